Context: an optimization exercise on an open-source flow, tuned for small area. The choices shown serve that exercise and are no tape-out recipe. At most, simulation tests tie the RTL to the original design; equivalence was not proved. The runs stand in the order in which they began. Some may have run side by side, so a run need not build on the results above it, and the first need not be the original design. The series may have gaps, and a smaller design here may also do less where the tests do not look. Function not checked in runs 1, 3 to 6 and 8: the RTL went through the layout flow alone. In runs 10 to 19 the design's own scripts or RTL, not TritonCTS, make the clock network. No driver is modelled on the clock port, so clock power and skew are understated where the tree is cut down; a real chip needs a root buffer or a tree.

`design/flow/run.sh`:
```
#!/bin/bash
# synth_recipe.tcl (not shown) runs the flow's synth.tcl, then flattens the netlist and writes it again
# the make line also repeats each setting of config.mk as NAME=value (left out here)
make -C /OpenROAD-flow-scripts/flow DESIGN_CONFIG=/design/flow/config.mk WORK_HOME=/design/flow/orfs CLKGATE_MAP_FILE= SYNTH_SCRIPT=/design/flow/synth_recipe.tcl finish
```
`design/flow/config.mk`:
```
export PLATFORM = sky130hd
export DESIGN_NAME = game_master_core
export DESIGN_NICKNAME = game_master_core
export VERILOG_FILES = /design/flow/design.v
export SDC_FILE = /design/flow/constraint.sdc
export NUM_CORES = 4
export LEC_CHECK = 0
export CAP_MARGIN = 20
export CORE_MARGIN = 2
export CORE_UTILIZATION = 40
export PLACE_DENSITY = 0.6
export SLEW_MARGIN = 20
```
`design/flow/constraint.sdc`:
```
create_clock -name core_clock -period 10.0 [get_ports {clk}]
set_input_delay 2.0000 -clock core_clock [delete_from_list [all_inputs] [get_ports {clk}]]
set_output_delay 2.0000 -clock core_clock [all_outputs]
set_load 0.01 [all_outputs]
```
`design/flow/design.v`:
```
`timescale 1ns / 1ps
module btn_debounce #(
    parameter SIZE = 8
) (
    input  clk,
    input  rst,
    input  btn_in,
    output btn_tick
);
    reg btn_in_d1, btn_in_d2, btn_in_d3, btn_in_d4;   
    wire set;   
    reg [SIZE-1:0] o;   
    always @(posedge clk or posedge rst) begin
        if (rst) begin
            btn_in_d1 <= 0;
            btn_in_d2 <= 0;
            btn_in_d3 <= 0;
            o <= 0;
        end else begin
            btn_in_d1 <= btn_in;
            btn_in_d2 <= btn_in_d1;
            if (set == 1) o <= 0;   
            else if (o[SIZE-1] == 0) o <= o + 1;   
            else btn_in_d3 <= btn_in_d2;   
        end
    end
    assign set = (btn_in_d1 != btn_in_d2) ? 1 : 0;   
    always @(posedge clk or posedge rst) begin
        if (rst) btn_in_d4 <= 0;
        else btn_in_d4 <= btn_in_d3;
    end
    assign btn_tick = btn_in_d3 & (~btn_in_d4);   
endmodule
`timescale 1ns / 1ps
module entire_fsm (
    input  logic clk,          
    input  logic rst,
    input  logic u_btn_tick,
    input  logic r_btn_tick,
    input  logic l_btn_tick,
    input  logic time_over,
    input  logic game_final,
    output logic start,
    output logic play_en,
    output logic restart,
    output logic [2:0] play_state
);
    typedef enum logic [2:0] {
        IDLE,
        START_WAIT,       
        PLAY,
        STOP,
        TIME_OVER,
        TOTAL_GAME_END,   
        RESTART
    } state;
    state cur_state, next_state;
    logic start_reg,   start_next;
    logic play_en_reg, play_en_next;
    logic restart_reg, restart_next;
    logic clock_en;
    logic clock_end_5s;
    assign start   = start_reg;
    assign play_en = play_en_reg;
    assign restart = restart_reg;
    always_ff @(posedge clk or posedge rst) begin
        if (rst) begin
            cur_state   <= IDLE;
            start_reg   <= 1'b0;
            play_en_reg <= 1'b0;
            restart_reg <= 1'b0;
        end else begin
            cur_state   <= next_state;
            start_reg   <= start_next;
            play_en_reg <= play_en_next;
            restart_reg <= restart_next;
        end
    end
    always_comb begin 
        case (cur_state)
            IDLE : play_state = 3'b000;
            START_WAIT :  play_state = 3'b001;     
            PLAY : play_state = 3'b010;
            STOP : play_state = 3'b011;
            TIME_OVER : play_state = 3'b100;
            TOTAL_GAME_END : play_state = 3'b101;  
            RESTART : play_state = 3'b110;
            default: play_state = 3'b000;
        endcase
    end
    always_comb begin
        next_state   = cur_state;
        start_next   = 1'b0;          
        play_en_next = play_en_reg;  
        restart_next = 1'b0;         
        clock_en     = 1'b0;
        case (cur_state)
            IDLE: begin
                play_en_next = 1'b0;
                if (u_btn_tick) begin
                    next_state = START_WAIT;
                    start_next = 1'b1;    
                end
            end
            START_WAIT: begin
                play_en_next = 1'b0;
                if (u_btn_tick) begin
                    next_state   = PLAY;
                    play_en_next = 1'b1;  
                end
            end
            PLAY: begin
                play_en_next = 1'b1;
                if (time_over) begin
                    next_state   = TIME_OVER;
                    play_en_next = 1'b0;
                end else if (game_final) begin
                    next_state   = TOTAL_GAME_END;
                    play_en_next = 1'b0;
                end else if (r_btn_tick) begin
                    next_state   = STOP;
                    play_en_next = 1'b0;
                end
            end
            STOP: begin
                play_en_next = 1'b0;
                if (r_btn_tick) begin
                    next_state   = PLAY;
                    play_en_next = 1'b1;
                end
            end
            TIME_OVER: begin
                play_en_next = 1'b0;
                if (l_btn_tick) begin
                    next_state   = RESTART;
                    restart_next = 1'b1;   
                end
            end
            TOTAL_GAME_END: begin
                play_en_next = 1'b0;
                if (l_btn_tick) begin
                    next_state   = RESTART;
                    restart_next = 1'b1;
                end
            end
            RESTART: begin
                play_en_next = 1'b0;
                clock_en     = 1'b1;       
                if (clock_end_5s) begin
                    next_state = START_WAIT;
                    start_next = 1'b1;     
                end
            end
            default: begin
                next_state   = IDLE;
            end
        endcase
    end
    counter_5s U_CNT_5S (
        .clk          (clk),            
        .rst          (rst),
        .clock_en     (clock_en),       
        .clock_end_5s(clock_end_5s)   
    );
endmodule
module counter_5s (
    input  logic clk,            
    input  logic rst,
    input  logic clock_en,       
    output logic clock_end_5s   
);
    localparam int MAX_COUNT = 1000 - 1;   
    logic [$clog2(MAX_COUNT+1)-1:0] counter;
    logic [2:0]                     cnt_5s;
    always_ff @(posedge clk or posedge rst) begin
        if (rst) begin
            counter       <= 0;
            cnt_5s       <= 0;
            clock_end_5s <= 1'b0;
        end else begin
            clock_end_5s <= 1'b0;
            if (!clock_en) begin
                counter <= 0;
                cnt_5s <= 0;
            end else begin
                if (counter == MAX_COUNT) begin
                    counter <= 0;
                    if (cnt_5s == 4'd2) begin
                        clock_end_5s <= 1'b1;   
                        cnt_5s       <= 0;
                    end else begin
                        cnt_5s <= cnt_5s + 1;
                    end
                end else begin
                    counter <= counter + 1;
                end
            end
        end
    end
endmodule
`timescale 1ns / 1ps
module timer (
    input  logic       clk,          
    input  logic       rst,
    input  logic       start,        
    input  logic       play_en,      
    input  logic       game_final,   
    input  logic       restart,
    output logic [3:0] sec0,         
    output logic [3:0] sec1,         
    output logic [3:0] min0,         
    output logic [3:0] min1,         
    output logic       time_over     
);
    logic clk_1s;
    logic run_stop;
    logic clear;
    timer_control_Unit U_timer_control_Unit (
        .clk(clk),
        .rst(rst),
        .start(start),   
        .play_en(play_en),   
        .game_final(game_final),   
        .time_over(time_over),   
        .restart(restart),   
        .run_stop(run_stop),
        .clear(clear)
    );
    Tick_gen_1s U_Tick_GEN_1S (
        .clk   (clk),     
        .rst   (rst),
        .run_stop(run_stop),
        .clk_1s(clk_1s)   
    );
    down_counter U_down_counter (
        .clk      (clk),
        .rst      (rst),
        .clk_1s   (clk_1s),
        .clear    (clear),
        .sec0     (sec0),
        .sec1     (sec1),
        .min0     (min0),
        .min1     (min1),
        .time_over(time_over)
    );
endmodule
module timer_control_Unit (
    input logic clk,
    input logic rst,
    input logic start,        
    input logic play_en,      
    input logic game_final,   
    input logic time_over,    
    input logic restart,      
    output logic run_stop,
    output logic clear
);
    typedef enum logic [1:0]{
        INIT,
        STOP,
        RUN,
        GAME_END
    } state_t;
    state_t cur_state, next_state;
    logic run_stop_reg, run_stop_next;
    logic clear_reg, clear_next;
    assign run_stop = run_stop_reg;
    assign clear = clear_reg;
    always_ff @(posedge clk, posedge rst) begin
        if (rst) begin
            cur_state <= INIT;
            run_stop_reg <= 0;
            clear_reg <= 1;
        end else begin
            cur_state <= next_state;
            run_stop_reg <= run_stop_next;
            clear_reg <= clear_next;
        end
    end
    always_comb begin
        next_state = cur_state;
        clear_next    = clear_reg;
        run_stop_next = run_stop_reg;
        case (cur_state)
            INIT: begin   
                clear_next = 1;
                run_stop_next = 0;
                if (start) begin
                    next_state = STOP;
                    clear_next = 0;
                    run_stop_next = 0;
                end
            end
            STOP: begin
                clear_next = 0;
                run_stop_next = 0;
                if (play_en) begin
                    next_state = RUN;
                    clear_next = 0;
                    run_stop_next = 1;
                end
            end
            RUN: begin
                clear_next = 0;
                run_stop_next = 1;
                if (time_over || game_final) begin   
                        next_state = GAME_END;
                        clear_next    = 0;
                        run_stop_next = 0;
                end else if (play_en == 0) begin
                    next_state = STOP;
                    clear_next = 0;
                    run_stop_next = 0;
                end
            end
            GAME_END: begin
                if (restart) begin
                    next_state = INIT;
                end
            end
        endcase
    end
endmodule
module down_counter (
    input  logic       clk,         
    input  logic       rst,
    input  logic       clk_1s,      
    input  logic       clear,       
    output logic [3:0] sec0,        
    output logic [3:0] sec1,        
    output logic [3:0] min0,        
    output logic [3:0] min1,        
    output logic       time_over    
);
    always_ff @(posedge clk or posedge rst) begin
        if (rst) begin
            min1      <= 4'd1;    
            min0      <= 4'd0;
            sec1      <= 4'd0;
            sec0      <= 4'd0;
            time_over <= 1'b0;
        end else begin
            if (clear) begin
                min1      <= 4'd1;
                min0      <= 4'd0;
                sec1      <= 4'd0;
                sec0      <= 4'd0;
                time_over <= 1'b0;
            end
            else if (time_over) begin
                time_over <= 1'b1;
            end
            else if (clk_1s) begin
                if ((min1 == 4'd0) && (min0 == 4'd0) &&
                    (sec1 == 4'd0) && (sec0 == 4'd1)) begin
                    min1      <= 4'd0;
                    min0      <= 4'd0;
                    sec1      <= 4'd0;
                    sec0      <= 4'd0;
                    time_over <= 1'b1;
                end else begin
                    if (sec0 > 0) begin
                        sec0 <= sec0 - 1;
                    end else begin
                        sec0 <= 4'd9;
                        if (sec1 > 0) begin
                            sec1 <= sec1 - 1;
                        end else begin
                            sec1 <= 4'd5;
                            if (min0 > 0) begin
                                min0 <= min0 - 1;
                            end else begin
                                min0 <= 4'd9;
                                if (min1 > 0) begin
                                    min1 <= min1 - 1;
                                end
                            end
                        end
                    end
                end
            end
        end
    end
endmodule
module Tick_gen_1s (
    input  logic clk,        
    input  logic rst,
    input  logic run_stop,   
    output logic clk_1s      
);
    localparam int MAX_COUNT = 1000 - 1;   
    logic [$clog2(MAX_COUNT+1)-1:0] counter;
    always_ff @(posedge clk or posedge rst) begin
        if (rst) begin
            counter <= 0;
            clk_1s  <= 0;
        end else begin
            if (!run_stop) begin
                counter <= counter;
                clk_1s  <= 0;
            end else begin
                if (counter == MAX_COUNT) begin
                    counter <= 0;
                    clk_1s  <= 1;    
                end else begin
                    counter <= counter + 1;
                    clk_1s  <= 0;
                end
            end
        end
    end
endmodule
`timescale 1ns / 1ps
module play_game_fsm(
    input  logic clk,          
    input  logic rst,
    input  logic start, 
    input  logic restart,
    input  logic play_en,
    input  logic die_en,
    input  logic [2:0] die_value,  
    input  logic final_state,  
    input logic  next_match, 
    output logic [5:0] p1_position,  
    output logic [5:0] p2_position,
    output logic i2c_show_signal,  
    output logic game_end,  
    output logic [1:0] game_win,  
    output logic wait_p1,  
    output logic wait_p2,
    output logic up_signal_p1,
    output logic down_signal_p1,
    output logic up_signal_p2,
    output logic down_signal_p2
    );
    typedef enum logic [3:0] {
        IDLE,
        NEW_MATCH,       
        WAIT_UPDATE_P1,  
        UPDATE_P1,  
        WAIT_UPDATE_P2,  
        UPDATE_P2,  
        COMPARE,  
        I2C_UPDATE,  
        CHECK_END,  
        END_CUR_MATCH,  
        WAIT_RESTART
    } state;
    state cur_state, next_state;
    logic i2c_show_signal_reg, i2c_show_signal_next;
    logic game_end_reg , game_end_next;
    logic [1:0] game_win_reg, game_win_next;
    logic [5:0] p1_position_reg, p1_position_next;
    logic [5:0] p2_position_reg, p2_position_next;
    logic wait_p1_reg , wait_p1_next;
    logic wait_p2_reg , wait_p2_next;
    logic clock_en , clock_en_reg , clock_en_next;
    logic clock_end_3s;
    logic up_en_reg_p1, up_en_next_p1;
    logic down_en_reg_p1 , down_en_next_p1;  
    logic up_en_reg_p2, up_en_next_p2;
    logic down_en_reg_p2 , down_en_next_p2;  
    localparam int I2C_DELAY_CYCLES = 8000 - 1;  
    logic [$clog2(I2C_DELAY_CYCLES+1)-1:0] i2c_cnt_reg, i2c_cnt_next;
    assign i2c_show_signal = i2c_show_signal_reg;
    assign game_end = game_end_reg;
    assign game_win = game_win_reg;
    assign p1_position = p1_position_reg;
    assign p2_position = p2_position_reg;
    assign wait_p1 = wait_p1_reg;
    assign wait_p2 = wait_p2_reg;
    assign clock_en = clock_en_reg;
    assign up_signal_p1 = up_en_reg_p1;
    assign down_signal_p1 = down_en_reg_p1;
    assign up_signal_p2 = up_en_reg_p2;
    assign down_signal_p2 = down_en_reg_p2;
    always_ff @( posedge clk or posedge rst ) begin 
        if(rst) begin
            cur_state <= IDLE;
            i2c_show_signal_reg <= 0;
            game_end_reg <= 0;
            game_win_reg <= 0;
            p1_position_reg <= 0;
            p2_position_reg <= 0;
            wait_p1_reg <=0;
            wait_p2_reg <=0;
            clock_en_reg <= 0;
            up_en_reg_p1   <=0;
            down_en_reg_p1 <=0;
            up_en_reg_p2   <=0;
            down_en_reg_p2 <=0;
            i2c_cnt_reg          <= 0; 
        end else begin
            cur_state <= next_state;
            i2c_show_signal_reg <= i2c_show_signal_next;
            game_end_reg <= game_end_next;
            game_win_reg <= game_win_next;
            p1_position_reg <= p1_position_next;
            p2_position_reg <= p2_position_next;
            wait_p1_reg <=wait_p1_next;
            wait_p2_reg <=wait_p2_next;
            clock_en_reg <= clock_en_next;
            up_en_reg_p1 <=up_en_next_p1;
            down_en_reg_p1 <=down_en_next_p1;
            up_en_reg_p2 <=up_en_next_p2;
            down_en_reg_p2 <=down_en_next_p2;
            i2c_cnt_reg          <= i2c_cnt_next; 
        end
    end
    always_comb begin
        next_state = cur_state;
        i2c_show_signal_next = i2c_show_signal_reg;
        game_end_next = 0;  
        game_win_next = game_win_reg;
        p1_position_next = p1_position_reg;
        p2_position_next = p2_position_reg;
        wait_p1_next = wait_p1_reg;
        wait_p2_next = wait_p2_reg;
        clock_en_next = clock_en_reg;
        up_en_next_p1 = up_en_reg_p1;
        down_en_next_p1 = down_en_reg_p1;
        up_en_next_p2 = up_en_reg_p2;
        down_en_next_p2 = down_en_reg_p2;
        i2c_cnt_next = i2c_cnt_reg;
        if(cur_state == IDLE) begin
            if(start) begin
                 next_state= NEW_MATCH ;
                 p1_position_next = 0;
                 p2_position_next = 0;
            end
        end 
        else if (cur_state == WAIT_RESTART) begin
                if (restart) begin
                    next_state = IDLE;
                end
        end
        if(play_en==0) begin
        end else begin
            case (cur_state)
                NEW_MATCH : begin
                    next_state = WAIT_UPDATE_P1;
                    wait_p1_next = 1;
                end
                WAIT_UPDATE_P1 : begin
                    if(die_en) begin
                        next_state = UPDATE_P1;
                        wait_p1_next = 0;
                        clock_en_next =1;  
                        p1_position_next = p1_position_reg + die_value;  
                        if(p1_position_next >= 40) p1_position_next = 6'd40;  
                    end
                end
                UPDATE_P1 : begin
                    if(clock_end_3s) begin  
                        clock_en_next = 0;
                        case (p1_position_reg)
                            6'd3 : p1_position_next = 6'd10;
                            6'd8 : p1_position_next = 6'd17;
                            6'd23: p1_position_next = 6'd30;
                            6'd11: p1_position_next = 6'd0;
                            6'd35: p1_position_next = 6'd32;
                            6'd26: p1_position_next = 6'd14;
                            default: p1_position_next = p1_position_reg;
                        endcase
                        case (p1_position_reg)
                            6'd3 : up_en_next_p1 = 1'b1;
                            6'd8 : up_en_next_p1 = 1'b1;
                            6'd23: up_en_next_p1 = 1'b1;
                            default:  up_en_next_p1 = up_en_reg_p1;
                        endcase
                        case (p1_position_reg)
                            6'd11: down_en_next_p1 = 1'b1;
                            6'd35: down_en_next_p1 = 1'b1;
                            6'd26: down_en_next_p1 = 1'b1;
                            default:  down_en_next_p1 = down_en_reg_p1;
                        endcase
                        next_state = WAIT_UPDATE_P2;
                        wait_p2_next = 1;
                    end                   
                end
                WAIT_UPDATE_P2 : begin
                    up_en_next_p1 = 1'b0;
                    down_en_next_p1 = 1'b0;
                    if(die_en) begin
                        next_state = UPDATE_P2;
                        wait_p2_next = 0;  
                        clock_en_next =1;  
                        p2_position_next = p2_position_reg + die_value; 
                        if(p2_position_next >= 40) p2_position_next = 6'd40;  
                    end
                end
                UPDATE_P2 : begin
                    if(clock_end_3s) begin  
                        clock_en_next = 0;
                        case (p2_position_reg)
                            6'd3 : p2_position_next = 6'd10;
                            6'd8 : p2_position_next = 6'd17;
                            6'd23: p2_position_next = 6'd30;
                            6'd11: p2_position_next = 6'd0;
                            6'd35: p2_position_next = 6'd32;
                            6'd26: p2_position_next = 6'd14;
                            default: p2_position_next = p2_position_reg;
                        endcase
                         case (p2_position_reg)
                            6'd3 : up_en_next_p2 = 1'b1;
                            6'd8 : up_en_next_p2 = 1'b1;
                            6'd23: up_en_next_p2 = 1'b1;
                            default:  up_en_next_p2 = up_en_reg_p2;
                        endcase
                        case (p2_position_reg)
                            6'd11: down_en_next_p2 = 1'b1;
                            6'd35: down_en_next_p2 = 1'b1;
                            6'd26: down_en_next_p2 = 1'b1;
                            default:  down_en_next_p2 = down_en_reg_p2;
                        endcase
                        next_state = COMPARE;
                    end                   
                end
                COMPARE : begin
                    up_en_next_p2 = 1'b0;
                    down_en_next_p2 = 1'b0;
                    if(p1_position_reg==p2_position_reg) begin
                        game_win_next = 2'b00; 
                    end else if (p1_position_reg>p2_position_reg) begin
                        game_win_next = 2'b01; 
                    end else if (p1_position_reg<p2_position_reg) begin
                        game_win_next = 2'b10; 
                    end
                    if (i2c_cnt_reg == I2C_DELAY_CYCLES) begin
                        i2c_cnt_next         = '0;       
                        next_state           = I2C_UPDATE;
                        i2c_show_signal_next = 1'b1;     
                    end else begin
                        i2c_cnt_next = i2c_cnt_reg + 1;
                    end
                end
                I2C_UPDATE : begin
                    i2c_show_signal_next = 0;  
                    next_state = CHECK_END;
                end 
                CHECK_END : begin  
                    if(p1_position_reg==6'd40 || p2_position_reg==6'd40) begin
                        next_state = END_CUR_MATCH;
                        game_end_next = 1;
                    end else begin  
                        next_state = WAIT_UPDATE_P1;
                        wait_p1_next = 1'b1;
                    end
                end
                END_CUR_MATCH : begin
                     if (final_state) begin
                        next_state = WAIT_RESTART;
                    end
                    else if (next_match) begin
                        next_state       = NEW_MATCH;
                        p1_position_next = 0;
                        p2_position_next = 0;
                    end
                    else begin
                        next_state = END_CUR_MATCH;
                    end          
                end
            endcase
        end
        if (restart) begin
            next_state           = IDLE;
            i2c_show_signal_next = 1'b0;
            wait_p1_next         = 1'b0;
            wait_p2_next         = 1'b0;
            clock_en_next        = 1'b0;
            up_en_next_p1        = 1'b0;
            down_en_next_p1      = 1'b0;
            up_en_next_p2        = 1'b0;
            down_en_next_p2      = 1'b0;
            i2c_cnt_next         = '0;
        end
    end
    counter_3s U_CNT_3S (
        .clk(clk),            
        .rst(rst),
        .clock_en(clock_en),       
        .clock_end_3s(clock_end_3s)   
    );
endmodule
module counter_3s (
    input  logic clk,            
    input  logic rst,
    input  logic clock_en,       
    output logic clock_end_3s   
);
    localparam int MAX_COUNT = 1000 - 1;   
    logic [$clog2(MAX_COUNT+1)-1:0] counter;
    logic [3:0]                     cnt_3s;
    always_ff @(posedge clk or posedge rst) begin
        if (rst) begin
            counter       <= 0;
            cnt_3s       <= 0;
            clock_end_3s <= 1'b0;
        end else begin
            clock_end_3s <= 1'b0;
            if (!clock_en) begin
                counter <= 0;
                cnt_3s <= 0;
            end else begin
                if (counter == MAX_COUNT) begin
                    counter <= 0;
                    if (cnt_3s == 4'd2) begin
                        clock_end_3s <= 1'b1;   
                        cnt_3s       <= 0;
                    end else begin
                        cnt_3s <= cnt_3s + 1;
                    end
                end else begin
                    counter <= counter + 1;
                end
            end
        end
    end
endmodule
`timescale 1ns / 1ps
module victory_tracker_fsm(
    input  logic       clk,        
    input  logic       rst,
    input  logic       start,      
    input  logic       restart,    
    input  logic       game_end,   
    input  logic [1:0] game_win,   
    output logic       final_state,
    output logic       next_match,   
    output logic       game_final,    
    output logic [1:0] game_result,    
    output logic [1:0] score_p1,
    output logic [1:0] score_p2
);
    typedef enum logic [2:0] {
        IDLE,           
        WAIT_GAME,      
        UPDATE_SCORE,   
        CHECK_END,      
        MATCH_OVER      
    } state_t;
    state_t cur_state, next_state;
    logic [1:0] score_p1_reg, score_p1_next;
    logic [1:0] score_p2_reg, score_p2_next;
    logic       game_final_reg,  game_final_next;
    logic [1:0] game_result_reg, game_result_next;
    logic final_state_reg, final_state_next;
    logic next_match_reg , next_match_next;
    assign game_final  = game_final_reg;
    assign game_result = game_result_reg;
    assign score_p1 = score_p1_reg;
    assign score_p2 = score_p2_reg;
    assign final_state =  final_state_reg;
    assign next_match = next_match_reg;
    localparam int I2C_DELAY_CYCLES = 8000 - 1;  
    logic [$clog2(I2C_DELAY_CYCLES+1)-1:0] i2c_cnt_reg, i2c_cnt_next;
    always_ff @(posedge clk or posedge rst) begin 
        if (rst) begin
            cur_state       <= IDLE;
            score_p1_reg        <= 2'd0;
            score_p2_reg        <= 2'd0;
            game_final_reg  <= 1'b0;
            game_result_reg <= 2'b00;
            final_state_reg <= 1'b0;
            next_match_reg  <= 1'b0;
            i2c_cnt_reg          <= 0; 
        end else begin
            cur_state       <= next_state;
            score_p1_reg        <= score_p1_next;
            score_p2_reg        <= score_p2_next;
            game_final_reg  <= game_final_next;
            game_result_reg <= game_result_next;
            final_state_reg <= final_state_next;
            next_match_reg  <= next_match_next;
            i2c_cnt_reg          <= i2c_cnt_next;
        end
    end
    always_comb begin 
        next_state       = cur_state;
        score_p1_next    = score_p1_reg;
        score_p2_next    = score_p2_reg;
        game_final_next  = 1'b0;  
        game_result_next = game_result_reg;
        final_state_next = final_state_reg;
        next_match_next  = 1'b0;  
        i2c_cnt_next = i2c_cnt_reg;
        case (cur_state)
            IDLE: begin
                score_p1_next    = 2'd0;
                score_p2_next    = 2'd0;
                game_final_next  = 1'b0;
                game_result_next = 2'b00;
                final_state_next = 1'b0;
                if (start) begin
                    next_state = WAIT_GAME;
                end
            end
            WAIT_GAME: begin
                if (game_end) begin
                    next_state = UPDATE_SCORE;
                end
                if (restart) begin
                    next_state = IDLE;
                end
            end
            UPDATE_SCORE: begin
                    if (i2c_cnt_reg == I2C_DELAY_CYCLES) begin
                        i2c_cnt_next         = '0;       
                        next_state           = CHECK_END;
                        case (game_win)
                    2'b00: begin  
                        score_p1_next = score_p1_reg + 1;
                        score_p2_next = score_p2_reg + 1;
                    end
                    2'b01: begin  
                        score_p1_next = score_p1_reg + 1;
                    end
                    2'b10: begin  
                        score_p2_next = score_p2_reg + 1;
                    end
                    default: begin
                    end
                endcase
                    end else begin
                        i2c_cnt_next = i2c_cnt_reg + 1;
                    end
            end
            CHECK_END: begin
                if (score_p1_reg == 2 || score_p2_reg == 2) begin
                    next_state      = MATCH_OVER;
                    game_final_next = 1'b1;
                    final_state_next = 1'b1;
                    if (score_p1_reg == 2 && score_p2_reg == 2)
                        game_result_next = 2'b00;  
                    else if (score_p1_reg == 2)
                        game_result_next = 2'b01;  
                    else if (score_p2_reg == 2)
                        game_result_next = 2'b10;  
                end else begin
                    next_state = WAIT_GAME;
                    next_match_next = 1'b1;
                end 
            end
            MATCH_OVER: begin
                game_final_next = 1'b0;
                if (restart) begin
                    next_state = IDLE;
                    final_state_next = 1'b0;
                end
            end
            default: begin
                next_state = IDLE;
            end
        endcase
    end
endmodule
`timescale 1ns / 1ps
module Game_Logic_Top (
    input  logic       clk,
    input  logic       rst,
    input  logic       u_btn,             
    input  logic       r_btn,             
    input  logic       l_btn,             
    input  logic       die_en,
    input  logic [2:0] die_value,         
    output logic [3:0] sec0,              
    output logic [3:0] sec1,              
    output logic [3:0] min0,              
    output logic [3:0] min1,              
    output logic [5:0] p1_position,
    output logic [5:0] p2_position,
    output logic [2:0] play_state,        
    output logic       wait_p1,           
    output logic       wait_p2,           
    output logic [1:0] score_p1,
    output logic [1:0] score_p2,
    output logic       i2c_show_signal,
    output logic [1:0] game_win,          
    output logic       game_final,        
    output logic [1:0] game_result,       
    output logic       up_signal_p1,      
    output logic       down_signal_p1,    
    output logic       up_signal_p2,      
    output logic       down_signal_p2,    
    output logic       restart
);
    logic u_btn_tick, l_btn_tick, r_btn_tick;
    logic start;
    logic play_en;
    logic time_over;
    logic w_game_final;
    logic final_state;
    logic next_match;
    logic game_end;
    logic w_restart;
    assign restart = w_restart;
    assign game_final = w_game_final;
    btn_debounce U_BTN_DEBOUNCE_UP (
        .clk     (clk),
        .rst     (rst),
        .btn_in  (u_btn),
        .btn_tick(u_btn_tick)
    );
    btn_debounce U_BTN_DEBOUNCE_R (
        .clk     (clk),
        .rst     (rst),
        .btn_in  (r_btn),
        .btn_tick(r_btn_tick)
    );
    btn_debounce U_BTN_DEBOUNCE_L (
        .clk     (clk),
        .rst     (rst),
        .btn_in  (l_btn),
        .btn_tick(l_btn_tick)
    );
    entire_fsm U_ENTIRE_FSM (
        .clk       (clk),
        .rst       (rst),
        .u_btn_tick(u_btn_tick),
        .r_btn_tick(r_btn_tick),
        .l_btn_tick(l_btn_tick),
        .time_over (time_over),
        .game_final(w_game_final),
        .start     (start),
        .play_en   (play_en),
        .restart   (w_restart),
        .play_state(play_state)      
    );
    timer U_TIMER (
        .clk       (clk),
        .rst       (rst),
        .start     (start),          
        .play_en   (play_en),        
        .game_final(w_game_final),   
        .restart   (w_restart),
        .sec0      (sec0),
        .sec1      (sec1),
        .min0      (min0),
        .min1      (min1),
        .time_over (time_over)
    );
    play_game_fsm U_PLAY_GAME_FSM (
        .clk            (clk),
        .rst            (rst),
        .start          (start),
        .restart        (w_restart),
        .play_en        (play_en),
        .die_en         (die_en),
        .die_value      (die_value),         
        .final_state    (final_state),
        .next_match     (next_match),
        .p1_position    (p1_position),
        .p2_position    (p2_position),
        .wait_p1        (wait_p1),
        .wait_p2        (wait_p2),
        .game_end       (game_end),          
        .game_win       (game_win),          
        .i2c_show_signal(i2c_show_signal),
        .up_signal_p1   (up_signal_p1),
        .down_signal_p1 (down_signal_p1),
        .up_signal_p2   (up_signal_p2),
        .down_signal_p2 (down_signal_p2)
    );
    victory_tracker_fsm U_VICTORY_TRACKER_FSM (
        .clk        (clk),
        .rst        (rst),
        .start      (start),
        .restart    (w_restart),
        .game_end   (game_end),       
        .game_win   (game_win),       
        .game_final (w_game_final),   
        .final_state(final_state),
        .next_match (next_match),
        .game_result(game_result),    
        .score_p1   (score_p1),
        .score_p2   (score_p2)
    );
endmodule
`timescale 1ns / 1ps
module I2C_Master (
    input      clk,
    input      reset,
    input      i2c_en,
    input      start,
    output reg ready,
    output reg done,
    input [1:0] mode,         
    input [6:0] slave_addr,   
    input [7:0] reg_addr,
    input [1:0] burst_len,    
    input      [31:0] tx_data,   
    output reg [31:0] rx_data,  
    output reg        tx_done,
    output reg        rx_done,
    output SCL,
    input  sda_i,
    output sda_o,
    output sda_oe
);
    localparam integer FCOUNT = 50;   
    typedef enum logic [1:0] {
        WRITE_ONLY = 2'b00,
        READ_ONLY  = 2'b01,
        REG_WRITE  = 2'b10,
        REG_READ   = 2'b11
    } mode_t;
    mode_t mode_sel;
    assign mode_sel = mode_t'(mode);
    logic slave_addr_rw;
    assign slave_addr_rw = (mode_sel == READ_ONLY) ? 1'b1 : 1'b0;  
    typedef enum logic [4:0] {
        IDLE,
        START1,
        START2,
        ADDR_W,
        ACK_ADDR_W,
        REG_ADDR,
        ACK_REG,
        WRITE_BYTE,
        ACK_WRITE,
        REP_START1,
        REP_START2,
        REP_START3,
        REP_START4,
        ADDR_R,
        ACK_ADDR_R,
        READ_BYTE,
        READ_HOLD,
        ACK_READ,
        NACK_READ,
        STOP1,
        STOP2,
        STOP3
    } state_t;
    state_t state, state_next;
    reg [7:0] temp_slave_addr_reg, temp_slave_addr_next;
    reg [7:0] temp_slave_reg_reg, temp_slave_reg_next;
    reg [31:0] temp_tx_data_reg, temp_tx_data_next;
    reg [7:0] temp_rx_data_reg, temp_rx_data_next;
    reg [3:0] bit_counter_reg, bit_counter_next;
    reg [2:0] slv_count_reg, slv_count_next;
    reg [1:0] burst_len_reg, burst_len_next;
    reg write_ack_reg, write_ack_next;
    reg read, read_next;
    reg tx_done_reg, tx_done_next;
    reg rx_done_reg, rx_done_next;
    reg [31:0] rx_data_reg, rx_data_next;
    reg [$clog2(FCOUNT)-1:0] sclk_counter_reg, sclk_counter_next;
    reg tick_sample;
    reg scl_en;
    reg start_stop_scl;
    reg data_ack_scl;
    reg sda_en;
    reg master_o_data;
    assign SCL = scl_en ? data_ack_scl : start_stop_scl;
    assign sda_o  = master_o_data;
    assign sda_oe = sda_en;
    assign tx_done = tx_done_reg;
    assign rx_done = rx_done_reg;
    assign rx_data = rx_data_reg;
    reg sclk_sync0, sclk_sync1;
    wire sclk_rising = sclk_sync0 & ~sclk_sync1;
    wire sclk_falling = ~sclk_sync0 & sclk_sync1;
    always @(posedge clk or posedge reset) begin
        if (reset) begin
            sclk_sync0 <= 1;
            sclk_sync1 <= 1;
        end else begin
            sclk_sync0 <= SCL;
            sclk_sync1 <= sclk_sync0;
        end
    end
    always @(posedge clk or posedge reset) begin
        if (reset) begin
            state               <= IDLE;
            sclk_counter_reg    <= 0;
            temp_tx_data_reg    <= 0;
            temp_slave_addr_reg <= 0;
            temp_slave_reg_reg  <= 0;
            bit_counter_reg     <= 0;
            slv_count_reg       <= 0;
            burst_len_reg       <= 0;
            tx_done_reg         <= 0;
            rx_done_reg         <= 0;
            write_ack_reg       <= 1'b1;
            read                <= 0;
            rx_data_reg         <= 0;
            temp_rx_data_reg    <= 0;
        end else begin
            state               <= state_next;
            sclk_counter_reg    <= sclk_counter_next;
            temp_tx_data_reg    <= temp_tx_data_next;
            temp_slave_addr_reg <= temp_slave_addr_next;
            temp_slave_reg_reg  <= temp_slave_reg_next;
            bit_counter_reg     <= bit_counter_next;
            slv_count_reg       <= slv_count_next;
            burst_len_reg       <= burst_len_next;
            tx_done_reg         <= tx_done_next;
            rx_done_reg         <= rx_done_next;
            write_ack_reg       <= write_ack_next;
            read                <= read_next;
            rx_data_reg         <= rx_data_next;
            temp_rx_data_reg    <= temp_rx_data_next;
        end
    end
    always @(*) begin
        state_next           = state;
        sclk_counter_next    = sclk_counter_reg;
        temp_tx_data_next    = temp_tx_data_reg;
        temp_rx_data_next    = temp_rx_data_reg;
        temp_slave_addr_next = temp_slave_addr_reg;
        temp_slave_reg_next  = temp_slave_reg_reg;
        bit_counter_next     = bit_counter_reg;
        slv_count_next       = slv_count_reg;
        burst_len_next       = burst_len_reg;
        tx_done_next         = 0;
        rx_done_next         = 0;
        write_ack_next       = write_ack_reg;
        read_next            = read;
        ready                = 0;
        done                 = 0;
        rx_data_next         = rx_data_reg;
        scl_en               = 0;
        start_stop_scl       = 1;
        sda_en               = 1;
        master_o_data        = 1;
        case (state)
            IDLE: begin
                master_o_data = 1'b1;
                ready = 1;
                if (start && i2c_en) begin
                    temp_slave_addr_next = {slave_addr, slave_addr_rw};
                    temp_slave_reg_next  = reg_addr;
                    temp_tx_data_next    = tx_data;
                    burst_len_next       = burst_len;
                    slv_count_next       = 0;
                    bit_counter_next     = 0;
                    state_next           = START1;
                end
            end
            START1: begin
                master_o_data = 0;
                if (sclk_counter_reg == FCOUNT - 1) begin
                    state_next        = START2;
                    sclk_counter_next = 0;
                end else begin
                    sclk_counter_next = sclk_counter_reg + 1;
                end
            end
            START2: begin
                master_o_data  = 1'b0;
                start_stop_scl = 1'b0;
                if (sclk_counter_reg == FCOUNT - 1) begin
                    sclk_counter_next = 0;
                    state_next        = ADDR_W;
                end else begin
                    sclk_counter_next = sclk_counter_reg + 1;
                end
            end
            ADDR_W: begin
                scl_en = 1;
                master_o_data = temp_slave_addr_reg[7];
                if (sclk_falling) begin
                    temp_slave_addr_next = {temp_slave_addr_reg[6:0], 1'b0};
                    if (bit_counter_reg == 7) begin
                        bit_counter_next = 0;
                        state_next       = ACK_ADDR_W;
                    end else begin
                        bit_counter_next = bit_counter_reg + 1;
                    end
                end
            end
            ACK_ADDR_W: begin
                scl_en = 1;
                sda_en = 0;
                if (sclk_rising) write_ack_next = sda_i;
                if (sclk_falling && (write_ack_reg == 0)) begin   
                    state_next = (mode_sel == REG_READ || mode_sel == REG_WRITE)
                               ? REG_ADDR : WRITE_BYTE;
                end else if (sclk_falling && (write_ack_reg == 1'b1))
                    state_next = STOP1;   
            end
            REG_ADDR: begin
                scl_en = 1;
                master_o_data = temp_slave_reg_reg[7];
                if (sclk_falling) begin
                    temp_slave_reg_next = {temp_slave_reg_reg[6:0], 1'b0};
                    if (bit_counter_reg == 7) begin
                        bit_counter_next = 0;
                        state_next       = ACK_REG;
                    end else begin
                        bit_counter_next = bit_counter_reg + 1;
                    end
                end
            end
            ACK_REG: begin
                scl_en = 1;
                sda_en = 0;
                if (sclk_rising) write_ack_next = sda_i;
                if (sclk_falling && write_ack_reg == 0)   
                    state_next = (mode_sel == REG_READ) ? REP_START1 : WRITE_BYTE;
                else if (sclk_falling && (write_ack_reg == 1'b1))
                    state_next = STOP1;   
            end
            WRITE_BYTE: begin
                scl_en = 1;
                master_o_data = temp_tx_data_reg[31 - (slv_count_reg*8) - bit_counter_reg];
                if (sclk_falling) begin
                    if (bit_counter_reg == 7) begin
                        bit_counter_next = 0;
                        slv_count_next   = slv_count_reg + 1;
                        state_next       = ACK_WRITE;
                        tx_done_next     = 1;
                    end else begin
                        bit_counter_next = bit_counter_reg + 1;
                    end
                end
            end
            ACK_WRITE: begin
                scl_en = 1;
                sda_en = 0;   
                if (sclk_rising) write_ack_next = sda_i;
                if (sclk_falling && write_ack_reg == 0)   
                    state_next = (slv_count_reg < burst_len_reg + 1) ? WRITE_BYTE : STOP1;
                else if (sclk_falling && (write_ack_reg == 1'b1))
                    state_next = STOP1;   
            end
            REP_START1: begin
                scl_en         = 1'b0;   
                start_stop_scl = 1'b0;   
                sda_en         = 1'b1;
                master_o_data  = 1'b1;   
                if (sclk_counter_reg == FCOUNT - 1) begin
                    sclk_counter_next    = 0;
                    state_next           = REP_START2;
                    temp_slave_addr_next = {slave_addr, 1'b1};
                    bit_counter_next     = 0;
                end else begin
                    sclk_counter_next = sclk_counter_reg + 1;
                end
            end
            REP_START2: begin
                scl_en         = 1'b0;
                start_stop_scl = 1'b1;   
                sda_en         = 1'b1;
                master_o_data  = 1'b1;   
                if (sclk_counter_reg == FCOUNT - 1) begin
                    sclk_counter_next = 0;
                    state_next        = REP_START3;
                end else begin
                    sclk_counter_next = sclk_counter_reg + 1;
                end
            end
            REP_START3: begin
                scl_en         = 1'b0;
                start_stop_scl = 1'b1;   
                sda_en         = 1'b1;
                master_o_data  = 1'b0;   
                if (sclk_counter_reg == FCOUNT - 1) begin
                    sclk_counter_next = 0;
                    state_next        = REP_START4;
                    bit_counter_next  = 0;
                    scl_en            = 1;
                end else begin
                    sclk_counter_next = sclk_counter_reg + 1;
                end
            end
            REP_START4: begin
                scl_en         = 1'b0;
                start_stop_scl = 1'b0;   
                sda_en         = 1'b1;
                master_o_data  = 1'b0;
                if (sclk_counter_reg == FCOUNT - 1) begin
                    sclk_counter_next = 0;
                    state_next        = ADDR_R;   
                    bit_counter_next  = 0;
                    scl_en            = 1;
                end else begin
                    sclk_counter_next = sclk_counter_reg + 1;
                end
            end
            ADDR_R: begin
                scl_en = 1;
                master_o_data = temp_slave_addr_reg[7];
                if (sclk_falling) begin  
                    temp_slave_addr_next = {temp_slave_addr_reg[6:0], 1'b0};
                    if (bit_counter_reg == 7) begin
                        bit_counter_next = 0;
                        state_next       = ACK_ADDR_R;
                    end else begin
                        bit_counter_next = bit_counter_reg + 1;
                    end
                end
            end
            ACK_ADDR_R: begin
                scl_en = 1;
                sda_en = 0;
                if (sclk_rising) write_ack_next = sda_i;
                if (sclk_falling && write_ack_reg == 0) state_next = READ_BYTE;
                else if (sclk_falling && (write_ack_reg == 1'b1))
                    state_next = STOP1;   
            end
            READ_BYTE: begin
                scl_en = 1;
                sda_en = 0;
                if (sclk_rising)
                    temp_rx_data_next = {temp_rx_data_reg[6:0], sda_i};
                if (sclk_falling) begin
                    if (bit_counter_reg == 7) begin
                        bit_counter_next = 0;
                        slv_count_next   = slv_count_reg + 1;
                        rx_done_next     = 1;
                        case (slv_count_reg)
                            3'd0: rx_data_next[31:24] = temp_rx_data_reg;
                            3'd1: rx_data_next[23:16] = temp_rx_data_reg;
                            3'd2: rx_data_next[15:8] = temp_rx_data_reg;
                            3'd3: rx_data_next[7:0] = temp_rx_data_reg;
                        endcase
                        state_next = READ_HOLD;
                    end else begin
                        bit_counter_next = bit_counter_reg + 1;
                    end
                end
            end
            READ_HOLD: begin
                scl_en = 1;
                if (slv_count_reg < burst_len_reg + 1) state_next = ACK_READ;
                else state_next = NACK_READ;
            end
            ACK_READ: begin
                scl_en = 1;
                master_o_data = 0;
                if (sclk_falling) state_next = READ_BYTE;
            end
            NACK_READ: begin
                scl_en = 1;
                master_o_data = 1;
                if (sclk_falling) state_next = STOP1;
            end
            STOP1: begin
                scl_en         = 0;   
                start_stop_scl = 0;   
                master_o_data  = 0;   
                if (sclk_counter_reg == 50 - 1) begin
                    sclk_counter_next = 0;
                    state_next        = STOP2;
                end else begin
                    sclk_counter_next = sclk_counter_reg + 1;
                end
            end
            STOP2: begin
                scl_en         = 0;
                start_stop_scl = 1;   
                master_o_data  = 0;  
                done           = 0;
                if (sclk_counter_reg == 25 - 1) begin
                    sclk_counter_next = 0;
                    state_next        = STOP3;
                end else begin
                    sclk_counter_next = sclk_counter_reg + 1;
                end
            end
            STOP3: begin
                scl_en         = 0;
                start_stop_scl = 1;   
                master_o_data  = 1;   
                done           = 1;
                if (sclk_counter_reg == 25 - 1) begin
                    sclk_counter_next = 0;
                    state_next        = IDLE;
                end else begin
                    sclk_counter_next = sclk_counter_reg + 1;
                end
            end
        endcase
    end
    parameter CLK3 = 100, CLK0 = 25, CLK1 = 50, CLK2 = 75;   
    reg [$clog2(CLK3)-1:0] counter_reg;
    always @(posedge clk or posedge reset) begin
        if (reset) begin
            counter_reg  <= 0;
            data_ack_scl <= 0;
        end else begin
            if (scl_en) begin
                if (counter_reg >= 0 && counter_reg < CLK0 - 1) begin
                    counter_reg  <= counter_reg + 1;
                    data_ack_scl <= 0;
                end else if (counter_reg >= CLK0-1 && counter_reg < CLK1-1) begin
                    counter_reg  <= counter_reg + 1;
                    data_ack_scl <= 1;
                end else if (counter_reg >= CLK1-1 && counter_reg < CLK2-1) begin
                    counter_reg  <= counter_reg + 1;
                    data_ack_scl <= 1;
                end else if (counter_reg >= CLK2-1 && counter_reg < CLK3-1-1) begin
                    counter_reg  <= counter_reg + 1;
                    data_ack_scl <= 0;
                end else if (counter_reg == CLK3 - 1 - 1) begin
                    counter_reg  <= counter_reg + 1;
                    data_ack_scl <= 0;
                end else if (counter_reg == CLK3 - 1) begin
                    counter_reg  <= 0;
                    data_ack_scl <= 0;
                end
            end else begin
                counter_reg  <= 0;
                data_ack_scl <= 0;
            end
        end
    end
endmodule
`timescale 1ns/1ps
module I2C_Game_Ctrl (
    input  logic       clk,
    input  logic       rst,
    input  logic       i2c_show_signal,    
    input  logic [1:0] game_win,           
    input  logic       game_final,         
    input  logic [1:0] game_result,        
    input  logic       restart,            
    input  logic       up_signal_p1,          
    input  logic       down_signal_p1,
    input  logic       up_signal_p2,          
    input  logic       down_signal_p2,
    output logic       SCL,
    input  logic       sda_i,
    output logic       sda_o,
    output logic       sda_oe
);
    localparam logic [6:0] P1_ADDR   = 7'b1010_101;   
    localparam logic [6:0] P2_ADDR   = 7'b0101_010;   
    localparam logic [7:0] REG0_ADDR = 8'h00;         
    localparam logic [7:0] REG1_ADDR = 8'h01;         
    localparam logic [7:0] REG2_ADDR = 8'h02;         
    localparam logic [1:0] MODE_REG_WRITE = 2'b10;    
    localparam logic [1:0] BURST_1BYTE    = 2'b00;    
    logic        i2c_en;
    logic        start;
    logic        ready;
    logic        done;
    logic [1:0]  mode;
    logic [6:0]  slave_addr;
    logic [7:0]  reg_addr;
    logic [1:0]  burst_len;
    logic [31:0] tx_data;
    I2C_Master U_I2C_MASTER (
        .clk        (clk),
        .reset      (rst),
        .i2c_en     (i2c_en),
        .start      (start),
        .ready      (ready),
        .done       (done),
        .mode       (mode),
        .slave_addr (slave_addr),
        .reg_addr   (reg_addr),
        .burst_len  (burst_len),
        .tx_data    (tx_data),
        .rx_data    (),
        .tx_done    (),
        .rx_done    (),
        .SCL        (SCL),
        .sda_i      (sda_i),
        .sda_o      (sda_o),
        .sda_oe     (sda_oe)
    );
    assign i2c_en = 1'b1;
    logic [7:0] p1_reg0_val, p2_reg0_val;
    logic [7:0] p1_reg1_val, p2_reg1_val;
    logic [7:0] p1_reg2_val, p2_reg2_val;
    always_comb begin
        p1_reg0_val = 8'd0;
        p2_reg0_val = 8'd0;
        case (game_win)
            2'b00: begin  
                p1_reg0_val = 8'd0;
                p2_reg0_val = 8'd0;
            end
            2'b01: begin  
                p1_reg0_val = 8'd1;
                p2_reg0_val = 8'd2;
            end
            2'b10: begin  
                p1_reg0_val = 8'd2;
                p2_reg0_val = 8'd1;
            end
            default: begin
                p1_reg0_val = 8'd0;
                p2_reg0_val = 8'd0;
            end
        endcase
        p1_reg1_val = 8'd0;
        p2_reg1_val = 8'd0;
        case (game_result)
            2'b00: begin  
                p1_reg1_val = 8'd1;
                p2_reg1_val = 8'd1;
            end
            2'b01: begin  
                p1_reg1_val = 8'd2;
                p2_reg1_val = 8'd3;
            end
            2'b10: begin  
                p1_reg1_val = 8'd3;
                p2_reg1_val = 8'd2;
            end
            default: begin
                p1_reg1_val = 8'd0;
                p2_reg1_val = 8'd0;
            end
        endcase
        p1_reg2_val = 8'd0;
        p2_reg2_val = 8'd0;
        if(up_signal_p1) p1_reg2_val=8'd2;
        if(up_signal_p2) p2_reg2_val=8'd2;
        if(down_signal_p1) p1_reg2_val=8'd1;
        if(down_signal_p2) p2_reg2_val=8'd1;
    end
    typedef enum logic [5:0] {
        ST_IDLE,
        ST_SHOW_P1_WAIT,
        ST_SHOW_P2_WAIT,
        ST_SHOW_P1_WR,
        ST_SHOW_P2_WR,        
        ST_FINAL_P1_WAIT,
        ST_FINAL_P2_WAIT,
        ST_FINAL_P1_WR,
        ST_FINAL_P2_WR,       
        ST_RST_P1_REG0_WAIT,
        ST_RST_P1_REG1_WAIT,
        ST_RST_P1_REG0_WR,
        ST_RST_P1_REG1_WR,    
        ST_RST_P2_REG0_WR,    
        ST_RST_P2_REG1_WAIT,
        ST_RST_P2_REG1_WR,    
        ST_RST_P2_WAIT_END,    
        ST_LADDER_P1_REG2_WAIT,
        ST_LADDER_P2_REG2_WAIT,
        ST_LADDER_P1_REG2_WR,
        ST_LADDER_P2_REG2_WR
    } ctrl_state_t;
    ctrl_state_t cur_state, next_state;
    logic        start_reg, start_next;
    logic [1:0]  mode_reg, mode_next;
    logic [6:0]  slave_addr_reg, slave_addr_next;
    logic [7:0]  reg_addr_reg, reg_addr_next;
    logic [1:0]  burst_len_reg, burst_len_next;
    logic [31:0] tx_data_reg, tx_data_next;
    assign start      = start_reg;
    assign mode       = mode_reg;
    assign slave_addr = slave_addr_reg;
    assign reg_addr   = reg_addr_reg;
    assign burst_len  = burst_len_reg;
    assign tx_data    = tx_data_reg;
    always_ff @(posedge clk or posedge rst) begin
        if (rst) begin
            cur_state       <= ST_IDLE;
            start_reg       <= 1'b0;
            mode_reg        <= MODE_REG_WRITE;
            slave_addr_reg  <= 7'd0;
            reg_addr_reg    <= 8'd0;
            burst_len_reg   <= BURST_1BYTE;
            tx_data_reg     <= 32'd0;
        end else begin
            cur_state       <= next_state;
            start_reg       <= start_next;
            mode_reg        <= mode_next;
            slave_addr_reg  <= slave_addr_next;
            reg_addr_reg    <= reg_addr_next;
            burst_len_reg   <= burst_len_next;
            tx_data_reg     <= tx_data_next;
        end
    end
    always_comb begin
        next_state       = cur_state;
        start_next       = 1'b0;
        mode_next        = mode_reg;
        slave_addr_next  = slave_addr_reg;
        reg_addr_next    = reg_addr_reg;
        burst_len_next   = burst_len_reg;
        tx_data_next     = tx_data_reg;
        case (cur_state)
            ST_IDLE: begin
                mode_next      = MODE_REG_WRITE;
                burst_len_next = BURST_1BYTE;
                if (restart) begin
                    slave_addr_next = P1_ADDR;
                    reg_addr_next   = REG0_ADDR;
                    tx_data_next    = {8'd0, 24'd0};     
                    next_state = ST_RST_P1_REG0_WR;
                end else if (game_final) begin
                    slave_addr_next = P1_ADDR;
                    reg_addr_next   = REG1_ADDR;
                    tx_data_next    = {p1_reg1_val, 24'd0};
                    next_state = ST_FINAL_P1_WR;
                end else if (i2c_show_signal) begin
                    slave_addr_next = P1_ADDR;
                    reg_addr_next   = REG0_ADDR;
                    tx_data_next    = {p1_reg0_val, 24'd0};
                    next_state = ST_SHOW_P1_WR;
                end else if (up_signal_p1 || down_signal_p1) begin 
                    slave_addr_next = P1_ADDR;
                    reg_addr_next   = REG2_ADDR;
                    tx_data_next    = {p1_reg2_val, 24'd0};
                    next_state = ST_LADDER_P1_REG2_WR;
                end else if (up_signal_p2 || down_signal_p2) begin 
                    slave_addr_next = P2_ADDR;
                    reg_addr_next   = REG2_ADDR;
                    tx_data_next    = {p2_reg2_val, 24'd0};
                    next_state = ST_LADDER_P2_REG2_WR;
                end
            end
            ST_SHOW_P1_WR : begin
                if (ready) begin
                    start_next = 1'b1;
                    next_state = ST_SHOW_P1_WAIT;
                end
            end
            ST_SHOW_P1_WAIT: begin
                if (done) begin
                    slave_addr_next = P2_ADDR;
                    reg_addr_next   = REG0_ADDR;
                    tx_data_next    = {p2_reg0_val, 24'd0};
                    next_state = ST_SHOW_P2_WR;
                end
            end
            ST_SHOW_P2_WR : begin
                if(ready) begin
                    start_next = 1'b1;
                    next_state = ST_SHOW_P2_WAIT;
                end
            end
            ST_SHOW_P2_WAIT: begin
                if (done) begin
                    next_state = ST_IDLE;
                end
            end
            ST_FINAL_P1_WR : begin
                if (ready) begin
                    start_next = 1'b1;
                    next_state = ST_FINAL_P1_WAIT;
                end
            end
            ST_FINAL_P1_WAIT: begin
                if (done) begin
                    slave_addr_next = P2_ADDR;
                    reg_addr_next   = REG1_ADDR;
                    tx_data_next    = {p2_reg1_val, 24'd0};
                    next_state = ST_FINAL_P2_WR;
                end
            end
            ST_FINAL_P2_WR : begin
                if(ready) begin
                    start_next = 1'b1;
                    next_state = ST_FINAL_P2_WAIT;
                end
            end
            ST_FINAL_P2_WAIT: begin
                if (done) begin
                    next_state = ST_IDLE;
                end
            end
            ST_RST_P1_REG0_WR : begin
                if (ready) begin
                        start_next = 1'b1;
                        next_state = ST_RST_P1_REG0_WAIT;
                    end
            end
            ST_RST_P1_REG0_WAIT: begin
                if (done) begin
                    slave_addr_next = P1_ADDR;
                    reg_addr_next   = REG1_ADDR;
                    tx_data_next    = {8'd0, 24'd0};
                    next_state = ST_RST_P1_REG1_WR;
                end
            end
            ST_RST_P1_REG1_WR : begin
                if(ready) begin
                    start_next = 1'b1;
                    next_state = ST_RST_P1_REG1_WAIT;
                end
            end
            ST_RST_P1_REG1_WAIT: begin
                if (done) begin
                    slave_addr_next = P2_ADDR;
                    reg_addr_next   = REG0_ADDR;
                    tx_data_next    = {8'd0, 24'd0};
                    next_state = ST_RST_P2_REG0_WR;
                end
            end
            ST_RST_P2_REG0_WR : begin
                if(ready) begin
                    start_next = 1'b1;
                    next_state = ST_RST_P2_REG1_WAIT;
                end
            end
            ST_RST_P2_REG1_WAIT: begin
                if (done) begin
                    slave_addr_next = P2_ADDR;
                    reg_addr_next   = REG1_ADDR;
                    tx_data_next    = {8'd0, 24'd0};
                    next_state =  ST_RST_P2_REG1_WR;
                end
            end
            ST_RST_P2_REG1_WR : begin
                if(ready) begin
                    start_next = 1'b1;
                    next_state = ST_RST_P2_WAIT_END;
                end
            end
            ST_RST_P2_WAIT_END: begin
                if (done) begin
                    next_state = ST_IDLE;
                end
            end
            ST_LADDER_P1_REG2_WR : begin
                if (ready) begin
                    start_next = 1'b1;
                    next_state = ST_LADDER_P1_REG2_WAIT;
                end
            end
            ST_LADDER_P1_REG2_WAIT : begin
                if (done) begin
                    next_state = ST_IDLE;
                end
            end
            ST_LADDER_P2_REG2_WR : begin
                if (ready) begin
                    start_next = 1'b1;
                    next_state = ST_LADDER_P2_REG2_WAIT;
                end
            end
            ST_LADDER_P2_REG2_WAIT : begin
                if (done) begin
                    next_state = ST_IDLE;
                end
            end
            default: begin
                next_state = ST_IDLE;
            end
        endcase
    end
endmodule
`timescale 1ns / 1ps
module game_master_core (
    input  logic       clk,
    input  logic       rst,
    input  logic       u_btn,
    input  logic       r_btn,
    input  logic       l_btn,
    input  logic       die_en,
    input  logic [2:0] die_value,
    output logic [3:0] sec0,
    output logic [3:0] sec1,
    output logic [3:0] min0,
    output logic [3:0] min1,
    output logic [5:0] p1_position,
    output logic [5:0] p2_position,
    output logic [2:0] play_state,
    output logic       wait_p1,
    output logic       wait_p2,
    output logic [1:0] score_p1,
    output logic [1:0] score_p2,
    output logic       scl,
    input  logic       sda_i,
    output logic       sda_o,
    output logic       sda_oe
);
    logic       w_i2c_show;
    logic [1:0] w_game_win;
    logic       w_game_final;
    logic [1:0] w_game_result;
    logic       w_up_p1, w_down_p1;
    logic       w_up_p2, w_down_p2;
    logic       w_restart;
    Game_Logic_Top U_GAME_LOGIC (
        .clk            (clk),
        .rst            (rst),
        .u_btn          (u_btn),
        .r_btn          (r_btn),
        .l_btn          (l_btn),
        .die_en         (die_en),
        .die_value      (die_value),
        .sec0           (sec0),
        .sec1           (sec1),
        .min0           (min0),
        .min1           (min1),
        .p1_position    (p1_position),
        .p2_position    (p2_position),
        .play_state     (play_state),
        .wait_p1        (wait_p1),
        .wait_p2        (wait_p2),
        .score_p1       (score_p1),
        .score_p2       (score_p2),
        .i2c_show_signal(w_i2c_show),
        .game_win       (w_game_win),
        .game_final     (w_game_final),
        .game_result    (w_game_result),
        .up_signal_p1   (w_up_p1),
        .down_signal_p1 (w_down_p1),
        .up_signal_p2   (w_up_p2),
        .down_signal_p2 (w_down_p2),
        .restart        (w_restart)
    );
    I2C_Game_Ctrl U_I2C_CTRL (
        .clk            (clk),
        .rst            (rst),
        .i2c_show_signal(w_i2c_show),
        .game_win       (w_game_win),
        .game_final     (w_game_final),
        .game_result    (w_game_result),
        .restart        (w_restart),
        .up_signal_p1   (w_up_p1),
        .down_signal_p1 (w_down_p1),
        .up_signal_p2   (w_up_p2),
        .down_signal_p2 (w_down_p2),
        .SCL            (scl),
        .sda_i          (sda_i),
        .sda_o          (sda_o),
        .sda_oe         (sda_oe)
    );
endmodule
```
==> run summary, run 1 <==
- Status: complete, no violations
- Final HPWL DP: 20800 um
- Critical path type: flip-flop to output pin
- Maximum clock rate: 188 MHz
- Clock Skew: 8.87 ps
- Total gr overflow: 0
- Synth warnings: 14
- Post-CTS Hold Fix Bufs: 0
- Die height: 189 um
- RSZ-0062 raised after global routing: false
- Initial Utilization: 40.8%
- Global-route total usage across every layer: 17.0%
- Largest net degree at the start of global routing: 98
- Cell with the most instances after synthesis: dfrtp_1
- Core Footprint: 33700 sq um
- FF-to-FF setup slack: 7180 ps
- Buffers inserted by post-CTS timing repair: 0
- Dominant cell type by area after synthesis: dfrtp_1
- # Max-Cap Violations: 0
- Final setup fails: 0
- Synthesized flop and latch total: 227
- Number of synthesized flops with an enable pin: 0
- Top Usage Layer GRT: met2
- CTS Buf Count: 27
- Residual DRC count: 0
- WL per Instance: 15.1 um
- RD Place Congestion: 0.887
- Max-slew violations: 0
- Met1 usage in global routing: 24.1%
- Antenna Nets Post-Route: 0
- CTS tree: done
- Vias: 11200
- DP Cell Count: 1965
- Clock buffer depth: 3
- Post-route setup TNS: 0 ps
- Num rows: 67
- Global-route wire length before repair: 52300 um
- Area of the mapped netlist: 13800 sq um
- Synth unique cells: 103
- Initial antenna violation count: 0
- Final non-filler cell total: 2014
- Nets: 1604
- Total wire length: 30400 um
- Seq/Total Area, Yosys: 41.3%
- Mean Syn Cell Area: 8.96 sq um
- Layout cell share with drive strength beyond 1: 7.66%
- Crit share post-route: 53.2%
- Final hold violation count: 0
- Crit end category: output pin
- Ranking of synthesized cells by area: dfrtp_1 40%, nor2_1 4.6%, ha_1 4.2%, o21ai_0 3.7%, a21oi_1 3.6%
- Hold Path Class: flip-flop to flip-flop
- Met3 usage: 2.09%
- Clock Latency Late Sink: 530 ps
- Syn-to-layout area delta: 12.3%
- Slew @ Worst Pin: 919 ps
- Router iterations before antenna repair: 5
- Async set or reset register ratio after synthesis: 100%
- Arr. time, crit path: 3320 ps
- Yosys top cell area share: 40.4%
- Clk root buf: clkbuf_16
- CTS clk-pin slew, worst paths: 60 ps
- Ant. Diodes: 0
- I/O Pins: 50
- Max H-tree Level: 1
- Relative slew slack: 38.7%
- Vias in the first global route: 10500
- Synth top cells by count: 222 x dfrtp_1, 167 x nor2_1, 121 x nand2_1
- Met2 Use GR: 27.5%
- Utilization after layout: 45.9%
- Max FO, Critical Path: 24
- DR vias/cell: 5.57
- Main synth FF type: dfrtp_1
- Die Wd: 189 um
- Critical Path RT: 8000 ps
- Shortest period the worst path allows: 5320 ps
- DIE AREA: 35900 sq um
- Clk sink count: 227
- Port Buffers: 49
- CTS resizes: 0
- CP startpoint kind: flip-flop
- Synth Instances: 1535
- Count of routing violations after the opening detailed-route iteration: 678
cells in the final DEF (no fill, tap or decap), types with 21 or more instances in the layout:
| cell | n |
|---|---|
| xnor2_1 | 41 |
| clkbuf_16 | 27 |
| nor2_1 | 167 |
| nand3_1 | 57 |
| nand2b_1 | 36 |
| o21ai_0 | 101 |
| nor2b_1 | 41 |
| inv_1 | 68 |
| clkdlybuf4s50_1 | 49 |
| xor2_1 | 31 |
| nand2_1 | 121 |
| nor3_1 | 31 |
| mux2i_1 | 21 |
| dfrtp_1 | 222 |
| and3_1 | 23 |
| a21oi_1 | 100 |
| ha_1 | 46 |
critical path, cell delays in order, from the launching register on:
cell	delay [ps]
dfrtp_1	790
inv_1	220
a41oi_1	320
nand2b_1	140
o2111ai_4	340
o221ai_1	200
o21ai_0	180
clkdlybuf4s50_1	600
kinds of logic after synthesis:
family	Yosys count	synth area share (%)
adders and majority gates	48	4.48
and+or+nand+nor	616	23.5
buffers and inverters	139	4.11
DFF	227	41.3
xor gates and xnor gates	72	4.58
muxes	41	3.19
AOI/OAI and AO/OA	392	18.8
per-stage QoR:
| step | worst slack [ps] | hold slack (ps) | instance area [sq um] |
|---|---|---|---|
| 2_1_floorplan | 1790 | 365 | 13800 |
| 3_5_place_dp | 5250 | 372 | 14500 |
| 5_1_grt | 4520 | 390 | 15500 |
| 3_3_place_gp | 5320 | 373 | 14500 |
| 6_report | 4680 | 379 | 15500 |
| 4_1_cts | 4690 | 382 | 15500 |
final timing paths:
path                                                                                   from                                                            to  cells after the start
worst max-delay path                           U_I2C_CTRL.U_I2C_MASTER.state[3]$_DFFE_PP0P_                                                           scl                      7
worst min-delay path                           U_I2C_CTRL.U_I2C_MASTER.sclk_sync0$_DFF_PP1_                  U_I2C_CTRL.U_I2C_MASTER.sclk_sync1$_DFF_PP1_                      0
worst max register to register  U_GAME_LOGIC.U_PLAY_GAME_FSM.p2_position_reg[0]$_DFFE_PP0P_   U_GAME_LOGIC.U_PLAY_GAME_FSM.p2_position_reg[2]$_DFFE_PP0P_                      9
worst min register to register                 U_I2C_CTRL.U_I2C_MASTER.sclk_sync0$_DFF_PP1_                  U_I2C_CTRL.U_I2C_MASTER.sclk_sync1$_DFF_PP1_                      0
max in group asynchronous                                                               rst  U_GAME_LOGIC.U_PLAY_GAME_FSM.U_CNT_3S.clock_end_3s$_DFF_PP0_                      3
min in group asynchronous                                                               rst       U_GAME_LOGIC.U_TIMER.U_down_counter.min0[3]$_DFFE_PP0P_                      2
layout make-up:
| type | count | area (sq um) |
|---|---|---|
| clock buffers | 42 | 832 |
| clock inverters | 7 | 95.1 |
| fillers | 3302 | 18200 |
| inverters | 70 | 270 |
| multi-input cells | 1169 | 7500 |
| flip-flops and latches | 227 | 5690 |
| well taps | 448 | 561 |
| repair buffers | 51 | 505 |
metal layers:
metal	part of all wire (%)	routed length, um	up-vias
met2	46	14100	216
met1	48	14500	5384
met4	2.1	648	0
met3	3.6	1090	55
li1	-	-	5558
met5	0	0	-
Power of run 1 is not shown: the default activity estimate is doubtful for this run.
==> run 2: changes to the inputs <==
==> design/flow/design.v (replaced) <==
`timescale 1ns / 1ps
module btn_debounce (
    input  logic clk,
    input  logic rst,
    input  logic btn_in,
    output logic btn_tick
);
    logic       d1, d2, d3, d4;
    logic [7:0] o;
    logic       set;
    assign set = d1 ^ d2;
    always_ff @(posedge clk or posedge rst) begin
        if (rst) begin
            d1 <= 1'b0;
            d2 <= 1'b0;
            d3 <= 1'b0;
            d4 <= 1'b0;
            o  <= 8'd0;
        end else begin
            d1 <= btn_in;
            d2 <= d1;
            d4 <= d3;
            if (set) o <= 8'd0;
            else if (!o[7]) o <= o + 8'd1;
            else d3 <= d2;
        end
    end
    assign btn_tick = d3 & ~d4;
endmodule
`timescale 1ns / 1ps
module game_master_core (
    input  logic       clk,
    input  logic       rst,
    input  logic       u_btn,
    input  logic       r_btn,
    input  logic       l_btn,
    input  logic       die_en,
    input  logic [2:0] die_value,
    output logic [3:0] sec0,
    output logic [3:0] sec1,
    output logic [3:0] min0,
    output logic [3:0] min1,
    output logic [5:0] p1_position,
    output logic [5:0] p2_position,
    output logic [2:0] play_state,
    output logic       wait_p1,
    output logic       wait_p2,
    output logic [1:0] score_p1,
    output logic [1:0] score_p2,
    output logic       scl,
    input  logic       sda_i,
    output logic       sda_o,
    output logic       sda_oe
);
    logic u_tick, r_tick, l_tick;
    btn_debounce U_DB_U (.clk(clk), .rst(rst), .btn_in(u_btn), .btn_tick(u_tick));
    btn_debounce U_DB_R (.clk(clk), .rst(rst), .btn_in(r_btn), .btn_tick(r_tick));
    btn_debounce U_DB_L (.clk(clk), .rst(rst), .btn_in(l_btn), .btn_tick(l_tick));
    localparam logic [2:0] E_IDLE = 3'd0, E_SW = 3'd1, E_PLAY = 3'd2, E_STOP = 3'd3,
                           E_TO = 3'd4, E_END = 3'd5, E_RST = 3'd6;
    logic [2:0]  es;
    logic        start_r, restart_r;
    logic        play_en;
    logic        time_over;
    logic        game_final_r;
    logic [12:0] cnt;
    logic        end_wait;
    assign play_en    = (es == E_PLAY);
    assign play_state = es;
    assign end_wait   = (es == E_RST) && !restart_r && (cnt == 13'd3000);
    always_ff @(posedge clk or posedge rst) begin
        if (rst) begin
            es        <= E_IDLE;
            start_r   <= 1'b0;
            restart_r <= 1'b0;
        end else begin
            start_r   <= 1'b0;
            restart_r <= 1'b0;
            case (es)
                E_IDLE: if (u_tick) begin es <= E_SW; start_r <= 1'b1; end
                E_SW:   if (u_tick) es <= E_PLAY;
                E_PLAY: begin
                    if (time_over) es <= E_TO;
                    else if (game_final_r) es <= E_END;
                    else if (r_tick) es <= E_STOP;
                end
                E_STOP: if (r_tick) es <= E_PLAY;
                E_TO, E_END: if (l_tick) begin es <= E_RST; restart_r <= 1'b1; end
                E_RST: if (end_wait) begin es <= E_SW; start_r <= 1'b1; end
                default: es <= E_IDLE;
            endcase
        end
    end
    localparam logic [1:0] T_INIT = 2'd0, T_STOP = 2'd1, T_RUN = 2'd2, T_END = 2'd3;
    logic [1:0] ts;
    logic       clear_r;
    logic [9:0] tcnt;
    logic       tick;
    logic       m1;
    logic [3:0] m0;
    logic [2:0] s1;
    logic [3:0] s0;
    always_ff @(posedge clk or posedge rst) begin
        if (rst) begin
            ts      <= T_INIT;
            clear_r <= 1'b1;
        end else begin
            clear_r <= (ts == T_INIT) && !start_r;
            case (ts)
                T_INIT: if (start_r) ts <= T_STOP;
                T_STOP: if (play_en) ts <= T_RUN;
                T_RUN: begin
                    if (time_over || game_final_r) ts <= T_END;
                    else if (!play_en) ts <= T_STOP;
                end
                default: if (restart_r) ts <= T_INIT;
            endcase
        end
    end
    always_ff @(posedge clk or posedge rst) begin
        if (rst) begin
            tcnt <= 10'd0;
            tick <= 1'b0;
        end else if (ts != T_RUN) begin
            tick <= 1'b0;
        end else if (tcnt == 10'd999) begin
            tcnt <= 10'd0;
            tick <= 1'b1;
        end else begin
            tcnt <= tcnt + 10'd1;
            tick <= 1'b0;
        end
    end
    assign time_over = !m1 && (m0 == 4'd0) && (s1 == 3'd0) && (s0 == 4'd0);
    always_ff @(posedge clk or posedge rst) begin
        if (rst) begin
            m1 <= 1'b1;
            m0 <= 4'd0;
            s1 <= 3'd0;
            s0 <= 4'd0;
        end else if (clear_r) begin
            m1 <= 1'b1;
            m0 <= 4'd0;
            s1 <= 3'd0;
            s0 <= 4'd0;
        end else if (tick && !time_over) begin
            if (s0 != 4'd0) s0 <= s0 - 4'd1;
            else begin
                s0 <= 4'd9;
                if (s1 != 3'd0) s1 <= s1 - 3'd1;
                else begin
                    s1 <= 3'd5;
                    if (m0 != 4'd0) m0 <= m0 - 4'd1;
                    else begin
                        m0 <= 4'd9;
                        m1 <= 1'b0;
                    end
                end
            end
        end
    end
    assign sec0 = s0;
    assign sec1 = {1'b0, s1};
    assign min0 = m0;
    assign min1 = {3'b000, m1};
    localparam logic [3:0] P_IDLE = 4'd0, P_NEW = 4'd1, P_W1 = 4'd2, P_U1 = 4'd3,
                           P_W2 = 4'd4, P_U2 = 4'd5, P_CMP = 4'd6, P_I2C = 4'd7,
                           P_CHK = 4'd8, P_END = 4'd9, P_WRS = 4'd10;
    logic [3:0] ps;
    logic [5:0] p1, p2;
    logic [1:0] gw;
    logic       game_end_r;
    logic       up1, dn1, up2, dn2;
    logic       final_state, next_match_r;
    logic       pulse3, cmp_done;
    logic [5:0] p1_sum, p2_sum;
    assign pulse3   = (cnt == 13'd3000);
    assign cmp_done = (cnt == 13'd7999);
    assign p1_sum   = p1 + {3'b000, die_value};
    assign p2_sum   = p2 + {3'b000, die_value};
    function automatic logic [5:0] ladder(input logic [5:0] p);
        case (p)
            6'd3:    ladder = 6'd10;
            6'd8:    ladder = 6'd17;
            6'd23:   ladder = 6'd30;
            6'd11:   ladder = 6'd0;
            6'd35:   ladder = 6'd32;
            6'd26:   ladder = 6'd14;
            default: ladder = p;
        endcase
    endfunction
    function automatic logic is_up(input logic [5:0] p);
        is_up = (p == 6'd3) || (p == 6'd8) || (p == 6'd23);
    endfunction
    function automatic logic is_dn(input logic [5:0] p);
        is_dn = (p == 6'd11) || (p == 6'd35) || (p == 6'd26);
    endfunction
    always_ff @(posedge clk or posedge rst) begin
        if (rst) cnt <= 13'd0;
        else if (restart_r) cnt <= 13'd1;
        else if (es == E_RST) cnt <= cnt + 13'd1;
        else begin
            case (ps)
                P_U1, P_U2: begin
                    if (pulse3) cnt <= play_en ? 13'd0 : 13'd1;
                    else cnt <= cnt + 13'd1;
                end
                P_CMP: begin
                    if (play_en) cnt <= cmp_done ? 13'd0 : cnt + 13'd1;
                end
                default: cnt <= 13'd0;
            endcase
        end
    end
    always_ff @(posedge clk or posedge rst) begin
        if (rst) begin
            ps         <= P_IDLE;
            p1         <= 6'd0;
            p2         <= 6'd0;
            gw         <= 2'b00;
            game_end_r <= 1'b0;
            up1        <= 1'b0;
            dn1        <= 1'b0;
            up2        <= 1'b0;
            dn2        <= 1'b0;
        end else begin
            game_end_r <= 1'b0;
            if (restart_r) begin
                ps  <= P_IDLE;
                up1 <= 1'b0;
                dn1 <= 1'b0;
                up2 <= 1'b0;
                dn2 <= 1'b0;
            end else begin
                if (ps == P_IDLE && start_r) begin
                    ps <= P_NEW;
                    p1 <= 6'd0;
                    p2 <= 6'd0;
                end
                if (play_en) begin
                    case (ps)
                        P_NEW: ps <= P_W1;
                        P_W1: if (die_en) begin
                            ps <= P_U1;
                            p1 <= (p1_sum >= 6'd40) ? 6'd40 : p1_sum;
                        end
                        P_U1: if (pulse3) begin
                            ps  <= P_W2;
                            p1  <= ladder(p1);
                            up1 <= is_up(p1);
                            dn1 <= is_dn(p1);
                        end
                        P_W2: begin
                            up1 <= 1'b0;
                            dn1 <= 1'b0;
                            if (die_en) begin
                                ps <= P_U2;
                                p2 <= (p2_sum >= 6'd40) ? 6'd40 : p2_sum;
                            end
                        end
                        P_U2: if (pulse3) begin
                            ps  <= P_CMP;
                            p2  <= ladder(p2);
                            up2 <= is_up(p2);
                            dn2 <= is_dn(p2);
                        end
                        P_CMP: begin
                            up2 <= 1'b0;
                            dn2 <= 1'b0;
                            if (p1 == p2) gw <= 2'b00;
                            else if (p1 > p2) gw <= 2'b01;
                            else gw <= 2'b10;
                            if (cmp_done) ps <= P_I2C;
                        end
                        P_I2C: ps <= P_CHK;
                        P_CHK: begin
                            if (p1 == 6'd40 || p2 == 6'd40) begin
                                ps         <= P_END;
                                game_end_r <= 1'b1;
                            end else ps <= P_W1;
                        end
                        P_END: begin
                            if (final_state) ps <= P_WRS;
                            else if (next_match_r) begin
                                ps <= P_NEW;
                                p1 <= 6'd0;
                                p2 <= 6'd0;
                            end
                        end
                        default: ;
                    endcase
                end
            end
        end
    end
    assign p1_position = p1;
    assign p2_position = p2;
    assign wait_p1     = (ps == P_W1);
    assign wait_p2     = (ps == P_W2);
    localparam logic [2:0] V_IDLE = 3'd0, V_WAIT = 3'd1, V_UPD = 3'd2, V_CHK = 3'd3,
                           V_OVER = 3'd4;
    logic [2:0]  vs;
    logic [1:0]  sc1, sc2;
    logic [12:0] vcnt;
    logic [1:0]  game_result;
    assign final_state = (vs == V_OVER);
    assign game_result = (vs == V_CHK) ? 2'b00 : {sc2[1] & ~sc1[1], sc1[1] & ~sc2[1]};
    always_ff @(posedge clk or posedge rst) begin
        if (rst) begin
            vs           <= V_IDLE;
            sc1          <= 2'd0;
            sc2          <= 2'd0;
            vcnt         <= 13'd0;
            game_final_r <= 1'b0;
            next_match_r <= 1'b0;
        end else begin
            game_final_r <= 1'b0;
            next_match_r <= 1'b0;
            case (vs)
                V_IDLE: begin
                    sc1 <= 2'd0;
                    sc2 <= 2'd0;
                    if (start_r) vs <= V_WAIT;
                end
                V_WAIT: begin
                    if (restart_r) vs <= V_IDLE;
                    else if (game_end_r) vs <= V_UPD;
                end
                V_UPD: begin
                    if (vcnt == 13'd7999) begin
                        vcnt <= 13'd0;
                        vs   <= V_CHK;
                        if (!gw[1]) sc1 <= sc1 + 2'd1;
                        if (!gw[0]) sc2 <= sc2 + 2'd1;
                    end else vcnt <= vcnt + 13'd1;
                end
                V_CHK: begin
                    if (sc1[1] || sc2[1]) begin
                        vs           <= V_OVER;
                        game_final_r <= 1'b1;
                    end else begin
                        vs           <= V_WAIT;
                        next_match_r <= 1'b1;
                    end
                end
                V_OVER: if (restart_r) vs <= V_IDLE;
                default: vs <= V_IDLE;
            endcase
        end
    end
    assign score_p1 = sc1;
    assign score_p2 = sc2;
    localparam logic [1:0] C_IDLE = 2'd0, C_WR = 2'd1, C_WAIT = 2'd2;
    logic [1:0] cph;
    logic       cslave;    
    logic [1:0] creg;      
    logic       crst;      
    logic [1:0] cdat;      
    logic       m_idle, m_done;
    logic [1:0] p1v0, p2v0, p1v1, p2v1, p1v2, p2v2;
    always_comb begin
        case (gw)
            2'b01:   begin p1v0 = 2'd1; p2v0 = 2'd2; end
            2'b10:   begin p1v0 = 2'd2; p2v0 = 2'd1; end
            default: begin p1v0 = 2'd0; p2v0 = 2'd0; end
        endcase
        case (game_result)
            2'b00:   begin p1v1 = 2'd1; p2v1 = 2'd1; end
            2'b01:   begin p1v1 = 2'd2; p2v1 = 2'd3; end
            2'b10:   begin p1v1 = 2'd3; p2v1 = 2'd2; end
            default: begin p1v1 = 2'd0; p2v1 = 2'd0; end
        endcase
        p1v2 = dn1 ? 2'd1 : (up1 ? 2'd2 : 2'd0);
        p2v2 = dn2 ? 2'd1 : (up2 ? 2'd2 : 2'd0);
    end
    always_ff @(posedge clk or posedge rst) begin
        if (rst) begin
            cph    <= C_IDLE;
            cslave <= 1'b0;
            creg   <= 2'd0;
            crst   <= 1'b0;
            cdat   <= 2'd0;
        end else begin
            case (cph)
                C_IDLE: begin
                    crst <= 1'b0;
                    if (restart_r) begin
                        cph <= C_WR; cslave <= 1'b0; creg <= 2'd0; cdat <= 2'd0; crst <= 1'b1;
                    end else if (game_final_r) begin
                        cph <= C_WR; cslave <= 1'b0; creg <= 2'd1; cdat <= p1v1;
                    end else if (ps == P_I2C) begin
                        cph <= C_WR; cslave <= 1'b0; creg <= 2'd0; cdat <= p1v0;
                    end else if (up1 || dn1) begin
                        cph <= C_WR; cslave <= 1'b0; creg <= 2'd2; cdat <= p1v2;
                    end else if (up2 || dn2) begin
                        cph <= C_WR; cslave <= 1'b1; creg <= 2'd2; cdat <= p2v2;
                    end
                end
                C_WR: if (m_idle) cph <= C_WAIT;
                default: if (m_done) begin
                    if (crst) begin
                        if (cslave && creg[0]) cph <= C_IDLE;
                        else begin
                            cph    <= C_WR;
                            cslave <= cslave | creg[0];
                            creg   <= {1'b0, ~creg[0]};
                        end
                    end else if (!cslave && creg == 2'd0) begin
                        cph <= C_WR; cslave <= 1'b1; cdat <= p2v0;
                    end else if (!cslave && creg == 2'd1) begin
                        cph <= C_WR; cslave <= 1'b1; cdat <= p2v1;
                    end else cph <= C_IDLE;
                end
            endcase
        end
    end
    localparam logic [3:0] M_IDLE = 4'd0, M_S1 = 4'd1, M_S2 = 4'd2, M_AW = 4'd3,
                           M_AAW = 4'd4, M_RA = 4'd5, M_AR = 4'd6, M_WB = 4'd7,
                           M_AWB = 4'd8, M_P1 = 4'd9, M_P2 = 4'd10, M_P3 = 4'd11;
    logic [3:0] ms;
    logic [6:0] mc;
    logic [2:0] bc;
    logic       wack;
    logic       m_data, m_ack, rising, falling;
    logic [7:0] m_byte;
    assign m_idle  = (ms == M_IDLE);
    assign m_done  = (ms == M_P3);
    assign m_ack   = (ms == M_AAW) || (ms == M_AR) || (ms == M_AWB);
    assign m_data  = (ms == M_AW) || (ms == M_RA) || (ms == M_WB) || m_ack;
    assign rising  = (mc == 7'd26);
    assign falling = (mc == 7'd76);
    always_comb begin
        case (ms)
            M_AW:    m_byte = cslave ? 8'h54 : 8'hAA;
            M_RA:    m_byte = {6'd0, creg};
            default: m_byte = {6'd0, cdat};
        endcase
    end
    always_ff @(posedge clk or posedge rst) begin
        if (rst) begin
            ms   <= M_IDLE;
            mc   <= 7'd0;
            bc   <= 3'd0;
            wack <= 1'b1;
        end else begin
            case (ms)
                M_IDLE: begin
                    mc <= 7'd0;
                    if (cph == C_WAIT) begin
                        ms <= M_S1;
                        bc <= 3'd0;
                    end
                end
                M_S1: if (mc == 7'd49) begin mc <= 7'd0; ms <= M_S2; end else mc <= mc + 7'd1;
                M_S2: if (mc == 7'd49) begin mc <= 7'd0; ms <= M_AW; end else mc <= mc + 7'd1;
                M_AW, M_RA, M_WB: begin
                    mc <= (mc == 7'd99) ? 7'd0 : mc + 7'd1;
                    if (falling) begin
                        bc <= bc + 3'd1;
                        if (bc == 3'd7) ms <= ms + 4'd1;
                    end
                end
                M_AAW, M_AR, M_AWB: begin
                    mc <= (mc == 7'd99) ? 7'd0 : mc + 7'd1;
                    if (rising) wack <= sda_i;
                    if (falling) begin
                        if (wack || ms == M_AWB) begin
                            ms <= M_P1;
                            mc <= 7'd0;
                        end else ms <= ms + 4'd1;
                    end
                end
                M_P1: if (mc == 7'd49) begin mc <= 7'd0; ms <= M_P2; end else mc <= mc + 7'd1;
                M_P2: if (mc == 7'd24) begin mc <= 7'd0; ms <= M_P3; end else mc <= mc + 7'd1;
                M_P3: if (mc == 7'd24) begin mc <= 7'd0; ms <= M_IDLE; end else mc <= mc + 7'd1;
                default: ms <= M_IDLE;
            endcase
        end
    end
    always_comb begin
        scl    = 1'b1;
        sda_o  = 1'b1;
        sda_oe = 1'b1;
        if (m_data) scl = (mc >= 7'd25) && (mc <= 7'd74);
        else if (ms == M_S2 || ms == M_P1) scl = 1'b0;
        if (m_ack) sda_oe = 1'b0;
        case (ms)
            M_S1, M_S2, M_P1, M_P2: sda_o = 1'b0;
            M_AW, M_RA, M_WB:       sda_o = m_byte[~bc];
            default:                sda_o = 1'b1;
        endcase
    end
endmodule
==> run 2 against run 1 <==
Still clean on timing, DRC and antenna. Global-route usage increased by 0.46 points. First-iteration DRC count decreased by 13%. Worst hold slack better by 47 ps. Clock-buffer cell count shrank 25. Sequential share of layout area decreased by 2.1 points. Register-to-register slack better by 20 ps. Die area down 31%. Setup slack improved by 470 ps. Via count decreased by 32%. Non-clock buffer count down 4. Largest cell class unchanged.
==> run summary, run 2 <==
- Largest net degree at the start of global routing: 82
- DIE AREA: 24700 sq um
- Port Buffers: 45
- Initial antenna violation count: 0
- RD Place Congestion: 0.840
- Antenna Nets Post-Route: 0
- Critical path type: flip-flop to output pin
- Final setup fails: 0
- Min-delay src: U_DB_L.d3$_DFFE_PP0P_
- Post-route cell area: 10700 sq um
- CTS resizes: 0
- Vias: 7662
- Crit. Startpoint: ms[0]$_DFFE_PP0P_
- CP startpoint kind: flip-flop
- Number of synthesized flops with an enable pin: 0
- CTS tree: done
- Synth warnings: 2
- Slew @ Worst Pin: 842 ps
- Hold Path Class: flip-flop to flip-flop
- Post-CTS Hold Fix Bufs: 0
- Clock Latency Late Sink: 420 ps
- Seq/Total Area, Yosys: 39.4%
- Router iterations before antenna repair: 5
- Core Footprint: 23300 sq um
- Placement Cell Area: 10000 sq um
- Max-slew violations: 0
- DP Cell Count: 1396
- DR vias/cell: 5.37
- Clk sink count: 148
- WL per Instance: 14.3 um
- Buffers inserted by post-CTS timing repair: 0
- Layout cell share with drive strength beyond 1: 7.21%
- Clk root buf: clkbuf_16
- Clock buffer depth: 2
- # Max-Cap Violations: 0
- Critical Path RT: 8000 ps
- Status: complete, no violations
- Global-route total usage across every layer: 17.5%
- Most frequent cells in the layout: 146 x nor2_1, 145 x dfrtp_1, 88 x nand2_1
- Maximum clock rate: 206 MHz
- Post-route setup TNS: 0 ps
- Yosys top cell area share: 38.6%
- CTS Buf Count: 17
- Ranking of synthesized cells by area: dfrtp_1 39%, nor2_1 5.8%, ha_1 5.2%, o21ai_0 3.6%, nand2_1 3.5%
- Final non-filler cell total: 1428
- Async set or reset register ratio after synthesis: 100%
- I/O Pins: 50
- Max FO, Critical Path: 5
- Area of the mapped netlist: 9400 sq um
- Crit end category: output pin
- Utilization after layout: 45.9%
- RSZ-0062 raised after global routing: false
- Main synth FF type: dfrtp_1
- Synth unique cells: 88
- Synth top cells by count: 146 x nor2_1, 145 x dfrtp_1, 88 x nand2_1
- Worst flop-to-flop path startpoint: ms[0]$_DFFE_PP0P_
- Ant. Diodes: 0
- Die height: 157 um
- Dominant cell type by area after synthesis: dfrtp_1
- Synthesized flop and latch total: 148
- Num rows: 56
- Syn-to-layout area delta: 13.5%
- Initial Utilization: 40.4%
- Shortest period the worst path allows: 4850 ps
- Global-route wire length before repair: 35400 um
- Clock Skew: 16.5 ps
- Mean Syn Cell Area: 8.71 sq um
- Die Wd: 157 um
- Relative slew slack: 43.4%
- Count of routing violations after the opening detailed-route iteration: 593
- Crit share post-route: 48.5%
- Final HPWL DP: 14600 um
- Commonest non-fill, non-tap cell in the layout: nor2_1
- Synth Instances: 1079
- Arr. time, crit path: 2850 ps
- Total wire length: 20500 um
- Nets: 1147
- Total gr overflow: 0
- Final hold violation count: 0
- Residual DRC count: 0
- CTS clk-pin slew, worst paths: 70 ps
- Cell with the most instances after synthesis: nor2_1
- Max H-tree Level: 4
- Vias in the first global route: 7274
[run 2: cell types whose count changed in the layout (fill, tap and decap cells not counted), sizes merged, moves of 19 or more]
cell	previous run	this run
nand3	58	39
a21oi	101	59
nand2	121	88
clkbuf	42	17
nor2	168	147
nor2b	42	22
dfrtp	222	145
xnor2	41	22
o21ai	103	73
[run 2: final timing paths]
kind                                  endpoint  cells past startpoint  slack (ps)
hold / removal             U_DB_L.d4$_DFF_PP0_                      0         430
setup / recovery                           scl                      8        5150
min in group asynchronous    m0[2]$_DFFE_PP0P_                      2        2040
setup reg to reg             mc[4]$_DFFE_PP0P_                      9        7200
hold reg to reg            U_DB_L.d4$_DFF_PP0_                      0         430
max in group asynchronous      dn1$_DFFE_PP0P_                      3        6830
[run 2: metal layers]
layer	GRT usage, %	vias up	wire (um)
met5	0	-	0
met4	5.80	0	272
met3	3.14	26	666
met2	28.6	135	9910
met1	23.4	3647	9630
li1	-	3854	-
[run 2: stage by stage]
step,setup slack [ps],hold slack [ps]
after floorplan,4030,388
after global placement,5500,409
after detailed placement,5450,415
after CTS,5150,437
after global routing,4910,458
final,5150,426
[run 2: layout make-up]
class / instances / area [sq um]
Timing Repair Buffer: 47 / 469
Clock buffer: 17 / 425
Multi-Input combinational cell: 829 / 5250
Tap cell: 319 / 399
Inverter: 53 / 204
Sequential cell: 148 / 3710
Clock inverter: 15 / 219
Fill cell: 2292 / 12600
[run 2: cells by family after synthesis]
family / share of synthesized area, %
other: 0.0399
XOR/XNOR: 5.22
buffers and inverters: 4.86
AO/OA/AOI/OAI: 17.4
AND/OR/NAND/NOR: 25.3
adder cells (fa/ha/maj): 5.62
multiplexers: 2.05
flip-flops: 39.4
[run 2: worst max-delay path: stages, from the launching register on]
cell             delay, ps
dfrtp_1                370
inv_1                  100
ha_1                   260
or2_2                  350
a22oi_1                340
and2_1                 280
a21oi_1                 60
a21oi_1                120
clkdlybuf4s50_1        540
Power of run 2 is not shown: the default activity estimate is doubtful for this run.
==> run 3: changes to the inputs <==
==> design/flow/design.v (replaced) <==
`timescale 1ns / 1ps
module btn_debounce (
    input  logic clk,
    input  logic rst,
    input  logic btn_in,
    output logic btn_tick
);
    localparam logic [7:0] START = 8'h3a;
    logic       d1, d2, d3, d4;
    logic [7:0] o;
    logic       set, low_ones, stable;
    assign set      = d1 ^ d2;
    assign low_ones = &o[6:0];
    assign stable   = low_ones & o[7];
    always_ff @(posedge clk or posedge rst) begin
        if (rst) begin
            d1 <= 1'b0;
            d2 <= 1'b0;
            d3 <= 1'b0;
            d4 <= 1'b0;
            o  <= START;
        end else begin
            d1 <= btn_in;
            d2 <= d1;
            d4 <= d3;
            if (set) o <= START;
            else o <= {o[6:0], ~(o[7] ^ o[5] ^ o[4] ^ o[3]) | low_ones};
            if (!set && stable) d3 <= d2;
        end
    end
    assign btn_tick = d3 & ~d4;
endmodule
`timescale 1ns / 1ps
module game_master_core (
    input  logic       clk,
    input  logic       rst,
    input  logic       u_btn,
    input  logic       r_btn,
    input  logic       l_btn,
    input  logic       die_en,
    input  logic [2:0] die_value,
    output logic [3:0] sec0,
    output logic [3:0] sec1,
    output logic [3:0] min0,
    output logic [3:0] min1,
    output logic [5:0] p1_position,
    output logic [5:0] p2_position,
    output logic [2:0] play_state,
    output logic       wait_p1,
    output logic       wait_p2,
    output logic [1:0] score_p1,
    output logic [1:0] score_p2,
    output logic       scl,
    input  logic       sda_i,
    output logic       sda_o,
    output logic       sda_oe
);
    function automatic logic [12:0] l13(input logic [12:0] s);
        l13 = {s[11:0], ~(s[12] ^ s[3] ^ s[2] ^ s[0])};
    endfunction
    function automatic logic [9:0] l10(input logic [9:0] s);
        l10 = {s[8:0], ~(s[9] ^ s[6])};
    endfunction
    function automatic logic [6:0] l7(input logic [6:0] s);
        l7 = {s[5:0], ~(s[6] ^ s[5])};
    endfunction
    localparam logic [12:0] C13_1    = 13'h1;      
    localparam logic [12:0] C13_3000 = 13'h1cd0;   
    localparam logic [12:0] C13_7999 = 13'hb86;    
    localparam logic [9:0]  C10_999  = 10'h2b2;    
    localparam logic [6:0]  C7_24    = 7'h57;
    localparam logic [6:0]  C7_26    = 7'h5c;
    localparam logic [6:0]  C7_49    = 7'h2b;
    localparam logic [6:0]  C7_74    = 7'h6c;
    localparam logic [6:0]  C7_76    = 7'h32;
    localparam logic [6:0]  C7_99    = 7'h4b;
    logic u_tick, r_tick, l_tick;
    btn_debounce U_DB_U (.clk(clk), .rst(rst), .btn_in(u_btn), .btn_tick(u_tick));
    btn_debounce U_DB_R (.clk(clk), .rst(rst), .btn_in(r_btn), .btn_tick(r_tick));
    btn_debounce U_DB_L (.clk(clk), .rst(rst), .btn_in(l_btn), .btn_tick(l_tick));
    localparam logic [2:0] E_IDLE = 3'd0, E_SW = 3'd1, E_PLAY = 3'd2, E_STOP = 3'd3,
                           E_TO = 3'd4, E_END = 3'd5, E_RST = 3'd6;
    logic [2:0]  es;
    logic        start_r, restart_r;
    logic        play_en;
    logic        time_over;
    logic        game_final;
    logic [12:0] cnt;
    logic        end_wait;
    assign play_en    = (es == E_PLAY);
    assign play_state = es;
    assign end_wait   = (es == E_RST) && !restart_r && (cnt == C13_3000);
    always_ff @(posedge clk or posedge rst) begin
        if (rst) begin
            es        <= E_IDLE;
            start_r   <= 1'b0;
            restart_r <= 1'b0;
        end else begin
            start_r   <= 1'b0;
            restart_r <= 1'b0;
            case (es)
                E_IDLE: if (u_tick) begin es <= E_SW; start_r <= 1'b1; end
                E_SW:   if (u_tick) es <= E_PLAY;
                E_PLAY: begin
                    if (time_over) es <= E_TO;
                    else if (game_final) es <= E_END;
                    else if (r_tick) es <= E_STOP;
                end
                E_STOP: if (r_tick) es <= E_PLAY;
                E_TO, E_END: if (l_tick) begin es <= E_RST; restart_r <= 1'b1; end
                E_RST: if (end_wait) begin es <= E_SW; start_r <= 1'b1; end
                default: es <= E_IDLE;
            endcase
        end
    end
    localparam logic [1:0] T_INIT = 2'd0, T_STOP = 2'd1, T_RUN = 2'd2, T_END = 2'd3;
    logic [1:0] ts;
    logic       clear_r;
    logic [9:0] tcnt;
    logic       tick;
    logic       m1;
    logic [3:0] m0;
    logic [2:0] s1;
    logic [3:0] s0;
    always_ff @(posedge clk or posedge rst) begin
        if (rst) begin
            ts      <= T_INIT;
            clear_r <= 1'b1;
        end else begin
            clear_r <= (ts == T_INIT) && !start_r;
            case (ts)
                T_INIT: if (start_r) ts <= T_STOP;
                T_STOP: if (play_en) ts <= T_RUN;
                T_RUN: begin
                    if (time_over || game_final) ts <= T_END;
                    else if (!play_en) ts <= T_STOP;
                end
                default: if (restart_r) ts <= T_INIT;
            endcase
        end
    end
    always_ff @(posedge clk or posedge rst) begin
        if (rst) tcnt <= 10'd0;
        else if (ts == T_RUN) tcnt <= (tcnt == C10_999) ? 10'd0 : l10(tcnt);
    end
    always_ff @(posedge clk) tick <= (ts == T_RUN) && (tcnt == C10_999);
    assign time_over = !m1 && (m0 == 4'd0) && (s1 == 3'd0) && (s0 == 4'd0);
    always_ff @(posedge clk or posedge rst) begin
        if (rst) begin
            m1 <= 1'b1;
            m0 <= 4'd0;
            s1 <= 3'd0;
            s0 <= 4'd0;
        end else if (clear_r) begin
            m1 <= 1'b1;
            m0 <= 4'd0;
            s1 <= 3'd0;
            s0 <= 4'd0;
        end else if (tick && !time_over) begin
            if (s0 != 4'd0) s0 <= s0 - 4'd1;
            else begin
                s0 <= 4'd9;
                if (s1 != 3'd0) s1 <= s1 - 3'd1;
                else begin
                    s1 <= 3'd5;
                    if (m0 != 4'd0) m0 <= m0 - 4'd1;
                    else begin
                        m0 <= 4'd9;
                        m1 <= 1'b0;
                    end
                end
            end
        end
    end
    assign sec0 = s0;
    assign sec1 = {1'b0, s1};
    assign min0 = m0;
    assign min1 = {3'b000, m1};
    localparam logic [3:0] P_IDLE = 4'd0, P_NEW = 4'd1, P_I2C = 4'd2, P_CHK = 4'd3,
                           P_W1 = 4'd4, P_U1 = 4'd5, P_W2 = 4'd6, P_U2 = 4'd7,
                           P_CMP = 4'd8, P_END1 = 4'd9, P_END = 4'd10, P_WRS = 4'd11;
    logic [3:0] ps;
    logic [5:0] p1, p2;
    logic [1:0] gw;
    logic       ev, evdn;        
    logic       final_state, next_match;
    logic       pulse3, cmp_done;
    logic       in_turn;
    logic [5:0] cur, sum, newpos;
    logic       cur_up, cur_dn;
    logic       upd, clr_pos;
    assign pulse3   = (cnt == C13_3000);
    assign cmp_done = (cnt == C13_7999);
    assign in_turn  = (ps[3:2] == 2'b01);
    assign cur    = ps[1] ? p2 : p1;
    assign sum    = cur + {3'b000, die_value};
    assign cur_up = (cur == 6'd3) || (cur == 6'd8) || (cur == 6'd23);
    assign cur_dn = (cur == 6'd11) || (cur == 6'd35) || (cur == 6'd26);
    always_comb begin
        if (!ps[0]) newpos = (sum >= 6'd40) ? 6'd40 : sum;
        else begin
            case (cur)
                6'd3:    newpos = 6'd10;
                6'd8:    newpos = 6'd17;
                6'd23:   newpos = 6'd30;
                6'd11:   newpos = 6'd0;
                6'd35:   newpos = 6'd32;
                6'd26:   newpos = 6'd14;
                default: newpos = cur;
            endcase
        end
    end
    assign upd     = play_en && in_turn && (ps[0] ? pulse3 : die_en);
    assign clr_pos = (ps == P_IDLE && start_r) ||
                     (play_en && (ps == P_END1 || ps == P_END) && !final_state && next_match);
    always_ff @(posedge clk or posedge rst) begin
        if (rst) cnt <= 13'd0;
        else if (restart_r) cnt <= C13_1;
        else if (es == E_RST) cnt <= l13(cnt);
        else if (in_turn && ps[0]) begin
            if (pulse3) cnt <= play_en ? 13'd0 : C13_1;
            else cnt <= l13(cnt);
        end else if (ps == P_CMP) begin
            if (play_en) cnt <= cmp_done ? 13'd0 : l13(cnt);
        end else cnt <= 13'd0;
    end
    always_ff @(posedge clk or posedge rst) begin
        if (rst) begin
            p1 <= 6'd0;
            p2 <= 6'd0;
        end else if (clr_pos) begin
            p1 <= 6'd0;
            p2 <= 6'd0;
        end else if (upd) begin
            if (ps[1]) p2 <= newpos;
            else p1 <= newpos;
        end
    end
    always_ff @(posedge clk or posedge rst) begin
        if (rst) begin
            ps   <= P_IDLE;
            ev   <= 1'b0;
        end else if (restart_r) begin
            ps <= P_IDLE;
            ev <= 1'b0;
        end else begin
            if (ps == P_IDLE && start_r) ps <= P_NEW;
            if (ps == P_END1) ps <= P_END;
            if (play_en) begin
                case (ps)
                    P_NEW: ps <= P_W1;
                    P_W1, P_W2: begin
                        ev <= 1'b0;
                        if (die_en) ps <= {ps[3:1], 1'b1};
                    end
                    P_U1, P_U2: if (pulse3) begin
                        ps <= ps[1] ? P_CMP : P_W2;
                        ev <= cur_up | cur_dn;
                    end
                    P_CMP: begin
                        ev <= 1'b0;
                        if (cmp_done) ps <= P_I2C;
                    end
                    P_I2C: ps <= P_CHK;
                    P_CHK: begin
                        if (p1 == 6'd40 || p2 == 6'd40) ps <= P_END1;
                        else ps <= P_W1;
                    end
                    P_END1, P_END: begin
                        if (final_state) ps <= P_WRS;
                        else if (next_match) ps <= P_NEW;
                    end
                    default: ;
                endcase
            end
        end
    end
    always_ff @(posedge clk) begin
        if (play_en && ps == P_CMP) begin
            if (p1 == p2) gw <= 2'b00;
            else if (p1 > p2) gw <= 2'b01;
            else gw <= 2'b10;
        end
        if (play_en && in_turn && ps[0] && pulse3) evdn <= cur_dn;
    end
    assign p1_position = p1;
    assign p2_position = p2;
    assign wait_p1     = (ps == P_W1);
    assign wait_p2     = (ps == P_W2);
    localparam logic [2:0] V_IDLE = 3'd0, V_WAIT = 3'd1, V_WAIT1 = 3'd2, V_UPD = 3'd3,
                           V_CHK = 3'd4, V_OVER1 = 3'd5, V_OVER = 3'd6;
    logic [2:0]  vs;
    logic [1:0]  sc1, sc2;
    logic [12:0] vcnt;
    logic [1:0]  game_result;
    assign final_state = (vs == V_OVER1) || (vs == V_OVER);
    assign game_final  = (vs == V_OVER1);
    assign next_match  = (vs == V_WAIT1);
    assign game_result = (vs == V_CHK) ? 2'b00 : {sc2[1] & ~sc1[1], sc1[1] & ~sc2[1]};
    always_ff @(posedge clk or posedge rst) begin
        if (rst) begin
            vs   <= V_IDLE;
            sc1  <= 2'd0;
            sc2  <= 2'd0;
            vcnt <= 13'd0;
        end else begin
            vcnt <= (vs == V_UPD && vcnt != C13_7999) ? l13(vcnt) : 13'd0;
            case (vs)
                V_IDLE: begin
                    sc1 <= 2'd0;
                    sc2 <= 2'd0;
                    if (start_r) vs <= V_WAIT;
                end
                V_WAIT, V_WAIT1: begin
                    if (restart_r) vs <= V_IDLE;
                    else if (ps == P_END1) vs <= V_UPD;
                    else vs <= V_WAIT;
                end
                V_UPD: begin
                    if (vcnt == C13_7999) begin
                        vs <= V_CHK;
                        if (!gw[1]) sc1 <= sc1 + 2'd1;
                        if (!gw[0]) sc2 <= sc2 + 2'd1;
                    end
                end
                V_CHK: vs <= (sc1[1] || sc2[1]) ? V_OVER1 : V_WAIT1;
                V_OVER1, V_OVER: vs <= restart_r ? V_IDLE : V_OVER;
                default: vs <= V_IDLE;
            endcase
        end
    end
    assign score_p1 = sc1;
    assign score_p2 = sc2;
    localparam logic [1:0] C_IDLE = 2'd0, C_WR = 2'd1, C_WAIT = 2'd2;
    logic [1:0] cph;
    logic       cslave;    
    logic [1:0] creg;      
    logic       crst;      
    logic [1:0] cdat;      
    logic       m_idle, m_done;
    logic [1:0] p1v0, p2v0, p1v1, p2v1;
    logic [1:0] evdat;
    logic       c_go;      
    logic       c_next;    
    always_comb begin
        case (gw)
            2'b01:   begin p1v0 = 2'd1; p2v0 = 2'd2; end
            2'b10:   begin p1v0 = 2'd2; p2v0 = 2'd1; end
            default: begin p1v0 = 2'd0; p2v0 = 2'd0; end
        endcase
        case (game_result)
            2'b00:   begin p1v1 = 2'd1; p2v1 = 2'd1; end
            2'b01:   begin p1v1 = 2'd2; p2v1 = 2'd3; end
            2'b10:   begin p1v1 = 2'd3; p2v1 = 2'd2; end
            default: begin p1v1 = 2'd0; p2v1 = 2'd0; end
        endcase
        evdat = evdn ? 2'd1 : 2'd2;
    end
    assign c_go   = (cph == C_IDLE) && (restart_r || game_final || ps == P_I2C || ev);
    assign c_next = (cph == C_WAIT) && m_done &&
                    (crst ? !(cslave && creg[0]) : (!cslave && !creg[1]));
    always_ff @(posedge clk or posedge rst) begin
        if (rst) cph <= C_IDLE;
        else begin
            case (cph)
                C_IDLE:  if (c_go) cph <= C_WR;
                C_WR:    if (m_idle) cph <= C_WAIT;
                default: if (m_done) cph <= c_next ? C_WR : C_IDLE;
            endcase
        end
    end
    always_ff @(posedge clk) begin
        if (cph == C_IDLE) begin
            crst <= restart_r;
            if (restart_r) begin
                cslave <= 1'b0; creg <= 2'd0; cdat <= 2'd0;
            end else if (game_final) begin
                cslave <= 1'b0; creg <= 2'd1; cdat <= p1v1;
            end else if (ps == P_I2C) begin
                cslave <= 1'b0; creg <= 2'd0; cdat <= p1v0;
            end else begin
                cslave <= ps[3]; creg <= 2'd2; cdat <= evdat;
            end
        end else if (c_next) begin
            if (crst) begin
                cslave <= cslave | creg[0];
                creg   <= {1'b0, ~creg[0]};
            end else begin
                cslave <= 1'b1;
                cdat   <= creg[0] ? p2v1 : p2v0;
            end
        end
    end
    localparam logic [3:0] M_IDLE = 4'd0, M_S1 = 4'd1, M_S2 = 4'd2, M_AW = 4'd3,
                           M_AAW = 4'd4, M_RA = 4'd5, M_AR = 4'd6, M_WB = 4'd7,
                           M_AWB = 4'd8, M_P1 = 4'd9, M_P2 = 4'd10, M_P3 = 4'd11;
    logic [3:0] ms;
    logic [6:0] mc;        
    logic [2:0] bc;        
    logic       wack;      
    logic       scl_d;     
    logic       m_data, m_ack, rising, falling, m_end;
    logic [7:0] m_byte;
    assign m_idle  = (ms == M_IDLE);
    assign m_done  = (ms == M_P3);
    assign m_ack   = (ms == M_AAW) || (ms == M_AR) || (ms == M_AWB);
    assign m_data  = (ms == M_AW) || (ms == M_RA) || (ms == M_WB) || m_ack;
    assign rising  = (mc == C7_26);
    assign falling = (mc == C7_76);
    always_comb begin
        case (ms)
            M_S1, M_S2, M_P1: m_end = (mc == C7_49);
            M_P2, M_P3:       m_end = (mc == C7_24);
            default:          m_end = 1'b0;
        endcase
    end
    always_comb begin
        case (ms)
            M_AW:    m_byte = cslave ? 8'h54 : 8'hAA;
            M_RA:    m_byte = {6'd0, creg};
            default: m_byte = {6'd0, cdat};
        endcase
    end
    always_ff @(posedge clk or posedge rst) begin
        if (rst) ms <= M_IDLE;
        else begin
            case (ms)
                M_IDLE: if (cph == C_WAIT) ms <= M_S1;
                M_S1, M_S2, M_P1, M_P2: if (m_end) ms <= ms + 4'd1;
                M_P3: if (m_end) ms <= M_IDLE;
                M_AW, M_RA, M_WB: if (falling && bc == 3'd7) ms <= ms + 4'd1;
                M_AAW, M_AR, M_AWB: if (falling) ms <= (wack || ms == M_AWB) ? M_P1 : ms + 4'd1;
                default: ms <= M_IDLE;
            endcase
        end
    end
    always_ff @(posedge clk) begin
        scl_d <= 1'b0;
        if (m_idle) begin
            mc <= 7'd0;
            bc <= 3'd0;
        end else if (m_data) begin
            mc    <= (mc == C7_99 || (m_ack && falling && (wack || ms == M_AWB))) ? 7'd0 : l7(mc);
            scl_d <= (mc == C7_24) ? 1'b1 : (mc == C7_74) ? 1'b0 : scl_d;
            if (m_ack && rising) wack <= sda_i;
            if (!m_ack && falling) bc <= bc + 3'd1;
        end else begin
            mc <= m_end ? 7'd0 : l7(mc);
        end
    end
    always_comb begin
        scl    = 1'b1;
        sda_o  = 1'b1;
        sda_oe = 1'b1;
        if (m_data) scl = scl_d;
        else if (ms == M_S2 || ms == M_P1) scl = 1'b0;
        if (m_ack) sda_oe = 1'b0;
        case (ms)
            M_S1, M_S2, M_P1, M_P2: sda_o = 1'b0;
            M_AW, M_RA, M_WB:       sda_o = m_byte[~bc];
            default:                sda_o = 1'b1;
        endcase
    end
endmodule
==> run 3 against run 2 <==
Clock skew shrank 4.5 ps. Design area shrank 12%. Via count shrank 16%. Register-to-register slack lost 510 ps. Cell count down 19%. Critical path type unchanged.
==> run summary, run 3 <==
- Residual DRC count: 0
- CP startpoint kind: flip-flop
- Clock buffer depth: 2
- Syn-to-layout area delta: 15.2%
- Yosys top cell area share: 33.2%
- Clock Skew: 11.9 ps
- Largest net degree at the start of global routing: 71
- Total gr overflow: 0
- Post-route cell area: 9380 sq um
- Total wire length: 18200 um
- WL per Instance: 15.7 um
- Layout cell share with drive strength beyond 1: 8.91%
- Die Wd: 147 um
- DIE AREA: 21500 sq um
- Hold Path Class: flip-flop to flip-flop
- Final setup fails: 0
- # Max-Cap Violations: 0
- Num rows: 52
- CTS clk-pin slew, worst paths: 60 ps
- Initial Utilization: 40.5%
- Core Footprint: 20100 sq um
- Commonest non-fill, non-tap cell in the layout: dfrtp_1
- Placement Cell Area: 8790 sq um
- Crit share post-route: 49.5%
- Clock Latency Late Sink: 430 ps
- Synth warnings: 2
- Port Buffers: 45
- DR vias/cell: 5.58
- Clk sink count: 144
- Synth top cells by count: 108 x dfrtp_1, 69 x nor2_1, 45 x a21oi_1, 45 x nand2_1, 40 x inv_1
- Synth Instances: 846
- Shortest period the worst path allows: 4950 ps
- Antenna Nets Post-Route: 0
- Buffers inserted by post-CTS timing repair: 0
- Initial antenna violation count: 0
- Mean Syn Cell Area: 9.63 sq um
- Vias: 6454
- Number of synthesized flops with an enable pin: 10
- Critical Path RT: 8000 ps
- Final HPWL DP: 12400 um
- CTS resizes: 0
- Status: complete, no violations
- Dominant cell type by area after synthesis: dfrtp_1
- Post-route setup TNS: 0 ps
- Clk root buf: clkbuf_16
- Nets: 911
- Router iterations before antenna repair: 5
- Maximum clock rate: 202 MHz
- Seq/Total Area, Yosys: 44.3%
- Critical path type: flip-flop to output pin
- CTS tree: done
- Vias in the first global route: 6201
- Async set or reset register ratio after synthesis: 84.7%
- Max-slew violations: 0
- Worst hold slack: 433 ps
- Die height: 147 um
- RD Place Congestion: 0.845
- Arr. time, crit path: 2950 ps
- # fillers: 1901
- Most frequent cells in the layout: 108 x dfrtp_1, 69 x nor2_1, 45 x nand2_1, 45 x a21oi_1, 45 x clkdlybuf4s50_1
- Post-CTS Hold Fix Bufs: 0
- Ant. Diodes: 0
- RSZ-0062 raised after global routing: false
- Area of the mapped netlist: 8150 sq um
- Main synth FF type: dfrtp_1
- Cell with the most instances after synthesis: dfrtp_1
- Synthesized flop and latch total: 144
- Max FO, Critical Path: 10
- Final hold violation count: 0
- CTS Buf Count: 17
- Global-route total usage across every layer: 17.5%
- Slew @ Worst Pin: 955 ps
- Max H-tree Level: 4
- Crit end category: output pin
- Register Area: 3610 sq um
- Synth unique cells: 81
- Global-route wire length before repair: 31000 um
- I/O Pins: 50
- Multi-input logic area: 4200 sq um
- Count of routing violations after the opening detailed-route iteration: 466
- Ranking of synthesized cells by area: dfrtp_1 33%, dfstp_2 4.5%, ha_1 4.0%, edfxtp_1 3.7%, nor2_1 3.2%
- Relative slew slack: 36.3%
-- run 3: cell count changes in the layout (fill, tap and decap cells not counted), sizes merged, moves of 17 or more --
cell / change
dfrtp: -37
inv: -18
nand2: -43
nand3: -17
nor2: -78
o21ai: -40
xor2: -28
-- run 3: cell families after synthesis --
group,after synthesis,synth area share [%]
AO/OA/AOI/OAI,211,18.3
XOR/XNOR,24,2.58
adder cells (fa/ha/maj),28,4.36
buffers and inverters,84,4.24
flip-flops,144,44.3
multiplexers,27,3.53
other,1,0.0460
AND/OR/NAND/NOR,327,22.6
-- run 3: final cells by class --
type	count	area share, %
inverter	40	1.63
multi-input combinational	621	44.8
clock inverter	11	1.37
timing repair buffer	50	5.20
sequential	144	38.5
tap	270	3.60
clock buffer	21	4.92
-- run 3: per-layer routing --
layer | vias to the layer above | GRT usage (%) | wire (um)
met5 | - | 0 | 0
met4 | 0 | 5.53 | 238
met3 | 22 | 3.73 | 723
met2 | 123 | 26.6 | 8180
met1 | 3138 | 25.1 | 9020
li1 | 3171 | - | -
-- run 3: path summary, 6_finish.rpt --
kind	from	to	slack [ps]	cells after the start
max	ms[1]$_DFFE_PP0P_	sda_o	5050	8
min	U_DB_L.d3$_DFFE_PP0P_	U_DB_L.d4$_DFF_PP0_	430	0
max reg2reg	ps[1]$_DFFE_PP0P_	p2[0]$_DFFE_PP0P_	6690	9
min reg2reg	U_DB_L.d3$_DFFE_PP0P_	U_DB_L.d4$_DFF_PP0_	430	0
max in group asynchronous	rst	ps[0]$_DFF_PP0_	6670	3
min in group asynchronous	rst	U_DB_U.o[0]$_DFF_PP0_	2000	2
-- run 3: worst max-delay path: stages, from the launching register on --
cell	delay, ps
dfrtp_1	390
inv_1	120
ha_1	390
nand2_1	130
or3_1	330
a311oi_1	330
o21ai_0	130
o311ai_0	110
clkdlybuf4s50_1	600
-- run 3: stage by stage --
stage	cells	setup slack, ps	utilization [%]
2_1_floorplan	849	4780	-
3_3_place_gp	1125	5520	43.7
3_5_place_dp	1125	5490	43.7
4_1_cts	1157	5030	46.7
5_1_grt	1157	4760	46.7
6_report	1157	5050	46.7
Power of run 3 is not shown: the default activity estimate is doubtful for this run.
==> run 4: changes to the inputs <==
--- a/design/flow/config.mk
+++ b/design/flow/config.mk
@@ -8,5 +8,6 @@
 export CAP_MARGIN = 20
 export CORE_MARGIN = 2
 export CORE_UTILIZATION = 40
+export CTS_BUF_LIST = sky130_fd_sc_hd__clkbuf_8
 export PLACE_DENSITY = 0.6
 export SLEW_MARGIN = 20
==> run 4 against run 3 <==
Register-to-register slack about the same. Cell count unchanged. Clock-buffer cell count down 4. Largest cell class unchanged.
==> run summary, run 4 <==
- Shortest period the worst path allows: 4990 ps
- Seq/Total Area, Yosys: 44.3%
- Clock buffer depth: 2
- RSZ-0062 raised after global routing: false
- Multi-input logic area: 4200 sq um
- Synth top cells by count: 108 x dfrtp_1, 69 x nor2_1, 45 x a21oi_1, 45 x nand2_1, 40 x inv_1
- Most frequent cells in the layout: 108 x dfrtp_1, 69 x nor2_1, 45 x nand2_1, 45 x a21oi_1, 45 x clkdlybuf4s50_1
- I/O Pins: 50
- CTS clk-pin slew, worst paths: 80 ps
- Main synth FF type: dfrtp_1
- Max-slew violations: 0
- RD Place Congestion: 0.845
- Async set or reset register ratio after synthesis: 84.7%
- Yosys top cell area share: 33.2%
- CTS resizes: 0
- Synth Instances: 846
- Hold Path Class: flip-flop to flip-flop
- Syn-to-layout area delta: 12.9%
- Synth warnings: 2
- Ant. Diodes: 0
- Buffers inserted by post-CTS timing repair: 0
- CTS tree: done
- Nets: 911
- Slew @ Worst Pin: 992 ps
- Final setup fails: 0
- CP startpoint kind: flip-flop
- Final non-filler cell total: 1157
- Status: complete, no violations
- Critical Path RT: 8000 ps
- Mean Syn Cell Area: 9.63 sq um
- Layout cell share with drive strength beyond 1: 8.91%
- Synth unique cells: 81
- Vias: 6430
- Clk sink count: 144
- Crit end category: output pin
- DP Cell Count: 1125
- Initial Utilization: 40.5%
- Cell with the most instances after synthesis: dfrtp_1
- Port Buffers: 45
- Ranking of synthesized cells by area: dfrtp_1 33%, dfstp_2 4.5%, ha_1 4.0%, edfxtp_1 3.7%, nor2_1 3.2%
- Antenna Nets Post-Route: 0
- Final hold violation count: 0
- Maximum clock rate: 200 MHz
- Clock Skew: 9.70 ps
- Clk root buf: clkbuf_8
- Core Footprint: 20100 sq um
- Num rows: 52
- Dominant cell type by area after synthesis: dfrtp_1
- Crit share post-route: 49.9%
- Router iterations before antenna repair: 5
- Count of routing violations after the opening detailed-route iteration: 420
- Number of synthesized flops with an enable pin: 10
- # Max-Cap Violations: 0
- Global-route total usage across every layer: 17.5%
- Commonest non-fill, non-tap cell in the layout: dfrtp_1
- Area of the mapped netlist: 8150 sq um
- Clock Latency Late Sink: 460 ps
- Largest net degree at the start of global routing: 71
- Global-route wire length before repair: 31100 um
- Total gr overflow: 0
- Register Area: 3610 sq um
- # fillers: 1932
- Initial antenna violation count: 0
- Arr. time, crit path: 2990 ps
- Post-route setup TNS: 0 ps
- Vias in the first global route: 6197
- Die height: 147 um
- Total wire length: 18100 um
- Die Wd: 147 um
- Residual DRC count: 0
- Critical path type: flip-flop to output pin
- DR vias/cell: 5.56
- DIE AREA: 21500 sq um
- Synthesized flop and latch total: 144
- Max FO, Critical Path: 10
- Final HPWL DP: 12400 um
- Relative slew slack: 33.9%
- CTS Buf Count: 17
- WL per Instance: 15.7 um
- Post-CTS Hold Fix Bufs: 0
- Worst hold slack: 450 ps
- Max H-tree Level: 4
==> run 4: cell families (layout without fill, tap and decap cells) <==
| kind of cell | Yosys count | in the layout | share of synthesized area, % |
|---|---|---|---|
| xor+xnor | 24 | 24 | 2.58 |
| flops | 144 | 144 | 44.3 |
| compound gates | 211 | 211 | 18.3 |
| other cells | 1 | 4 | 0.0460 |
| mux | 27 | 27 | 3.53 |
| fa+ha+maj | 28 | 28 | 4.36 |
| simple gates | 327 | 327 | 22.6 |
| buf+inv | 84 | 122 | 4.24 |
==> run 4: area by class of cell <==
type	count	area share, %
repair buffers	50	5.31
inverters	40	1.66
flip-flops and latches	144	39.3
clock buffers	17	2.54
clock inverters	15	1.85
multi-input cells	621	45.7
well taps	270	3.67
==> run 4: final timing paths <==
path | cells past startpoint | slack, ps | endpoint | from
worst max-delay path | 8 | 5010 | sda_o | ms[1]$_DFFE_PP0P_
worst min-delay path | 0 | 450 | U_DB_R.d4$_DFF_PP0_ | U_DB_R.d3$_DFFE_PP0P_
worst max register to register | 9 | 6690 | p2[0]$_DFFE_PP0P_ | ps[1]$_DFFE_PP0P_
worst min register to register | 0 | 450 | U_DB_R.d4$_DFF_PP0_ | U_DB_R.d3$_DFFE_PP0P_
max in group asynchronous | 3 | 6670 | ms[1]$_DFFE_PP0P_ | rst
min in group asynchronous | 2 | 1990 | U_DB_U.o[0]$_DFF_PP0_ | rst
==> run 4: per-stage QoR <==
step	util (%)	area, sq um	setup slack [ps]
4_1_cts	45.7	9200	4980
3_3_place_gp	43.7	8790	5520
2_1_floorplan	-	8160	4780
5_1_grt	45.7	9200	4710
3_5_place_dp	43.7	8790	5490
6_report	45.7	9200	5010
==> run 4: critical path: stages, from the launching register on <==
cell and delay, ps:
dfrtp_1 400, inv_1 120, ha_1 380, nand2_1 140, or3_1 330, a311oi_1 330, o21ai_0 130, o311ai_0 110
clkdlybuf4s50_1 600
==> run 4: metal layers <==
metal	share of wire (%)	track usage, %
met1	50	25.2
met2	45	26.7
met3	3.8	3.54
met4	1.1	5.10
met5	0	0
Power of run 4 is not shown: the default activity estimate is doubtful for this run.
==> run 5: changes to the inputs <==
--- a/design/flow/config.mk
+++ b/design/flow/config.mk
@@ -8,6 +8,6 @@
 export CAP_MARGIN = 20
 export CORE_MARGIN = 2
 export CORE_UTILIZATION = 40
-export CTS_BUF_LIST = sky130_fd_sc_hd__clkbuf_8
+export CTS_BUF_LIST = sky130_fd_sc_hd__clkbuf_4 sky130_fd_sc_hd__clkbuf_8
 export PLACE_DENSITY = 0.6
 export SLEW_MARGIN = 20
==> run 5 against run 4 <==
Setup slack better by 3.4 ps. Largest cell class unchanged. Sequential share of layout area about the same. Still clean. Critical endpoint unchanged. Clock-buffer cell count is 3 higher. Utilization up 0.056 points.
==> run summary, run 5 <==
- Total wire length: 18200 um
- Cell with the most instances after synthesis: dfrtp_1
- Arr. time, crit path: 2990 ps
- Residual DRC count: 0
- I/O Pins: 50
- Max-slew violations: 0
- Maximum clock rate: 201 MHz
- Max H-tree Level: 4
- Met2 wire len: 8170 um
- Routed wl met3: 708 um
- Mean Syn Cell Area: 9.63 sq um
- Core Footprint: 20100 sq um
- Mux contribution to synthesized area: 3.53%
- Die height: 147 um
- Vias: 6424
- Largest net degree at the start of global routing: 71
- CTS Buf Count: 17
- # fillers: 1932
- Post-CTS Hold Fix Bufs: 0
- Slew @ Worst Pin: 985 ps
- Synth warnings: 2
- Initial antenna violation count: 0
- Synth unique cells: 81
- Synth top cells by count: 108 x dfrtp_1, 69 x nor2_1, 45 x a21oi_1, 45 x nand2_1, 40 x inv_1
- Multi-input logic area: 4200 sq um
- Clk sink count: 144
- Crit-path cells: inv_1 -> ha_1 -> nand2_1 -> or3_1 -> a311oi_1 -> o21ai_0 -> o311ai_0 -> clkdlybuf4s50_1
- Compound-Gate Fraction of Synth Area: 18.3%
- Final hold violation count: 0
- Area of the mapped netlist: 8150 sq um
- Ranking of synthesized cells by area: dfrtp_1 33%, dfstp_2 4.5%, ha_1 4.0%, edfxtp_1 3.7%, nor2_1 3.2%
- Critical path type: flip-flop to output pin
- Post-route setup TNS: 0 ps
- Yosys top cell area share: 33.2%
- Port Buffers: 45
- Num rows: 52
- DIE AREA: 21500 sq um
- Relative slew slack: 34.3%
- # Max-Cap Violations: 0
- Async set or reset register ratio after synthesis: 84.7%
- Antenna Nets Post-Route: 0
- Shortest period the worst path allows: 4990 ps
- CP startpoint kind: flip-flop
- Critical Path RT: 8000 ps
- Crit end category: output pin
- RD Place Congestion: 0.845
- CTS clk-pin slew, worst paths: 80 ps
- Synthesized flop and latch total: 144
- Layout cell share with drive strength beyond 1: 9.24%
- XOR/XNOR Fraction of Synth Area: 2.58%
- Hold Path Class: flip-flop to flip-flop
- Clock Skew: 11.5 ps
- Post-Synth Simple-Gate Area: 22.6%
- Status: complete, no violations
- Crit share post-route: 49.9%
- CTS tree: done
- RSZ-0062 raised after global routing: false
- Number of synthesized flops with an enable pin: 10
- Commonest non-fill, non-tap cell in the layout: dfrtp_1
- Initial Utilization: 40.5%
- CP max stage delay: 600 ps
- Synth Area in Adders: 4.36%
- Dominant cell type by area after synthesis: dfrtp_1
- Max FO, Critical Path: 10
- Syn-to-layout area delta: 13.0%
- Clock Latency Late Sink: 460 ps
- DR vias/cell: 5.55
- Die Wd: 147 um
- Synth Instances: 846
- Count of routing violations after the opening detailed-route iteration: 440
- Clk root buf: clkbuf_8
- Largest family of logic cells by synthesized area: simple AND/OR/NAND/NOR gates
- Final setup fails: 0
- Slowest stage cell, crit path: clkdlybuf4s50_1
- Ant. Diodes: 0
- Vias in the first global route: 6200
- Final HPWL DP: 12400 um
- CTS resizes: 0
- Clock buffer depth: 2
- M1 wire length: 9100 um
- Global-route wire length before repair: 31100 um
- Global-route total usage across every layer: 17.5%
- Highest metal used: met4
- Seq/Total Area, Yosys: 44.3%
- Buffers inserted by post-CTS timing repair: 0
- Router iterations before antenna repair: 4
- Main synth FF type: dfrtp_1
- Register Area: 3610 sq um
- Most frequent cells in the layout: 108 x dfrtp_1, 69 x nor2_1, 45 x nand2_1, 45 x a21oi_1, 45 x clkdlybuf4s50_1
- Nets: 911
- WL per Instance: 15.7 um
- Total gr overflow: 0
## run 5: final timing paths
path                            slack (ps)               endpoint  cells after the start                  start
worst min-delay path                   450    U_DB_R.d4$_DFF_PP0_                      0  U_DB_R.d3$_DFFE_PP0P_
max in group asynchronous             6680     cnt[0]$_DFFE_PP0P_                      3                    rst
worst min register to register         450    U_DB_R.d4$_DFF_PP0_                      0  U_DB_R.d3$_DFFE_PP0P_
min in group asynchronous             1980  U_DB_U.o[0]$_DFF_PP0_                      2                    rst
worst max-delay path                  5010                  sda_o                      8      ms[1]$_DFFE_PP0P_
worst max register to register        6680      p2[0]$_DFFE_PP0P_                      9      ps[1]$_DFFE_PP0P_
## run 5: final cells by class
cell class,instances,area share [%]
clock buffers,20,2.79
well taps,270,3.67
flip-flops and latches,144,39.2
repair buffers,50,5.30
multi-input cells,621,45.7
inverters,40,1.66
clock inverters,12,1.73
## run 5: logic make-up after synthesis
logic type / after synthesis
buffers and inverters: 84
flip-flops: 144
adder cells (fa/ha/maj): 28
XOR/XNOR: 24
multiplexers: 27
AO/OA/AOI/OAI: 211
AND/OR/NAND/NOR: 327
other: 1
## run 5: critical path: cells and delay by family, from the launching register on
family                   cells  cell delay (ps)
AO/OA/AOI/OAI                3              570
adder cells (fa/ha/maj)      1              380
buffers and inverters        2              720
flip-flops                   1              400
AND/OR/NAND/NOR              2              470
## run 5: routing by layer
metal / vias up / GRT usage, %
met3: 18 / 3.54
met4: 0 / 5.10
li1: 3164 / -
met2: 107 / 26.7
met1: 3135 / 25.3
met5: - / 0
## run 5: per-stage QoR
step / utilization [%] / area [sq um] / worst slack (ps) / hold WS, ps / instances
after floorplan: - / 8160 / 4780 / 390 / 849
after global placement: 43.7 / 8790 / 5520 / 422 / 1125
after detailed placement: 43.7 / 8790 / 5490 / 426 / 1125
after CTS: 45.8 / 9210 / 4980 / 445 / 1157
after global routing: 45.8 / 9210 / 4710 / 465 / 1157
final: 45.8 / 9210 / 5010 / 450 / 1157
Power of run 5 is not shown: the default activity estimate is doubtful for this run.
==> run 6: changes to the inputs <==
==> design/flow/flow/run.sh (new file) <==
#!/bin/bash
# Own layout flow: the standard synthesis, then an area re-mapping of its
# combinational logic (the flip-flops stay exactly as synthesized), then
# the standard layout steps with port buffers of the smallest size.
# Each tool's output goes to a log of its own in this folder.
set -euo pipefail
W=$PWD
R=$W/orfs/results/$FLOW_PLATFORM/game_master_core/base
LIB=$FLOW_HOME/platforms/$FLOW_PLATFORM/lib/sky130_fd_sc_hd__tt_025C_1v80.lib
YOSYS=${YOSYS_EXE:-$(dirname "$FLOW_HOME")/tools/install/yosys/bin/yosys}

# 1. standard synthesis (1_2_yosys.v, 1_synth.odb)
bash standard.sh synth > log_1_synth.log 2>&1

# 2. area re-mapping of the combinational logic
cp "$R/1_2_yosys.v" "$W/1_2_yosys_standard.v"
sed -e "s#IN_LIB#$LIB#g" -e "s#IN_NETLIST#$W/1_2_yosys_standard.v#" \
    -e "s#OUT_NETLIST#$W/1_2_yosys_remapped.v#" -e "s#OUT_STAT#$W/remapped_stat.txt#" \
    flow/reabc.ys > "$W/reabc_run.ys"
"$YOSYS" -s "$W/reabc_run.ys" > log_2_reabc.log 2>&1
cp "$W/1_2_yosys_remapped.v" "$R/1_2_yosys.v"
rm -f "$R/1_synth.odb" "$R/1_synth.sdc"

# 3. the rest of the standard layout
bash standard.sh "BUFFER_PORTS_ARGS=-buffer_cell sky130_fd_sc_hd__buf_1" finish > log_3_layout.log 2>&1
test -f out/final.def
==> design/flow/flow/reabc.ys (new file) <==
# Re-map the combinational logic of the standard synthesis for area.
# The flip-flops are kept as they are (same instances, names and cells);
# every other cell is expanded to its function and mapped again by ABC with
# an area-oriented script, without the timing-driven buffering.
read_liberty -ignore_miss_func IN_LIB
read_verilog IN_NETLIST
hierarchy -top game_master_core
setattr -mod -set keep_hierarchy 1 sky130_fd_sc_hd__df* sky130_fd_sc_hd__edf*
flatten
rename -hide w:* i:* %d o:* %d
opt
abc -liberty IN_LIB  -dont_use sky130_fd_sc_hd__probe_p_8 -dont_use sky130_fd_sc_hd__probec_p_8 -dont_use sky130_fd_sc_hd__lpflow_bleeder_1 -dont_use sky130_fd_sc_hd__lpflow_clkbufkapwr_1 -dont_use sky130_fd_sc_hd__lpflow_clkbufkapwr_16 -dont_use sky130_fd_sc_hd__lpflow_clkbufkapwr_2 -dont_use sky130_fd_sc_hd__lpflow_clkbufkapwr_4 -dont_use sky130_fd_sc_hd__lpflow_clkbufkapwr_8 -dont_use sky130_fd_sc_hd__lpflow_clkinvkapwr_1 -dont_use sky130_fd_sc_hd__lpflow_clkinvkapwr_16 -dont_use sky130_fd_sc_hd__lpflow_clkinvkapwr_2 -dont_use sky130_fd_sc_hd__lpflow_clkinvkapwr_4 -dont_use sky130_fd_sc_hd__lpflow_clkinvkapwr_8 -dont_use sky130_fd_sc_hd__lpflow_decapkapwr_12 -dont_use sky130_fd_sc_hd__lpflow_decapkapwr_3 -dont_use sky130_fd_sc_hd__lpflow_decapkapwr_4 -dont_use sky130_fd_sc_hd__lpflow_decapkapwr_6 -dont_use sky130_fd_sc_hd__lpflow_decapkapwr_8 -dont_use sky130_fd_sc_hd__lpflow_inputiso0n_1 -dont_use sky130_fd_sc_hd__lpflow_inputiso0p_1 -dont_use sky130_fd_sc_hd__lpflow_inputiso1n_1 -dont_use sky130_fd_sc_hd__lpflow_inputiso1p_1 -dont_use sky130_fd_sc_hd__lpflow_inputisolatch_1 -dont_use sky130_fd_sc_hd__lpflow_isobufsrc_1 -dont_use sky130_fd_sc_hd__lpflow_isobufsrc_16 -dont_use sky130_fd_sc_hd__lpflow_isobufsrc_2 -dont_use sky130_fd_sc_hd__lpflow_isobufsrc_4 -dont_use sky130_fd_sc_hd__lpflow_isobufsrc_8 -dont_use sky130_fd_sc_hd__lpflow_isobufsrckapwr_16 -dont_use sky130_fd_sc_hd__lpflow_lsbuf_lh_hl_isowell_tap_1 -dont_use sky130_fd_sc_hd__lpflow_lsbuf_lh_hl_isowell_tap_2 -dont_use sky130_fd_sc_hd__lpflow_lsbuf_lh_hl_isowell_tap_4 -dont_use sky130_fd_sc_hd__lpflow_lsbuf_lh_isowell_4 -dont_use sky130_fd_sc_hd__lpflow_lsbuf_lh_isowell_tap_1 -dont_use sky130_fd_sc_hd__lpflow_lsbuf_lh_isowell_tap_2 -dont_use sky130_fd_sc_hd__lpflow_lsbuf_lh_isowell_tap_4 -script "+strash;dch;map -a;strash;dch;map -a;strash;dch;map -a;topo"
splitnets
opt_clean -purge
hilomap -hicell sky130_fd_sc_hd__conb_1 HI -locell sky130_fd_sc_hd__conb_1 LO
opt_clean -purge
insbuf -buf sky130_fd_sc_hd__buf_4 A X
opt_clean -purge
blackbox sky130_fd_sc_hd__df* sky130_fd_sc_hd__edf*
tee -o OUT_STAT stat -liberty IN_LIB
write_verilog -noattr -nohex -nodec OUT_NETLIST
==> design/flow/standard.sh (new file) <==
#!/bin/bash
# synth_recipe.tcl (not shown) runs the flow's synth.tcl, then flattens the netlist and writes it again
# the make line also repeats each setting of config.mk as NAME=value (left out here)
make -C /OpenROAD-flow-scripts/flow DESIGN_CONFIG=/design/flow/config.mk WORK_HOME=/design/flow/orfs CLKGATE_MAP_FILE= SYNTH_SCRIPT=/design/flow/synth_recipe.tcl "${@:-finish}"
--- a/design/flow/config.mk
+++ b/design/flow/config.mk
@@ -8,6 +8,6 @@
 export CAP_MARGIN = 20
 export CORE_MARGIN = 2
 export CORE_UTILIZATION = 40
-export CTS_BUF_LIST = sky130_fd_sc_hd__clkbuf_4 sky130_fd_sc_hd__clkbuf_8
+export CTS_BUF_LIST = sky130_fd_sc_hd__clkbuf_8
 export PLACE_DENSITY = 0.6
 export SLEW_MARGIN = 20
removed: design/flow/run.sh
==> run 6 against run 5 <==
Critical path depth did not move. Maximum frequency grew 21%. Synthesized area is 13% lower. Non-clock buffer count fell by 3. Clock skew increased by 2.4 ps. Cell count rose by 4.4%. Register-to-register slack improved by 100 ps. Critical path type unchanged.
==> run summary, run 6 <==
- CP startpoint kind: flip-flop
- Count of routing violations after the opening detailed-route iteration: 397
- Global-route wire length before repair: 27000 um
- Clock Skew: 14.0 ps
- Global-route total usage across every layer: 18.1%
- Max-slew violations: 0
- Area of the mapped netlist: 7080 sq um
- Final HPWL DP: 11700 um
- Clk root buf: clkbuf_8
- Status: complete, no violations
- Most frequent cells in the layout: 176 x clkinv_1, 171 x nor2_1, 118 x nand2_1
- Nets: 980
- Initial Utilization: 40.9%
- Clk sink count: 144
- Die Wd: 137 um
- Max FO, Critical Path: 6
- Final non-filler cell total: 1208
- Commonest non-fill, non-tap cell in the layout: clkinv_1
- DP Cell Count: 1176
- Post-CTS Hold Fix Bufs: 0
- Relative slew slack: 45.5%
- Slowest stage cell, crit path: dfrtp_1
- Crit-path cells: clkinv_1 -> nor2_1 -> nor2_1 -> nor2_1 -> clkinv_1 -> nand2_1 -> nand2_1 -> buf_1
- Final setup fails: 0
- Num rows: 48
- Arr. time, crit path: 2110 ps
- Final hold violation count: 0
- Buf/Inv on CP: 3
- Layout cell share with drive strength beyond 1: 5.60%
- Port Buffers: 45
- Crit-path leading delay family: simple AND/OR/NAND/NOR gates
- Slew @ Worst Pin: 811 ps
- Vias in the first global route: 5752
- Ant. Diodes: 0
- Residual DRC count: 0
- Total gr overflow: 0
- Critical path type: flip-flop to output pin
- RSZ-0062 raised after global routing: false
- CP max stage delay: 440 ps
- CTS Buf Count: 17
- Max H-tree Level: 4
- I/O Pins: 50
- Synth warnings: 2
- DIE AREA: 18800 sq um
- Total wire length: 15800 um
- WL per Instance: 13.1 um
- Mean Syn Cell Area: 7.83 sq um
- Shortest period the worst path allows: 4110 ps
- Critical Path RT: 8000 ps
- Post-route setup TNS: 0 ps
- # Max-Cap Violations: 0
- Crit end category: output pin
- Initial antenna violation count: 0
- Clock Latency Late Sink: 460 ps
- Antenna Nets Post-Route: 0
- Buffers inserted by post-CTS timing repair: 0
- Top cell by count, worst path: nor2_1
- Maximum clock rate: 243 MHz
- DR vias/cell: 5.13
- Hold Path Class: flip-flop to flip-flop
- Syn-to-layout area delta: 12.4%
- Synth Instances: 904
- Die height: 137 um
- Core Footprint: 17300 sq um
- RD Place Congestion: 0.919
- Vias: 6200
- Router iterations before antenna repair: 5
- Largest net degree at the start of global routing: 64
- CTS clk-pin slew, worst paths: 80 ps
- CTS resizes: 0
- CTS tree: done
- Crit share post-route: 41.1%
- Clock buffer depth: 2
run 6: cell count changes in the layout (fill, tap and decap cells not counted), moves of 26 or more:
cell,delta
o22ai_1,+30
nand2b_1,-35
buf_1,+45
nand2_1,+73
inv_1,-39
nor2_1,+102
ha_1,-26
clkinv_1,+176
clkdlybuf4s50_1,-45
run 6: layer usage:
layer	part of all wire, %	vias up	wire length, um	track usage (%)
li1	-	3156	-	-
met3	6.9	13	1080	6.26
met1	47	2829	7350	24.3
met5	0	-	0	0
met2	46	202	7180	27.6
met4	0.93	0	147	5.33
run 6: through the flow:
step | worst slack (ps) | util, % | area [sq um] | hold WS [ps]
2_1_floorplan | 5890 | - | 7080 | 374
3_3_place_gp | 6380 | 43.6 | 7550 | 385
3_5_place_dp | 6350 | 43.6 | 7550 | 387
4_1_cts | 5850 | 46.0 | 7960 | 407
5_1_grt | 5600 | 46.0 | 7960 | 413
6_report | 5890 | 46.0 | 7960 | 409
run 6: area by class of cell:
class	instances	area, sq um
multi-input combinational	583	2810
clock buffer	18	248
fill	1742	9340
inverter	177	667
timing repair buffer	47	184
tap	225	282
clock inverter	14	159
sequential	144	3610
run 6: path summary, 6_finish.rpt:
path | from | to | slack, ps | cells past startpoint
worst max-delay path | ms[0]$_DFFE_PP0P_ | sda_oe | 5890 | 8
worst min-delay path | U_DB_L.d1$_DFF_PP0_ | U_DB_L.d2$_DFF_PP0_ | 410 | 0
worst max register to register | cnt[0]$_DFFE_PP0P_ | p2[2]$_DFFE_PP0P_ | 6780 | 12
worst min register to register | U_DB_L.d1$_DFF_PP0_ | U_DB_L.d2$_DFF_PP0_ | 410 | 0
max in group asynchronous | rst | vcnt[12]$_DFF_PP0_ | 7090 | 3
min in group asynchronous | rst | U_DB_U.o[7]$_DFF_PP0_ | 1650 | 2
Power of run 6 is not shown: the default activity estimate is doubtful for this run.
==> run 7: changes to the inputs <==
--- a/design/flow/design.v
+++ b/design/flow/design.v
@@ -194,21 +194,24 @@
     assign in_turn  = (ps[3:2] == 2'b01);
     assign cur    = ps[1] ? p2 : p1;
     assign sum    = cur + {3'b000, die_value};
-    assign cur_up = (cur == 6'd3) || (cur == 6'd8) || (cur == 6'd23);
-    assign cur_dn = (cur == 6'd11) || (cur == 6'd35) || (cur == 6'd26);
+    logic at3, at8, at11, at23, at26, at35;
+    assign at3  = (cur == 6'd3);
+    assign at8  = (cur == 6'd8);
+    assign at11 = (cur[4:0] == 5'd11);
+    assign at23 = (cur[4:0] == 5'd23);
+    assign at26 = (cur[4:0] == 5'd26);
+    assign at35 = cur[5] && (cur[2:0] == 3'd3);
+    assign cur_up = at3 || at8 || at23;
+    assign cur_dn = at11 || at35 || at26;
     always_comb begin
-        if (!ps[0]) newpos = (sum >= 6'd40) ? 6'd40 : sum;
-        else begin
-            case (cur)
-                6'd3:    newpos = 6'd10;
-                6'd8:    newpos = 6'd17;
-                6'd23:   newpos = 6'd30;
-                6'd11:   newpos = 6'd0;
-                6'd35:   newpos = 6'd32;
-                6'd26:   newpos = 6'd14;
-                default: newpos = cur;
-            endcase
-        end
+        if (!ps[0]) newpos = (sum[5] && sum[3]) ? 6'd40 : sum;
+        else if (at3)  newpos = 6'd10;
+        else if (at8)  newpos = 6'd17;
+        else if (at23) newpos = 6'd30;
+        else if (at11) newpos = 6'd0;
+        else if (at35) newpos = 6'd32;
+        else if (at26) newpos = 6'd14;
+        else newpos = cur;
     end
     assign upd     = play_en && in_turn && (ps[0] ? pulse3 : die_en);
     assign clr_pos = (ps == P_IDLE && start_r) ||
@@ -263,7 +266,7 @@
                     end
                     P_I2C: ps <= P_CHK;
                     P_CHK: begin
-                        if (p1 == 6'd40 || p2 == 6'd40) ps <= P_END1;
+                        if ((p1[5] && p1[3]) || (p2[5] && p2[3])) ps <= P_END1;
                         else ps <= P_W1;
                     end
                     P_END1, P_END: begin
==> run 7 against run 6 <==
Still clean on timing, DRC and antenna. Critical path depth grew 1. Maximum frequency shrank 0.42%. Global-route usage shrank 0.56 points. Highest routed layer unchanged.
==> run summary, run 7 <==
- Register Area: 3610 sq um
- Shortest period the worst path allows: 4130 ps
- Max FO, Critical Path: 10
- Hold Path Class: flip-flop to flip-flop
- Multi-input logic area: 2740 sq um
- Max H-tree Level: 4
- Total wire length: 15200 um
- Clock Skew: 14.7 ps
- Clk root buf: clkbuf_8
- Maximum clock rate: 242 MHz
- Buffers inserted by post-CTS timing repair: 0
- Synth Instances: 881
- Nets: 958
- CTS tree: done
- Final non-filler cell total: 1186
- Layout cell share with drive strength beyond 1: 6.04%
- Initial Utilization: 40.7%
- Post-route setup TNS: 0 ps
- Status: complete, no violations
- Router iterations before antenna repair: 5
- # fillers: 1697
- WL per Instance: 12.8 um
- Core Footprint: 17200 sq um
- CP startpoint kind: flip-flop
- CP max stage delay: 430 ps
- Critical Path RT: 8000 ps
- DP Cell Count: 1153
- Final HPWL DP: 11000 um
- Crit end category: output pin
- Initial antenna violation count: 0
- CTS Buf Count: 17
- Clock buffer depth: 2
- CTS clk-pin slew, worst paths: 70 ps
- Synth warnings: 2
- Global-route total usage across every layer: 17.5%
- DIE AREA: 18600 sq um
- Worst flop-to-flop path startpoint: ps[1]$_DFFE_PP0P_
- Syn-to-layout area delta: 12.8%
- Global-route wire length before repair: 26300 um
- Largest net degree at the start of global routing: 81
- Die Wd: 137 um
- Port Buffers: 45
- Relative slew slack: 39.8%
- Slowest stage cell, crit path: dfrtp_1
- Critical path type: flip-flop to output pin
- Clock Latency Late Sink: 460 ps
- RSZ-0062 raised after global routing: false
- RD Place Congestion: 0.899
- Crit share post-route: 41.3%
- Crit-path cells: clkinv_1 -> nor2_1 -> nand2_1 -> clkinv_1 -> a21oi_1 -> nand2_1 -> a22oi_1 -> o21ai_0 -> buf_1
- Arr. time, crit path: 2130 ps
- Clk sink count: 144
- Final hold violation count: 0
- I/O Pins: 50
- Crit. Startpoint: ms[3]$_DFFE_PP0P_
- Vias: 6046
- FF-to-FF End: p2[4]$_DFFE_PP0P_
- Antenna Nets Post-Route: 0
- Final setup fails: 0
- CTS resizes: 0
- Count of routing violations after the opening detailed-route iteration: 410
- R2R cell count: 12
- Mean Syn Cell Area: 7.97 sq um
- Max-slew violations: 0
- Vias in the first global route: 5760
- Total gr overflow: 0
- FF-to-FF setup slack: 6690 ps
- Commonest non-fill, non-tap cell in the layout: clkinv_1
- Area of the mapped netlist: 7020 sq um
- # Max-Cap Violations: 0
- CP endpoint: scl
- Post-CTS Hold Fix Bufs: 0
- Num rows: 48
- Slew @ Worst Pin: 893 ps
- Most frequent cells in the layout: 179 x clkinv_1, 166 x nor2_1, 108 x dfrtp_1
- Ant. Diodes: 0
- Residual DRC count: 0
- Die height: 137 um
- DR vias/cell: 5.10
-- run 7: cell type report --
| cell class | count | area share [%] |
|---|---|---|
| clock inverter | 13 | 1.88 |
| inverter | 180 | 8.56 |
| sequential | 144 | 45.6 |
| timing repair buffer | 48 | 2.57 |
| clock buffer | 19 | 3.30 |
| multi-input combinational | 557 | 34.5 |
| tap | 225 | 3.55 |
-- run 7: worst min path at each step --
stage                                    from                  end  slack [ps]  cells after the start
final                     U_DB_U.d1$_DFF_PP0_  U_DB_U.d2$_DFF_PP0_         410                      0
after global routing      U_DB_U.d1$_DFF_PP0_  U_DB_U.d2$_DFF_PP0_         420                      0
after CTS                 U_DB_U.d1$_DFF_PP0_  U_DB_U.d2$_DFF_PP0_         410                      0
after detailed placement  U_DB_U.d1$_DFF_PP0_  U_DB_U.d2$_DFF_PP0_         390                      0
after global placement    U_DB_U.d1$_DFF_PP0_  U_DB_U.d2$_DFF_PP0_         390                      0
after floorplan           U_DB_L.d1$_DFF_PP0_  U_DB_L.d2$_DFF_PP0_         370                      0
-- run 7: through the flow --
step / util (%) / cell area [sq um] / hold WS (ps) / worst slack [ps]
finish: 46.0 / 7920 / 410 / 5870
global route: 46.0 / 7920 / 415 / 5690
CTS: 45.8 / 7900 / 413 / 5850
detailed placement: 43.5 / 7490 / 392 / 6170
global placement: 43.5 / 7490 / 389 / 6210
floorplan: - / 7020 / 368 / 5890
-- run 7: critical path, delay by kind of cell (launching register included) --
family / cells / cell delay [ps]
compound gates: 3 / 530
buf+inv: 3 / 390
flops: 1 / 430
simple gates: 3 / 350
-- run 7: layer usage --
metal	vias to the layer above	GRT usage, %	share of wire, %
met2	141	27.4	46
met1	2796	23.5	48
met4	0	5.67	1.3
met5	-	0	0
met3	18	5.04	4.7
li1	3091	-	-
Power of run 7 is not shown: the default activity estimate is doubtful for this run.
==> run 8: changes to the inputs <==
--- a/design/flow/design.v
+++ b/design/flow/design.v
@@ -5,7 +5,7 @@
     input  logic btn_in,
     output logic btn_tick
 );
-    localparam logic [7:0] START = 8'h3a;
+    localparam logic [7:0] START = 8'h11;
     logic       d1, d2, d3, d4;
     logic [7:0] o;
     logic       set, low_ones, stable;
@@ -17,17 +17,16 @@
             d1 <= 1'b0;
             d2 <= 1'b0;
             d3 <= 1'b0;
-            d4 <= 1'b0;
             o  <= START;
         end else begin
             d1 <= btn_in;
             d2 <= d1;
-            d4 <= d3;
             if (set) o <= START;
-            else o <= {o[6:0], ~(o[7] ^ o[5] ^ o[4] ^ o[3]) | low_ones};
+            else o <= {o[6:0], ~(o[7] ^ o[6] ^ o[4] ^ o[2]) | low_ones};
             if (!set && stable) d3 <= d2;
         end
     end
+    always_ff @(posedge clk) d4 <= d3;
     assign btn_tick = d3 & ~d4;
 endmodule
 `timescale 1ns / 1ps
@@ -216,9 +215,8 @@
     assign upd     = play_en && in_turn && (ps[0] ? pulse3 : die_en);
     assign clr_pos = (ps == P_IDLE && start_r) ||
                      (play_en && (ps == P_END1 || ps == P_END) && !final_state && next_match);
-    always_ff @(posedge clk or posedge rst) begin
-        if (rst) cnt <= 13'd0;
-        else if (restart_r) cnt <= C13_1;
+    always_ff @(posedge clk) begin
+        if (restart_r) cnt <= C13_1;
         else if (es == E_RST) cnt <= l13(cnt);
         else if (in_turn && ps[0]) begin
             if (pulse3) cnt <= play_en ? 13'd0 : C13_1;
@@ -305,9 +303,7 @@
             vs   <= V_IDLE;
             sc1  <= 2'd0;
             sc2  <= 2'd0;
-            vcnt <= 13'd0;
         end else begin
-            vcnt <= (vs == V_UPD && vcnt != C13_7999) ? l13(vcnt) : 13'd0;
             case (vs)
                 V_IDLE: begin
                     sc1 <= 2'd0;
@@ -332,6 +328,7 @@
             endcase
         end
     end
+    always_ff @(posedge clk) vcnt <= (vs == V_UPD && vcnt != C13_7999) ? l13(vcnt) : 13'd0;
     assign score_p1 = sc1;
     assign score_p2 = sc2;
     localparam logic [1:0] C_IDLE = 2'd0, C_WR = 2'd1, C_WAIT = 2'd2;
--- a/design/flow/flow/run.sh
+++ b/design/flow/flow/run.sh
@@ -22,5 +22,7 @@
 rm -f "$R/1_synth.odb" "$R/1_synth.sdc"
 
 # 3. the rest of the standard layout
-bash standard.sh "BUFFER_PORTS_ARGS=-buffer_cell sky130_fd_sc_hd__buf_1" finish > log_3_layout.log 2>&1
+bash standard.sh "BUFFER_PORTS_ARGS=-buffer_cell sky130_fd_sc_hd__buf_1" \
+    "CTS_ARGS=-sink_clustering_enable -repair_clock_nets -dont_use_dummy_load -buf_list sky130_fd_sc_hd__clkbuf_8" \
+    finish > log_3_layout.log 2>&1
 test -f out/final.def
==> run 8 against run 7 <==
Setup slack better by 97 ps. Clock skew is 9.1 ps higher. Critical path depth is 1 lower. Routed wire length is 0.73% higher. Highest routed layer unchanged.
==> run summary, run 8 <==
- WL per Instance: 13.0 um
- Shortest period the worst path allows: 4030 ps
- Status: complete, no violations
- DR vias/cell: 5.14
- Port Buffers: 45
- Total gr overflow: 0
- Hold Path Stages: 0
- Critical path type: flip-flop to output pin
- Worst flop-to-flop path startpoint: ps[0]$_DFF_PP0_
- Area of the mapped netlist: 6950 sq um
- Final non-filler cell total: 1180
- Arr. time, crit path: 2030 ps
- RSZ-0062 raised after global routing: false
- Utilization after layout: 44.7%
- Mean Syn Cell Area: 7.80 sq um
- Maximum clock rate: 248 MHz
- Global-route total usage across every layer: 17.3%
- Commonest non-fill, non-tap cell in the layout: nor2_1
- Max FO, Critical Path: 6
- Crit share post-route: 40.3%
- Syn-to-layout area delta: 10.1%
- FF-to-FF End: cnt[1]$_SDFFE_PP0P_
- Core Footprint: 17100 sq um
- Router iterations before antenna repair: 6
- DP Cell Count: 1163
- Num rows: 48
- Post-route setup TNS: 0 ps
- Min-delay src: U_DB_U.d1$_DFF_PP0_
- Critical Path RT: 8000 ps
- Vias: 6063
- Clk sink count: 144
- Max H-tree Level: 4
- Antenna Nets Post-Route: 0
- Die Wd: 136 um
- Clock Latency Late Sink: 430 ps
- Clock Skew: 23.8 ps
- Hold Path Class: flip-flop to flip-flop
- Die height: 136 um
- Layout cell share with drive strength beyond 1: 4.29%
- Final setup fails: 0
- FF-to-FF setup slack: 6780 ps
- Largest net degree at the start of global routing: 56
- Global-route wire length before repair: 25800 um
- CP startpoint kind: flip-flop
- Vias in the first global route: 5628
- Final hold violation count: 0
- I/O Pins: 50
- Max-slew violations: 0
- # Max-Cap Violations: 0
- Buffers inserted by post-CTS timing repair: 0
- CTS Buf Count: 17
- Clock buffer depth: 2
- Initial antenna violation count: 0
- Most frequent cells in the layout: 174 x nor2_1, 160 x clkinv_1, 86 x nand2_1
- Ant. Diodes: 0
- R2R cell count: 9
- Crit end category: output pin
- Hold Path End: U_DB_U.d2$_DFF_PP0_
- CTS tree: done
- DIE AREA: 18400 sq um
- Initial Utilization: 40.6%
- Synth Instances: 891
- CTS clk-pin slew, worst paths: 70 ps
- Final HPWL DP: 11300 um
- Clk root buf: clkbuf_8
- Slew @ Worst Pin: 1080 ps
- Synth warnings: 2
- CTS resizes: 0
- RD Place Congestion: 0.921
- Residual DRC count: 0
- Relative slew slack: 27.2%
- Post-CTS Hold Fix Bufs: 0
- Nets: 967
- Total wire length: 15300 um
- Count of routing violations after the opening detailed-route iteration: 440
run 8: final cells by class:
cell class / instances / area, sq um
Timing Repair Buffer: 47 / 184
Clock buffer: 17 / 234
Multi-Input combinational cell: 586 / 2890
Fill cell: 1740 / 9460
Inverter: 161 / 607
Sequential cell: 144 / 3460
Tap cell: 225 / 282
run 8: worst max path at each step:
stage                          endpoint  slack, ps               from  depth (start not counted)
floorplan           U_DB_L.d1$_DFF_PP0_       6450                rst                          1
global placement      p2[0]$_DFFE_PP0P_       6330       die_value[0]                         10
detailed placement    p2[0]$_DFFE_PP0P_       6270       die_value[0]                         10
CTS                                 scl       5920  ms[0]$_DFFE_PP0P_                          8
global route                        scl       5780  ms[1]$_DFFE_PP0P_                          8
finish                              scl       5970  ms[1]$_DFFE_PP0P_                          8
run 8: per-layer routing:
layer  track usage, %  vias to the layer above  part of all wire [%]
li1                 -                     3124                     -
met1             24.0                     2764                    48
met2             26.5                      146                    45
met3             4.10                       29                   5.1
met4             6.48                        0                   2.0
met5                0                        -                     0
run 8: metrics by stage:
| step | instance area [sq um] | setup WS (ps) | hold slack (ps) |
|---|---|---|---|
| after floorplan | 6950 | 6450 | 368 |
| after global placement | 7420 | 6330 | 384 |
| after detailed placement | 7420 | 6270 | 388 |
| after CTS | 7650 | 5920 | 399 |
| after global routing | 7650 | 5780 | 412 |
| final | 7650 | 5970 | 396 |
run 8: worst max-delay path: stages (launching register included):
cell and delay (ps):
dfrtp_1 420, clkinv_1 100, nor2_1 70, nor2_1 140
clkinv_1 100, a21oi_1 390, nor2_1 80, a31oi_1 150
buf_1 170
Power of run 8 is not shown: the default activity estimate is doubtful for this run.
==> run 9: changes to the inputs <==
--- a/design/flow/design.v
+++ b/design/flow/design.v
@@ -78,7 +78,8 @@
     btn_debounce U_DB_R (.clk(clk), .rst(rst), .btn_in(r_btn), .btn_tick(r_tick));
     btn_debounce U_DB_L (.clk(clk), .rst(rst), .btn_in(l_btn), .btn_tick(l_tick));
     localparam logic [2:0] E_IDLE = 3'd0, E_SW = 3'd1, E_PLAY = 3'd2, E_STOP = 3'd3,
-                           E_TO = 3'd4, E_END = 3'd5, E_RST = 3'd6;
+                           E_TO = 3'd4, E_END = 3'd5, E_RST = 3'd6,
+                           E_SW1 = 3'd7;   
     logic [2:0]  es;
     logic        start_r, restart_r;
     logic        play_en;
@@ -87,19 +88,18 @@
     logic [12:0] cnt;
     logic        end_wait;
     assign play_en    = (es == E_PLAY);
-    assign play_state = es;
+    assign play_state = (es == E_SW1) ? E_SW : es;
+    assign start_r    = (es == E_SW1);
     assign end_wait   = (es == E_RST) && !restart_r && (cnt == C13_3000);
     always_ff @(posedge clk or posedge rst) begin
         if (rst) begin
             es        <= E_IDLE;
-            start_r   <= 1'b0;
             restart_r <= 1'b0;
         end else begin
-            start_r   <= 1'b0;
             restart_r <= 1'b0;
             case (es)
-                E_IDLE: if (u_tick) begin es <= E_SW; start_r <= 1'b1; end
-                E_SW:   if (u_tick) es <= E_PLAY;
+                E_IDLE: if (u_tick) es <= E_SW1;
+                E_SW, E_SW1: es <= u_tick ? E_PLAY : E_SW;
                 E_PLAY: begin
                     if (time_over) es <= E_TO;
                     else if (game_final) es <= E_END;
@@ -107,8 +107,7 @@
                 end
                 E_STOP: if (r_tick) es <= E_PLAY;
                 E_TO, E_END: if (l_tick) begin es <= E_RST; restart_r <= 1'b1; end
-                E_RST: if (end_wait) begin es <= E_SW; start_r <= 1'b1; end
-                default: es <= E_IDLE;
+                default: if (end_wait) es <= E_SW1;   
             endcase
         end
     end
==> run 9 against run 8 <==
Sequential share of layout area grew 0.10 points. Via count decreased by 0.74%. Design area down 0.95%. Die area is 0.82% lower. Flip-flop and latch count shrank 1. First-iteration DRC count decreased by 18%. Highest routed layer unchanged.
==> run summary, run 9 <==
- CP max stage delay: 460 ps
- Arr. time, crit path: 2040 ps
- Clk sink count: 143
- CTS Buf Count: 17
- Final setup fails: 0
- Slowest stage cell, crit path: dfrtp_1
- Nets: 967
- # Max-Cap Violations: 0
- Ant. Diodes: 0
- Max-slew violations: 0
- Crit share post-route: 40.4%
- Most frequent cells in the layout: 173 x clkinv_1, 163 x nor2_1, 101 x nand2_1
- Buffers inserted by post-CTS timing repair: 0
- Largest net degree at the start of global routing: 48
- Layout cell share with drive strength beyond 1: 3.77%
- Relative slew slack: 36.3%
- Initial Utilization: 41.3%
- Die height: 135 um
- Count of routing violations after the opening detailed-route iteration: 362
- Placement Cell Area: 7350 sq um
- Utilization after layout: 45.4%
- Port Buffers: 45
- Residual DRC count: 0
- Post-route cell area: 7580 sq um
- Hold Path Class: flip-flop to flip-flop
- Router iterations before antenna repair: 5
- Critical Path RT: 8000 ps
- Crit end category: output pin
- CTS tree: done
- Final HPWL DP: 11200 um
- Synth Instances: 892
- Crit-path cells: nor2_1 -> clkinv_1 -> nor2_1 -> clkinv_1 -> nor2_1 -> clkinv_1 -> o21ai_0 -> clkinv_1 -> buf_1
- Initial antenna violation count: 0
- Status: complete, no violations
- Die Wd: 135 um
- Mean Syn Cell Area: 7.73 sq um
- Clock Latency Late Sink: 440 ps
- Syn-to-layout area delta: 9.99%
- Crit-path leading delay family: buffers and inverters
- Final hold violation count: 0
- CTS clk-pin slew, worst paths: 60 ps
- Vias in the first global route: 5604
- Maximum clock rate: 248 MHz
- Critical path type: flip-flop to output pin
- Num rows: 47
- Post-route setup TNS: 0 ps
- CP startpoint kind: flip-flop
- Max FO, Critical Path: 7
- Clock buffer depth: 2
- Area of the mapped netlist: 6890 sq um
- Total gr overflow: 0
- Buf/Inv on CP: 5
- WL per Instance: 12.8 um
- DIE AREA: 18300 sq um
- Clock Skew: 23.8 ps
- Synth warnings: 2
- Global-route total usage across every layer: 17.5%
- Total wire length: 15000 um
- Core Footprint: 16700 sq um
- CTS resizes: 0
- Vias: 6018
- Post-CTS Hold Fix Bufs: 0
- I/O Pins: 50
- Antenna Nets Post-Route: 0
- Shortest period the worst path allows: 4040 ps
- Commonest non-fill, non-tap cell in the layout: clkinv_1
- RSZ-0062 raised after global routing: false
- Slew @ Worst Pin: 952 ps
- Top cell by count, worst path: clkinv_1
- Global-route wire length before repair: 25700 um
- Worst hold slack: 400 ps
- DR vias/cell: 5.12
- RD Place Congestion: 0.921
- Max H-tree Level: 4
- Clk root buf: clkbuf_8
-- run 9: cell type report --
cell class,instances,area (sq um)
clock buffer,17,234
fill,1729,9120
inverter,174,656
multi-input combinational,575,2810
sequential,143,3430
tap,220,275
timing repair buffer,46,176
-- run 9: worst paths after layout --
check                      slack, ps           startpoint                   to  cells past startpoint
setup reg to reg                6680    ps[1]$_DFFE_PP0P_    p2[0]$_DFFE_PP0P_                     14
hold reg to reg                  400  U_DB_U.d1$_DFF_PP0_  U_DB_U.d2$_DFF_PP0_                      0
setup / recovery                5960    ms[0]$_DFFE_PP0P_               sda_oe                      9
hold / removal                   400  U_DB_U.d1$_DFF_PP0_  U_DB_U.d2$_DFF_PP0_                      0
min in group asynchronous       1620                  rst  U_DB_L.d2$_DFF_PP0_                      2
max in group asynchronous       7360                  rst       ev$_DFFE_PP0P_                      3
-- run 9: metal layers --
metal / up-vias / GRT usage, % / routed length (um)
li1: 3114 / - / -
met1: 2742 / 23.7 / 7330
met2: 135 / 26.5 / 6690
met3: 27 / 4.45 / 694
met4: 0 / 7.70 / 331
met5: - / 0 / 0
-- run 9: per-stage QoR --
| step | std cells | worst slack [ps] |
|---|---|---|
| after CTS | 1175 | 5920 |
| after floorplan | 892 | 6460 |
| after global routing | 1175 | 5700 |
| after detailed placement | 1158 | 6340 |
| final | 1175 | 5960 |
| after global placement | 1158 | 6370 |
Power of run 9 is not shown: the default activity estimate is doubtful for this run.
==> run 10: changes to the inputs <==
--- a/design/flow/flow/run.sh
+++ b/design/flow/flow/run.sh
@@ -1,7 +1,8 @@
 #!/bin/bash
 # Own layout flow: the standard synthesis, then an area re-mapping of its
 # combinational logic (the flip-flops stay exactly as synthesized), then
-# the standard layout steps with port buffers of the smallest size.
+# the standard layout steps with port buffers of the smallest size and a
+# smaller balanced clock tree of our own (flow/cts.tcl).
 # Each tool's output goes to a log of its own in this folder.
 set -euo pipefail
 W=$PWD
@@ -21,8 +22,17 @@
 cp "$W/1_2_yosys_remapped.v" "$R/1_2_yosys.v"
 rm -f "$R/1_synth.odb" "$R/1_synth.sdc"
 
-# 3. the rest of the standard layout
-bash standard.sh "BUFFER_PORTS_ARGS=-buffer_cell sky130_fd_sc_hd__buf_1" \
-    "CTS_ARGS=-sink_clustering_enable -repair_clock_nets -dont_use_dummy_load -buf_list sky130_fd_sc_hd__clkbuf_8" \
-    finish > log_3_layout.log 2>&1
+# 3. placement, with port buffers of the smallest size
+PORTBUF="BUFFER_PORTS_ARGS=-buffer_cell sky130_fd_sc_hd__buf_1"
+bash standard.sh "$PORTBUF" place > log_3_place.log 2>&1
+
+# 4. clock tree: flow/cts.tcl in place of ORFS's CTS step (a root buffer and
+#    ten leaf buffers, each driving one cluster of flip-flops)
+bash standard.sh run "RUN_SCRIPT=$W/flow/cts.tcl" RUN_LOG_NAME_STEM=4_1_cts \
+    MY_CTS_CLOCK_PORT=clk MY_CTS_LEAVES=10 MY_CTS_LEAF_CELL=sky130_fd_sc_hd__clkbuf_8 \
+    MY_CTS_ROOT_CELL=sky130_fd_sc_hd__clkbuf_8 > log_4_cts.log 2>&1
+test -f "$R/4_1_cts.odb"
+
+# 5. routing and the rest of the standard layout
+bash standard.sh "$PORTBUF" finish > log_5_route_finish.log 2>&1
 test -f out/final.def
==> design/flow/flow/cts.tcl (new file) <==
# Clock tree step in place of ORFS's CTS: a two-level balanced tree.
# A root buffer beside the clk pin drives NLEAF leaf buffers; each leaf drives
# one cluster of flip-flops (k-means on their placed locations) and sits at
# the cluster's centre. Then the same legalisation and timing repair as ORFS's
# CTS step, and the same outputs (4_1_cts.odb, 4_cts.sdc).
utl::set_metrics_stage "cts__{}"
source $::env(SCRIPTS_DIR)/load.tcl
erase_non_stage_variables cts
load_design 3_place.odb 3_place.sdc

set nleaf [expr {[info exists ::env(MY_CTS_LEAVES)] ? $::env(MY_CTS_LEAVES) : 6}]
set leaf_cell [expr {[info exists ::env(MY_CTS_LEAF_CELL)] ? $::env(MY_CTS_LEAF_CELL) : "sky130_fd_sc_hd__clkbuf_8"}]
set root_cell [expr {[info exists ::env(MY_CTS_ROOT_CELL)] ? $::env(MY_CTS_ROOT_CELL) : "sky130_fd_sc_hd__clkbuf_8"}]

set db [ord::get_db]
set block [ord::get_db_block]
set clk_bterm [$block findBTerm $::env(MY_CTS_CLOCK_PORT)]
set clk_net [$clk_bterm getNet]

# flip-flop clock pins on the clock net
set sinks {}
foreach it [$clk_net getITerms] {
  lappend sinks $it
}
set n [llength $sinks]
puts "manual CTS: $n sinks, $nleaf leaves ($leaf_cell), root $root_cell"

proc iterm_xy { it } {
  set box [[$it getInst] getBBox]
  return [list [expr {([$box xMin] + [$box xMax]) / 2.0}] [expr {([$box yMin] + [$box yMax]) / 2.0}]]
}
set pts {}
foreach it $sinks { lappend pts [iterm_xy $it] }

# k-means, seeded with points spread along x then y order
set order [lsort -real -index 0 [lmap p $pts {set p}]]
set cent {}
for {set k 0} {$k < $nleaf} {incr k} {
  lappend cent [lindex $order [expr {int(($k + 0.5) * $n / $nleaf)}]]
}
set assign [lrepeat $n 0]
for {set iter 0} {$iter < 50} {incr iter} {
  # balanced assignment: each cluster takes at most ceil(n/nleaf) sinks,
  # points taken in order of their best distance
  set cap [expr {int(ceil(double($n) / $nleaf))}]
  set pairs {}
  for {set i 0} {$i < $n} {incr i} {
    lassign [lindex $pts $i] x y
    for {set k 0} {$k < $nleaf} {incr k} {
      lassign [lindex $cent $k] cx cy
      lappend pairs [list [expr {abs($x - $cx) + abs($y - $cy)}] $i $k]
    }
  }
  set pairs [lsort -real -index 0 $pairs]
  set done [lrepeat $n 0]
  set fill [lrepeat $nleaf 0]
  set new [lrepeat $n 0]
  foreach pr $pairs {
    lassign $pr d i k
    if {[lindex $done $i] || [lindex $fill $k] >= $cap} continue
    lset done $i 1
    lset fill $k [expr {[lindex $fill $k] + 1}]
    lset new $i $k
  }
  set ncent {}
  for {set k 0} {$k < $nleaf} {incr k} {
    set sx 0.0; set sy 0.0; set c 0
    for {set i 0} {$i < $n} {incr i} {
      if {[lindex $new $i] == $k} {
        lassign [lindex $pts $i] x y
        set sx [expr {$sx + $x}]; set sy [expr {$sy + $y}]; incr c
      }
    }
    if {$c > 0} { lappend ncent [list [expr {$sx / $c}] [expr {$sy / $c}]] } else { lappend ncent [lindex $cent $k] }
  }
  set cent $ncent
  if {$new == $assign} break
  set assign $new
}

# root buffer next to the clock pin
set pin_box [$clk_bterm getBBox]
set px [expr {([$pin_box xMin] + [$pin_box xMax]) / 2}]
set py [expr {([$pin_box yMin] + [$pin_box yMax]) / 2}]
set core [$block getCoreArea]
set px [expr {max([$core xMin], min($px, [$core xMax] - 10000))}]
set py [expr {max([$core yMin], min($py, [$core yMax] - 10000))}]

set root [odb::dbInst_create $block [$db findMaster $root_cell] clkbuf_root]
$root setLocation $px $py
$root setPlacementStatus PLACED
set root_net [odb::dbNet_create $block clknet_root]
$root_net setSigType CLOCK
[$root findITerm A] connect $clk_net
[$root findITerm X] connect $root_net

for {set k 0} {$k < $nleaf} {incr k} {
  lassign [lindex $cent $k] cx cy
  set b [odb::dbInst_create $block [$db findMaster $leaf_cell] clkbuf_leaf_$k]
  $b setLocation [expr {int($cx)}] [expr {int($cy)}]
  $b setPlacementStatus PLACED
  set net [odb::dbNet_create $block clknet_leaf_$k]
  $net setSigType CLOCK
  [$b findITerm A] connect $root_net
  [$b findITerm X] connect $net
  set cnt 0
  for {set i 0} {$i < $n} {incr i} {
    if {[lindex $assign $i] == $k} {
      set it [lindex $sinks $i]
      $it disconnect
      $it connect $net
      incr cnt
    }
  }
  puts "leaf $k: $cnt sinks at ([expr {int($cx)}], [expr {int($cy)}])"
}

set_propagated_clock [all_clocks]

set_placement_padding -global \
  -left $::env(CELL_PAD_IN_SITES_DETAIL_PLACEMENT) \
  -right $::env(CELL_PAD_IN_SITES_DETAIL_PLACEMENT)
detailed_placement
log_cmd estimate_parasitics -placement

report_clock_skew
report_check_types -max_slew -max_capacitance -violators

repair_timing_helper
detailed_placement
check_placement -verbose

report_metrics 4 "cts final"

orfs_write_db $::env(RESULTS_DIR)/4_1_cts.odb
orfs_write_sdc $::env(RESULTS_DIR)/4_cts.sdc
==> run 10 against run 9 <==
Utilization shrank 0.49 points. Synthesized cell count unchanged. Register-to-register slack about the same.
==> run summary, run 10 <==
- Buf/Inv on CP: 5
- Clock Latency Late Sink: 430 ps
- Core Footprint: 16700 sq um
- # fillers: 1736
- FF-to-FF End: p2[0]$_DFFE_PP0P_
- Critical path type: flip-flop to output pin
- Initial antenna violation count: 0
- Router iterations before antenna repair: 5
- Post-route setup TNS: 0 ps
- Global-route total usage across every layer: 16.2%
- Post-CTS Hold Fix Bufs: 0
- Largest net degree at the start of global routing: 48
- CP startpoint kind: flip-flop
- Shortest period the worst path allows: 4050 ps
- Status: complete, no violations
- Commonest non-fill, non-tap cell in the layout: clkinv_1
- Mean Syn Cell Area: 7.73 sq um
- Vias: 5980
- Crit end category: output pin
- Buffers inserted by post-CTS timing repair: 0
- Arr. time, crit path: 2050 ps
- Final HPWL DP: 11200 um
- Max FO, Critical Path: 7
- DR vias/cell: 5.12
- CP max stage delay: 470 ps
- RSZ-0062 raised after global routing: false
- Total wire length: 14800 um
- Most frequent cells in the layout: 173 x clkinv_1, 163 x nor2_1, 101 x nand2_1
- Min-delay src: U_DB_U.d1$_DFF_PP0_
- Hold Path End: U_DB_U.d2$_DFF_PP0_
- Synth warnings: 2
- Count of routing violations after the opening detailed-route iteration: 391
- Crit-path cells: nor2_1 -> clkinv_1 -> nor2_1 -> clkinv_1 -> nor2_1 -> clkinv_1 -> o21ai_0 -> clkinv_1 -> buf_1
- Initial Utilization: 41.3%
- CTS clk-pin slew, worst paths: 90 ps
- Num rows: 47
- Maximum clock rate: 247 MHz
- RD Place Congestion: 0.921
- DIE AREA: 18300 sq um
- R2R cell count: 14
- Die Wd: 135 um
- Hold Path Stages: 0
- Ant. Diodes: 0
- Slowest stage cell, crit path: dfrtp_1
- Critical Path RT: 8000 ps
- I/O Pins: 50
- Final hold violation count: 0
- Area of the mapped netlist: 6890 sq um
- Layout cell share with drive strength beyond 1: 3.16%
- Port Buffers: 45
- Nets: 961
- Crit share post-route: 40.5%
- Residual DRC count: 0
- Max-slew violations: 0
- Die height: 135 um
- Global-route wire length before repair: 25400 um
- # Max-Cap Violations: 0
- Relative slew slack: 37.4%
- Antenna Nets Post-Route: 0
- Hold Path Class: flip-flop to flip-flop
- Synth Instances: 892
- Total gr overflow: 0
- WL per Instance: 12.7 um
- Vias in the first global route: 5557
- Crit-path leading delay family: buffers and inverters
- Clock Skew: 10.7 ps
- Final setup fails: 0
- Slew @ Worst Pin: 936 ps
- Top cell by count, worst path: clkinv_1
- FF-to-FF setup slack: 6680 ps
- Syn-to-layout area delta: 8.79%
- Worst flop-to-flop path startpoint: ps[1]$_DFFE_PP0P_
- CTS resizes: 0
-- run 10: worst register-to-register path: stages, from the launching register on --
cell	delay [ps]
dfrtp_1	610
o21ai_0	790
clkinv_1	390
nor2_1	230
clkinv_1	100
nand2_1	60
nor2_1	50
nor2_1	110
nor2_1	70
clkinv_1	80
nand2_1	70
nor2_1	210
nor2_1	70
a32oi_1	270
o22ai_1	110
-- run 10: worst max-delay path by stage --
stage                      start             endpoint  slack, ps  cells after the start
2_1_floorplan                rst  U_DB_L.d1$_DFF_PP0_       6460                      1
3_3_place_gp        die_value[0]    p2[2]$_DFFE_PP0P_       6370                     13
3_5_place_dp        die_value[0]    p2[2]$_DFFE_PP0P_       6340                     13
4_1_cts        ms[0]$_DFFE_PP0P_               sda_oe       5900                      9
5_1_grt        ms[0]$_DFFE_PP0P_               sda_oe       5680                      9
6_report       ms[0]$_DFFE_PP0P_               sda_oe       5950                      9
-- run 10: cell type report --
type / count / area [sq um] / area share, %
timing repair buffer: 46 / 176 / 2.35
multi-input combinational: 575 / 2810 / 37.4
sequential: 143 / 3430 / 45.8
tap: 220 / 275 / 3.67
inverter: 174 / 656 / 8.74
buffer: 11 / 151 / 2.02
-- run 10: per-stage QoR --
stage | instance area [sq um] | std cells | utilization (%) | hold WS, ps | worst slack (ps)
floorplan | 6890 | 892 | - | 368 | 6460
global placement | 7350 | 1158 | 44.0 | 377 | 6370
detailed placement | 7350 | 1158 | 44.0 | 392 | 6340
global route | 7500 | 1169 | 44.9 | 428 | 5680
finish | 7500 | 1169 | 44.9 | 406 | 5950
-- run 10: routing by layer --
layer  track usage, %  part of all wire (%)  vias up
met5                0                     0        -
met3             1.91                   5.0       30
met2             26.2                    45      138
li1                 -                     -     3095
met4             3.70                   2.1        0
met1             23.5                    48     2717
Power of run 10 is not shown: the default activity estimate is doubtful for this run.
==> run 11: changes to the inputs <==
--- a/design/flow/design.v
+++ b/design/flow/design.v
@@ -390,9 +390,10 @@
             end
         end
     end
-    localparam logic [3:0] M_IDLE = 4'd0, M_S1 = 4'd1, M_S2 = 4'd2, M_AW = 4'd3,
-                           M_AAW = 4'd4, M_RA = 4'd5, M_AR = 4'd6, M_WB = 4'd7,
-                           M_AWB = 4'd8, M_P1 = 4'd9, M_P2 = 4'd10, M_P3 = 4'd11;
+    localparam logic [3:0] M_IDLE = 4'b0000, M_S1 = 4'b0001, M_S2 = 4'b0010,
+                           M_P1 = 4'b0100, M_P2 = 4'b0101, M_P3 = 4'b0110,
+                           M_AW = 4'b1000, M_AAW = 4'b1001, M_RA = 4'b1010,
+                           M_AR = 4'b1011, M_WB = 4'b1100, M_AWB = 4'b1101;
     logic [3:0] ms;
     logic [6:0] mc;        
     logic [2:0] bc;        
@@ -402,8 +403,8 @@
     logic [7:0] m_byte;
     assign m_idle  = (ms == M_IDLE);
     assign m_done  = (ms == M_P3);
-    assign m_ack   = (ms == M_AAW) || (ms == M_AR) || (ms == M_AWB);
-    assign m_data  = (ms == M_AW) || (ms == M_RA) || (ms == M_WB) || m_ack;
+    assign m_ack   = ms[3] && ms[0];
+    assign m_data  = ms[3];
     assign rising  = (mc == C7_26);
     assign falling = (mc == C7_76);
     always_comb begin
@@ -425,7 +426,8 @@
         else begin
             case (ms)
                 M_IDLE: if (cph == C_WAIT) ms <= M_S1;
-                M_S1, M_S2, M_P1, M_P2: if (m_end) ms <= ms + 4'd1;
+                M_S1, M_P1, M_P2: if (m_end) ms <= ms + 4'd1;
+                M_S2: if (m_end) ms <= M_AW;
                 M_P3: if (m_end) ms <= M_IDLE;
                 M_AW, M_RA, M_WB: if (falling && bc == 3'd7) ms <= ms + 4'd1;
                 M_AAW, M_AR, M_AWB: if (falling) ms <= (wack || ms == M_AWB) ? M_P1 : ms + 4'd1;
==> run 11 against run 10 <==
Still clean. Routed wire length decreased by 1.6%. Utilization increased by 0.083 points. Clock skew about the same. Synthesized area decreased by 0.62%. Flip-flop and latch count unchanged. Critical path depth decreased by 2. Register-to-register slack got worse by 70 ps. Sequential share of layout area increased by 0.077 points. First-iteration DRC count decreased by 0.26%. Global-route usage increased by 0.094 points. Worst hold slack improved by 2.2 ps.
==> run summary, run 11 <==
- Largest net degree at the start of global routing: 51
- Die Wd: 135 um
- Global-route total usage across every layer: 16.3%
- Relative slew slack: 30.0%
- # Max-Cap Violations: 0
- Post-route setup TNS: 0 ps
- CTS resizes: 0
- Total gr overflow: 0
- Critical Path RT: 8000 ps
- Post-CTS Hold Fix Bufs: 0
- Hold Path End: U_DB_L.d2$_DFF_PP0_
- Clock Latency Late Sink: 430 ps
- Hold Path Class: flip-flop to flip-flop
- Global-route wire length before repair: 25500 um
- Port Buffers: 45
- R2R cell count: 9
- Most frequent cells in the layout: 163 x nor2_1, 157 x clkinv_1, 96 x nand2_1
- Nets: 948
- Syn-to-layout area delta: 9.28%
- Final hold violation count: 0
- Crit share post-route: 40.7%
- Maximum clock rate: 246 MHz
- Synth Instances: 875
- Vias in the first global route: 5467
- RSZ-0062 raised after global routing: false
- Final setup fails: 0
- Final HPWL DP: 10900 um
- Worst flop-to-flop path startpoint: ps[1]$_DFFE_PP0P_
- Critical path type: flip-flop to output pin
- Initial Utilization: 41.2%
- FF-to-FF setup slack: 6610 ps
- Total wire length: 14600 um
- FF-to-FF End: p1[2]$_DFFE_PP0P_
- Max-slew violations: 0
- Layout cell share with drive strength beyond 1: 3.63%
- Residual DRC count: 0
- Max FO, Critical Path: 7
- Core Footprint: 16600 sq um
- Crit end category: output pin
- Shortest period the worst path allows: 4070 ps
- CP startpoint kind: flip-flop
- Vias: 5910
- Min-delay src: U_DB_L.d1$_DFF_PP0_
- Synth warnings: 2
- Hold Path Stages: 0
- CTS clk-pin slew, worst paths: 90 ps
- Antenna Nets Post-Route: 0
- Num rows: 47
- Commonest non-fill, non-tap cell in the layout: nor2_1
- Area of the mapped netlist: 6850 sq um
- DR vias/cell: 5.11
- Status: complete, no violations
- Placement Cell Area: 7330 sq um
- Count of routing violations after the opening detailed-route iteration: 390
- Buffers inserted by post-CTS timing repair: 0
- WL per Instance: 12.6 um
- Ant. Diodes: 0
- DIE AREA: 18200 sq um
- Slew @ Worst Pin: 1050 ps
- Arr. time, crit path: 2070 ps
- Mean Syn Cell Area: 7.83 sq um
- Router iterations before antenna repair: 5
- Post-route cell area: 7480 sq um
- Final non-filler cell total: 1156
- RD Place Congestion: 0.890
- # fillers: 1745
- Die height: 135 um
- I/O Pins: 50
- Clock Skew: 10.7 ps
- DP Cell Count: 1145
- Initial antenna violation count: 0
-- run 11: cell types whose count changed in the layout (fill, tap and decap cells not counted), sizes merged, moves of 4 or more --
| cell | delta |
|---|---|
| a211oi | +4 |
| a21oi | +14 |
| a22oi | +13 |
| buf | +4 |
| clkinv | -16 |
| nand2 | -5 |
| nand3 | -7 |
| nand4 | +5 |
| nor4 | -4 |
| o22ai | -13 |
| o311ai | -4 |
| xnor2 | +6 |
-- run 11: cell type report --
| cell class | instances | area, sq um | share of cell area (%) |
|---|---|---|---|
| plain buffers | 11 | 151 | 2.02 |
| inverters | 158 | 596 | 7.96 |
| flip-flops and latches | 143 | 3430 | 45.9 |
| well taps | 220 | 275 | 3.68 |
| multi-input cells | 574 | 2820 | 37.7 |
| repair buffers | 50 | 206 | 2.76 |
-- run 11: layer usage --
metal,up-vias,GRT usage (%),routed length [um]
li1,3058,-,-
met1,2717,24.5,7430
met2,121,26.5,6370
met3,14,1.31,623
met4,0,2.05,165
met5,-,0,0
-- run 11: worst max-delay path: stages, from the launching register on --
cell and delay (ps):
dfrtp_1 440, clkinv_1 220, nor2_1 190, clkinv_1 130, nor2_1 230, clkinv_1 140
nor2_1 130, buf_1 170
-- run 11: how the worst max path moves through the flow --
| stage | slack [ps] | cells past startpoint | end | start |
|---|---|---|---|---|
| 2_1_floorplan | 6460 | 1 | U_DB_L.d1$_DFF_PP0_ | rst |
| 3_3_place_gp | 6370 | 10 | p1[2]$_DFFE_PP0P_ | die_value[1] |
| 3_5_place_dp | 6300 | 10 | p1[2]$_DFFE_PP0P_ | die_value[1] |
| 4_1_cts | 5930 | 7 | wait_p2 | ps[2]$_DFFE_PP0P_ |
| 5_1_grt | 5650 | 7 | wait_p2 | ps[2]$_DFFE_PP0P_ |
| 6_report | 5930 | 7 | wait_p2 | ps[2]$_DFFE_PP0P_ |
-- run 11: stage by stage --
stage / util, % / setup slack [ps] / hold WS, ps
final: 45.0 / 5930 / 408
after global routing: 45.0 / 5650 / 428
after detailed placement: 44.1 / 6300 / 393
after global placement: 44.1 / 6370 / 388
after floorplan: - / 6460 / 369
Power of run 11 is not shown: the default activity estimate is doubtful for this run.
==> run 12: changes to the inputs <==
--- a/design/flow/flow/run.sh
+++ b/design/flow/flow/run.sh
@@ -29,7 +29,7 @@
 # 4. clock tree: flow/cts.tcl in place of ORFS's CTS step (a root buffer and
 #    ten leaf buffers, each driving one cluster of flip-flops)
 bash standard.sh run "RUN_SCRIPT=$W/flow/cts.tcl" RUN_LOG_NAME_STEM=4_1_cts \
-    MY_CTS_CLOCK_PORT=clk MY_CTS_LEAVES=10 MY_CTS_LEAF_CELL=sky130_fd_sc_hd__clkbuf_8 \
+    MY_CTS_CLOCK_PORT=clk MY_CTS_LEAVES=8 MY_CTS_LEAF_CELL=sky130_fd_sc_hd__clkbuf_8 \
     MY_CTS_ROOT_CELL=sky130_fd_sc_hd__clkbuf_8 > log_4_cts.log 2>&1
 test -f "$R/4_1_cts.odb"
 
--- a/design/flow/config.mk
+++ b/design/flow/config.mk
@@ -7,7 +7,7 @@
 export LEC_CHECK = 0
 export CAP_MARGIN = 20
 export CORE_MARGIN = 2
-export CORE_UTILIZATION = 40
+export CORE_UTILIZATION = 60
 export CTS_BUF_LIST = sky130_fd_sc_hd__clkbuf_8
-export PLACE_DENSITY = 0.6
+export PLACE_DENSITY = 0.75
 export SLEW_MARGIN = 20
==> run 12 against run 11 <==
Via count increased by 2.3%. Global-route usage increased by 7.6 points. Worst hold slack got worse by 14 ps. Cell count decreased by 7.1%. Setup slack improved by 28 ps. Die area decreased by 32%. Critical path depth unchanged.
==> run summary, run 12 <==
- Status: complete, no violations
- Final HPWL DP: 11000 um
- Ant. Diodes: 0
- Max-slew violations: 0
- Die height: 111 um
- Buffers inserted by post-CTS timing repair: 0
- Total wire length: 14700 um
- Max FO, Critical Path: 7
- Routed wl met3: 702 um
- Largest net degree at the start of global routing: 49
- Highest metal used: met4
- DIE AREA: 12300 sq um
- M1 wire length: 6790 um
- Count of routing violations after the opening detailed-route iteration: 577
- Critical Path RT: 8000 ps
- Total gr overflow: 0
- CP startpoint kind: flip-flop
- Final setup fails: 0
- Synth warnings: 2
- Most frequent cells in the layout: 162 x nor2_1, 157 x clkinv_1, 96 x nand2_1
- Hold Path Class: flip-flop to flip-flop
- Slew @ Worst Pin: 1050 ps
- # fillers: 976
- Vias in the first global route: 5795
- I/O Pins: 50
- Multi-input logic area: 2830 sq um
- Global-route total usage across every layer: 23.9%
- Antenna Nets Post-Route: 0
- Layout cell share with drive strength beyond 1: 3.22%
- Arr. time, crit path: 2040 ps
- Crit. Startpoint: ps[2]$_DFFE_PP0P_
- Router iterations before antenna repair: 5
- Critical path type: flip-flop to output pin
- Post-CTS Hold Fix Bufs: 0
- Final hold violation count: 0
- Hold Path Stages: 0
- Initial Utilization: 60.8%
- Worst flop-to-flop path startpoint: ps[1]$_DFFE_PP0P_
- R2R cell count: 9
- Clock Skew: 24.4 ps
- Clock Latency Late Sink: 430 ps
- Min-delay src: U_DB_R.d3$_DFFE_PP0P_
- Num rows: 39
- Port Buffers: 45
- Mean Syn Cell Area: 7.83 sq um
- Synth Instances: 875
- CTS resizes: 0
- Met2 wire len: 7020 um
- Nets: 943
- WL per Instance: 13.7 um
- Shortest period the worst path allows: 4040 ps
- Area of the mapped netlist: 6850 sq um
- Residual DRC count: 0
- Crit end category: output pin
- Core Footprint: 11300 sq um
- Register Area: 3430 sq um
- CTS clk-pin slew, worst paths: 130 ps
- Syn-to-layout area delta: 7.16%
- Vias: 6048
- Initial antenna violation count: 0
- Die Wd: 111 um
- Post-route setup TNS: 0 ps
- DR vias/cell: 5.63
- RD Place Congestion: 0.913
- Commonest non-fill, non-tap cell in the layout: nor2_1
- Crit share post-route: 40.4%
- Relative slew slack: 29.2%
- Maximum clock rate: 248 MHz
- # Max-Cap Violations: 0
- Global-route wire length before repair: 25700 um
- RSZ-0062 raised after global routing: false
run 12: changes by cell type in the layout (fill, tap and decap cells not counted), sizes merged:
cell | previous run | this run
buf | 50 | 47
clkbuf | 11 | 9
clkinv | 157 | 158
inv | 1 | 0
run 12: final timing paths:
kind                       slack [ps]                    end
setup / recovery                 5960                wait_p2
hold / removal                    390      U_DB_R.d4$_DFF_P_
hold reg to reg                   390      U_DB_R.d4$_DFF_P_
max in group asynchronous        7240      vs[1]$_DFFE_PP0P_
min in group asynchronous        1670  U_DB_R.o[7]$_DFF_PP0_
setup reg to reg                 6700      p1[2]$_DFFE_PP0P_
run 12: critical path, cell delays in order (launching register included):
cell and delay (ps):
dfrtp_1 450, clkinv_1 220, nor2_1 190, clkinv_1 130, nor2_1 200, clkinv_1 140
nor2_1 120, buf_1 160
run 12: routing by layer:
layer | global-route usage (%) | up-vias
met1 | 34.0 | 2817
met4 | 3.58 | 0
met3 | 1.97 | 24
met2 | 41.1 | 164
li1 | - | 3043
met5 | 0 | -
run 12: cell type report:
class	instances	share of cell area, %
inverters	158	8.10
well taps	143	2.44
repair buffers	47	2.51
flip-flops and latches	143	46.8
multi-input cells	574	38.5
plain buffers	9	1.69
run 12: through the flow:
step / instances / hold slack (ps) / setup slack, ps / area (sq um) / utilization [%]
after floorplan: 875 / 369 / 6460 / 6850 / -
after detailed placement: 1065 / 386 / 6330 / 7210 / 64.0
final: 1074 / 394 / 5960 / 7340 / 65.1
after global routing: 1074 / 409 / 5710 / 7340 / 65.1
after global placement: 1065 / 378 / 6380 / 7210 / 64.0
Power of run 12 is not shown: the default activity estimate is doubtful for this run.
==> run 13: changes to the inputs <==
--- a/design/flow/design.v
+++ b/design/flow/design.v
@@ -189,7 +189,17 @@
     logic       upd, clr_pos;
     assign pulse3   = (cnt == C13_3000);
     assign cmp_done = (cnt == C13_7999);
-    assign in_turn  = (ps[3:2] == 2'b01);
+    logic ps_idle, ps_new, ps_i2c, ps_chk, ps_w, ps_u, ps_cmp, ps_end1, ps_endx;
+    assign ps_idle  = (ps == P_IDLE);
+    assign ps_new   = ~ps[3] & ~ps[2] & ~ps[1] & ps[0];
+    assign ps_i2c   = ~ps[3] & ~ps[2] & ps[1] & ~ps[0];
+    assign ps_chk   = ~ps[3] & ~ps[2] & ps[1] & ps[0];
+    assign in_turn  = ps[2];
+    assign ps_w     = ps[2] & ~ps[0];
+    assign ps_u     = ps[2] & ps[0];
+    assign ps_cmp   = ps[3] & ~ps[1] & ~ps[0];
+    assign ps_end1  = ps[3] & ~ps[1] & ps[0];
+    assign ps_endx  = ps[3] & (ps[1] ^ ps[0]);    
     assign cur    = ps[1] ? p2 : p1;
     assign sum    = cur + {3'b000, die_value};
     logic at3, at8, at11, at23, at26, at35;
@@ -212,15 +222,15 @@
         else newpos = cur;
     end
     assign upd     = play_en && in_turn && (ps[0] ? pulse3 : die_en);
-    assign clr_pos = (ps == P_IDLE && start_r) ||
-                     (play_en && (ps == P_END1 || ps == P_END) && !final_state && next_match);
+    assign clr_pos = (ps_idle && start_r) ||
+                     (play_en && ps_endx && !final_state && next_match);
     always_ff @(posedge clk) begin
         if (restart_r) cnt <= C13_1;
         else if (es == E_RST) cnt <= l13(cnt);
-        else if (in_turn && ps[0]) begin
+        else if (ps_u) begin
             if (pulse3) cnt <= play_en ? 13'd0 : C13_1;
             else cnt <= l13(cnt);
-        end else if (ps == P_CMP) begin
+        end else if (ps_cmp) begin
             if (play_en) cnt <= cmp_done ? 13'd0 : l13(cnt);
         end else cnt <= 13'd0;
     end
@@ -244,49 +254,43 @@
             ps <= P_IDLE;
             ev <= 1'b0;
         end else begin
-            if (ps == P_IDLE && start_r) ps <= P_NEW;
-            if (ps == P_END1) ps <= P_END;
+            if (ps_idle && start_r) ps <= P_NEW;
+            if (ps_end1) ps <= P_END;
             if (play_en) begin
-                case (ps)
-                    P_NEW: ps <= P_W1;
-                    P_W1, P_W2: begin
-                        ev <= 1'b0;
-                        if (die_en) ps <= {ps[3:1], 1'b1};
-                    end
-                    P_U1, P_U2: if (pulse3) begin
-                        ps <= ps[1] ? P_CMP : P_W2;
-                        ev <= cur_up | cur_dn;
-                    end
-                    P_CMP: begin
-                        ev <= 1'b0;
-                        if (cmp_done) ps <= P_I2C;
-                    end
-                    P_I2C: ps <= P_CHK;
-                    P_CHK: begin
-                        if ((p1[5] && p1[3]) || (p2[5] && p2[3])) ps <= P_END1;
-                        else ps <= P_W1;
-                    end
-                    P_END1, P_END: begin
-                        if (final_state) ps <= P_WRS;
-                        else if (next_match) ps <= P_NEW;
-                    end
-                    default: ;
-                endcase
+                if (ps_new) ps <= P_W1;
+                if (ps_w) begin
+                    ev <= 1'b0;
+                    if (die_en) ps <= {ps[3:1], 1'b1};
+                end
+                if (ps_u && pulse3) begin
+                    ps <= ps[1] ? P_CMP : P_W2;
+                    ev <= cur_up | cur_dn;
+                end
+                if (ps_cmp) begin
+                    ev <= 1'b0;
+                    if (cmp_done) ps <= P_I2C;
+                end
+                if (ps_i2c) ps <= P_CHK;
+                if (ps_chk) ps <= ((p1[5] && p1[3]) || (p2[5] && p2[3])) ? P_END1 : P_W1;
+                if (ps_endx) begin
+                    if (final_state) ps <= P_WRS;
+                    else if (next_match) ps <= P_NEW;
+                end
             end
         end
     end
     always_ff @(posedge clk) begin
-        if (play_en && ps == P_CMP) begin
+        if (play_en && ps_cmp) begin
             if (p1 == p2) gw <= 2'b00;
             else if (p1 > p2) gw <= 2'b01;
             else gw <= 2'b10;
         end
-        if (play_en && in_turn && ps[0] && pulse3) evdn <= cur_dn;
+        if (play_en && ps_u && pulse3) evdn <= cur_dn;
     end
     assign p1_position = p1;
     assign p2_position = p2;
-    assign wait_p1     = (ps == P_W1);
-    assign wait_p2     = (ps == P_W2);
+    assign wait_p1     = ps_w & ~ps[1];
+    assign wait_p2     = ps_w & ps[1];
     localparam logic [2:0] V_IDLE = 3'd0, V_WAIT = 3'd1, V_WAIT1 = 3'd2, V_UPD = 3'd3,
                            V_CHK = 3'd4, V_OVER1 = 3'd5, V_OVER = 3'd6;
     logic [2:0]  vs;
@@ -311,7 +315,7 @@
                 end
                 V_WAIT, V_WAIT1: begin
                     if (restart_r) vs <= V_IDLE;
-                    else if (ps == P_END1) vs <= V_UPD;
+                    else if (ps_end1) vs <= V_UPD;
                     else vs <= V_WAIT;
                 end
                 V_UPD: begin
@@ -341,6 +345,10 @@
     logic [1:0] evdat;
     logic       c_go;      
     logic       c_next;    
+    logic       c_idle, c_wr, c_wait;
+    assign c_idle = ~cph[1] & ~cph[0];
+    assign c_wr   = cph[0];
+    assign c_wait = cph[1];    
     always_comb begin
         case (gw)
             2'b01:   begin p1v0 = 2'd1; p2v0 = 2'd2; end
@@ -355,27 +363,23 @@
         endcase
         evdat = evdn ? 2'd1 : 2'd2;
     end
-    assign c_go   = (cph == C_IDLE) && (restart_r || game_final || ps == P_I2C || ev);
-    assign c_next = (cph == C_WAIT) && m_done &&
+    assign c_go   = c_idle && (restart_r || game_final || ps_i2c || ev);
+    assign c_next = c_wait && m_done &&
                     (crst ? !(cslave && creg[0]) : (!cslave && !creg[1]));
     always_ff @(posedge clk or posedge rst) begin
         if (rst) cph <= C_IDLE;
-        else begin
-            case (cph)
-                C_IDLE:  if (c_go) cph <= C_WR;
-                C_WR:    if (m_idle) cph <= C_WAIT;
-                default: if (m_done) cph <= c_next ? C_WR : C_IDLE;
-            endcase
-        end
+        else if (c_go || (c_wait && c_next)) cph <= C_WR;
+        else if (c_wr && m_idle) cph <= C_WAIT;
+        else if (c_wait && m_done) cph <= C_IDLE;
     end
     always_ff @(posedge clk) begin
-        if (cph == C_IDLE) begin
+        if (c_idle) begin
             crst <= restart_r;
             if (restart_r) begin
                 cslave <= 1'b0; creg <= 2'd0; cdat <= 2'd0;
             end else if (game_final) begin
                 cslave <= 1'b0; creg <= 2'd1; cdat <= p1v1;
-            end else if (ps == P_I2C) begin
+            end else if (ps_i2c) begin
                 cslave <= 1'b0; creg <= 2'd0; cdat <= p1v0;
             end else begin
                 cslave <= ps[3]; creg <= 2'd2; cdat <= evdat;
@@ -401,38 +405,36 @@
     logic       scl_d;     
     logic       m_data, m_ack, rising, falling, m_end;
     logic [7:0] m_byte;
+    logic m_s1, m_s2, m_p1, m_p2;
     assign m_idle  = (ms == M_IDLE);
-    assign m_done  = (ms == M_P3);
-    assign m_ack   = ms[3] && ms[0];
+    assign m_done  = ms[2] & ms[1];
+    assign m_ack   = ms[3] & ms[0];
     assign m_data  = ms[3];
+    assign m_s1    = ~ms[3] & ~ms[2] & ms[0];
+    assign m_s2    = ~ms[3] & ~ms[2] & ms[1];
+    assign m_p1    = ~ms[3] & ms[2] & ~ms[1] & ~ms[0];
+    assign m_p2    = ~ms[3] & ms[2] & ms[0];
     assign rising  = (mc == C7_26);
     assign falling = (mc == C7_76);
     always_comb begin
-        case (ms)
-            M_S1, M_S2, M_P1: m_end = (mc == C7_49);
-            M_P2, M_P3:       m_end = (mc == C7_24);
-            default:          m_end = 1'b0;
-        endcase
+        if (m_s1 || m_s2 || m_p1) m_end = (mc == C7_49);
+        else if (m_p2 || m_done)  m_end = (mc == C7_24);
+        else m_end = 1'b0;
     end
     always_comb begin
-        case (ms)
-            M_AW:    m_byte = cslave ? 8'h54 : 8'hAA;
-            M_RA:    m_byte = {6'd0, creg};
-            default: m_byte = {6'd0, cdat};
-        endcase
+        if (!ms[2] && !ms[1]) m_byte = cslave ? 8'h54 : 8'hAA;
+        else if (ms[1]) m_byte = {6'd0, creg};
+        else m_byte = {6'd0, cdat};
     end
     always_ff @(posedge clk or posedge rst) begin
         if (rst) ms <= M_IDLE;
         else begin
-            case (ms)
-                M_IDLE: if (cph == C_WAIT) ms <= M_S1;
-                M_S1, M_P1, M_P2: if (m_end) ms <= ms + 4'd1;
-                M_S2: if (m_end) ms <= M_AW;
-                M_P3: if (m_end) ms <= M_IDLE;
-                M_AW, M_RA, M_WB: if (falling && bc == 3'd7) ms <= ms + 4'd1;
-                M_AAW, M_AR, M_AWB: if (falling) ms <= (wack || ms == M_AWB) ? M_P1 : ms + 4'd1;
-                default: ms <= M_IDLE;
-            endcase
+            if (m_idle && c_wait) ms <= M_S1;
+            if ((m_s1 || m_p1 || m_p2) && m_end) ms <= ms + 4'd1;
+            if (m_s2 && m_end) ms <= M_AW;
+            if (m_done && m_end) ms <= M_IDLE;
+            if (m_data && !ms[0] && falling && bc == 3'd7) ms <= ms + 4'd1;
+            if (m_ack && falling) ms <= (wack || ms[2]) ? M_P1 : ms + 4'd1;
         end
     end
     always_ff @(posedge clk) begin
@@ -441,7 +443,7 @@
             mc <= 7'd0;
             bc <= 3'd0;
         end else if (m_data) begin
-            mc    <= (mc == C7_99 || (m_ack && falling && (wack || ms == M_AWB))) ? 7'd0 : l7(mc);
+            mc    <= (mc == C7_99 || (m_ack && falling && (wack || ms[2]))) ? 7'd0 : l7(mc);
             scl_d <= (mc == C7_24) ? 1'b1 : (mc == C7_74) ? 1'b0 : scl_d;
             if (m_ack && rising) wack <= sda_i;
             if (!m_ack && falling) bc <= bc + 3'd1;
@@ -454,12 +456,9 @@
         sda_o  = 1'b1;
         sda_oe = 1'b1;
         if (m_data) scl = scl_d;
-        else if (ms == M_S2 || ms == M_P1) scl = 1'b0;
+        else if (m_s2 || m_p1) scl = 1'b0;
         if (m_ack) sda_oe = 1'b0;
-        case (ms)
-            M_S1, M_S2, M_P1, M_P2: sda_o = 1'b0;
-            M_AW, M_RA, M_WB:       sda_o = m_byte[~bc];
-            default:                sda_o = 1'b1;
-        endcase
+        if (m_s1 || m_s2 || m_p1 || m_p2) sda_o = 1'b0;
+        else if (m_data) sda_o = m_byte[~bc];
     end
 endmodule
--- a/design/flow/flow/run.sh
+++ b/design/flow/flow/run.sh
@@ -13,13 +13,30 @@
 # 1. standard synthesis (1_2_yosys.v, 1_synth.odb)
 bash standard.sh synth > log_1_synth.log 2>&1
 
-# 2. area re-mapping of the combinational logic
+# 2. area re-mapping of the combinational logic: a few area-oriented ABC
+#    scripts, keeping the smallest result (all are the same logic)
 cp "$R/1_2_yosys.v" "$W/1_2_yosys_standard.v"
-sed -e "s#IN_LIB#$LIB#g" -e "s#IN_NETLIST#$W/1_2_yosys_standard.v#" \
-    -e "s#OUT_NETLIST#$W/1_2_yosys_remapped.v#" -e "s#OUT_STAT#$W/remapped_stat.txt#" \
-    flow/reabc.ys > "$W/reabc_run.ys"
-"$YOSYS" -s "$W/reabc_run.ys" > log_2_reabc.log 2>&1
-cp "$W/1_2_yosys_remapped.v" "$R/1_2_yosys.v"
+SCRIPTS=(
+  "+strash;dch;map -a;strash;dch;map -a;strash;dch;map -a;topo"
+  "+strash;dch -f;map -a;strash;dch -f;map -a;strash;dch -f;map -a;topo"
+  "+strash;ifraig;dch;map -a;strash;ifraig;dch;map -a;strash;dch;map -a;topo"
+  "+strash;drw;drf;dch;map -a;strash;dch;map -a;strash;dch;map -a;topo"
+)
+best=""; best_area=""
+for i in "${!SCRIPTS[@]}"; do
+  sed -e "s#IN_LIB#$LIB#g" -e "s#IN_NETLIST#$W/1_2_yosys_standard.v#" \
+      -e "s#OUT_NETLIST#$W/remapped_$i.v#" -e "s#OUT_STAT#$W/remapped_stat_$i.txt#" \
+      -e "s#ABC_SCRIPT#${SCRIPTS[$i]}#" flow/reabc.ys > "$W/reabc_run_$i.ys"
+  if "$YOSYS" -s "$W/reabc_run_$i.ys" > "log_2_reabc_$i.log" 2>&1; then
+    a=$(grep "Chip area for module '.game_master_core'" "$W/remapped_stat_$i.txt" | tail -1 | awk '{print $NF}')
+    echo "script $i: area $a" >> log_2_reabc_choice.log
+    if [[ -z "$best_area" ]] || awk -v a="$a" -v b="$best_area" 'BEGIN{exit !(a < b)}'; then
+      best=$i; best_area=$a
+    fi
+  fi
+done
+echo "chosen: script $best, area $best_area" >> log_2_reabc_choice.log
+cp "$W/remapped_$best.v" "$R/1_2_yosys.v"
 rm -f "$R/1_synth.odb" "$R/1_synth.sdc"
 
 # 3. placement, with port buffers of the smallest size
@@ -29,7 +46,7 @@
 # 4. clock tree: flow/cts.tcl in place of ORFS's CTS step (a root buffer and
 #    ten leaf buffers, each driving one cluster of flip-flops)
 bash standard.sh run "RUN_SCRIPT=$W/flow/cts.tcl" RUN_LOG_NAME_STEM=4_1_cts \
-    MY_CTS_CLOCK_PORT=clk MY_CTS_LEAVES=8 MY_CTS_LEAF_CELL=sky130_fd_sc_hd__clkbuf_8 \
+    MY_CTS_CLOCK_PORT=clk MY_CTS_LEAVES=10 MY_CTS_LEAF_CELL=sky130_fd_sc_hd__clkbuf_8 \
     MY_CTS_ROOT_CELL=sky130_fd_sc_hd__clkbuf_8 > log_4_cts.log 2>&1
 test -f "$R/4_1_cts.odb"
 
==> design/flow/flow/reabc.ys (replaced) <==
# Re-map the combinational logic of the standard synthesis for area.
# The flip-flops are kept as they are (same instances, names and cells);
# every other cell is expanded to its function and mapped again by ABC with
# an area-oriented script, without the timing-driven buffering.
read_liberty -ignore_miss_func IN_LIB
read_verilog IN_NETLIST
hierarchy -top game_master_core
setattr -mod -set keep_hierarchy 1 sky130_fd_sc_hd__df* sky130_fd_sc_hd__edf*
flatten
rename -hide w:* i:* %d o:* %d
opt
abc -liberty IN_LIB  -dont_use sky130_fd_sc_hd__probe_p_8 -dont_use sky130_fd_sc_hd__probec_p_8 -dont_use sky130_fd_sc_hd__lpflow_bleeder_1 -dont_use sky130_fd_sc_hd__lpflow_clkbufkapwr_1 -dont_use sky130_fd_sc_hd__lpflow_clkbufkapwr_16 -dont_use sky130_fd_sc_hd__lpflow_clkbufkapwr_2 -dont_use sky130_fd_sc_hd__lpflow_clkbufkapwr_4 -dont_use sky130_fd_sc_hd__lpflow_clkbufkapwr_8 -dont_use sky130_fd_sc_hd__lpflow_clkinvkapwr_1 -dont_use sky130_fd_sc_hd__lpflow_clkinvkapwr_16 -dont_use sky130_fd_sc_hd__lpflow_clkinvkapwr_2 -dont_use sky130_fd_sc_hd__lpflow_clkinvkapwr_4 -dont_use sky130_fd_sc_hd__lpflow_clkinvkapwr_8 -dont_use sky130_fd_sc_hd__lpflow_decapkapwr_12 -dont_use sky130_fd_sc_hd__lpflow_decapkapwr_3 -dont_use sky130_fd_sc_hd__lpflow_decapkapwr_4 -dont_use sky130_fd_sc_hd__lpflow_decapkapwr_6 -dont_use sky130_fd_sc_hd__lpflow_decapkapwr_8 -dont_use sky130_fd_sc_hd__lpflow_inputiso0n_1 -dont_use sky130_fd_sc_hd__lpflow_inputiso0p_1 -dont_use sky130_fd_sc_hd__lpflow_inputiso1n_1 -dont_use sky130_fd_sc_hd__lpflow_inputiso1p_1 -dont_use sky130_fd_sc_hd__lpflow_inputisolatch_1 -dont_use sky130_fd_sc_hd__lpflow_isobufsrc_1 -dont_use sky130_fd_sc_hd__lpflow_isobufsrc_16 -dont_use sky130_fd_sc_hd__lpflow_isobufsrc_2 -dont_use sky130_fd_sc_hd__lpflow_isobufsrc_4 -dont_use sky130_fd_sc_hd__lpflow_isobufsrc_8 -dont_use sky130_fd_sc_hd__lpflow_isobufsrckapwr_16 -dont_use sky130_fd_sc_hd__lpflow_lsbuf_lh_hl_isowell_tap_1 -dont_use sky130_fd_sc_hd__lpflow_lsbuf_lh_hl_isowell_tap_2 -dont_use sky130_fd_sc_hd__lpflow_lsbuf_lh_hl_isowell_tap_4 -dont_use sky130_fd_sc_hd__lpflow_lsbuf_lh_isowell_4 -dont_use sky130_fd_sc_hd__lpflow_lsbuf_lh_isowell_tap_1 -dont_use sky130_fd_sc_hd__lpflow_lsbuf_lh_isowell_tap_2 -dont_use sky130_fd_sc_hd__lpflow_lsbuf_lh_isowell_tap_4 -script "ABC_SCRIPT"
splitnets
opt_clean -purge
hilomap -hicell sky130_fd_sc_hd__conb_1 HI -locell sky130_fd_sc_hd__conb_1 LO
opt_clean -purge
insbuf -buf sky130_fd_sc_hd__buf_4 A X
opt_clean -purge
blackbox sky130_fd_sc_hd__df* sky130_fd_sc_hd__edf*
tee -o OUT_STAT stat -liberty IN_LIB
write_verilog -noattr -nohex -nodec OUT_NETLIST
--- a/design/flow/config.mk
+++ b/design/flow/config.mk
@@ -7,7 +7,7 @@
 export LEC_CHECK = 0
 export CAP_MARGIN = 20
 export CORE_MARGIN = 2
-export CORE_UTILIZATION = 60
+export CORE_UTILIZATION = 40
 export CTS_BUF_LIST = sky130_fd_sc_hd__clkbuf_8
-export PLACE_DENSITY = 0.75
+export PLACE_DENSITY = 0.6
 export SLEW_MARGIN = 20
==> run 13 against run 12 <==
Die area rose by 47%. Critical path depth fell by 4. Setup slack improved by 260 ps.
==> run summary, run 13 <==
- Total wire length: 15000 um
- Vias: 5901
- Initial Utilization: 41.1%
- Router iterations before antenna repair: 6
- Critical Path RT: 8000 ps
- Worst path depth: 3
- Multi-input logic area: 2760 sq um
- Count of routing violations after the opening detailed-route iteration: 302
- Synth warnings: 2
- Max FO, Critical Path: 16
- RSZ-0062 raised after global routing: false
- Worst flop-to-flop path startpoint: ps[1]$_DFF_PP0_
- Slew @ Worst Pin: 839 ps
- Global-route wire length before repair: 25600 um
- WL per Instance: 13.0 um
- Slowest stage cell, crit path: dfrtp_1
- Area of the mapped netlist: 6810 sq um
- Buffers inserted by post-CTS timing repair: 0
- Post-CTS Hold Fix Bufs: 0
- Hold Path Class: flip-flop to flip-flop
- Arr. time, crit path: 1780 ps
- Maximum clock rate: 264 MHz
- Crit. Startpoint: ps[1]$_DFF_PP0_
- CP startpoint kind: flip-flop
- Crit-path leading delay family: flip-flops
- Initial antenna violation count: 0
- I/O Pins: 50
- DR vias/cell: 5.11
- Die Wd: 134 um
- FF-to-FF End: p1[1]$_DFFE_PP0P_
- CP max stage delay: 610 ps
- CTS clk-pin slew, worst paths: 100 ps
- DIE AREA: 18100 sq um
- Final setup fails: 0
- Most frequent cells in the layout: 167 x nor2_1, 162 x clkinv_1, 105 x nand2_1
- Largest net degree at the start of global routing: 52
- Relative slew slack: 43.5%
- Clock Latency Late Sink: 430 ps
- Core Footprint: 16600 sq um
- RD Place Congestion: 0.890
- Num rows: 47
- CP endpoint: wait_p2
- Final hold violation count: 0
- Mean Syn Cell Area: 7.78 sq um
- Total gr overflow: 0
- Post-route setup TNS: 0 ps
- Status: complete, no violations
- Ant. Diodes: 0
- # fillers: 1678
- Layout cell share with drive strength beyond 1: 3.10%
- Residual DRC count: 0
- Register Area: 3430 sq um
- Global-route total usage across every layer: 16.5%
- Final HPWL DP: 11400 um
- Commonest non-fill, non-tap cell in the layout: nor2_1
- Syn-to-layout area delta: 9.22%
- CTS resizes: 0
- Synth Instances: 875
- Clock Skew: 19.9 ps
- Crit-path cells: clkinv_1 -> nor3_1 -> buf_1
- Antenna Nets Post-Route: 0
- Max-slew violations: 0
- Die height: 134 um
- Shortest period the worst path allows: 3780 ps
- Buf/Inv on CP: 2
- FF-to-FF setup slack: 6780 ps
- Nets: 947
- R2R cell count: 14
- Port Buffers: 45
- Crit end category: output pin
- Crit share post-route: 37.8%
- # Max-Cap Violations: 0
- Critical path type: flip-flop to output pin
- Vias in the first global route: 5413
==> run 13: how the worst min path moves through the flow <==
| stage | end | start | cells past startpoint | slack [ps] |
|---|---|---|---|---|
| after CTS | restart_r$_DFF_PP0_ | U_DB_L.d4$_DFF_P_ | 1 | 410 |
| after global placement | U_DB_R.d4$_DFF_P_ | U_DB_R.d3$_DFFE_PP0P_ | 0 | 380 |
| after floorplan | U_DB_R.d4$_DFF_P_ | U_DB_R.d3$_DFFE_PP0P_ | 0 | 370 |
| after global routing | U_DB_U.d2$_DFF_PP0_ | U_DB_U.d1$_DFF_PP0_ | 0 | 440 |
| final | U_DB_R.d4$_DFF_P_ | U_DB_R.d3$_DFFE_PP0P_ | 0 | 400 |
| after detailed placement | U_DB_R.d4$_DFF_P_ | U_DB_R.d3$_DFFE_PP0P_ | 0 | 390 |
==> run 13: through the flow <==
stage	hold slack [ps]	instances	setup WS (ps)	cell area, sq um	util (%)
after floorplan	368	875	6460	6810	-
after global placement	381	1144	6440	7290	43.9
after detailed placement	386	1144	6390	7290	43.9
after global routing	435	1155	5990	7440	44.8
final	401	1155	6220	7440	44.8
==> run 13: area by class of cell <==
class                      count  share of cell area (%)
buffer                        11                    2.04
inverter                     163                    8.26
multi-input combinational    569                    37.2
sequential                   143                    46.2
tap                          220                    3.70
timing repair buffer          49                    2.67
==> run 13: worst reg2reg max path, cell delays in order (launching register included) <==
cell and delay, ps:
dfrtp_1 540, o21ai_0 710, clkinv_1 420, nor2_1 260, nor2_1 100, a21oi_1 180
clkinv_1 110, nor2_1 130, nor2_1 70, nand2_1 70, a31o_2 160, nand2_1 40
a21oi_1 200, nand2_1 70, o21ai_0 70
==> run 13: metal layers <==
metal  routed length (um)  global-route usage [%]
met5                    0                       0
met4                  262                    2.75
met3                  738                    1.50
met2                 6650                    26.8
met1                 7370                    24.6
Power of run 13 is not shown: the default activity estimate is doubtful for this run.
==> run 14: changes to the inputs <==
--- a/design/flow/design.v
+++ b/design/flow/design.v
@@ -201,7 +201,8 @@
     assign ps_end1  = ps[3] & ~ps[1] & ps[0];
     assign ps_endx  = ps[3] & (ps[1] ^ ps[0]);    
     assign cur    = ps[1] ? p2 : p1;
-    assign sum    = cur + {3'b000, die_value};
+    logic [5:0] delta;
+    assign sum    = cur + delta;
     logic at3, at8, at11, at23, at26, at35;
     assign at3  = (cur == 6'd3);
     assign at8  = (cur == 6'd8);
@@ -212,14 +213,14 @@
     assign cur_up = at3 || at8 || at23;
     assign cur_dn = at11 || at35 || at26;
     always_comb begin
-        if (!ps[0]) newpos = (sum[5] && sum[3]) ? 6'd40 : sum;
-        else if (at3)  newpos = 6'd10;
-        else if (at8)  newpos = 6'd17;
-        else if (at23) newpos = 6'd30;
-        else if (at11) newpos = 6'd0;
-        else if (at35) newpos = 6'd32;
-        else if (at26) newpos = 6'd14;
-        else newpos = cur;
+        if (!ps[0]) delta = {3'b000, die_value};
+        else if (at3 || at23) delta = 6'd7;
+        else if (at8)  delta = 6'd9;
+        else if (at11) delta = -6'd11;
+        else if (at35) delta = -6'd3;
+        else if (at26) delta = -6'd12;
+        else delta = 6'd0;
+        newpos = (sum[5] && sum[3]) ? 6'd40 : sum;
     end
     assign upd     = play_en && in_turn && (ps[0] ? pulse3 : die_en);
     assign clr_pos = (ps_idle && start_r) ||
--- a/design/flow/flow/run.sh
+++ b/design/flow/flow/run.sh
@@ -21,6 +21,10 @@
   "+strash;dch -f;map -a;strash;dch -f;map -a;strash;dch -f;map -a;topo"
   "+strash;ifraig;dch;map -a;strash;ifraig;dch;map -a;strash;dch;map -a;topo"
   "+strash;drw;drf;dch;map -a;strash;dch;map -a;strash;dch;map -a;topo"
+  "+strash;drw;drf;dch;map -a;strash;drw;drf;dch;map -a;strash;dch;map -a;topo"
+  "+strash;drw;drf;dch -f;map -a;strash;dch -f;map -a;strash;dch -f;map -a;topo"
+  "+strash;ifraig;drw;drf;dch;map -a;strash;dch;map -a;strash;dch;map -a;topo"
+  "+strash;dc2;drw;dch;map -a;strash;dch;map -a;strash;dch;map -a;topo"
 )
 best=""; best_area=""
 for i in "${!SCRIPTS[@]}"; do
==> run 14 against run 13 <==
Sequential share of layout area rose by 0.65 points. Synthesized area fell by 1.4%. Global-route usage fell by 0.24 points. Critical path type is now flip-flop to flip-flop. Critical endpoint is now p2[1]$_DFFE_PP0P_. Largest cell class unchanged.
==> run summary, run 14 <==
- Arr. time, crit path: 4280 ps
- Buffers inserted by post-CTS timing repair: 0
- Residual DRC count: 0
- RD Place Congestion: 0.904
- Clock Skew: 14.7 ps
- Hold Path Stages: 0
- Min-delay src: U_DB_L.d1$_DFF_PP0_
- Placement Cell Area: 7180 sq um
- Maximum clock rate: 251 MHz
- Vias: 5663
- Most frequent cells in the layout: 166 x clkinv_1, 163 x nor2_1, 94 x nand2_1
- Hold Path End: U_DB_L.d2$_DFF_PP0_
- CP startpoint kind: flip-flop
- Layout cell share with drive strength beyond 1: 2.97%
- Global-route wire length before repair: 25100 um
- Final hold violation count: 0
- Met2 Use GR: 25.9%
- FF-to-FF End: p2[1]$_DFFE_PP0P_
- Multi-input logic area: 2650 sq um
- Crit share post-route: 39.9%
- Worst slack at placement: 5850 ps
- Mean Syn Cell Area: 7.90 sq um
- CTS resizes: 0
- Slew @ Worst Pin: 893 ps
- Die Wd: 134 um
- Commonest non-fill, non-tap cell in the layout: clkinv_1
- Largest net degree at the start of global routing: 69
- Crit end category: flip-flop
- Vias in the first global route: 5345
- Core Footprint: 16500 sq um
- Relative slew slack: 40.4%
- WL per Instance: 12.8 um
- I/O Pins: 50
- Shortest period the worst path allows: 3990 ps
- Antenna Nets Post-Route: 0
- DIE AREA: 17800 sq um
- R2R cell count: 18
- Ant. Diodes: 0
- Syn-to-layout area delta: 9.24%
- Global-route total usage across every layer: 16.3%
- Num rows: 47
- Hold Path Class: flip-flop to flip-flop
- Crit-path leading delay family: simple AND/OR/NAND/NOR gates
- Critical path type: flip-flop to flip-flop
- Slowest stage cell, crit path: or4_2
- Post-route setup TNS: 0 ps
- Synth warnings: 2
- Synth Instances: 850
- Total gr overflow: 0
- RSZ-0062 raised after global routing: false
- Clock Latency Late Sink: 430 ps
- Nets: 921
- Initial Utilization: 40.8%
- Final setup fails: 0
- Worst flop-to-flop path startpoint: ps[1]$_DFF_PP0_
- Total wire length: 14400 um
- Area of the mapped netlist: 6710 sq um
- FF-to-FF setup slack: 6010 ps
- DR vias/cell: 5.02
- Met1 usage in global routing: 24.7%
- # Max-Cap Violations: 0
- Initial antenna violation count: 0
- Register Area: 3430 sq um
- CTS clk-pin slew, worst paths: 90 ps
- Post-CTS Hold Fix Bufs: 0
- Slack of the critical path: 6010 ps
- CP max stage delay: 670 ps
- Top Usage Layer GRT: met2
- Met3 usage: 1.33%
- Final HPWL DP: 10700 um
- Buf/Inv on CP: 3
- Die height: 134 um
- Max-slew violations: 0
- Critical Path RT: 10290 ps
- Post-route cell area: 7330 sq um
- Crit-path cells: clkinv_1 -> nor2_1 -> clkinv_1 -> o22ai_1 -> clkinv_1 -> nor2_1 -> nand3_1 -> nand3_1 -> o21ai_0 -> or2_2 -> nand3_1 -> nand2_1 -> nand2_1 -> o21ai_0 -> and2_2 -> or4_2 -> nand2_1 -> o22ai_1
- Status: complete, no violations
- # fillers: 1695
- Max FO, Critical Path: 15
- Count of routing violations after the opening detailed-route iteration: 384
- Port Buffers: 45
- Router iterations before antenna repair: 5
run 14: area by class of cell:
class | instances | share of cell area (%)
Buffer | 11 | 2.06
Multi-Input combinational cell | 540 | 36.2
Tap cell | 220 | 3.75
Timing Repair Buffer | 48 | 2.61
Inverter | 167 | 8.58
Sequential cell | 143 | 46.8
run 14: worst max path at each step:
stage                          startpoint           endpoint  slack, ps  depth (start not counted)
after floorplan              die_value[1]  p1[0]$_DFFE_PP0P_       6100                         10
after global placement       die_value[1]  p2[4]$_DFFE_PP0P_       5870                         11
after detailed placement     die_value[1]  p2[0]$_DFFE_PP0P_       5850                         11
after CTS                 ps[1]$_DFF_PP0_  p2[0]$_DFFE_PP0P_       6030                         18
after global routing      ps[1]$_DFF_PP0_  p2[0]$_DFFE_PP0P_       5530                         18
final                     ps[1]$_DFF_PP0_  p2[1]$_DFFE_PP0P_       6010                         18
run 14: routing by layer:
metal	vias to the layer above	wire length, um
li1	2942	-
met3	21	513
met1	2599	7370
met4	0	261
met5	-	0
met2	101	6270
run 14: stage by stage:
stage          hold WS, ps  instances  util [%]
6_report               411       1129      44.5
3_5_place_dp           390       1117      43.6
5_1_grt                429       1129      44.5
2_1_floorplan          368        850         -
3_3_place_gp           389       1117      43.6
Power of run 14 is not shown: the default activity estimate is doubtful for this run.
==> run 15: changes to the inputs <==
--- a/design/flow/flow/run.sh
+++ b/design/flow/flow/run.sh
@@ -50,8 +50,8 @@
 # 4. clock tree: flow/cts.tcl in place of ORFS's CTS step (a root buffer and
 #    ten leaf buffers, each driving one cluster of flip-flops)
 bash standard.sh run "RUN_SCRIPT=$W/flow/cts.tcl" RUN_LOG_NAME_STEM=4_1_cts \
-    MY_CTS_CLOCK_PORT=clk MY_CTS_LEAVES=10 MY_CTS_LEAF_CELL=sky130_fd_sc_hd__clkbuf_8 \
-    MY_CTS_ROOT_CELL=sky130_fd_sc_hd__clkbuf_8 > log_4_cts.log 2>&1
+    MY_CTS_CLOCK_PORT=clk MY_CTS_LEAVES=9 MY_CTS_LEAF_CELL=sky130_fd_sc_hd__clkbuf_8 \
+    MY_CTS_ROOT_CELL=sky130_fd_sc_hd__clkbuf_4 > log_4_cts.log 2>&1
 test -f "$R/4_1_cts.odb"
 
 # 5. routing and the rest of the standard layout
==> run 15 against run 14 <==
Synthesized area unchanged. Maximum frequency decreased by 0.92%. First-iteration DRC count decreased by 1.0%. Register-to-register slack got worse by 40 ps. Setup slack got worse by 37 ps. Global-route usage decreased by 0.12 points. Die area unchanged. Critical path depth unchanged. Routed wire length increased by 0.32%. Sequential share of layout area increased by 0.13 points. Synthesized cell count unchanged. Largest cell class unchanged.
==> run summary, run 15 <==
- Status: complete, no violations
- Port Buffers: 45
- Hold Path Class: flip-flop to flip-flop
- Register Area: 3430 sq um
- I/O Pins: 50
- Synth warnings: 2
- Maximum clock rate: 248 MHz
- Total wire length: 14500 um
- Mean Syn Cell Area: 7.90 sq um
- Crit-path leading delay family: simple AND/OR/NAND/NOR gates
- Relative slew slack: 40.0%
- Critical Path RT: 10400 ps
- Most frequent cells in the layout: 166 x clkinv_1, 163 x nor2_1, 94 x nand2_1
- WL per Instance: 12.8 um
- Antenna Nets Post-Route: 0
- Total gr overflow: 0
- RSZ-0062 raised after global routing: false
- Syn-to-layout area delta: 8.95%
- Count of routing violations after the opening detailed-route iteration: 380
- Residual DRC count: 0
- Utilization after layout: 44.4%
- Final HPWL DP: 10700 um
- Initial antenna violation count: 0
- Post-route setup TNS: 0 ps
- CP max stage delay: 670 ps
- Die height: 134 um
- Slew @ Worst Pin: 900 ps
- Buffers inserted by post-CTS timing repair: 0
- Global-route wire length before repair: 24900 um
- CTS resizes: 0
- Largest net degree at the start of global routing: 69
- # Max-Cap Violations: 0
- Clock Skew: 21.8 ps
- Area of the mapped netlist: 6710 sq um
- Global-route total usage across every layer: 16.2%
- DR vias/cell: 5.05
- FF-to-FF setup slack: 5970 ps
- Nets: 920
- Buf/Inv on CP: 3
- Crit end category: flip-flop
- Num rows: 47
- Arr. time, crit path: 4420 ps
- DIE AREA: 17800 sq um
- Router iterations before antenna repair: 5
- Die Wd: 134 um
- Final setup fails: 0
- Layout cell share with drive strength beyond 1: 2.86%
- Vias in the first global route: 5323
- Clock Latency Late Sink: 550 ps
- # fillers: 1698
- RD Place Congestion: 0.904
- Synth Instances: 850
- Slowest stage cell, crit path: or4_2
- Max FO, Critical Path: 15
- Ant. Diodes: 0
- CP startpoint kind: flip-flop
- Max-slew violations: 0
- Core Footprint: 16500 sq um
- Crit share post-route: 40.3%
- Commonest non-fill, non-tap cell in the layout: clkinv_1
- Final hold violation count: 0
- Critical path type: flip-flop to flip-flop
- Crit-path cells: clkinv_1 -> nor2_1 -> clkinv_1 -> o22ai_1 -> clkinv_1 -> nor2_1 -> nand3_1 -> nand3_1 -> o21ai_0 -> or2_2 -> nand3_1 -> nand2_1 -> nand2_1 -> o21ai_0 -> and2_2 -> or4_2 -> nand2_1 -> o22ai_1
- Multi-input logic area: 2650 sq um
- CTS clk-pin slew, worst paths: 120 ps
- Shortest period the worst path allows: 4030 ps
- Post-CTS Hold Fix Bufs: 0
- Initial Utilization: 40.8%
- Vias: 5701
[run 15: stage by stage]
| stage | setup WS [ps] | std cells | cell area, sq um | hold WS [ps] |
|---|---|---|---|---|
| after detailed placement | 5850 | 1117 | 7180 | 390 |
| after global routing | 5500 | 1128 | 7310 | 427 |
| after global placement | 5870 | 1117 | 7180 | 389 |
| final | 5970 | 1128 | 7310 | 413 |
| after floorplan | 6100 | 850 | 6710 | 368 |
[run 15: layer usage]
layer / vias up / wire (um) / track usage (%)
met1: 2624 / 7460 / 24.6
li1: 2940 / - / -
met5: - / 0 / 0
met3: 13 / 548 / 1.33
met4: 0 / 206 / 2.48
met2: 124 / 6240 / 25.8
[run 15: final cells by class]
cell class	count	area share [%]
buffer	10	1.80
inverter	167	8.60
multi-input combinational	540	36.3
sequential	143	46.9
tap	220	3.76
timing repair buffer	48	2.62
[run 15: final timing paths]
path                                          to  cells past startpoint                   from
setup / recovery               p2[1]$_DFFE_PP0P_                     18        ps[1]$_DFF_PP0_
hold / removal                 U_DB_L.d4$_DFF_P_                      0  U_DB_L.d3$_DFFE_PP0P_
setup reg to reg               p2[1]$_DFFE_PP0P_                     18        ps[1]$_DFF_PP0_
hold reg to reg                U_DB_L.d4$_DFF_P_                      0  U_DB_L.d3$_DFFE_PP0P_
max in group asynchronous     sc2[0]$_DFFE_PP0P_                      3                    rst
min in group asynchronous  U_DB_R.o[5]$_DFF_PP0_                      2                    rst
Power of run 15 is not shown: the default activity estimate is doubtful for this run.
==> run 16: changes to the inputs <==
==> design/flow/flow/run.sh (replaced) <==
#!/bin/bash
# Own layout flow: the standard synthesis, then an area re-mapping of its
# combinational logic (the flip-flops stay exactly as synthesized), then
# the standard layout steps with port buffers of the smallest size and a
# smaller balanced clock tree of our own (flow/cts.tcl).
# Each tool's output goes to a log of its own in this folder.
set -euo pipefail
W=$PWD
R=$W/orfs/results/$FLOW_PLATFORM/game_master_core/base
LIB=$FLOW_HOME/platforms/$FLOW_PLATFORM/lib/sky130_fd_sc_hd__tt_025C_1v80.lib
YOSYS=${YOSYS_EXE:-$(dirname "$FLOW_HOME")/tools/install/yosys/bin/yosys}

# 1. standard synthesis (1_2_yosys.v, 1_synth.odb)
bash standard.sh synth > log_1_synth.log 2>&1

# 2. area re-mapping of the combinational logic: several area-oriented ABC
#    scripts (four of them with ABC's &deepsyn, from different seeds), run
#    four at a time, keeping the smallest result (all are the same logic)
cp "$R/1_2_yosys.v" "$W/1_2_yosys_standard.v"
MAP3="dch;map -a;strash;dch;map -a;strash;dch;map -a;topo"
SCRIPTS=(
  "+strash;&get -n;&deepsyn -T 100 -S 0;&put;$MAP3"
  "+strash;&get -n;&deepsyn -T 100 -S 1;&put;$MAP3"
  "+strash;&get -n;&deepsyn -T 100 -S 2;&put;$MAP3"
  "+strash;&get -n;&deepsyn -T 100 -S 3;&put;$MAP3"
  "+strash;$MAP3"
  "+strash;dch -f;map -a;strash;dch -f;map -a;strash;dch -f;map -a;topo"
  "+strash;ifraig;dch;map -a;strash;ifraig;dch;map -a;strash;dch;map -a;topo"
  "+strash;drw;drf;$MAP3"
)
run_map() {
  local i=$1
  python3 - "$LIB" "$W" "$i" "${SCRIPTS[$i]}" flow/reabc.ys > "$W/reabc_run_$i.ys" <<'PY'
import sys
lib, w, i, script, tmpl = sys.argv[1:6]
s = open(tmpl).read()
s = s.replace('IN_LIB', lib).replace('IN_NETLIST', w + '/1_2_yosys_standard.v')
s = s.replace('OUT_NETLIST', '%s/remapped_%s.v' % (w, i)).replace('OUT_STAT', '%s/remapped_stat_%s.txt' % (w, i))
s = s.replace('ABC_SCRIPT', script)
print(s, end='')
PY
  "$YOSYS" -s "$W/reabc_run_$i.ys" > "log_2_reabc_$i.log" 2>&1 || true
}
for i in 0 1 2 3; do run_map $i & done
wait
for i in 4 5 6 7; do run_map $i & done
wait
best=""; best_area=""
for i in "${!SCRIPTS[@]}"; do
  f="$W/remapped_stat_$i.txt"
  [[ -f "$f" && -f "$W/remapped_$i.v" ]] || { echo "script $i: failed" >> log_2_reabc_choice.log; continue; }
  a=$(grep "Chip area for module '.game_master_core'" "$f" | tail -1 | awk '{print $NF}')
  echo "script $i: area $a" >> log_2_reabc_choice.log
  if [[ -n "$a" ]] && { [[ -z "$best_area" ]] || awk -v a="$a" -v b="$best_area" 'BEGIN{exit !(a < b)}'; }; then
    best=$i; best_area=$a
  fi
done
echo "chosen: script $best, area $best_area" >> log_2_reabc_choice.log
cp "$W/remapped_$best.v" "$R/1_2_yosys.v"
rm -f "$R/1_synth.odb" "$R/1_synth.sdc"

# 3. placement, with port buffers of the smallest size
PORTBUF="BUFFER_PORTS_ARGS=-buffer_cell sky130_fd_sc_hd__buf_1"
bash standard.sh "$PORTBUF" place > log_3_place.log 2>&1

# 4. clock tree: flow/cts.tcl in place of ORFS's CTS step (a root buffer and
#    ten leaf buffers, each driving one cluster of flip-flops)
bash standard.sh run "RUN_SCRIPT=$W/flow/cts.tcl" RUN_LOG_NAME_STEM=4_1_cts \
    MY_CTS_CLOCK_PORT=clk MY_CTS_LEAVES=10 MY_CTS_LEAF_CELL=sky130_fd_sc_hd__clkbuf_8 \
    MY_CTS_ROOT_CELL=sky130_fd_sc_hd__clkbuf_8 > log_4_cts.log 2>&1
test -f "$R/4_1_cts.odb"

# 5. routing and the rest of the standard layout
bash standard.sh "$PORTBUF" finish > log_5_route_finish.log 2>&1
test -f out/final.def
==> run 16 against run 15 <==
Synthesized area decreased by 4.6%. Design area fell by 4.2%. Utilization hardly changed. Die area shrank 4.4%. First-iteration DRC count fell by 23%. Worst hold slack worse by 7.8 ps. Maximum frequency fell by 2.8%. Via count shrank 8.5%. Critical path type is now flip-flop to output pin.
==> run summary, run 16 <==
- Post-route cell area: 7010 sq um
- Buffers inserted by post-CTS timing repair: 0
- Critical path type: flip-flop to output pin
- CTS clk-pin slew, worst paths: 100 ps
- I/O Pins: 50
- Max FO, Critical Path: 21
- Hold Path Class: flip-flop to flip-flop
- RSZ-0062 raised after global routing: false
- Multi-input logic area: 2390 sq um
- Total gr overflow: 0
- Utilization after layout: 44.4%
- Register Area: 3430 sq um
- Most frequent cells in the layout: 154 x clkinv_1, 154 x nor2_1, 84 x dfrtp_1
- Final HPWL DP: 9850 um
- Clock Skew: 15.5 ps
- Post-CTS Hold Fix Bufs: 0
- Vias: 5215
- Critical Path RT: 8000 ps
- Residual DRC count: 0
- Router iterations before antenna repair: 4
- Initial antenna violation count: 0
- Clock Latency Late Sink: 420 ps
- DIE AREA: 17000 sq um
- Arr. time, crit path: 2140 ps
- Worst hold slack: 405 ps
- WL per Instance: 12.4 um
- Num rows: 46
- Layout cell share with drive strength beyond 1: 3.67%
- Syn-to-layout area delta: 9.37%
- Shortest period the worst path allows: 4140 ps
- Port Buffers: 45
- Area of the mapped netlist: 6410 sq um
- Nets: 856
- Core Footprint: 15800 sq um
- FF-to-FF setup slack: 5920 ps
- # Max-Cap Violations: 0
- Synth warnings: 2
- Maximum clock rate: 241 MHz
- Vias in the first global route: 5033
- Post-route setup TNS: 0 ps
- Die Wd: 131 um
- CTS resizes: 0
- Max-slew violations: 0
- Die height: 131 um
- Antenna Nets Post-Route: 0
- Initial Utilization: 40.6%
- Slew @ Worst Pin: 860 ps
- Final setup fails: 0
- Ant. Diodes: 0
- RD Place Congestion: 0.899
- Synth Instances: 787
- Global-route total usage across every layer: 15.6%
- Placement Cell Area: 6860 sq um
- Global-route wire length before repair: 22600 um
- Status: complete, no violations
- CP startpoint kind: flip-flop
- Total wire length: 13100 um
- DR vias/cell: 4.92
- Count of routing violations after the opening detailed-route iteration: 291
- Mean Syn Cell Area: 8.14 sq um
- Crit share post-route: 41.4%
- # fillers: 1599
- Crit end category: output pin
- Largest net degree at the start of global routing: 69
- Final hold violation count: 0
- Relative slew slack: 42.7%
## run 16: final cells by class
class / count / share of cell area [%]
flip-flops and latches: 143 / 49.0
multi-input cells: 489 / 34.1
inverters: 155 / 8.34
well taps: 216 / 3.86
repair buffers: 46 / 2.52
plain buffers: 11 / 2.16
## run 16: through the flow
step / std cells / setup slack, ps
global placement: 1049 / 5790
global route: 1060 / 5350
detailed placement: 1049 / 5750
finish: 1060 / 5860
floorplan: 787 / 6190
## run 16: path summary, 6_finish.rpt
path,from,end,cells past startpoint
setup / recovery,ps[1]$_DFF_PP0_,wait_p2,5
hold / removal,U_DB_L.d4$_DFF_P_,restart_r$_DFF_PP0_,1
setup reg to reg,ps[1]$_DFF_PP0_,p2[4]$_DFFE_PP0P_,21
hold reg to reg,U_DB_L.d4$_DFF_P_,restart_r$_DFF_PP0_,1
max in group asynchronous,rst,p2[2]$_DFFE_PP0P_,3
min in group asynchronous,rst,U_DB_R.o[3]$_DFF_PP0_,2
## run 16: metal layers
metal  global-route usage [%]  routed length [um]
met3                     1.30                 403
met4                     3.63                 294
met5                        0                   0
met2                     25.8                5840
met1                     22.5                6600
## run 16: critical path, stage by stage (launching register included)
cell and delay (ps):
dfrtp_1 720, clkinv_1 290, nor2_1 250, clkinv_1 160, nor2_1 140, buf_1 170
Power of run 16 is not shown: the default activity estimate is doubtful for this run.
==> run 17: changes to the inputs <==
--- a/design/flow/design.v
+++ b/design/flow/design.v
@@ -15,18 +15,19 @@
     always_ff @(posedge clk or posedge rst) begin
         if (rst) begin
             d1 <= 1'b0;
-            d2 <= 1'b0;
             d3 <= 1'b0;
             o  <= START;
         end else begin
             d1 <= btn_in;
-            d2 <= d1;
             if (set) o <= START;
             else o <= {o[6:0], ~(o[7] ^ o[6] ^ o[4] ^ o[2]) | low_ones};
             if (!set && stable) d3 <= d2;
         end
     end
-    always_ff @(posedge clk) d4 <= d3;
+    always_ff @(posedge clk) begin
+        d2 <= d1;
+        d4 <= d3;
+    end
     assign btn_tick = d3 & ~d4;
 endmodule
 `timescale 1ns / 1ps
@@ -91,12 +92,11 @@
     assign play_state = (es == E_SW1) ? E_SW : es;
     assign start_r    = (es == E_SW1);
     assign end_wait   = (es == E_RST) && !restart_r && (cnt == C13_3000);
+    always_ff @(posedge clk) restart_r <= (es == E_TO || es == E_END) && l_tick;
     always_ff @(posedge clk or posedge rst) begin
         if (rst) begin
             es        <= E_IDLE;
-            restart_r <= 1'b0;
         end else begin
-            restart_r <= 1'b0;
             case (es)
                 E_IDLE: if (u_tick) es <= E_SW1;
                 E_SW, E_SW1: es <= u_tick ? E_PLAY : E_SW;
@@ -106,7 +106,7 @@
                     else if (r_tick) es <= E_STOP;
                 end
                 E_STOP: if (r_tick) es <= E_PLAY;
-                E_TO, E_END: if (l_tick) begin es <= E_RST; restart_r <= 1'b1; end
+                E_TO, E_END: if (l_tick) es <= E_RST;
                 default: if (end_wait) es <= E_SW1;   
             endcase
         end
@@ -120,12 +120,11 @@
     logic [3:0] m0;
     logic [2:0] s1;
     logic [3:0] s0;
+    always_ff @(posedge clk) clear_r <= (ts == T_INIT) && !start_r;
     always_ff @(posedge clk or posedge rst) begin
         if (rst) begin
             ts      <= T_INIT;
-            clear_r <= 1'b1;
         end else begin
-            clear_r <= (ts == T_INIT) && !start_r;
             case (ts)
                 T_INIT: if (start_r) ts <= T_STOP;
                 T_STOP: if (play_en) ts <= T_RUN;
==> run 17 against run 16 <==
Die area shrank 0.23%. Synthesized cell count grew 0.13%. Still clean on timing, DRC and antenna. Highest routed layer unchanged. Global-route usage shrank 0.078 points. Largest cell class unchanged.
==> run summary, run 17 <==
- Status: complete, no violations
- Buffers inserted by post-CTS timing repair: 0
- DIE AREA: 17000 sq um
- Post-CTS Hold Fix Bufs: 0
- I/O Pins: 50
- Final non-filler cell total: 1061
- CTS resizes: 0
- Vias in the first global route: 4883
- Crit end category: output pin
- Die Wd: 130 um
- Maximum clock rate: 258 MHz
- Area of the mapped netlist: 6390 sq um
- Clock Latency Late Sink: 420 ps
- DR vias/cell: 4.95
- Hold Path Class: flip-flop to flip-flop
- Synth Instances: 788
- Clock Skew: 21.8 ps
- Ant. Diodes: 0
- Synth warnings: 2
- Layout cell share with drive strength beyond 1: 3.79%
- # Max-Cap Violations: 0
- Core Footprint: 15800 sq um
- DP Cell Count: 1050
- FF-to-FF setup slack: 6460 ps
- Die height: 130 um
- Buf/Inv on CP: 2
- Arr. time, crit path: 1870 ps
- Count of routing violations after the opening detailed-route iteration: 239
- Mean Syn Cell Area: 8.11 sq um
- Nets: 857
- Max-slew violations: 0
- Total wire length: 13000 um
- CTS clk-pin slew, worst paths: 90 ps
- RD Place Congestion: 0.842
- Total gr overflow: 0
- Residual DRC count: 0
- Slew @ Worst Pin: 864 ps
- Most frequent cells in the layout: 149 x clkinv_1, 149 x nor2_1, 86 x nand2_1
- Crit-path leading delay family: flip-flops
- Shortest period the worst path allows: 3870 ps
- Initial antenna violation count: 0
- Vias: 5256
- Max FO, Critical Path: 16
- Syn-to-layout area delta: 9.38%
- RSZ-0062 raised after global routing: false
- Final HPWL DP: 9770 um
- # fillers: 1625
- Final hold violation count: 0
- Global-route total usage across every layer: 15.5%
- CP max stage delay: 660 ps
- Num rows: 46
- Critical path type: flip-flop to output pin
- Global-route wire length before repair: 22400 um
- Antenna Nets Post-Route: 0
- Crit share post-route: 38.7%
- Relative slew slack: 42.4%
- Initial Utilization: 40.5%
- Crit-path cells: clkinv_1 -> nor3_1 -> buf_1
- Post-route setup TNS: 0 ps
- CP startpoint kind: flip-flop
- WL per Instance: 12.3 um
- Largest net degree at the start of global routing: 66
- Slowest stage cell, crit path: dfrtp_1
- Critical Path RT: 8000 ps
- Router iterations before antenna repair: 7
- Port Buffers: 45
- Final setup fails: 0
run 17: cell types whose count changed in the layout (fill, tap and decap cells not counted), moves of 4 or more:
cell / previous run / this run
clkinv_1: 154 / 149
nor2_1: 154 / 149
dfxtp_1: 41 / 46
nand2_1: 82 / 86
o211ai_1: 5 / 0
o22ai_1: 25 / 31
xnor2_1: 9 / 2
dfrtp_1: 84 / 80
a21oi_1: 46 / 39
nand3_1: 23 / 29
run 17: per-stage QoR:
stage | utilization, % | hold WS, ps | worst slack (ps) | cell area [sq um]
after floorplan | - | 360 | 6360 | 6390
after global routing | 44.3 | 416 | 5940 | 6990
after global placement | 43.4 | 373 | 5980 | 6840
final | 44.3 | 401 | 6130 | 6990
after detailed placement | 43.4 | 378 | 5930 | 6840
run 17: area by class of cell:
type                       instances  area [sq um]  area share, %
buffer                            11           151           2.17
multi-input combinational        495          2420           34.6
sequential                       143          3410           48.7
inverter                         150           564           8.07
timing repair buffer              46           176           2.52
tap                              216           270           3.87
run 17: worst paths after layout:
path | start | endpoint | cells past startpoint
worst max-delay path | ps[1]$_DFF_PP0_ | wait_p2 | 3
worst min register to register | U_DB_U.d1$_DFF_PP0_ | U_DB_U.d2$_DFF_P_ | 0
max in group asynchronous | rst | es[0]$_DFFE_PP0P_ | 3
worst min-delay path | U_DB_U.d1$_DFF_PP0_ | U_DB_U.d2$_DFF_P_ | 0
min in group asynchronous | rst | U_DB_R.o[3]$_DFF_PP0_ | 2
worst max register to register | ps[1]$_DFF_PP0_ | p2[4]$_DFFE_PP0P_ | 15
run 17: per-layer routing:
metal / up-vias / track usage (%) / wire [um]
met5: - / 0 / 0
met4: 0 / 2.32 / 178
met3: 14 / 1.14 / 513
met2: 107 / 26.5 / 5850
met1: 2408 / 22.3 / 6470
li1: 2727 / - / -
Power of run 17 is not shown: the default activity estimate is doubtful for this run.
==> run 18: changes to the inputs <==
--- a/design/flow/config.mk
+++ b/design/flow/config.mk
@@ -5,9 +5,9 @@
 export SDC_FILE = /design/flow/constraint.sdc
 export NUM_CORES = 4
 export LEC_CHECK = 0
-export CAP_MARGIN = 20
+export CAP_MARGIN = 0
 export CORE_MARGIN = 2
 export CORE_UTILIZATION = 40
 export CTS_BUF_LIST = sky130_fd_sc_hd__clkbuf_8
 export PLACE_DENSITY = 0.6
-export SLEW_MARGIN = 20
+export SLEW_MARGIN = 0
==> run 18 against run 17 <==
Critical path type unchanged. Flip-flop and latch count unchanged. Still clean. Register-to-register slack barely moved. Clock skew stayed put. Critical path depth stayed put.
==> run summary, run 18 <==
- Area of the mapped netlist: 6390 sq um
- Mean Syn Cell Area: 8.11 sq um
- Total gr overflow: 0
- Crit. Startpoint: ps[1]$_DFF_PP0_
- Min-delay src: U_DB_U.d1$_DFF_PP0_
- I/O Pins: 50
- Layout cell share with drive strength beyond 1: 3.79%
- Maximum clock rate: 258 MHz
- Post-CTS Hold Fix Bufs: 0
- Syn-to-layout area delta: 9.38%
- Most frequent cells in the layout: 149 x clkinv_1, 149 x nor2_1, 86 x nand2_1
- Max FO, Critical Path: 16
- Vias in the first global route: 4883
- Num rows: 46
- Nets: 857
- CP startpoint kind: flip-flop
- Port Buffers: 45
- Critical path type: flip-flop to output pin
- Status: complete, no violations
- Shortest period the worst path allows: 3870 ps
- Max-slew violations: 0
- Global-route wire length before repair: 22400 um
- Global-route total usage across every layer: 15.5%
- Final non-filler cell total: 1061
- Synth warnings: 2
- Worst flop-to-flop path startpoint: ps[1]$_DFF_PP0_
- Clock Latency Late Sink: 420 ps
- # fillers: 1625
- Initial antenna violation count: 0
- Critical Path RT: 8000 ps
- Crit end category: output pin
- Buffers inserted by post-CTS timing repair: 0
- RD Place Congestion: 0.842
- Clock Skew: 21.8 ps
- CTS resizes: 0
- Count of routing violations after the opening detailed-route iteration: 239
- Largest net degree at the start of global routing: 66
- Synth Instances: 788
- WL per Instance: 12.3 um
- Arr. time, crit path: 1870 ps
- Crit-path cells: clkinv_1 -> nor3_1 -> buf_1
- Final hold violation count: 0
- Router iterations before antenna repair: 7
- Antenna Nets Post-Route: 0
- Residual DRC count: 0
- DP Cell Count: 1050
- Relative slew slack: 42.4%
- DIE AREA: 17000 sq um
- Ant. Diodes: 0
- Post-route setup TNS: 0 ps
- Final setup fails: 0
- FF-to-FF setup slack: 6460 ps
- CTS clk-pin slew, worst paths: 90 ps
- RSZ-0062 raised after global routing: false
- DR vias/cell: 4.95
- Die height: 130 um
- Core Footprint: 15800 sq um
- Crit share post-route: 38.7%
- Initial Utilization: 40.5%
- Vias: 5256
- Die Wd: 130 um
- Hold Path Class: flip-flop to flip-flop
- Total wire length: 13000 um
- Slowest stage cell, crit path: dfrtp_1
- Final HPWL DP: 9770 um
- CP max stage delay: 660 ps
- # Max-Cap Violations: 0
- Slew @ Worst Pin: 864 ps
## run 18: path summary, 6_finish.rpt
kind	end	cells past startpoint
worst max register to register	p2[4]$_DFFE_PP0P_	15
worst min register to register	U_DB_U.d2$_DFF_P_	0
worst min-delay path	U_DB_U.d2$_DFF_P_	0
worst max-delay path	wait_p2	3
min in group asynchronous	U_DB_R.o[3]$_DFF_PP0_	2
max in group asynchronous	es[0]$_DFFE_PP0P_	3
## run 18: routing by layer
layer	wire, um	track usage (%)	up-vias
li1	-	-	2727
met4	178	2.32	0
met1	6470	22.3	2408
met3	513	1.14	14
met5	0	0	-
met2	5850	26.5	107
## run 18: final cells by class
cell class / instances / area (sq um) / area share, %
well taps: 216 / 270 / 3.87
flip-flops and latches: 143 / 3410 / 48.7
plain buffers: 11 / 151 / 2.17
multi-input cells: 495 / 2420 / 34.6
inverters: 150 / 564 / 8.07
repair buffers: 46 / 176 / 2.52
## run 18: worst max-delay path: cells and delay by family (launching register included)
family,cells,cell delay (ps)
simple gates,1,250
buf+inv,2,540
flops,1,660
## run 18: stage by stage
step / setup WS, ps / hold slack [ps] / cell area (sq um) / util, %
2_1_floorplan: 6360 / 360 / 6390 / -
3_3_place_gp: 5980 / 373 / 6840 / 43.4
3_5_place_dp: 5930 / 378 / 6840 / 43.4
5_1_grt: 5940 / 416 / 6990 / 44.3
6_report: 6130 / 401 / 6990 / 44.3
Power of run 18 is not shown: the default activity estimate is doubtful for this run.
==> run 19: changes to the inputs <==
--- a/design/flow/flow/run.sh
+++ b/design/flow/flow/run.sh
@@ -13,19 +13,18 @@
 # 1. standard synthesis (1_2_yosys.v, 1_synth.odb)
 bash standard.sh synth > log_1_synth.log 2>&1
 
-# 2. area re-mapping of the combinational logic: several area-oriented ABC
-#    scripts (four of them with ABC's &deepsyn, from different seeds), run
-#    four at a time, keeping the smallest result (all are the same logic)
+# 2. area re-mapping of the combinational logic: ABC's &deepsyn from a few
+#    seeds and one plain area script, each followed by area mapping, run
+#    four at a time; the smallest result is kept (all are the same logic)
 cp "$R/1_2_yosys.v" "$W/1_2_yosys_standard.v"
 MAP3="dch;map -a;strash;dch;map -a;strash;dch;map -a;topo"
+MAP5="dch;map -a;strash;dch;map -a;strash;dch;map -a;strash;dch;map -a;strash;dch;map -a;topo"
 SCRIPTS=(
-  "+strash;&get -n;&deepsyn -T 100 -S 0;&put;$MAP3"
-  "+strash;&get -n;&deepsyn -T 100 -S 1;&put;$MAP3"
-  "+strash;&get -n;&deepsyn -T 100 -S 2;&put;$MAP3"
-  "+strash;&get -n;&deepsyn -T 100 -S 3;&put;$MAP3"
-  "+strash;$MAP3"
-  "+strash;dch -f;map -a;strash;dch -f;map -a;strash;dch -f;map -a;topo"
-  "+strash;ifraig;dch;map -a;strash;ifraig;dch;map -a;strash;dch;map -a;topo"
+  "+strash;&get -n;&deepsyn -T 80 -S 2;&put;$MAP5"
+  "+strash;&get -n;&deepsyn -T 60 -S 2;&deepsyn -T 60 -S 5;&put;$MAP3"
+  "+strash;&get -n;&deepsyn -T 80 -S 0;&put;$MAP3"
+  "+strash;&get -n;&deepsyn -T 80 -S 1;&put;$MAP5"
+  "+strash;&get -n;&deepsyn -T 80 -S 3;&put;$MAP3"
   "+strash;drw;drf;$MAP3"
 )
 run_map() {
@@ -43,7 +42,7 @@
 }
 for i in 0 1 2 3; do run_map $i & done
 wait
-for i in 4 5 6 7; do run_map $i & done
+for i in 4 5; do run_map $i & done
 wait
 best=""; best_area=""
 for i in "${!SCRIPTS[@]}"; do
--- a/design/flow/config.mk
+++ b/design/flow/config.mk
@@ -5,9 +5,9 @@
 export SDC_FILE = /design/flow/constraint.sdc
 export NUM_CORES = 4
 export LEC_CHECK = 0
-export CAP_MARGIN = 0
+export CAP_MARGIN = 20
 export CORE_MARGIN = 2
 export CORE_UTILIZATION = 40
 export CTS_BUF_LIST = sky130_fd_sc_hd__clkbuf_8
 export PLACE_DENSITY = 0.6
-export SLEW_MARGIN = 0
+export SLEW_MARGIN = 20
==> run 19 against run 18 <==
Still clean. Flip-flop and latch count is the same. Cell count shrank 1.0%. First-iteration DRC count grew 36%. Maximum frequency shrank 1.2%. Via count shrank 2.8%. Critical path depth grew 2. Global-route usage shrank 0.14 points. Sequential share of layout area grew 0.35 points. Register-to-register slack lost 190 ps. Setup slack lost 48 ps. Routed wire length shrank 1.3%. Utilization shrank 0.16 points. Critical endpoint is now sda_o.
==> run summary, run 19 <==
- Status: complete, no violations
- Crit share post-route: 39.2%
- Global-route total usage across every layer: 15.4%
- Placement Cell Area: 6790 sq um
- Residual DRC count: 0
- Layout cell share with drive strength beyond 1: 3.12%
- Worst flop-to-flop path startpoint: ps[1]$_DFF_PP0_
- CTS clk-pin slew, worst paths: 90 ps
- Min-delay src: U_DB_R.d3$_DFFE_PP0P_
- Multi-input logic area: 2350 sq um
- Die Wd: 130 um
- Worst hold slack: 396 ps
- Max-slew violations: 0
- RSZ-0062 raised after global routing: false
- Commonest non-fill, non-tap cell in the layout: clkinv_1
- Final hold violation count: 0
- Vias: 5108
- Register Area: 3410 sq um
- DR vias/cell: 4.86
- Critical Path RT: 8000 ps
- Post-CTS Hold Fix Bufs: 0
- Clock Latency Late Sink: 430 ps
- Post-route setup TNS: 0 ps
- # fillers: 1575
- Most frequent cells in the layout: 155 x clkinv_1, 140 x nor2_1, 80 x dfrtp_1
- Syn-to-layout area delta: 9.45%
- Total wire length: 12800 um
- Router iterations before antenna repair: 4
- FF-to-FF End: p1[1]$_DFFE_PP0P_
- Core Footprint: 15700 sq um
- Antenna Nets Post-Route: 0
- Synth warnings: 2
- Max FO, Critical Path: 7
- Port Buffers: 45
- Final setup fails: 0
- Slew @ Worst Pin: 951 ps
- Utilization after layout: 44.2%
- Shortest period the worst path allows: 3920 ps
- Count of routing violations after the opening detailed-route iteration: 325
- Hold Path Class: flip-flop to flip-flop
- Global-route wire length before repair: 22100 um
- Num rows: 46
- Arr. time, crit path: 1920 ps
- Vias in the first global route: 4796
- Hold Path End: U_DB_R.d4$_DFF_P_
- Final HPWL DP: 9640 um
- Clock Skew: 14.6 ps
- Mean Syn Cell Area: 8.16 sq um
- Die height: 130 um
- Relative slew slack: 36.0%
- Nets: 846
- R2R cell count: 12
- RD Place Congestion: 0.836
- Area of the mapped netlist: 6340 sq um
- DIE AREA: 16900 sq um
- Initial antenna violation count: 0
- Ant. Diodes: 0
- Buffers inserted by post-CTS timing repair: 0
- FF-to-FF setup slack: 6270 ps
- Crit end category: output pin
- # Max-Cap Violations: 0
- WL per Instance: 12.2 um
- I/O Pins: 50
- Hold Path Stages: 0
- CP startpoint kind: flip-flop
- Initial Utilization: 40.4%
- Critical path type: flip-flop to output pin
- Maximum clock rate: 255 MHz
- Total gr overflow: 0
- Largest net degree at the start of global routing: 55
- CTS resizes: 0
- Synth Instances: 777
- Post-route cell area: 6940 sq um
## run 19: area by class of cell
| type | count | area share [%] |
|---|---|---|
| Sequential cell | 143 | 49.1 |
| Inverter | 156 | 8.45 |
| Timing Repair Buffer | 46 | 2.54 |
| Buffer | 11 | 2.18 |
| Tap cell | 216 | 3.89 |
| Multi-Input combinational cell | 478 | 33.8 |
## run 19: worst max-delay path by stage
stage	startpoint	end	slack, ps	depth (start not counted)
floorplan	die_value[0]	p1[1]$_DFFE_PP0P_	6390	10
global route	ms[1]$_DFFE_PP0P_	sda_o	5830	7
global placement	die_value[0]	p1[1]$_DFFE_PP0P_	5980	11
CTS	ms[1]$_DFFE_PP0P_	sda_o	6030	5
detailed placement	die_value[0]	p1[1]$_DFFE_PP0P_	5870	11
finish	ms[1]$_DFFE_PP0P_	sda_o	6080	5
## run 19: stage by stage
stage | instances | setup WS, ps
finish | 1050 | 6080
global route | 1050 | 5830
detailed placement | 1039 | 5870
global placement | 1039 | 5980
floorplan | 777 | 6390
## run 19: worst max-delay path, stage by stage, from the launching register on
cell and delay, ps:
dfrtp_1 420, clkinv_1 190, a21oi_1 290, o21ai_0 190, o22ai_1 230, buf_1 170
## run 19: routing by layer
metal	global-route usage (%)	wire, um	share of wire [%]	vias up
met1	22.5	6460	50	2331
met2	25.2	5700	44	82
met4	2.59	193	1.5	0
met5	0	0	0	-
li1	-	-	-	2681
met3	1.72	485	3.8	14
Power of run 19 is not shown: the default activity estimate is doubtful for this run.

## what the ideal ports hide
In the flow no input, the clock included, has a driving cell. The finished layouts below were timed again as built, in two steps.
Step 1, drivers: a clkbuf_16 drives clk and a buf_2 each remaining input, both assumed.
Step 2 moves the port delays by t, midway between the first and last clock arrival at a register: inputs arrive t later, outputs are due t later. That takes back most of the time a late clock gives input paths.
a / b / c = ideal / step 1 / step 2; a / b = the first two.
| run | shift t [ns] | setup WS [ns] | slew at the worst register clock pin (ns) | worst slew at a driven data input, ns |
|---|---|---|---|---|
| run 1 | 0.583 | 4.683 / 4.631 / 5.214 | 0.06 / 0.06 | 0.04 |
| run 2 | 0.464 | 5.150 / 5.100 / 5.396 | 0.07 / 0.07 | 0.03 |
| run 3 | 0.473 | 5.048 / 5.001 / 5.474 | 0.07 / 0.07 | 0.04 |
| run 4 | 0.494 | 5.011 / 4.971 / 5.465 | 0.09 / 0.09 | 0.04 |
| run 5 | 0.491 | 5.014 / 4.975 / 5.466 | 0.09 / 0.09 | 0.04 |
| run 6 | 0.491 | 5.887 / 5.851 / 6.317 | 0.09 / 0.09 | 0.03 |
| run 7 | 0.488 | 5.870 / 5.830 / 6.131 | 0.09 / 0.09 | 0.05 |
| run 8 | 0.458 | 5.967 / 5.930 / 6.239 | 0.08 / 0.08 | 0.03 |
| run 9 | 0.467 | 5.963 / 5.927 / 6.309 | 0.08 / 0.08 | 0.05 |
| run 10 | 0.436 | 5.953 / 5.937 / 6.310 | 0.09 / 0.09 | 0.05 |
| run 11 | 0.445 | 5.932 / 5.916 / 6.285 | 0.10 / 0.10 | 0.03 |
| run 12 | 0.429 | 5.960 / 5.944 / 6.315 | 0.13 / 0.13 | 0.03 |
| run 13 | 0.433 | 6.216 / 6.201 / 6.381 | 0.10 / 0.10 | 0.04 |
| run 14 | 0.438 | 6.010 / 6.010 / 5.832 | 0.10 / 0.10 | 0.03 |
| run 15 | 0.550 | 5.973 / 5.962 / 5.833 | 0.12 / 0.12 | 0.03 |
| run 16 | 0.425 | 5.858 / 5.843 / 5.727 | 0.10 / 0.10 | 0.04 |
| run 17 | 0.427 | 6.130 / 6.113 / 5.946 | 0.10 / 0.10 | 0.03 |
| run 18 | 0.427 | 6.130 / 6.113 / 5.946 | 0.10 / 0.10 | 0.03 |
| run 19 | 0.441 | 6.082 / 6.065 / 5.852 | 0.10 / 0.10 | 0.03 |
After both steps every run listed still meets setup and hold. For run 19, which loses most, drivers alone change the setup slack by -0.017 ns; drivers and shift together by -0.230 ns.
